This is an optimization exercise on Yosys and OpenROAD, whose aim is small area, not a production implementation. Where RTL was checked, it was by simulation tests only, not by an equivalence proof against the original. The runs stand in the order in which they began. Some may have run side by side, so a run need not build on the results above it, and the first need not be the original design. The series may have gaps, and a smaller design here may also do less where the tests do not look. Function not checked in run 2: the RTL went through the layout flow alone. The clock cells of runs 6 to 18 come from the design's own scripts or RTL, not from TritonCTS. The flow treats the clock pin as an ideal source. Dropping or thinning the clock tree relies on that and would not hold on a real chip. Power and IR drop assume default switching activity.

==> design.v <==
`timescale 1ns / 1ps
module digital_clock(
    output reg [7:0] seg_out,
    output reg [3:0] seg_digit,
    input clk,
    input reset
    );
	reg [1:0] state;
	integer state_count;
	reg state_sel;
    parameter s0 = 2'b00;
    parameter s1 = 2'b01;
    parameter s2 = 2'b10;
    parameter s3 = 2'b11;
	parameter SEC_LIMIT = 99;
	parameter SCAN_LIMIT = 20;
	integer count;
	integer sec;
	integer min01;
	integer min10;
	integer hour01;
	integer hour10;
	integer mode;
	 always@(posedge clk , negedge reset)begin
			if(!reset)begin
				state_count <= 0;
				state_sel <= 0;
			end
			else begin
				if (state_count <SCAN_LIMIT)begin
					state_count <= state_count + 1 ;
					state_sel <= 0;
				end
				else begin
					state_count <= 0;
					state_sel <= 1;
				end
			end
  end
    always@(posedge clk, negedge reset)
    begin
        if(!reset)
            state <= s0;
        else if(state_sel)
            state <= state + 2'b01;
    end
	always@(posedge clk, negedge reset)begin
        if(!reset)begin
            count<=0;
			sec <= 0;
			min01<=0;
			min10<=0;
			hour01<=0;	
			hour10<=0;
        end
        else begin
            if(count < SEC_LIMIT)
				count <= count +1;
			else begin
				count <= 0;
                if(sec < 59)
					sec <= sec +1;
                else begin
					sec <= 0;
					min01 <= min01 +1 ;
				end
            end
			if(min01 > 9)begin
				min01 <= 0;
				min10 <= min10 + 1;
			end
			else
				;
			if(min10 > 5)begin
				min10 <= 0;
				hour01 <= hour01 +1;
			end
			else
				;
			if(hour01 > 3 && hour10 == 2)begin
				hour01 <= 0;
				hour10 <= 0;
			end
			else if(hour01 > 9) begin
				hour01 <= 0;
				hour10 <= hour10 + 1;
			end	
			else
				;
		end
	end
	always@(posedge clk, negedge reset)begin
		if(!reset)begin
            seg_out <= 8'b1111_1100;
            seg_digit <= 4'b1110;
            mode <= 0;
        end
		else begin
			case(state)
			s0:begin
				seg_digit <= 4'b1110;
				mode <= min01;
			end
			s1:begin
				seg_digit <= 4'b1101;
				mode <= min10;
			end
			s2:begin
				seg_digit <= 4'b1011;
				mode <= hour01;
			end
			s3:begin
				seg_digit <= 4'b0111;
				mode <= hour10;
			end
			endcase
			case(mode)
			0:seg_out[7:0] <= 8'b1111_1100;
			1:seg_out[7:0] <= 8'b0110_0000;
			2:seg_out[7:0] <= 8'b1101_1010;
			3:seg_out[7:0] <= 8'b1111_0010;
			4:seg_out[7:0] <= 8'b0110_0110;
			5:seg_out[7:0] <= 8'b1011_0110;
			6:seg_out[7:0] <= 8'b1011_1110;
			7:seg_out[7:0] <= 8'b1110_0000;
			8:seg_out[7:0] <= 8'b1111_1110;
			9:seg_out[7:0] <= 8'b1110_0110;
			default : seg_out[7:0] <= 8'b1111_1100;
			endcase
		end
	end
endmodule
==> run.sh <==
#!/bin/bash
# synth_recipe.tcl (not shown) runs the flow's synth.tcl, then flattens the netlist and writes it again
# the make line also repeats each setting of config.mk as NAME=value (left out here)
make -C /OpenROAD-flow-scripts/flow DESIGN_CONFIG=/design/flow/config.mk WORK_HOME=/design/flow/orfs CLKGATE_MAP_FILE= SYNTH_SCRIPT=/design/flow/synth_recipe.tcl finish
==> config.mk <==
export PLATFORM = sky130hd
export DESIGN_NAME = digital_clock
export DESIGN_NICKNAME = digital_clock
export VERILOG_FILES = /design/flow/design.v
export SDC_FILE = /design/flow/constraint.sdc
export NUM_CORES = 4
export LEC_CHECK = 0
export CAP_MARGIN = 20
export CORE_MARGIN = 2
export CORE_UTILIZATION = 40
export SLEW_MARGIN = 20
==> constraint.sdc <==
create_clock -name core_clock -period 5.0 [get_ports {clk}]
set_input_delay 1.0000 -clock core_clock [delete_from_list [all_inputs] [get_ports {clk}]]
set_output_delay 1.0000 -clock core_clock [all_outputs]
set_load 0.01 [all_outputs]
==> flow_summary.toml, run 1 <==
[setup_path]
setup.worst_path.class = "flip-flop to flip-flop"
rrSetupSlack_ns = 2.03
crit_required_ns = 5.48
crit_fanout = 30
r2r_end = "min01[29]$_DFFE_PN0P_"
reg2reg_depth = 7
arrival_ns = 3.45
rr_startpoint = "count[0]$_DFF_PN0_"
crit_path_end_kind = "flip-flop"
start_kind = "flip-flop"

[run_status]
outcome = "no timing/DRC/antenna violations"

[route]
wirelength_mm = 38.6
drtPass1Iterations = 10
via_count = 12236
drc_errors = 0
wire_per_inst_um = 19.1
dr.first_iter.drc_count = 1228
ant_nets = 0
vias_per_cell = 6.07

[cts]
cts_resized = 0
clk_latency_ns = 0.59
cts_tree = "built"
cts_max_path_buffers = 3
post_cts_buffers = 0
cts_made_buffers = 31
ctsHoldBuffers = 0
clock-root-buffer = "clkbuf_16"
clkSlewWorstSetupHoldPaths_ns = 0.06
cts_sinks = 270
htreeDepth = 1

[sta]
finalMaxSlewViolations = 0
min_period_over_period = 0.595
slew_headroom = 0.334
hold_violations = 0
tightest_slew_ns = 0.991
fin_crit_ns = 2.97
max_freq_mhz = 336
setup_viol = 0
finalSetupTns_ns = 0
rsz0062_at_grt = "false"
clock_skew_ns = 0.0241

[global_route]
grt_pass1_wl_mm = 63.2
grt-ovfl-total = 0
gr-max-usage-layer = "met2"
grt_util_all_layers = 0.201
grt_pass1_vias = 11692
grt_max_degree = 103
antenna_found_initial = 0
use_met2 = 0.315
use_met3 = 0.0299
grtUsageMet1 = 0.280

[layout]
area_growth_syn_to_layout_pct = 9.49
diodes = 0
nets = 1550
layout-drive-gt1-share = 0.0788

[die]
die_w_um = 197
rows = 70
core_mm2 = 0.0365
dieArea_mm2 = 0.0386
ioPinCount = 14
die_y_um = 197
start_util = 0.406

[synth]
synth_cell_types = 74
synth-edff-count = 0
synth.top_cell.area_share = 0.441
yosysTopAreaCell = "dfrtp_1"
synth_fp_nets = 1581
netlist_instances = 1555
yosysMostFrequentCell = "dfrtp_1"
ys_seq_elements = 270
synthTopCellsByArea = "dfrtp_1 (44%), xnor2_1 (4.0%), a21oi_1 (3.8%), nor4_1 (3.5%), nor2_1 (2.9%)"
yosysWarnings = 1
synthTopCellsByCount = "dfrtp_1 (261), a21oi_1 (114), nor2_1 (114)"
synth.avg_cell_area_um2 = 9.53
ys_async_sr_fraction = 1.00
netlist_area_mm2 = 0.0148
yosys_most_used_dff = "dfrtp_1"
yosysSeqAreaShare = 0.456

[placed_design]
io_buffers = 12
place_congestion = 0.904
hpwl_mm = 26.4

[min_path]
hold_class = "input port to asynchronous set/reset pin"

[run]
drv_cap = 0
worst max path at each step:
stage                       startpoint               endpoint  cells after the start
finish              count[0]$_DFF_PN0_  min01[29]$_DFFE_PN0P_                      7
global route        count[0]$_DFF_PN0_  min01[30]$_DFFE_PN0P_                      7
CTS                 count[0]$_DFF_PN0_     sec[8]$_DFFE_PN0N_                      7
detailed placement  count[0]$_DFF_PN0_  min01[29]$_DFFE_PN0P_                      7
global placement    count[0]$_DFF_PN0_  min01[29]$_DFFE_PN0P_                      7
floorplan           count[0]$_DFF_PN0_  min01[29]$_DFFE_PN0P_                      8
cells by family after synthesis:
group / after synthesis / synth area share
other cells: 1 / 0.000253
buf+inv: 153 / 0.0479
compound gates: 306 / 0.142
simple gates: 675 / 0.256
fa+ha+maj: 24 / 0.0203
flops: 270 / 0.456
mux: 27 / 0.0183
xor+xnor: 99 / 0.0585
critical path, stage by stage, from the launching register on:
cell      delay [ns]
dfrtp_1         0.41
ha_1            0.25
nor4_1          0.44
o211ai_2        0.23
o31ai_4         0.81
buf_4           0.42
nor4_1          0.10
o21a_1          0.20
state kept, by name (all words and copies together) (netlist names):
signal,flops
count,32
hour01,32
hour10,32
min01,32
min10,32
mode,32
sec,32
state_count,32
seg_out,7
seg_digit,4
state,2
state_sel,1
routing by layer:
metal	vias up	share of wire	wire, µm
li1	5780	-	-
met1	6018	0.45	17400
met2	350	0.45	17500
met3	88	0.059	2290
met4	0	0.037	1420
met5	-	0	0
stage by stage:
stage / hold WS (ns) / cells / utilization / cell area [µm²] / worst slack [ns]
2_1_floorplan: 0.455 / 1555 / - / 14800 / 2.84
3_3_place_gp: 0.467 / 1957 / 0.416 / 15200 / 2.12
3_5_place_dp: 0.477 / 1958 / 0.416 / 15200 / 2.03
4_1_cts: 0.465 / 2016 / 0.443 / 16200 / 2.04
5_1_grt: 0.490 / 2017 / 0.444 / 16200 / 1.81
6_report: 0.426 / 2017 / 0.444 / 16200 / 2.03
area by class of cell:
| type | count | area, µm² |
|---|---|---|
| clock buffer | 42 | 857 |
| timing repair buffer | 29 | 285 |
| clock inverter | 16 | 126 |
| inverter | 60 | 225 |
| tap | 468 | 586 |
| sequential | 270 | 6770 |
| fill | 3474 | 20300 |
| multi-input combinational | 1132 | 7380 |
cell usage in the layout, fill, tap and decap left out, types with 7 or more instances in the layout:
| cell | count |
|---|---|
| o21ai_1 | 12 |
| nand2_1 | 99 |
| or4_1 | 45 |
| o2111ai_1 | 7 |
| clkbuf_1 | 7 |
| dfrtp_1 | 261 |
| or3_1 | 44 |
| buf_4 | 15 |
| nor4_1 | 82 |
| inv_1 | 59 |
| nand3_1 | 79 |
| clkinv_2 | 12 |
| o21ai_0 | 35 |
| nand4_1 | 65 |
| dfstp_2 | 9 |
| xor2_1 | 31 |
| mux2i_1 | 26 |
| clkbuf_16 | 31 |
| a21oi_1 | 114 |
| clkdlybuf4s50_1 | 11 |
| a31o_2 | 10 |
| and2_1 | 15 |
| ha_1 | 23 |
| nor3_1 | 37 |
| o31ai_1 | 48 |
| and4_1 | 28 |
| a222oi_1 | 32 |
| and3_1 | 32 |
| nor2_1 | 112 |
| xnor2_1 | 68 |
Power of run 1 is not shown: the default activity estimate is doubtful for this run.
==> inputs of run 2 (changes only) <==
==> design.v (replaced) <==
`timescale 1ns / 1ps
module digital_clock(
    output [7:0] seg_out,
    output [3:0] seg_digit,
    input clk,
    input reset
    );
	reg [6:0] cnt;
	reg [4:0] scnt;
	reg [1:0] sel;       
	reg [5:0] sec;
	reg [3:0] min01;
	reg [2:0] min10;
	reg [3:0] hour01;
	reg [1:0] hour10;
	wire tick  = (cnt == 7'd101);
	wire stick = scnt[4] & scnt[2] & scnt[1] & scnt[0];    
	wire mtick = tick & (sec == 6'd59);
	always @(posedge clk, negedge reset) begin
		if (!reset) begin
			cnt <= 0;
			scnt <= 0;
			sel <= 0;
			sec <= 0;
			min01 <= 0;
			min10 <= 0;
			hour01 <= 0;
			hour10 <= 0;
		end else begin
			cnt <= tick ? 7'd2 : cnt + 7'd1;
			scnt <= stick ? 5'd3 : scnt + 5'd1;
			sel <= sel + {1'b0, stick};
			if (tick)
				sec <= (sec == 6'd59) ? 6'd0 : sec + 6'd1;
			if (mtick)
				min01 <= min01 + 4'd1;
			if (min01[3] & min01[1]) begin           
				min01 <= 0;
				min10 <= min10 + 3'd1;
			end
			if (min10[2] & min10[1]) begin           
				min10 <= 0;
				hour01 <= hour01 + 4'd1;
			end
			if (hour01[2] & hour10[1]) begin         
				hour01 <= 0;
				hour10 <= 0;
			end else if (hour01[3] & hour01[1]) begin   
				hour01 <= 0;
				hour10 <= hour10 + 2'd1;
			end
		end
	end
	wire [1:0] dsel = sel + {1'b0, stick};
	assign seg_digit = ~(4'b0001 << dsel);
	reg [3:0] mode;
	always @(*) begin
		case (sel)
			2'd0: mode = min01;
			2'd1: mode = {1'b0, min10};
			2'd2: mode = hour01;
			default: mode = {2'b00, hour10};
		endcase
	end
	reg [7:0] seg;
	always @(*) begin
		case (mode)
			4'd1: seg = 8'b0110_0000;
			4'd2: seg = 8'b1101_1010;
			4'd3: seg = 8'b1111_0010;
			4'd4: seg = 8'b0110_0110;
			4'd5: seg = 8'b1011_0110;
			4'd6: seg = 8'b1011_1110;
			4'd7: seg = 8'b1110_0000;
			4'd8: seg = 8'b1111_1110;
			4'd9: seg = 8'b1110_0110;
			default: seg = 8'b1111_1100;
		endcase
	end
	assign seg_out = seg;
endmodule
==> run 2 against run 1 <==
  * Area after synthesis decreased by 87%
  * Die area decreased by 87%
  * Maximum frequency decreased by 16%
  * Sequential share of layout area decreased by 3.2 points
  * Still clean
==> flow_summary.toml, run 2 <==
[setup_path]
rr_startpoint = "cnt[1]$_DFF_PN0_"
rrSetupSlack_ns = 3.41
setup.worst_path.class = "flip-flop to output pin"
crit_path_end_kind = "output pin"
crit_fanout = 8
start_kind = "flip-flop"
crit_required_ns = 4.00
reg2reg_depth = 6
arrival_ns = 2.54
r2r_end = "min01[2]$_DFFE_PN0P_"

[layout]
area_growth_syn_to_layout_pct = 15.4
diodes = 0
nFillCells = 400
largest_reg_flops = 7
instances_no_fill = 258
nets = 221
largest-register = "cnt"
final_common_cell = "dfrtp_1"
layout-drive-gt1-share = 0.102
reg.largest.list = "cnt: 7 flops, sec: 6 flops, scnt: 5 flops"
final_cell_mix = "dfrtp_1 (33), nand2_1 (21), nand3_1 (14), ha_1 (14), nor2_1 (13)"

[synth]
synthTopCellsByCount = "dfrtp_1 (33), nand2_1 (21), ha_1 (14), nand3_1 (14), nor2_1 (13)"
synth_fp_nets = 205
yosysTopAreaCell = "dfrtp_1"
netlist_area_mm2 = 0.00186
synth.avg_cell_area_um2 = 9.84
synth-edff-count = 0
yosysWarnings = 1
synth.top_cell.area_share = 0.444
ys_seq_elements = 33
yosysSeqAreaShare = 0.444
ys_async_sr_fraction = 1.00
synth_cell_types = 39
yosysMostFrequentCell = "dfrtp_1"
synthTopCellsByArea = "dfrtp_1 (44%), ha_1 (9.4%), nand2_1 (4.2%), nand3_1 (3.8%), xor2_1 (3.8%)"
yosys_most_used_dff = "dfrtp_1"
netlist_instances = 189

[placed_design]
hpwl_mm = 2.49
place_congestion = 0.791
place_inst = 250
io_buffers = 12

[cts]
ctsHoldBuffers = 0
htreeDepth = 2
clock-root-buffer = "clkbuf_8"
clkSlewWorstSetupHoldPaths_ns = 0.07
cts_resized = 0
cts_max_path_buffers = 2
post_cts_buffers = 0
clk_latency_ns = 0.29
cts_made_buffers = 5
cts_sinks = 33
cts_tree = "built"

[sta]
max_freq_mhz = 282
rsz0062_at_grt = "false"
finalMaxSlewViolations = 0
fin_crit_ns = 3.54
min_period_over_period = 0.709
finalSetupTns_ns = 0
clock_skew_ns = 0.00820
setup_viol = 0
hold_violations = 0

[min_path]
holdPathEnd = "cnt[4]$_DFF_PN0_"
hold-path-cell-count = 1
hold_start = "cnt[4]$_DFF_PN0_"
hold_class = "flip-flop to flip-flop"

[die]
dieArea_mm2 = 0.00521
die_y_um = 72.2
start_util = 0.421
core_mm2 = 0.00441
ioPinCount = 14
die_w_um = 72.2
rows = 24

[route]
via_count = 1369
ant_nets = 0
wirelength_mm = 3.36
wire_per_inst_um = 13.0
drc_errors = 0
vias_per_cell = 5.31
dr.first_iter.drc_count = 54
drtPass1Iterations = 4

[global_route]
grt-ovfl-total = 0
antenna_found_initial = 0
grt_util_all_layers = 0.150
grt_pass1_vias = 1374
grt_pass1_wl_mm = 6.07
grt_max_degree = 34

[run_status]
outcome = "no timing/DRC/antenna violations"

[run]
drv_cap = 0
## run 2: changes by cell type in the layout (fill, tap and decap cells not counted), sizes merged, moves of 78 or more
cell,previous run,this run
nand2,99,21
nor2,114,13
dfrtp,261,33
nor4,88,0
a21oi,116,10
## run 2: cells by family after synthesis
logic type	synth area share
mux	0.0578
buf+inv	0.0343
fa+ha+maj	0.0942
compound gates	0.105
simple gates	0.211
flops	0.444
xor+xnor	0.0518
other cells	0.00202
## run 2: routing by layer
layer | vias to the layer above | wire length, µm | share of wire | global-route usage
met2 | 18 | 1620 | 0.48 | 0.247
met3 | 8 | 106 | 0.032 | 0.0375
li1 | 687 | - | - | -
met1 | 656 | 1560 | 0.46 | 0.182
met4 | 0 | 77 | 0.023 | 0.0734
met5 | - | 0 | 0 | 0
## run 2: worst max path at each step
stage	startpoint	end	slack, ns	depth (start not counted)
2_1_floorplan	sel[0]$_DFF_PN0_	seg_out[2]	2.38	4
3_3_place_gp	sel[1]$_DFF_PN0_	seg_out[7]	1.83	5
3_5_place_dp	sel[1]$_DFF_PN0_	seg_out[7]	1.77	5
4_1_cts	sel[1]$_DFF_PN0_	seg_out[3]	1.44	5
5_1_grt	sel[1]$_DFF_PN0_	seg_out[3]	1.33	5
6_report	sel[1]$_DFF_PN0_	seg_out[7]	1.46	5
## run 2: area by class of cell
type,count,area [µm²],share of cell area
multi-input cells,141,971,0.452
clock buffers,7,86.3,0.0402
well taps,52,65.1,0.0303
inverters,11,41.3,0.0192
clock inverters,1,30.0,0.0140
flip-flops and latches,33,826,0.385
repair buffers,13,128,0.0594
## run 2: worst max-delay path, stage by stage (launching register included)
cell and delay [ns]:
dfrtp_1 0.53, mux4_2 0.60, ha_1 0.26, mux2_2 0.27, nand2_1 0.06, clkdlybuf4s50_1 0.53
## run 2: stage by stage
step / hold WS [ns] / setup WS [ns] / utilization / instance area, µm²
3_5_place_dp: 0.500 / 1.77 / 0.460 / 2030
4_1_cts: 0.511 / 1.44 / 0.486 / 2150
5_1_grt: 0.529 / 1.33 / 0.486 / 2150
3_3_place_gp: 0.489 / 1.83 / 0.460 / 2030
6_report: 0.499 / 1.46 / 0.486 / 2150
2_1_floorplan: 0.453 / 2.38 / - / 1860
Power of run 2 is not shown: the default activity estimate is doubtful for this run.
==> inputs of run 3 (changes only) <==
--- a/design.v
+++ b/design.v
@@ -5,33 +5,28 @@
     input clk,
     input reset
     );
-	reg [6:0] cnt;
-	reg [4:0] scnt;
-	reg [1:0] sel;       
-	reg [5:0] sec;
-	reg [3:0] min01;
-	reg [2:0] min10;
-	reg [3:0] hour01;
-	reg [1:0] hour10;
-	wire tick  = (cnt == 7'd101);
-	wire stick = scnt[4] & scnt[2] & scnt[1] & scnt[0];    
-	wire mtick = tick & (sec == 6'd59);
+	reg [12:0] tim;      
+	reg [4:0]  scn;      
+	reg [1:0]  sel;      
+	reg [3:0]  min01;
+	reg [2:0]  min10;
+	reg [3:0]  hour01;
+	reg [1:0]  hour10;
+	wire mtick = (tim[12:1] == 12'b110100011010);
+	wire stick = (scn[4:1] == 4'b0101);
 	always @(posedge clk, negedge reset) begin
 		if (!reset) begin
-			cnt <= 0;
-			scnt <= 0;
+			tim <= 13'b0010100011010;
+			scn <= 5'b10110;
 			sel <= 0;
-			sec <= 0;
 			min01 <= 0;
 			min10 <= 0;
 			hour01 <= 0;
 			hour10 <= 0;
 		end else begin
-			cnt <= tick ? 7'd2 : cnt + 7'd1;
-			scnt <= stick ? 5'd3 : scnt + 5'd1;
+			tim <= {tim[11:0], ~(tim[12] ^ tim[11]) ^ mtick};
+			scn <= {scn[3:0], ~(scn[4] ^ scn[2]) ^ stick};
 			sel <= sel + {1'b0, stick};
-			if (tick)
-				sec <= (sec == 6'd59) ? 6'd0 : sec + 6'd1;
 			if (mtick)
 				min01 <= min01 + 4'd1;
 			if (min01[3] & min01[1]) begin           
==> run 3 against run 2 <==
  * First-iteration DRC count shrank 69%
  * Cell count shrank 25%
  * Non-clock buffer count is the same
  * Clock skew shrank 0.0038 ns
  * Critical path type unchanged
  * Global-route usage shrank 0.87 points
  * Largest cell class is now registers
  * Critical path depth grew 1
==> flow_summary.toml, run 3 <==
[route]
drc_errors = 0
vias_per_cell = 5.04
drtPass1Iterations = 2
wire_per_inst_um = 13.2
via_count = 977
ant_nets = 0
wirelength_mm = 2.57
dr.first_iter.drc_count = 17

[synth]
synth.avg_cell_area_um2 = 12.0
yosysTopAreaCell = "dfrtp_1"
synth_fa_ha_area_frac = 0.0885
netlist_instances = 130
synth_xor_area_frac = 0.0394
muxShareOfSynthArea = 0.0780
synth-edff-count = 0
yosysSeqAreaShare = 0.537
synthSimpleGateAreaFrac = 0.143
synth_compound_area_frac = 0.0780
netlist_area_mm2 = 0.00156
ys_async_sr_fraction = 1.00
synth_top_family_by_area = "simple AND/OR/NAND/NOR gates"
synthTopCellsByArea = "dfrtp_1 (40%), dfstp_2 (14%), ha_1 (8.8%), xor2_1 (3.4%), mux2i_1 (3.2%)"
yosysWarnings = 1
synth_cell_types = 38
yosysMostFrequentCell = "dfrtp_1"
ys_seq_elements = 33
yosys_most_used_dff = "dfrtp_1"
synthTopCellsByCount = "dfrtp_1 (25), nand2_1 (12), ha_1 (11)"
synth.top_cell.area_share = 0.402
synth_fp_nets = 143

[setup_path]
setup.worst_path.class = "flip-flop to output pin"
critical-path-max-stage-delay_ns = 0.69
rrSetupSlack_ns = 3.64
crit_required_ns = 4.00
crit_path_end_kind = "output pin"
crit_fanout = 7
arrival_ns = 2.59
startpoint = "sel[0]$_DFF_PN0_"
crit_chain = "mux4_1 -> inv_1 -> ha_1 -> mux2i_1 -> o22a_2 -> clkdlybuf4s50_1"
start_kind = "flip-flop"
crit_slowest_cell = "mux4_1"
rr_startpoint = "scn[1]$_DFF_PN1_"

[layout]
area_growth_syn_to_layout_pct = 17.4
final_cell_mix = "dfrtp_1 (25), nand2_1 (12), clkdlybuf4s50_1 (12)"
diodes = 0
nets = 158
largest_reg_flops = 13
final_cell_area_mm2 = 0.00183
layout-drive-gt1-share = 0.171
nFillCells = 356
final_common_cell = "dfrtp_1"
reg.largest.list = "tim: 13 flops, scn: 5 flops"
largest-register = "tim"

[placed_design]
placed_cell_area_mm2 = 0.00171
hpwl_mm = 1.77
io_buffers = 12
pre_cts_slack_ns = 1.71
place_congestion = 0.775

[global_route]
grt-ovfl-total = 0
grt_util_all_layers = 0.141
grt_pass1_wl_mm = 4.47
grt_pass1_vias = 995
antenna_found_initial = 0
grt_max_degree = 34

[cts]
cts_tree = "built"
cts_resized = 0
clkSlewWorstSetupHoldPaths_ns = 0.07
clk_latency_ns = 0.28
ctsHoldBuffers = 0
cts_made_buffers = 5
htreeDepth = 2
clock-root-buffer = "clkbuf_8"
cts_max_path_buffers = 2
post_cts_buffers = 0
cts_sinks = 33

[sta]
finalMaxSlewViolations = 0
finalSetupTns_ns = 0
fin_crit_ns = 3.59
fin_ws_ns = 1.41
rsz0062_at_grt = "false"
hold_violations = 0
min_period_over_period = 0.718
max_freq_mhz = 279
setup_viol = 0
clock_skew_ns = 0.00436

[die]
dieArea_mm2 = 0.00440
die_y_um = 66.4
rows = 22
ioPinCount = 14
die_w_um = 66.4
start_util = 0.422
core_mm2 = 0.00369

[min_path]
hold_start = "tim[0]$_DFF_PN0_"
hold_class = "flip-flop to flip-flop"

[run]
drv_cap = 0

[power]
power_leakage_nw = 0.808
ir_drop_mv = 0.168
power.density_mw_per_mm2 = 287
power_mw = 0.524

[run_status]
outcome = "no timing/DRC/antenna violations"
-- run 3: changes by cell type in the layout (fill, tap and decap cells not counted), sizes merged, moves of 6 or more --
cell and delta:
dfstp +8, nand2 -9, inv -6, o21ai -9, nand3 -8, dfrtp -8, nor2 -8
-- run 3: critical path: cells and delay by family (launching register included) --
| kind | cells | cell delay, ns |
|---|---|---|
| multiplexers | 2 | 0.78 |
| buffers and inverters | 2 | 0.62 |
| flip-flops | 1 | 0.49 |
| AO/OA/AOI/OAI | 1 | 0.20 |
| adder cells (fa/ha/maj) | 1 | 0.20 |
-- run 3: area by class of cell --
cell class	count	area, µm²	share of cell area
Inverter	5	18.8	0.0103
Multi-Input combinational cell	87	668	0.366
Timing Repair Buffer	13	128	0.0699
Clock buffer	5	68.8	0.0377
Tap cell	48	60.1	0.0329
Sequential cell	33	836	0.458
Clock inverter	3	46.3	0.0254
-- run 3: kinds of logic after synthesis --
kind of cell,count (synthesis)
AND/OR/NAND/NOR,41
adder cells (fa/ha/maj),11
multiplexers,9
buffers and inverters,10
other,1
flip-flops,33
AO/OA/AOI/OAI,18
XOR/XNOR,7
-- run 3: per-layer routing --
metal,wire length [µm],GRT usage,vias up,share of wire
met3,112,0.0460,5,0.044
li1,-,-,480,-
met5,0,0,-,0
met1,1230,0.175,474,0.48
met2,1190,0.216,18,0.46
met4,44,0.0765,0,0.017
-- run 3: worst paths after layout --
check                               endpoint  depth (start not counted)
hold reg to reg             tim[1]$_DFF_PN1_                          0
setup reg to reg            sel[1]$_DFF_PN0_                          4
min in group asynchronous  tim[12]$_DFF_PN0_                          2
setup / recovery                  seg_out[3]                          6
max in group asynchronous   tim[8]$_DFF_PN1_                          2
hold / removal              tim[1]$_DFF_PN1_                          0
-- run 3: power by group --
group	internal, mW	total (mW)	switching [mW]
sequential	0.267	0.267	0
clock	0.149	0.250	0.101
combinational	0.00119	0.00636	0.00517
total	0.417	0.524	0.106
-- run 3: per-stage QoR --
stage / utilization / hold WS [ns] / std cells
after CTS: 0.495 / 0.363 / 194
after global routing: 0.495 / 0.372 / 194
after detailed placement: 0.464 / 0.348 / 186
final: 0.495 / 0.357 / 194
after global placement: 0.464 / 0.337 / 186
after floorplan: - / 0.333 / 130
==> inputs of run 4 (changes only) <==
==> flow/run.sh (new file) <==
#!/bin/bash
# Own layout flow: the standard flow, except
#  - synthesis maps the logic with an area-oriented ABC script and no adder
#    cells (registers are checked to match the standard synthesis),
#  - ports are buffered with the smallest buffer,
#  - clock tree synthesis uses small clock buffers and no dummy loads.
set -euo pipefail
W=$(pwd)
F=$W/flow
R=$W/orfs/results/$FLOW_PLATFORM/digital_clock/base

# 1. the standard synthesis, for its register names
bash standard.sh synth > std_synth.log 2>&1
cp $R/1_2_yosys.v std_netlist.v

# 2. our synthesis
export OWN_ABC_SCRIPT=$F/abc_area.script
make -C $FLOW_HOME DESIGN_CONFIG=$FLOW_CONFIG WORK_HOME=$W/orfs_own CLKGATE_MAP_FILE= \
  SYNTH_SCRIPT=$F/own_synth.tcl ADDER_MAP_FILE= synth > own_synth.log 2>&1
cp $W/orfs_own/results/$FLOW_PLATFORM/digital_clock/base/1_2_yosys.v own_netlist.v
if python3 $F/regs.py std_netlist.v own_netlist.v > regs.log 2>&1; then
  cp own_netlist.v $R/1_2_yosys.v
  touch $R/1_2_yosys.v
else
  echo "registers differ; keeping the standard netlist" >> regs.log
fi

# 3. the rest of the standard flow
export BUFFER_PORTS_ARGS="-buffer_cell sky130_fd_sc_hd__buf_1"
export CTS_ARGS="-sink_clustering_enable -repair_clock_nets -dont_use_dummy_load -buf_list {sky130_fd_sc_hd__clkbuf_2 sky130_fd_sc_hd__clkbuf_4 sky130_fd_sc_hd__clkbuf_8}"
bash standard.sh finish > finish.log 2>&1
==> flow/abc_area.script (new file) <==
strash
&get -n
&deepsyn -T 10
&put
dch -f
map -a
==> flow/own_synth.tcl (new file) <==
# The standard flow's synthesis script (synth_recipe.tcl) with one change: the final ABC
# mapping uses the area-oriented script in this folder (OWN_ABC_SCRIPT).
proc synth {args} { yosys synth -nofsm -noshare {*}$args }
proc abc {args} {
  set i [lsearch -exact $args -script]
  if { $i >= 0 } {
    set args [lreplace $args [expr { $i + 1 }] [expr { $i + 1 }] $::env(OWN_ABC_SCRIPT)]
  }
  yosys abc {*}$args
}
source $::env(SCRIPTS_DIR)/synth.tcl
# left out here: clear keep_hierarchy, flatten, clean up, hide names made inside functions, write 1_2_yosys.v
==> flow/regs.py (new file) <==
# regs.py std.v own.v: exit 0 when both netlists hold the same registers
# (same instance names, same cell type up to drive strength)
import re, sys
def regs(path):
    out = {}
    for cell, name in re.findall(r'^\s*(sky130_fd_sc_hd__\w+)\s+(\S+)\s*\(', open(path).read(), re.M):
        base = re.sub(r'_\d+$', '', cell.replace('sky130_fd_sc_hd__', ''))
        if base.startswith(('df', 'edf', 'sdf', 'sedf', 'dl')):
            out[name] = base
    return out
a, b = regs(sys.argv[1]), regs(sys.argv[2])
print(len(a), 'registers in the standard netlist,', len(b), 'in ours')
sys.exit(0 if a == b and a else 1)
==> standard.sh (new file) <==
#!/bin/bash
# synth_recipe.tcl (not shown) runs the flow's synth.tcl, then flattens the netlist and writes it again
# the make line also repeats each setting of config.mk as NAME=value (left out here)
make -C /OpenROAD-flow-scripts/flow DESIGN_CONFIG=/design/flow/config.mk WORK_HOME=/design/flow/orfs CLKGATE_MAP_FILE= SYNTH_SCRIPT=/design/flow/synth_recipe.tcl "${@:-finish}"
removed: run.sh
==> run 4 against run 3 <==
  * Critical path type unchanged
  * Non-clock buffer count fell by 1
  * Sequential share of layout area rose by 11 points
  * First-iteration DRC count rose by 53%
  * Sequential power barely moved
  * Area after synthesis fell by 14%
  * Maximum frequency rose by 3.3%
  * Clock skew rose by 0.012 ns
  * Clock power fell by 53%
  * Worst setup slack improved by 0.11 ns
  * Die area fell by 13%
  * Flip-flop and latch count did not move
  * Via count rose by 0.20%
==> flow_summary.toml, run 4 <==
[layout]
reg.largest.list = "tim: 13 flops, scn: 5 flops"
final_cell_mix = "clkinv_1 (26), dfrtp_1 (25), nor2_1 (22)"
area_growth_syn_to_layout_pct = 9.96
nets = 162
diodes = 0
final_common_cell = "clkinv_1"
largest_reg_flops = 13
instances_no_fill = 204
layout-drive-gt1-share = 0.0949
largest-register = "tim"

[placed_design]
place_inst = 199
pre_cts_slack_ns = 1.88
io_buffers = 12
place_congestion = 0.758
hpwl_mm = 1.75

[sta]
finalMaxSlewViolations = 0
setup_viol = 0
fin_crit_ns = 3.47
fin_ws_ns = 1.53
slew_headroom = 0.496
finalSetupTns_ns = 0
max_freq_mhz = 288
rsz0062_at_grt = "false"
clock_skew_ns = 0.0166
tightest_slew_ns = 0.756
hold_violations = 0
hold_ws_ns = 0.366
min_period_over_period = 0.695

[route]
wirelength_mm = 2.33
ant_nets = 0
vias_per_cell = 4.80
wire_per_inst_um = 11.4
drtPass1Iterations = 4
dr.first_iter.drc_count = 26
via_count = 979
drc_errors = 0

[setup_path]
start_kind = "flip-flop"
crit_fanout = 6
arrival_ns = 2.47
crit_required_ns = 4.00
setup.worst_path.class = "flip-flop to output pin"
crit_path_end_kind = "output pin"

[die]
die_y_um = 62.0
dieArea_mm2 = 0.00384
start_util = 0.409
ioPinCount = 14
core_mm2 = 0.00328
rows = 21
die_w_um = 62.0

[global_route]
grt_pass1_vias = 932
grt-ovfl-total = 0
antenna_found_initial = 0
grt_max_degree = 34
grt_pass1_wl_mm = 3.82
grt_util_all_layers = 0.144

[power]
power.density_mw_per_mm2 = 264
power_leakage_nw = 0.588
ir_drop_mv = 0.160

[synth]
netlist_instances = 142
synth_fp_nets = 144
netlist_area_mm2 = 0.00134
synth.avg_cell_area_um2 = 9.46
yosysWarnings = 1

[cts]
clock-root-buffer = "clkbuf_4"
cts_tree = "built"
cts_sinks = 33
htreeDepth = 2
ctsHoldBuffers = 0
clk_latency_ns = 0.32
cts_max_path_buffers = 2
cts_resized = 0
cts_made_buffers = 5
post_cts_buffers = 0
clkSlewWorstSetupHoldPaths_ns = 0.09

[run_status]
outcome = "no timing/DRC/antenna violations"

[min_path]
hold_class = "flip-flop to flip-flop"

[run]
drv_cap = 0
-- run 4: metrics by stage --
stage           util  power [mW]  area, µm²
2_1_floorplan      -       0.273       1340
3_3_place_gp   0.438       0.278       1440
3_5_place_dp   0.438       0.278       1440
4_1_cts        0.450       0.398       1480
5_1_grt        0.450       0.413       1480
6_report       0.450       0.390       1480
-- run 4: metal layers --
layer  vias to the layer above  track usage  wire length [µm]
li1                        492            -                 -
met1                       476        0.163              1050
met2                         6        0.237              1180
met3                         5       0.0497                63
met4                         0       0.0821                38
met5                         -            0                 0
-- run 4: critical path, stage by stage (launching register included) --
cell and delay [ns]:
dfrtp_1 0.44, nor2_1 0.27, clkinv_1 0.14, o221ai_1 0.39, o21ai_0 0.26, clkinv_1 0.08, nand2_1 0.07, a22oi_1 0.21
nand3b_1 0.15, buf_1 0.16
-- run 4: path summary, 6_finish.rpt --
| kind | slack [ns] | cells after the start | to | from |
|---|---|---|---|---|
| worst min register to register | 0.37 | 0 | scn[1]$_DFF_PN1_ | scn[0]$_DFF_PN0_ |
| min in group asynchronous | 0.74 | 1 | tim[7]$_DFF_PN0_ | reset |
| max in group asynchronous | 3.77 | 1 | min10[0]$_DFFE_PN0P_ | reset |
| worst max-delay path | 1.53 | 9 | seg_out[7] | sel[0]$_DFF_PN0_ |
| worst min-delay path | 0.37 | 0 | scn[1]$_DFF_PN1_ | scn[0]$_DFF_PN0_ |
| worst max register to register | 3.11 | 8 | min01[3]$_DFFE_PN0P_ | tim[4]$_DFF_PN1_ |
-- run 4: cell type report --
type | count | area, µm²
Tap cell | 46 | 57.6
Inverter | 26 | 97.6
Sequential cell | 33 | 836
Clock buffer | 5 | 37.5
Timing Repair Buffer | 12 | 46.3
Multi-Input combinational cell | 82 | 403
Fill cell | 323 | 1810
-- run 4: power breakdown --
group          internal (mW)  switching [mW]
sequential             0.267               0
clock                 0.0468          0.0714
combinational       0.000263         0.00493
==> inputs of run 5 (changes only) <==
==> design.v (replaced) <==
`timescale 1ns / 1ps
module digital_clock(
    output [7:0] seg_out,
    output [3:0] seg_digit,
    input clk,
    input reset
    );
	reg [2:0]  pre;      
	reg [2:0]  sev;      
	reg [10:0] tim;      
	reg [1:0]  sel;      
	reg [3:0]  min01;
	reg [2:0]  min10;
	reg [3:0]  hour01;
	reg [1:0]  hour10;
	wire tend = ~tim[10] & tim[9] & tim[8] & (tim[6:0] == 7'd0);
	wire mtick = tend & pre[1] & pre[0];           
	wire stick = pre[2] & pre[1] & sev[1] & sev[0];   
	wire c1 = min01[3] & min01[1];
	wire c2 = min10[2] & min10[1];
	wire c3 = hour01[3] & hour01[1];
	always @(posedge clk, negedge reset) begin
		if (!reset) begin
			pre <= 3'b000;
			sev <= 3'b000;
			tim <= 11'b00110000000;
			sel <= 0;
			min01 <= 0;
			min10 <= 0;
			hour01 <= 0;
			hour10 <= 0;
		end else begin
			pre <= {pre[1:0], ~pre[0] | pre[2]};
			sev <= {sev[1:0], ~(sev[2] ^ sev[1])};
			tim <= {tim[9:0], ~(tim[10] ^ tim[8]) ^ tend};
			sel <= {sel[1] ^ (sel[0] & stick), sel[0] ^ stick};
			min01[0] <= min01[0] ^ mtick;
			min01[1] <= (min01[1] & ~min01[3]) ^ (mtick & min01[0]);
			min01[2] <= min01[2] ^ (mtick & min01[0] & min01[1]);
			min01[3] <= (min01[3] & ~min01[1]) | (mtick & min01[0] & min01[1] & min01[2]);
			min10[0] <= min10[0] ^ c1;
			min10[1] <= (min10[1] & ~min10[2]) ^ (c1 & min10[0]);
			min10[2] <= (min10[2] & ~min10[1]) | (c1 & min10[0] & min10[1]);
			hour01[0] <= hour01[0] ^ c2;
			hour01[1] <= (hour01[1] & ~hour01[3]) ^ (c2 & hour01[0]);
			hour01[2] <= (hour01[2] & ~hour10[1]) ^ (c2 & hour01[0] & hour01[1]);
			hour01[3] <= (hour01[3] & ~hour01[1]) | (c2 & hour01[0] & hour01[1] & hour01[2]);
			hour10[0] <= hour10[0] ^ c3;
			hour10[1] <= (hour10[1] & ~hour01[2]) | (hour10[0] & c3);
		end
	end
	wire [1:0] dsel = {sel[1] ^ (sel[0] & stick), sel[0] ^ stick};
	assign seg_digit = ~(4'b0001 << dsel);
	wire [3:0] x;
	assign x[3] = ~sel[0] & (sel[1] ? hour01[3] : min01[3]);
	assign x[2] = sel[1] ? (~sel[0] & hour01[2]) : (sel[0] ? min10[2] : min01[2]);
	assign x[1] = sel[1] ? (sel[0] ? hour10[1] : hour01[1]) : (sel[0] ? min10[1] : min01[1]);
	assign x[0] = sel[1] ? (sel[0] ? hour10[0] : hour01[0]) : (sel[0] ? min10[0] : min01[0]);
	assign seg_out[7] = x[3] | x[1] | ~(x[2] ^ x[0]);
	assign seg_out[6] = ~(x[2] & (x[1] ^ x[0]));
	assign seg_out[5] = x[3] | x[2] | ~x[1] | x[0];
	assign seg_out[4] = ~((~x[1] & (x[2] ^ x[0])) | (x[2] & x[1] & x[0]));
	assign seg_out[3] = ~x[0] & (~x[2] | x[1]);
	assign seg_out[2] = ~((~x[3] & ~x[2] & (x[1] | x[0])) | (x[1] & x[0]));
	assign seg_out[1] = ~((~x[3] & ~x[2] & ~x[1]) | (x[2] & x[1] & x[0]) | (x[3] & x[1]));
	assign seg_out[0] = 1'b0;
endmodule
--- a/flow/run.sh
+++ b/flow/run.sh
@@ -27,5 +27,6 @@
 
 # 3. the rest of the standard flow
 export BUFFER_PORTS_ARGS="-buffer_cell sky130_fd_sc_hd__buf_1"
-export CTS_ARGS="-sink_clustering_enable -repair_clock_nets -dont_use_dummy_load -buf_list {sky130_fd_sc_hd__clkbuf_2 sky130_fd_sc_hd__clkbuf_4 sky130_fd_sc_hd__clkbuf_8}"
+CTS_DEFAULT="-sink_clustering_enable -repair_clock_nets -dont_use_dummy_load -buf_list {sky130_fd_sc_hd__clkbuf_2 sky130_fd_sc_hd__clkbuf_4 sky130_fd_sc_hd__clkbuf_8}"
+export CTS_ARGS="${OWN_CTS_ARGS:-$CTS_DEFAULT}"
 bash standard.sh finish > finish.log 2>&1
==> flow/abc_area.script (replaced) <==
strash
&get -n
&deepsyn -T 10
&put
&get -n
&dch -f
&nf -R 1000 -a
&put
strash
&get -n
&dch -f
&nf -R 1000 -a
&put
==> run 5 against run 4 <==
  * Utilization fell by 0.53 points
  * Sequential power decreased by 3%
  * Flip-flop and latch count is 1 lower
  * Critical path type unchanged
==> flow_summary.toml, run 5 <==
[global_route]
grt_max_degree = 33
grt_pass1_wl_mm = 3.51
antenna_found_initial = 0
grt_util_all_layers = 0.133
grt_pass1_vias = 754
grt-ovfl-total = 0

[run]
drv_cap = 0

[synth]
synth.top_cell.area_share = 0.561
netlist_area_mm2 = 0.00134
ys_seq_elements = 32
synthTopCellsByArea = "dfrtp_1 (56%), ha_1 (7.5%), xnor2_1 (4.6%), dfstp_2 (3.9%), mux4_2 (3.4%)"
yosysSeqAreaShare = 0.600
yosysMostFrequentCell = "dfrtp_1"
synthTopCellsByCount = "dfrtp_1 (30), ha_1 (8), nand2_1 (7), nor2_1 (7), xnor2_1 (7)"
synth_cell_types = 29
yosysWarnings = 1
yosysTopAreaCell = "dfrtp_1"
ys_async_sr_fraction = 1.00
synth_fp_nets = 114
synth.avg_cell_area_um2 = 12.9
netlist_instances = 104
synth-edff-count = 0
yosys_most_used_dff = "dfrtp_1"

[die]
die_w_um = 61.9
core_mm2 = 0.00328
rows = 21
start_util = 0.408
ioPinCount = 14
die_y_um = 61.9
dieArea_mm2 = 0.00383

[sta]
finalMaxSlewViolations = 0
finalSetupTns_ns = 0
hold_violations = 0
rsz0062_at_grt = "false"
min_period_over_period = 0.607
setup_viol = 0
fin_crit_ns = 3.03
clock_skew_ns = 0.0154
max_freq_mhz = 330

[route]
wirelength_mm = 1.97
ant_nets = 0
dr.first_iter.drc_count = 27
dr_wl_met3_um = 102
wire_per_inst_um = 11.9
routed-wl-met2_um = 829
met1_length_mm = 1.01
vias_per_cell = 4.46
topRoutingLayerUsed = "met4"
drtPass1Iterations = 4
via_count = 736
drc_errors = 0

[power]
power_frac_comb = 0.015
pwr-share-clk = 0.312
p_seq_frac = 0.673
power_mw = 0.384
switching_share = 0.203
power.density_mw_per_mm2 = 263
ir_drop_mv = 0.164
power_leakage_nw = 0.699
cellInternalPower_mw = 0.306
p_switching_mw = 0.0780

[setup_path]
start_kind = "flip-flop"
crit_required_ns = 4.00
crit_path_end_kind = "output pin"
rrSetupSlack_ns = 3.21
setup.worst_path.class = "flip-flop to output pin"
crit_fanout = 6
arrival_ns = 2.03

[cts]
clkSlewWorstSetupHoldPaths_ns = 0.09
cts_made_buffers = 5
cts_sinks = 32
cts_resized = 0
ctsHoldBuffers = 0
post_cts_buffers = 0
htreeDepth = 2
cts_max_path_buffers = 2
clk_latency_ns = 0.32
clock-root-buffer = "clkbuf_4"
cts_tree = "built"

[placed_design]
io_buffers = 12
hpwl_mm = 1.44
place_congestion = 0.702
place_inst = 160

[layout]
largest-register = "tim"
nFillCells = 309
largest_reg_flops = 11
layout-drive-gt1-share = 0.109
reg.largest.list = "tim: 11 flops, hour01: 4 flops, min01: 4 flops"
utilization = 0.445
instances_no_fill = 165
diodes = 0
final_common_cell = "dfrtp_1"
area_growth_syn_to_layout_pct = 9.07
nets = 131
final_cell_mix = "dfrtp_1 (30), buf_1 (12), ha_1 (8)"

[run_status]
outcome = "no timing/DRC/antenna violations"

[min_path]
hold_class = "flip-flop to flip-flop"
-- run 5: kinds of logic (layout without fill, tap and decap cells) --
family                   Yosys count  in the layout  share of synthesized area
AO/OA/AOI/OAI                      6              6                     0.0327
XOR/XNOR                           9              9                     0.0589
adder cells (fa/ha/maj)            8              8                     0.0748
buffers and inverters              9             24                     0.0364
flip-flops                        32             32                      0.600
multiplexers                       6              6                     0.0645
other                              1              1                    0.00280
AND/OR/NAND/NOR                   33             33                      0.130
-- run 5: layer usage --
metal,vias to the layer above,GRT usage
met5,-,0
met1,340,0.183
li1,373,-
met2,21,0.186
met4,0,0.0547
met3,2,0.0559
-- run 5: final cells by class --
class / count / area, µm² / share of cell area
multi-input combinational: 63 / 487 / 0.333
tap: 46 / 57.6 / 0.0394
clock buffer: 5 / 37.5 / 0.0257
inverter: 6 / 22.5 / 0.0154
timing repair buffer: 13 / 52.6 / 0.0360
sequential: 32 / 803 / 0.550
-- run 5: path summary, 6_finish.rpt --
kind / startpoint / to / cells after the start
worst max-delay path: sel[0]$_DFF_PN0_ / seg_out[7] / 4
worst min-delay path: tim[4]$_DFF_PN0_ / tim[5]$_DFF_PN0_ / 0
worst max register to register: tim[8]$_DFF_PN1_ / min01[2]$_DFF_PN0_ / 6
worst min register to register: tim[4]$_DFF_PN0_ / tim[5]$_DFF_PN0_ / 0
max in group asynchronous: reset / tim[7]$_DFF_PN1_ / 2
min in group asynchronous: reset / tim[1]$_DFF_PN0_ / 2
-- run 5: power by group through the flow --
| stage | combinational (mW) | clock, mW | sequential (mW) |
|---|---|---|---|
| floorplan | 0.000906 | 0 | 0.264 |
| global placement | 0.00593 | 0 | 0.264 |
| detailed placement | 0.00626 | 0 | 0.264 |
| CTS | 0.00628 | 0.128 | 0.259 |
| global route | 0.00713 | 0.142 | 0.259 |
| finish | 0.00575 | 0.120 | 0.259 |
-- run 5: metrics by stage --
stage,hold slack (ns),setup WS (ns),area (µm²)
2_1_floorplan,0.345,2.48,1340
3_3_place_gp,0.346,2.36,1420
3_5_place_dp,0.356,2.31,1420
4_1_cts,0.368,1.94,1460
5_1_grt,0.377,1.78,1460
6_report,0.365,1.97,1460
-- run 5: critical path, stage by stage (launching register included) --
cell	delay [ns]
dfrtp_1	0.50
mux4_2	0.63
xnor2_1	0.15
or3_1	0.30
buf_1	0.13
==> inputs of run 6 (changes only) <==
--- a/flow/run.sh
+++ b/flow/run.sh
@@ -29,4 +29,7 @@
 export BUFFER_PORTS_ARGS="-buffer_cell sky130_fd_sc_hd__buf_1"
 CTS_DEFAULT="-sink_clustering_enable -repair_clock_nets -dont_use_dummy_load -buf_list {sky130_fd_sc_hd__clkbuf_2 sky130_fd_sc_hd__clkbuf_4 sky130_fd_sc_hd__clkbuf_8}"
 export CTS_ARGS="${OWN_CTS_ARGS:-$CTS_DEFAULT}"
+export OWN_CLK_BUF=${OWN_CLK_BUF:-sky130_fd_sc_hd__clkbuf_16}
+export OWN_CLK_NBUF=${OWN_CLK_NBUF:-1}
+export POST_CTS_TCL=$F/post_cts.tcl
 bash standard.sh finish > finish.log 2>&1
==> flow/post_cts.tcl (new file) <==
# POST_CTS_TCL hook: replace the clock tree that CTS built (a root buffer and
# four leaf buffers) with OWN_CLK_NBUF clock buffers of type OWN_CLK_BUF, each
# driven by the clock port and driving one group of registers (k-means on the
# register locations), placed at its group's centre; then re-legalise.
set block [ord::get_db_block]
set db [ord::get_db]
set clk_net [$block findNet clk]
set nbuf $::env(OWN_CLK_NBUF)
set tree {}
foreach inst [$block getInsts] {
  if { [string match "clkbuf_*" [$inst getName]] } {
    lappend tree $inst
  }
}
# register clock pins and their locations
set pins {}
foreach inst [$block getInsts] {
  if { ![[$inst getMaster] isSequential] } { continue }
  set it [$inst findITerm CLK]
  if { $it == "NULL" } { continue }
  set loc [$inst getLocation]
  lappend pins [list $it [lindex $loc 0] [lindex $loc 1]]
}
# k-means, seeded from the pins sorted by x
set sorted [lsort -integer -index 1 $pins]
set np [llength $sorted]
set cx {}
set cy {}
for { set k 0 } { $k < $nbuf } { incr k } {
  set p [lindex $sorted [expr { int(($k + 0.5) * $np / $nbuf) }]]
  lappend cx [lindex $p 1]
  lappend cy [lindex $p 2]
}
for { set iter 0 } { $iter < 20 } { incr iter } {
  set sx [lrepeat $nbuf 0.0]
  set sy [lrepeat $nbuf 0.0]
  set sn [lrepeat $nbuf 0]
  set assign {}
  foreach p $sorted {
    set best 0
    set bd 1e30
    for { set k 0 } { $k < $nbuf } { incr k } {
      set dx [expr { [lindex $p 1] - [lindex $cx $k] }]
      set dy [expr { [lindex $p 2] - [lindex $cy $k] }]
      set d [expr { abs($dx) + abs($dy) }]
      if { $d < $bd } { set bd $d; set best $k }
    }
    lappend assign $best
    lset sx $best [expr { [lindex $sx $best] + [lindex $p 1] }]
    lset sy $best [expr { [lindex $sy $best] + [lindex $p 2] }]
    lset sn $best [expr { [lindex $sn $best] + 1 }]
  }
  for { set k 0 } { $k < $nbuf } { incr k } {
    if { [lindex $sn $k] > 0 } {
      lset cx $k [expr { [lindex $sx $k] / [lindex $sn $k] }]
      lset cy $k [expr { [lindex $sy $k] / [lindex $sn $k] }]
    }
  }
}
# remove the CTS tree
foreach inst $tree {
  foreach it [$inst getITerms] {
    set net [$it getNet]
    if { $net != "NULL" && [$net getName] != "clk" } {
      $it disconnect
      if { [llength [$net getITerms]] == 0 && [llength [$net getBTerms]] == 0 } {
        odb::dbNet_destroy $net
      }
    }
  }
  odb::dbInst_destroy $inst
}
# new buffers
set buf_master [$db findMaster $::env(OWN_CLK_BUF)]
set nets {}
for { set k 0 } { $k < $nbuf } { incr k } {
  set net [odb::dbNet_create $block "clknet_own_$k"]
  $net setSigType CLOCK
  set buf [odb::dbInst_create $block $buf_master "clkbuf_own_$k"]
  [$buf findITerm A] connect $clk_net
  [$buf findITerm X] connect $net
  $buf setLocation [expr { int([lindex $cx $k]) }] [expr { int([lindex $cy $k]) }]
  $buf setPlacementStatus PLACED
  lappend nets $net
}
foreach p $sorted k $assign {
  set it [lindex $p 0]
  $it disconnect
  $it connect [lindex $nets $k]
}
puts "post_cts: [llength $tree] tree buffers replaced by $nbuf $::env(OWN_CLK_BUF) driving $np clock pins"
detailed_placement
check_placement -verbose
estimate_parasitics -placement
==> run 6 against run 5 <==
  * Flip-flop and latch count stayed put
  * Area after synthesis stayed put
  * Sequential share of layout area is 0.48 points higher
  * Clock power is 19% lower
  * Utilization is 0.38 points lower
  * First-iteration DRC count is 19% lower
  * Clock skew is 0.013 ns lower
  * Critical path depth stayed put
  * Routed wire length is 1.2% lower
  * Maximum frequency is 4.3% higher
==> flow_summary.toml, run 6 <==
[run_status]
outcome = "no timing/DRC/antenna violations"

[global_route]
grt_max_degree = 33
grt_pass1_wl_mm = 3.39
grt-ovfl-total = 0
grt_util_all_layers = 0.120
grt_pass1_vias = 697
antenna_found_initial = 0

[power]
power_mw = 0.362
p_seq_frac = 0.715
cellInternalPower_mw = 0.297
switching_share = 0.180
power.density_mw_per_mm2 = 250
ir_drop_mv = 0.199
power_frac_comb = 0.016
p_switching_mw = 0.0653
power_leakage_nw = 0.688
pwr-share-clk = 0.269

[synth]
synthTopCellsByCount = "dfrtp_1 (30), ha_1 (8), nand2_1 (7), nor2_1 (7), xnor2_1 (7)"
synth_cell_types = 29
yosys_most_used_dff = "dfrtp_1"
yosysSeqAreaShare = 0.600
netlist_instances = 104
synthTopCellsByArea = "dfrtp_1 (56%), ha_1 (7.5%), xnor2_1 (4.6%), dfstp_2 (3.9%), mux4_2 (3.4%)"
synth.top_cell.area_share = 0.561
yosysTopAreaCell = "dfrtp_1"
yosysWarnings = 1
yosysMostFrequentCell = "dfrtp_1"
synth-edff-count = 0
synth_fp_nets = 114
synth.avg_cell_area_um2 = 12.9
netlist_area_mm2 = 0.00134
ys_async_sr_fraction = 1.00
ys_seq_elements = 32

[sta]
rsz0062_at_grt = "false"
fin_crit_ns = 2.91
clock_skew_ns = 0.00194
hold_violations = 0
finalSetupTns_ns = 0
min_period_over_period = 0.581
setup_viol = 0
max_freq_mhz = 344
finalMaxSlewViolations = 0

[setup_path]
arrival_ns = 1.91
r2r_end = "min01[2]$_DFF_PN0_"
crit_required_ns = 4.00
start_kind = "flip-flop"
crit_path_end_kind = "output pin"
setup.worst_path.class = "flip-flop to output pin"
rr_startpoint = "tim[8]$_DFF_PN1_"
crit_fanout = 6
reg2reg_depth = 6
rrSetupSlack_ns = 3.24

[route]
dr.first_iter.drc_count = 22
via_count = 718
vias_per_cell = 4.46
ant_nets = 0
wirelength_mm = 1.94
drc_errors = 0
drtPass1Iterations = 4
wire_per_inst_um = 12.1

[cts]
clkSlewWorstSetupHoldPaths_ns = 0.11
clk_latency_ns = 0.17
cts_sinks = 32

[die]
dieArea_mm2 = 0.00383
rows = 21
die_y_um = 61.9
core_mm2 = 0.00328
start_util = 0.408
die_w_um = 61.9
ioPinCount = 14

[placed_design]
place_inst = 160
place_congestion = 0.702
io_buffers = 12
hpwl_mm = 1.44
placed_cell_area_mm2 = 0.00142

[layout]
instances_no_fill = 161
area_growth_syn_to_layout_pct = 8.13
largest_reg_flops = 11
nets = 131
diodes = 0
final_cell_area_mm2 = 0.00145
layout-drive-gt1-share = 0.0783
reg.largest.list = "tim: 11 flops, hour01: 4 flops, min01: 4 flops"
final_common_cell = "dfrtp_1"
final_cell_mix = "dfrtp_1 (30), buf_1 (12), ha_1 (8)"
largest-register = "tim"

[min_path]
hold_start = "tim[7]$_DFF_PN1_"
hold-path-cell-count = 0
holdPathEnd = "tim[8]$_DFF_PN1_"
hold_class = "flip-flop to flip-flop"

[run]
drv_cap = 0
run 6: cell counts after synthesis:
No cell type changed its count.
run 6: critical path, cell delays in order, from the launching register on:
cell	delay, ns
dfrtp_1	0.52
mux4_2	0.63
xnor2_1	0.15
or3_1	0.30
buf_1	0.13
run 6: worst max-delay path by stage:
| stage | start | end | slack (ns) |
|---|---|---|---|
| after floorplan | sel[0]$_DFF_PN0_ | seg_out[7] | 2.48 |
| after global placement | sel[0]$_DFF_PN0_ | seg_out[7] | 2.36 |
| after detailed placement | sel[0]$_DFF_PN0_ | seg_out[7] | 2.31 |
| after global routing | sel[0]$_DFF_PN0_ | seg_out[2] | 1.93 |
| final | sel[0]$_DFF_PN0_ | seg_out[7] | 2.09 |
run 6: logic make-up after synthesis:
group	count (synthesis)	share of synthesized area
compound gates	6	0.0327
xor+xnor	9	0.0589
fa+ha+maj	8	0.0748
buf+inv	9	0.0364
flops	32	0.600
mux	6	0.0645
other cells	1	0.00280
simple gates	33	0.130
run 6: power by group through the flow:
stage	clock network [mW]	logic [mW]	registers [mW]
2_1_floorplan	0	0.000906	0.264
3_3_place_gp	0	0.00593	0.264
3_5_place_dp	0	0.00626	0.264
5_1_grt	0.113	0.00716	0.259
6_report	0.0975	0.00584	0.259
run 6: layer usage:
metal  vias to the layer above  track usage  wire length (µm)
met3                         2       0.0124                47
met5                         -            0                 0
met1                       342        0.195              1060
met4                         0       0.0274                19
li1                        361            -                 -
met2                        13        0.173               820
run 6: cell type report:
cell class,instances,area [µm²]
sequential,32,803
tap,46,57.6
buffer,1,25.0
inverter,6,22.5
multi-input combinational,63,487
timing repair buffer,13,52.6
fill,304,1840
run 6: metrics by stage:
| stage | setup slack, ns | utilization | hold slack (ns) |
|---|---|---|---|
| global placement | 2.36 | 0.433 | 0.346 |
| detailed placement | 2.31 | 0.433 | 0.356 |
| finish | 2.09 | 0.441 | 0.368 |
| floorplan | 2.48 | - | 0.345 |
| global route | 1.93 | 0.441 | 0.380 |
==> inputs of run 7 (changes only) <==
--- a/flow/run.sh
+++ b/flow/run.sh
@@ -29,7 +29,7 @@
 export BUFFER_PORTS_ARGS="-buffer_cell sky130_fd_sc_hd__buf_1"
 CTS_DEFAULT="-sink_clustering_enable -repair_clock_nets -dont_use_dummy_load -buf_list {sky130_fd_sc_hd__clkbuf_2 sky130_fd_sc_hd__clkbuf_4 sky130_fd_sc_hd__clkbuf_8}"
 export CTS_ARGS="${OWN_CTS_ARGS:-$CTS_DEFAULT}"
-export OWN_CLK_BUF=${OWN_CLK_BUF:-sky130_fd_sc_hd__clkbuf_16}
-export OWN_CLK_NBUF=${OWN_CLK_NBUF:-1}
+export OWN_CLK_BUF=${OWN_CLK_BUF:-sky130_fd_sc_hd__clkbuf_8}
+export OWN_CLK_NBUF=${OWN_CLK_NBUF:-2}
 export POST_CTS_TCL=$F/post_cts.tcl
 bash standard.sh finish > finish.log 2>&1
==> run 7 against run 6 <==
  * Still clean
  * Sequential power barely moved
  * Sequential share of layout area fell by 0.096 points
  * Die area did not move
  * Area after synthesis did not move
  * Maximum frequency rose by 0.86%
  * Worst setup slack improved by 0.025 ns
  * Global-route usage rose by 0.13 points
  * Via count rose by 0.56%
  * Critical path depth did not move
  * Largest cell class unchanged
  * Highest routed layer unchanged
==> flow_summary.toml, run 7 <==
[run_status]
outcome = "no timing/DRC/antenna violations"

[layout]
nets = 132
reg.largest.list = "tim: 11 flops, hour01: 4 flops, min01: 4 flops"
diodes = 0
final_cell_mix = "dfrtp_1 (30), buf_1 (12), ha_1 (8)"
largest_reg_flops = 11
largest-register = "tim"
area_growth_syn_to_layout_pct = 8.32
layout-drive-gt1-share = 0.0862
final_common_cell = "dfrtp_1"

[setup_path]
rrSetupSlack_ns = 3.23
setup.worst_path.class = "flip-flop to output pin"
arrival_ns = 1.88
reg2reg_depth = 6
startpoint = "sel[0]$_DFF_PN0_"
start_kind = "flip-flop"
crit_fanout = 6
r2r_end = "min01[2]$_DFF_PN0_"
crit_path_end_kind = "output pin"
crit_path_end = "seg_out[7]"
crit_slowest_cell = "mux4_2"
crit_chain = "mux4_2 -> xnor2_1 -> or3_1 -> buf_1"
rr_startpoint = "tim[8]$_DFF_PN1_"
critical-path-max-stage-delay_ns = 0.63
crit_required_ns = 4.00

[power]
cellInternalPower_mw = 0.296
ir_drop_mv = 0.153
power_frac_comb = 0.016
p_switching_mw = 0.0646
switching_share = 0.179
p_seq_frac = 0.717
pwr-share-clk = 0.267
power_leakage_nw = 0.690
power.density_mw_per_mm2 = 249
power_mw = 0.361

[synth]
yosysTopAreaCell = "dfrtp_1"
yosys_most_used_dff = "dfrtp_1"
synth_fp_nets = 114
ys_seq_elements = 32
netlist_instances = 104
yosysSeqAreaShare = 0.600
ys_async_sr_fraction = 1.00
synthTopCellsByCount = "dfrtp_1 (30), ha_1 (8), nand2_1 (7), nor2_1 (7), xnor2_1 (7)"
synth_fa_ha_area_frac = 0.0748
netlist_area_mm2 = 0.00134
synth_compound_area_frac = 0.0327
synth_top_family_by_area = "simple AND/OR/NAND/NOR gates"
synthTopCellsByArea = "dfrtp_1 (56%), ha_1 (7.5%), xnor2_1 (4.6%), dfstp_2 (3.9%), mux4_2 (3.4%)"
yosysWarnings = 1
synth.avg_cell_area_um2 = 12.9
synth_xor_area_frac = 0.0589
synth_cell_types = 29
yosysMostFrequentCell = "dfrtp_1"
synthSimpleGateAreaFrac = 0.130
synth-edff-count = 0
muxShareOfSynthArea = 0.0645
synth.top_cell.area_share = 0.561

[die]
start_util = 0.408
die_y_um = 61.9
dieArea_mm2 = 0.00383
rows = 21
ioPinCount = 14
die_w_um = 61.9
core_mm2 = 0.00328

[sta]
finalMaxSlewViolations = 0
min_period_over_period = 0.576
max_freq_mhz = 347
fin_ws_ns = 2.12
setup_viol = 0
clock_skew_ns = 0.00696
hold_violations = 0
finalSetupTns_ns = 0
fin_crit_ns = 2.88
rsz0062_at_grt = "false"

[global_route]
antenna_found_initial = 0
grt_max_degree = 33
grt_pass1_wl_mm = 3.41
grt-ovfl-total = 0
grt_pass1_vias = 737
grt_util_all_layers = 0.121

[placed_design]
pre_cts_slack_ns = 2.31
io_buffers = 12
place_congestion = 0.702
hpwl_mm = 1.44

[cts]
cts_sinks = 32
clkSlewWorstSetupHoldPaths_ns = 0.10
clk_latency_ns = 0.15

[route]
wire_per_inst_um = 11.8
drtPass1Iterations = 4
wirelength_mm = 1.92
vias_per_cell = 4.46
via_count = 722
dr.first_iter.drc_count = 19
drc_errors = 0
ant_nets = 0

[run]
drv_cap = 0

[min_path]
hold_class = "flip-flop to flip-flop"
## run 7: kinds of logic (layout without fill, tap and decap cells)
group                      after synthesis  count (layout)
other                                    1               1
adders and majority gates                8               8
DFF                                     32              32
xor gates and xnor gates                 9               9
buffers and inverters                    9              21
muxes                                    6               6
and+or+nand+nor                         33              33
AOI/OAI and AO/OA                        6               6
## run 7: layout make-up
cell class                      count  area (µm²)
Buffer                              2        27.5
Tap cell                           46        57.6
Sequential cell                    32         803
Inverter                            6        22.5
Timing Repair Buffer               13        52.6
Multi-Input combinational cell     63         487
Fill cell                         303        1830
## run 7: per-stage QoR
step	util	instance area (µm²)	hold WS (ns)	std cells
2_1_floorplan	-	1340	0.345	104
3_3_place_gp	0.433	1420	0.346	160
3_5_place_dp	0.433	1420	0.356	160
5_1_grt	0.442	1450	0.377	162
6_report	0.442	1450	0.366	162
## run 7: worst min-delay path by stage
| stage | from | end | slack, ns | depth (start not counted) |
|---|---|---|---|---|
| floorplan | tim[7]$_DFF_PN1_ | tim[8]$_DFF_PN1_ | 0.35 | 0 |
| global placement | tim[7]$_DFF_PN1_ | tim[8]$_DFF_PN1_ | 0.35 | 0 |
| detailed placement | tim[7]$_DFF_PN1_ | tim[8]$_DFF_PN1_ | 0.36 | 0 |
| global route | tim[7]$_DFF_PN1_ | tim[8]$_DFF_PN1_ | 0.38 | 0 |
| finish | tim[7]$_DFF_PN1_ | tim[8]$_DFF_PN1_ | 0.37 | 0 |
## run 7: power by group through the flow
| stage | registers [mW] | clock network (mW) | logic [mW] |
|---|---|---|---|
| final | 0.259 | 0.0965 | 0.00577 |
| after global routing | 0.259 | 0.112 | 0.00713 |
| after global placement | 0.264 | 0 | 0.00593 |
| after floorplan | 0.264 | 0 | 0.000906 |
| after detailed placement | 0.264 | 0 | 0.00626 |
## run 7: layer usage
metal / part of all wire / GRT usage / vias to the layer above / wire length [µm]
met4: 0.015 / 0.0456 / 0 / 29
met5: 0 / 0 / - / 0
met1: 0.53 / 0.182 / 337 / 1010
met3: 0.031 / 0.0124 / 3 / 60
met2: 0.42 / 0.183 / 18 / 815
li1: - / - / 364 / -
## run 7: critical path, delay by kind of cell (launching register included)
| family | cells | cell delay (ns) |
|---|---|---|
| xor+xnor | 1 | 0.15 |
| simple gates | 1 | 0.30 |
| flops | 1 | 0.51 |
| mux | 1 | 0.63 |
| buf+inv | 1 | 0.13 |
==> inputs of run 8 (changes only) <==
--- a/flow/run.sh
+++ b/flow/run.sh
@@ -29,7 +29,7 @@
 export BUFFER_PORTS_ARGS="-buffer_cell sky130_fd_sc_hd__buf_1"
 CTS_DEFAULT="-sink_clustering_enable -repair_clock_nets -dont_use_dummy_load -buf_list {sky130_fd_sc_hd__clkbuf_2 sky130_fd_sc_hd__clkbuf_4 sky130_fd_sc_hd__clkbuf_8}"
 export CTS_ARGS="${OWN_CTS_ARGS:-$CTS_DEFAULT}"
-export OWN_CLK_BUF=${OWN_CLK_BUF:-sky130_fd_sc_hd__clkbuf_8}
-export OWN_CLK_NBUF=${OWN_CLK_NBUF:-2}
+export OWN_CLK_BUF=${OWN_CLK_BUF:-sky130_fd_sc_hd__clkbuf_4}
+export OWN_CLK_NBUF=${OWN_CLK_NBUF:-4}
 export POST_CTS_TCL=$F/post_cts.tcl
 bash standard.sh finish > finish.log 2>&1
==> run 8 against run 7 <==
  * Sequential share of layout area is 0.095 points lower
  * Clock skew grew 0.011 ns
  * Area after synthesis stayed put
  * Register-to-register slack about the same
  * Clock power decreased by 1%
  * Die area stayed put
  * Synthesized cell count did not move
  * Final area up 0.17%
  * Sequential power about the same
  * Worst setup slack better by 0.026 ns
  * Worst hold slack worse by 0.024 ns
==> flow_summary.toml, run 8 <==
[cts]
cts_sinks = 32
clkSlewWorstSetupHoldPaths_ns = 0.10
clk_latency_ns = 0.16

[synth]
synth-edff-count = 0
yosysWarnings = 1
ys_async_sr_fraction = 1.00
netlist_instances = 104
ys_seq_elements = 32
synth_fa_ha_area_frac = 0.0748
synth_compound_area_frac = 0.0327
synth.top_cell.area_share = 0.561
yosys_most_used_dff = "dfrtp_1"
synthSimpleGateAreaFrac = 0.130
synthTopCellsByCount = "dfrtp_1 (30), ha_1 (8), nand2_1 (7), nor2_1 (7), xnor2_1 (7)"
synth_top_family_by_area = "simple AND/OR/NAND/NOR gates"
yosysMostFrequentCell = "dfrtp_1"
synth_fp_nets = 114
yosysTopAreaCell = "dfrtp_1"
netlist_area_mm2 = 0.00134
synthTopCellsByArea = "dfrtp_1 (56%), ha_1 (7.5%), xnor2_1 (4.6%), dfstp_2 (3.9%), mux4_2 (3.4%)"
synth_cell_types = 29
yosysSeqAreaShare = 0.600
muxShareOfSynthArea = 0.0645
synth.avg_cell_area_um2 = 12.9
synth_xor_area_frac = 0.0589

[power]
switching_share = 0.173
p_switching_mw = 0.0624
power.density_mw_per_mm2 = 248
pwr-share-clk = 0.265
ir_drop_mv = 0.138
p_seq_frac = 0.719
power_mw = 0.360
power_leakage_nw = 0.694
power_frac_comb = 0.016
cellInternalPower_mw = 0.298

[global_route]
grt-ovfl-total = 0
grt_pass1_wl_mm = 3.40
antenna_found_initial = 0
grt_max_degree = 33
grt_util_all_layers = 0.124
grt_pass1_vias = 743

[sta]
clock_skew_ns = 0.0183
min_period_over_period = 0.571
fin_ws_ns = 2.14
fin_crit_ns = 2.86
rsz0062_at_grt = "false"
hold_violations = 0
setup_viol = 0
hold_ws_ns = 0.341
finalMaxSlewViolations = 0
max_freq_mhz = 350
finalSetupTns_ns = 0

[route]
ant_nets = 0
wire_per_inst_um = 11.7
wirelength_mm = 1.92
dr.first_iter.drc_count = 22
vias_per_cell = 4.49
drtPass1Iterations = 4
via_count = 736
drc_errors = 0

[die]
core_mm2 = 0.00328
dieArea_mm2 = 0.00383
rows = 21
die_y_um = 61.9
start_util = 0.408
die_w_um = 61.9
ioPinCount = 14

[placed_design]
hpwl_mm = 1.44
place_inst = 160
io_buffers = 12
placed_cell_area_mm2 = 0.00142
pre_cts_slack_ns = 2.31
place_congestion = 0.702

[layout]
utilization = 0.442
final_cell_area_mm2 = 0.00145
largest-register = "tim"
instances_no_fill = 164
reg.largest.list = "tim: 11 flops, hour01: 4 flops, min01: 4 flops"
final_cell_mix = "dfrtp_1 (30), buf_1 (12), ha_1 (8)"
area_growth_syn_to_layout_pct = 8.50
diodes = 0
largest_reg_flops = 11
final_common_cell = "dfrtp_1"
nets = 134
layout-drive-gt1-share = 0.102

[setup_path]
r2r_end = "min01[2]$_DFF_PN0_"
crit_fanout = 6
crit_path_end = "seg_out[7]"
crit_path_end_kind = "output pin"
startpoint = "sel[0]$_DFF_PN0_"
setup.worst_path.class = "flip-flop to output pin"
arrival_ns = 1.86
crit_required_ns = 4.00
rr_startpoint = "tim[8]$_DFF_PN1_"
start_kind = "flip-flop"
reg2reg_depth = 6
rrSetupSlack_ns = 3.22

[run_status]
outcome = "no timing/DRC/antenna violations"

[min_path]
hold_class = "flip-flop to flip-flop"
hold_start = "tim[7]$_DFF_PN1_"

[run]
drv_cap = 0
[run 8: cell families after synthesis]
group / after synthesis
flops: 32
simple gates: 33
fa+ha+maj: 8
xor+xnor: 9
other cells: 1
mux: 6
buf+inv: 9
compound gates: 6
[run 8: area by class of cell]
cell class	instances	area, µm²
buffer	4	30.0
fill	307	1830
inverter	6	22.5
multi-input combinational	63	487
sequential	32	803
tap	46	57.6
timing repair buffer	13	52.6
[run 8: worst min path at each step]
stage,end,cells after the start
global placement,tim[8]$_DFF_PN1_,0
finish,tim[8]$_DFF_PN1_,0
floorplan,tim[8]$_DFF_PN1_,0
detailed placement,tim[8]$_DFF_PN1_,0
global route,tim[8]$_DFF_PN1_,0
[run 8: power by group through the flow]
stage / Combinational (mW) / Sequential (mW) / Clock, mW
after floorplan: 0.000906 / 0.264 / 0
after global placement: 0.00593 / 0.264 / 0
after detailed placement: 0.00626 / 0.264 / 0
after global routing: 0.00713 / 0.259 / 0.112
final: 0.00575 / 0.259 / 0.0955
[run 8: per-layer routing]
| layer | share of wire | track usage |
|---|---|---|
| met1 | 0.52 | 0.180 |
| met3 | 0.036 | 0.0248 |
| met4 | 0.016 | 0.0547 |
| met2 | 0.43 | 0.179 |
| met5 | 0 | 0 |
[run 8: critical path, cell delays in order (launching register included)]
cell and delay, ns:
dfrtp_1 0.49, mux4_2 0.63, xnor2_1 0.15, or3_1 0.30, buf_1 0.13
==> inputs of run 9 (changes only) <==
--- a/flow/run.sh
+++ b/flow/run.sh
@@ -29,7 +29,7 @@
 export BUFFER_PORTS_ARGS="-buffer_cell sky130_fd_sc_hd__buf_1"
 CTS_DEFAULT="-sink_clustering_enable -repair_clock_nets -dont_use_dummy_load -buf_list {sky130_fd_sc_hd__clkbuf_2 sky130_fd_sc_hd__clkbuf_4 sky130_fd_sc_hd__clkbuf_8}"
 export CTS_ARGS="${OWN_CTS_ARGS:-$CTS_DEFAULT}"
-export OWN_CLK_BUF=${OWN_CLK_BUF:-sky130_fd_sc_hd__clkbuf_4}
-export OWN_CLK_NBUF=${OWN_CLK_NBUF:-4}
+export OWN_CLK_BUF=${OWN_CLK_BUF:-sky130_fd_sc_hd__clkbuf_16}
+export OWN_CLK_NBUF=${OWN_CLK_NBUF:-1}
 export POST_CTS_TCL=$F/post_cts.tcl
 bash standard.sh finish > finish.log 2>&1
--- a/config.mk
+++ b/config.mk
@@ -7,5 +7,6 @@
 export LEC_CHECK = 0
 export CAP_MARGIN = 20
 export CORE_MARGIN = 2
-export CORE_UTILIZATION = 40
+export CORE_UTILIZATION = 70
+export PLACE_DENSITY = 0.75
 export SLEW_MARGIN = 20
==> run 9 against run 8 <==
  * Synthesized cell count is the same
  * Clock power shrank 2.8%
  * Maximum frequency shrank 0.22%
  * Die area shrank 40%
  * Via count grew 1.8%
  * Final area shrank 2.2%
  * Global-route usage grew 6.3 points
  * Combinational power shrank 3.8%
  * Sequential share of layout area grew 1.2 points
  * Critical path type unchanged
  * Critical endpoint unchanged
==> flow_summary.toml, run 9 <==
[min_path]
hold-path-cell-count = 0
holdPathEnd = "tim[8]$_DFF_PN1_"
hold_class = "flip-flop to flip-flop"
hold_start = "tim[7]$_DFF_PN1_"

[route]
wirelength_mm = 1.81
dr.first_iter.drc_count = 6
drtPass1Iterations = 4
ant_nets = 0
wire_per_inst_um = 12.9
vias_per_cell = 5.35
via_count = 749
drc_errors = 0

[synth]
synth_fa_ha_area_frac = 0.0748
synth_compound_area_frac = 0.0327
synth_fp_nets = 114
netlist_area_mm2 = 0.00134
synth_cell_types = 29
yosysSeqAreaShare = 0.600
synth.avg_cell_area_um2 = 12.9
synth.top_cell.area_share = 0.561
synthSimpleGateAreaFrac = 0.130
synth-edff-count = 0
yosysTopAreaCell = "dfrtp_1"
synth_xor_area_frac = 0.0589
muxShareOfSynthArea = 0.0645
yosysWarnings = 1
ys_seq_elements = 32
synthTopCellsByCount = "dfrtp_1 (30), ha_1 (8), nand2_1 (7), nor2_1 (7), xnor2_1 (7)"
yosysMostFrequentCell = "dfrtp_1"
netlist_instances = 104
ys_async_sr_fraction = 1.00
synthTopCellsByArea = "dfrtp_1 (56%), ha_1 (7.5%), xnor2_1 (4.6%), dfstp_2 (3.9%), mux4_2 (3.4%)"
yosys_most_used_dff = "dfrtp_1"
synth_top_family_by_area = "simple AND/OR/NAND/NOR gates"

[setup_path]
reg2reg_depth = 6
critical-path-max-stage-delay_ns = 0.62
r2r_end = "min01[2]$_DFF_PN0_"
crit_chain = "mux4_2 -> xnor2_1 -> or3_1 -> buf_1"
crit_fanout = 6
rr_startpoint = "tim[8]$_DFF_PN1_"
start_kind = "flip-flop"
crit_path_end_kind = "output pin"
setup.worst_path.class = "flip-flop to output pin"
crit_slowest_cell = "mux4_2"
arrival_ns = 1.86
crit_required_ns = 4.00
rrSetupSlack_ns = 3.13

[layout]
reg.largest.list = "tim: 11 flops, hour01: 4 flops, min01: 4 flops"
largest_reg_flops = 11
seq_area_um2 = 803
layout-drive-gt1-share = 0.0783
largest-register = "tim"
final_cell_mix = "dfrtp_1 (30), buf_1 (12), ha_1 (8)"
nets = 131
final_cell_area_mm2 = 0.00142
multi_input_area_um2 = 487
diodes = 0
area_growth_syn_to_layout_pct = 6.17
nFillCells = 97
final_common_cell = "dfrtp_1"
utilization = 0.806

[die]
dieArea_mm2 = 0.00228
ioPinCount = 14
die_y_um = 47.7
die_w_um = 47.7
rows = 15
start_util = 0.759
core_mm2 = 0.00176

[power]
p_switching_mw = 0.0606
power_frac_comb = 0.015
pwr-share-clk = 0.260
power.density_mw_per_mm2 = 251
power_mw = 0.357
ir_drop_mv = 0.309
switching_share = 0.170
p_seq_frac = 0.725
power_leakage_nw = 0.688
cellInternalPower_mw = 0.296

[sta]
finalMaxSlewViolations = 0
finalSetupTns_ns = 0
clock_skew_ns = 0.00260
setup_viol = 0
hold_ws_ns = 0.364
hold_violations = 0
fin_crit_ns = 2.86
max_freq_mhz = 349
rsz0062_at_grt = "false"
min_period_over_period = 0.572

[global_route]
grt_max_degree = 33
grt_pass1_vias = 619
antenna_found_initial = 0
grt_pass1_wl_mm = 2.92
grt-ovfl-total = 0
grt_util_all_layers = 0.186

[placed_design]
placed_cell_area_mm2 = 0.00140
place_congestion = 0.798
io_buffers = 12
hpwl_mm = 1.43

[run_status]
outcome = "no timing/DRC/antenna violations"

[run]
drv_cap = 0

[cts]
cts_sinks = 32
clkSlewWorstSetupHoldPaths_ns = 0.10
clk_latency_ns = 0.16
## run 9: cells by family after synthesis
| logic type | Yosys count |
|---|---|
| compound gates | 6 |
| xor+xnor | 9 |
| fa+ha+maj | 8 |
| buf+inv | 9 |
| flops | 32 |
| mux | 6 |
| other cells | 1 |
| simple gates | 33 |
## run 9: critical path: cells and delay by family (launching register included)
kind	cells	cell delay (ns)
multiplexers	1	0.62
flip-flops	1	0.49
AND/OR/NAND/NOR	1	0.31
XOR/XNOR	1	0.15
buffers and inverters	1	0.13
## run 9: how the worst max path moves through the flow
stage	from	endpoint	slack, ns
2_1_floorplan	sel[0]$_DFF_PN0_	seg_out[7]	2.48
3_5_place_dp	sel[0]$_DFF_PN0_	seg_out[7]	2.33
3_3_place_gp	sel[0]$_DFF_PN0_	seg_out[7]	2.37
5_1_grt	sel[0]$_DFF_PN0_	seg_out[2]	2.01
6_report	sel[0]$_DFF_PN0_	seg_out[7]	2.14
## run 9: power by group through the flow
stage / registers [mW] / logic [mW] / clock network [mW]
after floorplan: 0.264 / 0.000906 / 0
final: 0.259 / 0.00553 / 0.0928
after detailed placement: 0.264 / 0.00591 / 0
after global placement: 0.264 / 0.00581 / 0
after global routing: 0.259 / 0.00703 / 0.103
## run 9: through the flow
| step | std cells | worst slack, ns |
|---|---|---|
| 5_1_grt | 140 | 2.01 |
| 2_1_floorplan | 104 | 2.48 |
| 3_3_place_gp | 139 | 2.37 |
| 3_5_place_dp | 139 | 2.33 |
| 6_report | 140 | 2.14 |
## run 9: metal layers
metal / vias to the layer above / global-route usage / wire length [µm]
met3: 2 / 0.0226 / 42
li1: 369 / - / -
met2: 10 / 0.267 / 826
met4: 0 / 0.0324 / 10
met5: - / 0 / 0
met1: 368 / 0.316 / 931
## run 9: cell type report
| class | count | share of cell area |
|---|---|---|
| Multi-Input combinational cell | 63 | 0.342 |
| Inverter | 6 | 0.0158 |
| Buffer | 1 | 0.0176 |
| Sequential cell | 32 | 0.565 |
| Timing Repair Buffer | 13 | 0.0370 |
| Tap cell | 25 | 0.0220 |
==> inputs of run 10 (changes only) <==
--- a/flow/run.sh
+++ b/flow/run.sh
@@ -29,7 +29,7 @@
 export BUFFER_PORTS_ARGS="-buffer_cell sky130_fd_sc_hd__buf_1"
 CTS_DEFAULT="-sink_clustering_enable -repair_clock_nets -dont_use_dummy_load -buf_list {sky130_fd_sc_hd__clkbuf_2 sky130_fd_sc_hd__clkbuf_4 sky130_fd_sc_hd__clkbuf_8}"
 export CTS_ARGS="${OWN_CTS_ARGS:-$CTS_DEFAULT}"
-export OWN_CLK_BUF=${OWN_CLK_BUF:-sky130_fd_sc_hd__clkbuf_16}
-export OWN_CLK_NBUF=${OWN_CLK_NBUF:-1}
+export OWN_CLK_BUF=${OWN_CLK_BUF:-sky130_fd_sc_hd__clkbuf_4}
+export OWN_CLK_NBUF=${OWN_CLK_NBUF:-3}
 export POST_CTS_TCL=$F/post_cts.tcl
 bash standard.sh finish > finish.log 2>&1
==> run 10 against run 9 <==
  * Critical path depth did not move
  * Cell count is 1.4% higher
  * Area after synthesis did not move
  * Die area stayed put
  * Highest routed layer unchanged
==> flow_summary.toml, run 10 <==
[power]
p_switching_mw = 0.0598
pwr-share-clk = 0.240
power_leakage_nw = 0.689
p_seq_frac = 0.744
power.density_mw_per_mm2 = 245
switching_share = 0.172
power_frac_comb = 0.016
cellInternalPower_mw = 0.288
ir_drop_mv = 0.290

[layout]
nFillCells = 104
largest-register = "tim"
diodes = 0
final_cell_mix = "dfrtp_1 (30), buf_1 (12), ha_1 (8)"
reg.largest.list = "tim: 11 flops, hour01: 4 flops, min01: 4 flops"
final_cell_area_mm2 = 0.00142
nets = 133
final_common_cell = "dfrtp_1"
layout-drive-gt1-share = 0.0940
area_growth_syn_to_layout_pct = 5.98
largest_reg_flops = 11

[setup_path]
crit_path_end_kind = "output pin"
crit_slowest_cell = "mux4_2"
reg2reg_depth = 6
crit_fanout = 6
setup.worst_path.class = "flip-flop to output pin"
start_kind = "flip-flop"
rr_startpoint = "tim[8]$_DFF_PN1_"
critical-path-max-stage-delay_ns = 0.62
r2r_end = "min01[2]$_DFF_PN0_"
crit_chain = "mux4_2 -> xnor2_1 -> or3_1 -> buf_1"
crit_required_ns = 4.00
rrSetupSlack_ns = 3.12
arrival_ns = 1.82

[die]
rows = 15
ioPinCount = 14
die_y_um = 47.7
dieArea_mm2 = 0.00228
die_w_um = 47.7
core_mm2 = 0.00176
start_util = 0.759

[cts]
clk_latency_ns = 0.18
clkSlewWorstSetupHoldPaths_ns = 0.12
cts_sinks = 32

[global_route]
grt_max_degree = 33
grt_util_all_layers = 0.193
grt_pass1_vias = 639
antenna_found_initial = 0
grt-ovfl-total = 0
grt_pass1_wl_mm = 2.93

[run]
drv_cap = 0

[sta]
rsz0062_at_grt = "false"
fin_ws_ns = 2.18
clock_skew_ns = 0.0452
finalMaxSlewViolations = 0
finalSetupTns_ns = 0
max_freq_mhz = 355
setup_viol = 0
min_period_over_period = 0.563
hold_ws_ns = 0.338
hold_violations = 0
fin_crit_ns = 2.82

[min_path]
hold_class = "flip-flop to flip-flop"
hold_start = "tim[7]$_DFF_PN1_"
hold-path-cell-count = 0
holdPathEnd = "tim[8]$_DFF_PN1_"

[synth]
synth_fp_nets = 114
yosysMostFrequentCell = "dfrtp_1"
synthTopCellsByArea = "dfrtp_1 (56%), ha_1 (7.5%), xnor2_1 (4.6%), dfstp_2 (3.9%), mux4_2 (3.4%)"
synth_cell_types = 29
ys_async_sr_fraction = 1.00
synthTopCellsByCount = "dfrtp_1 (30), ha_1 (8), nand2_1 (7), nor2_1 (7), xnor2_1 (7)"
netlist_instances = 104
synth-edff-count = 0
synth.top_cell.area_share = 0.561
yosysTopAreaCell = "dfrtp_1"
yosysWarnings = 1
netlist_area_mm2 = 0.00134
yosysSeqAreaShare = 0.600
yosys_most_used_dff = "dfrtp_1"
synth.avg_cell_area_um2 = 12.9
ys_seq_elements = 32

[route]
vias_per_cell = 5.31
drc_errors = 0
dr.first_iter.drc_count = 5
wirelength_mm = 1.84
wire_per_inst_um = 12.9
via_count = 754
drtPass1Iterations = 4
ant_nets = 0

[run_status]
outcome = "no timing/DRC/antenna violations"

[placed_design]
place_congestion = 0.798
pre_cts_slack_ns = 2.33
placed_cell_area_mm2 = 0.00140
io_buffers = 12
hpwl_mm = 1.43
-- run 10: cell counts after synthesis --
Identical to the previous run, type by type.
-- run 10: per-stage QoR --
| step | util | instances | total power [mW] |
|---|---|---|---|
| after floorplan | - | 104 | 0.265 |
| after global placement | 0.791 | 139 | 0.270 |
| after detailed placement | 0.791 | 139 | 0.270 |
| after global routing | 0.804 | 142 | 0.361 |
| final | 0.804 | 142 | 0.348 |
-- run 10: how the worst max path moves through the flow --
stage | startpoint | end | slack (ns) | cells past startpoint
floorplan | sel[0]$_DFF_PN0_ | seg_out[7] | 2.48 | 4
global placement | sel[0]$_DFF_PN0_ | seg_out[7] | 2.37 | 4
detailed placement | sel[0]$_DFF_PN0_ | seg_out[7] | 2.33 | 4
global route | sel[0]$_DFF_PN0_ | seg_out[2] | 2.07 | 6
finish | sel[0]$_DFF_PN0_ | seg_out[7] | 2.18 | 4
-- run 10: routing by layer --
layer | share of wire | up-vias | global-route usage
li1 | - | 373 | -
met1 | 0.52 | 365 | 0.311
met2 | 0.44 | 12 | 0.267
met3 | 0.026 | 4 | 0.0453
met4 | 0.013 | 0 | 0.0541
met5 | 0 | - | 0
-- run 10: power by group through the flow --
stage / registers (mW) / clock network, mW / logic [mW]
after floorplan: 0.264 / 0 / 0.000906
after global placement: 0.264 / 0 / 0.00581
after detailed placement: 0.264 / 0 / 0.00591
after global routing: 0.259 / 0.0951 / 0.00703
final: 0.259 / 0.0836 / 0.00562
-- run 10: cell families (layout without fill, tap and decap cells) --
group | Yosys count | after routing | share of synthesized area
flops | 32 | 32 | 0.600
fa+ha+maj | 8 | 8 | 0.0748
xor+xnor | 9 | 9 | 0.0589
other cells | 1 | 1 | 0.00280
mux | 6 | 6 | 0.0645
buf+inv | 9 | 22 | 0.0364
simple gates | 33 | 33 | 0.130
compound gates | 6 | 6 | 0.0327
-- run 10: critical path: cells and delay by family (launching register included) --
family,cells,cell delay [ns]
xor gates and xnor gates,1,0.15
and+or+nand+nor,1,0.31
DFF,1,0.47
buffers and inverters,1,0.13
muxes,1,0.62
-- run 10: final cells by class --
type	instances	area (µm²)	area share
Multi-Input combinational cell	63	487	0.343
Timing Repair Buffer	13	52.6	0.0370
Buffer	3	22.5	0.0159
Tap cell	25	31.3	0.0220
Inverter	6	22.5	0.0159
Sequential cell	32	803	0.566
==> inputs of run 11 (changes only) <==
--- a/flow/run.sh
+++ b/flow/run.sh
@@ -29,7 +29,7 @@
 export BUFFER_PORTS_ARGS="-buffer_cell sky130_fd_sc_hd__buf_1"
 CTS_DEFAULT="-sink_clustering_enable -repair_clock_nets -dont_use_dummy_load -buf_list {sky130_fd_sc_hd__clkbuf_2 sky130_fd_sc_hd__clkbuf_4 sky130_fd_sc_hd__clkbuf_8}"
 export CTS_ARGS="${OWN_CTS_ARGS:-$CTS_DEFAULT}"
-export OWN_CLK_BUF=${OWN_CLK_BUF:-sky130_fd_sc_hd__clkbuf_4}
-export OWN_CLK_NBUF=${OWN_CLK_NBUF:-3}
+export OWN_CLK_BUF=${OWN_CLK_BUF:-sky130_fd_sc_hd__buf_12}
+export OWN_CLK_NBUF=${OWN_CLK_NBUF:-1}
 export POST_CTS_TCL=$F/post_cts.tcl
 bash standard.sh finish > finish.log 2>&1
==> run 11 against run 10 <==
  * Area after synthesis unchanged
  * Routed wire length rose by 1.1%
  * Worst hold slack better by 0.026 ns
  * Sequential share of layout area is 0.10 points higher
  * Global-route usage down 0.31 points
  * Final area down 0.18%
  * Die area unchanged
  * Worst setup slack worse by 0.033 ns
  * Via count down 0.80%
  * Flip-flop and latch count did not move
==> flow_summary.toml, run 11 <==
[sta]
finalSetupTns_ns = 0
clock_skew_ns = 0.00255
fin_crit_ns = 2.85
hold_violations = 0
finalMaxSlewViolations = 0
setup_viol = 0
min_period_over_period = 0.570
rsz0062_at_grt = "false"
max_freq_mhz = 351

[cts]
clk_latency_ns = 0.14
cts_sinks = 32
clkSlewWorstSetupHoldPaths_ns = 0.11

[global_route]
grt_pass1_vias = 622
grt_max_degree = 33
grt_pass1_wl_mm = 2.91
grt-ovfl-total = 0
grt_util_all_layers = 0.190
antenna_found_initial = 0

[layout]
layout-drive-gt1-share = 0.0783
final_common_cell = "dfrtp_1"
utilization = 0.803
largest-register = "tim"
final_cell_area_mm2 = 0.00142
reg.largest.list = "tim: 11 flops, hour01: 4 flops, min01: 4 flops"
nets = 131
diodes = 0
area_growth_syn_to_layout_pct = 5.79
largest_reg_flops = 11
final_cell_mix = "dfrtp_1 (30), buf_1 (12), ha_1 (8)"

[placed_design]
hpwl_mm = 1.43
io_buffers = 12
place_congestion = 0.798
placed_cell_area_mm2 = 0.00140

[die]
start_util = 0.759
dieArea_mm2 = 0.00228
die_w_um = 47.7
core_mm2 = 0.00176
rows = 15
die_y_um = 47.7
ioPinCount = 14

[route]
via_count = 748
ant_nets = 0
drtPass1Iterations = 4
wirelength_mm = 1.86
vias_per_cell = 5.34
drc_errors = 0
dr.first_iter.drc_count = 5
wire_per_inst_um = 13.3

[run]
drv_cap = 0

[setup_path]
crit_path_end_kind = "output pin"
setup.worst_path.class = "flip-flop to output pin"
arrival_ns = 1.85
crit_fanout = 6
crit_required_ns = 4.00
start_kind = "flip-flop"

[run_status]
outcome = "no timing/DRC/antenna violations"

[power]
ir_drop_mv = 0.335
power.density_mw_per_mm2 = 249
power_leakage_nw = 0.685
power_mw = 0.353

[synth]
synth.avg_cell_area_um2 = 12.9
netlist_area_mm2 = 0.00134
yosys_most_used_dff = "dfrtp_1"
yosysSeqAreaShare = 0.600
synthTopCellsByArea = "dfrtp_1 (56%), ha_1 (7.5%), xnor2_1 (4.6%), dfstp_2 (3.9%), mux4_2 (3.4%)"
synth_cell_types = 29
netlist_instances = 104
yosysTopAreaCell = "dfrtp_1"
synthTopCellsByCount = "dfrtp_1 (30), ha_1 (8), nand2_1 (7), nor2_1 (7), xnor2_1 (7)"
ys_async_sr_fraction = 1.00
ys_seq_elements = 32
synth_fp_nets = 114
yosysWarnings = 1
synth-edff-count = 0
synth.top_cell.area_share = 0.561
yosysMostFrequentCell = "dfrtp_1"

[min_path]
hold_class = "flip-flop to flip-flop"
==> run 11: cell counts after synthesis <==
No cell type changed its count.
==> run 11: layer usage <==
layer / vias up / track usage / part of all wire
li1: 369 / - / -
met4: 0 / 0.0486 / 0.011
met1: 369 / 0.312 / 0.50
met5: - / 0 / 0
met2: 8 / 0.275 / 0.46
met3: 2 / 0.0226 / 0.020
==> run 11: layout make-up <==
cell class,instances,area [µm²]
Fill cell,99,348
Multi-Input combinational cell,63,487
Tap cell,25,31.3
Inverter,6,22.5
Sequential cell,32,803
Buffer,1,20.0
Timing Repair Buffer,13,52.6
==> run 11: where the power goes <==
group	internal, mW	switching, mW
sequential	0.259	0
clock	0.0327	0.0558
combinational	0.000698	0.00497
total	0.292	0.0608
==> run 11: final timing paths <==
kind / startpoint / end / slack [ns] / cells past startpoint
hold / removal: tim[7]$_DFF_PN1_ / tim[8]$_DFF_PN1_ / 0.36 / 0
hold reg to reg: tim[7]$_DFF_PN1_ / tim[8]$_DFF_PN1_ / 0.36 / 0
min in group asynchronous: reset / min01[3]$_DFF_PN0_ / 0.85 / 2
setup / recovery: sel[0]$_DFF_PN0_ / seg_out[7] / 2.15 / 4
max in group asynchronous: reset / tim[8]$_DFF_PN1_ / 3.84 / 2
setup reg to reg: tim[8]$_DFF_PN1_ / min01[2]$_DFF_PN0_ / 3.12 / 6
==> run 11: kinds of logic after synthesis <==
| group | after synthesis | synth area share |
|---|---|---|
| and+or+nand+nor | 33 | 0.130 |
| DFF | 32 | 0.600 |
| xor gates and xnor gates | 9 | 0.0589 |
| buffers and inverters | 9 | 0.0364 |
| adders and majority gates | 8 | 0.0748 |
| AOI/OAI and AO/OA | 6 | 0.0327 |
| muxes | 6 | 0.0645 |
| other | 1 | 0.00280 |
==> run 11: metrics by stage <==
stage / hold slack [ns] / std cells / worst slack, ns
finish: 0.364 / 140 / 2.15
detailed placement: 0.349 / 139 / 2.33
floorplan: 0.345 / 104 / 2.48
global placement: 0.346 / 139 / 2.37
global route: 0.368 / 140 / 2.03
==> run 11: worst max-delay path, stage by stage (launching register included) <==
cell and delay, ns:
dfrtp_1 0.49, mux4_2 0.62, xnor2_1 0.15, or3_1 0.31
buf_1 0.13
==> inputs of run 12 (changes only) <==
==> design.v (replaced) <==
`timescale 1ns / 1ps
module digital_clock(
    output [7:0] seg_out,
    output [3:0] seg_digit,
    input clk,
    input reset
    );
	reg  [2:0] pre_q;
	wire [2:0] pre_n;
	wire [2:0] pre = pre_q ^ 3'd0;
	reg  [2:0] sev_q;
	wire [2:0] sev_n;
	wire [2:0] sev = sev_q ^ 3'd0;
	reg  [10:0] tim_q;
	wire [10:0] tim_n;
	wire [10:0] tim = tim_q ^ 11'd1;
	reg  [1:0] sel_q;
	wire [1:0] sel_n;
	wire [1:0] sel = sel_q ^ 2'd2;
	reg  [3:0] min01_q;
	wire [3:0] min01_n;
	wire [3:0] min01 = min01_q ^ 4'd0;
	reg  [2:0] min10_q;
	wire [2:0] min10_n;
	wire [2:0] min10 = min10_q ^ 3'd0;
	reg  [3:0] hour01_q;
	wire [3:0] hour01_n;
	wire [3:0] hour01 = hour01_q ^ 4'd4;
	reg  [1:0] hour10_q;
	wire [1:0] hour10_n;
	wire [1:0] hour10 = hour10_q ^ 2'd0;
	wire tend = ~tim[10] & tim[9] & tim[8] & (tim[6:0] == 7'd0);
	wire mtick = tend & pre[1] & pre[0];              
	wire stick = pre[2] & pre[1] & sev[1] & sev[0];   
	wire c1 = min01[3] & min01[1];
	wire c2 = min10[2] & min10[1];
	wire c3 = hour01[3] & hour01[1];
	assign pre_n = {pre[1:0], ~pre[0] | pre[2]};
	assign sev_n = {sev[1:0], ~(sev[2] ^ sev[1])};
	assign tim_n = {tim[9:0], ~(tim[10] ^ tim[8]) ^ tend};
	assign sel_n = {sel[1] ^ (sel[0] & stick), sel[0] ^ stick};
	assign min01_n[0] = min01[0] ^ mtick;
	assign min01_n[1] = (min01[1] & ~min01[3]) ^ (mtick & min01[0]);
	assign min01_n[2] = min01[2] ^ (mtick & min01[0] & min01[1]);
	assign min01_n[3] = (min01[3] & ~min01[1]) | (mtick & min01[0] & min01[1] & min01[2]);
	assign min10_n[0] = min10[0] ^ c1;
	assign min10_n[1] = (min10[1] & ~min10[2]) ^ (c1 & min10[0]);
	assign min10_n[2] = min10[2] ^ (min10[1] & (min10[2] | (c1 & min10[0])));
	assign hour01_n[0] = hour01[0] ^ c2;
	assign hour01_n[1] = (hour01[1] & ~hour01[3]) ^ (c2 & hour01[0]);
	assign hour01_n[2] = (hour01[2] & ~hour10[1]) ^ (c2 & hour01[0] & hour01[1]);
	assign hour01_n[3] = (hour01[3] & ~hour01[1]) | (c2 & hour01[0] & hour01[1] & hour01[2]);
	assign hour10_n[0] = hour10[0] ^ c3;
	assign hour10_n[1] = (hour10[1] & ~hour01[2]) | (hour10[0] & c3);
	wire [1:0] dsel = {sel[1] ^ (sel[0] & stick), sel[0] ^ stick};
	assign seg_digit = ~(4'b0001 << dsel);
	wire [3:0] x;
	assign x[3] = ~sel[0] & (sel[1] ? hour01[3] : min01[3]);
	assign x[2] = sel[1] ? (~sel[0] & hour01[2]) : (sel[0] ? min10[2] : min01[2]);
	assign x[1] = sel[1] ? (sel[0] ? hour10[1] : hour01[1]) : (sel[0] ? min10[1] : min01[1]);
	assign x[0] = sel[1] ? (sel[0] ? hour10[0] : hour01[0]) : (sel[0] ? min10[0] : min01[0]);
	assign seg_out[7] = x[3] | x[1] | ~(x[2] ^ x[0]);
	assign seg_out[6] = ~(x[2] & (x[1] ^ x[0]));
	assign seg_out[5] = x[3] | x[2] | ~x[1] | x[0];
	assign seg_out[4] = ~((~x[1] & (x[2] ^ x[0])) | (x[2] & x[1] & x[0]));
	assign seg_out[3] = ~x[0] & (~x[2] | x[1]);
	assign seg_out[2] = ~((~x[3] & ~x[2] & (x[1] | x[0])) | (x[1] & x[0]));
	assign seg_out[1] = ~((~x[3] & ~x[2] & ~x[1]) | (x[2] & x[1] & x[0]) | (x[3] & x[1]));
	assign seg_out[0] = 1'b0;
	always @(posedge clk, negedge reset) begin
		if (!reset) begin
			pre_q <= 3'b000 ^ 3'd0;
			sev_q <= 3'b000 ^ 3'd0;
			tim_q <= 11'b00110000000 ^ 11'd1;
			sel_q <= 2'b00 ^ 2'd2;
			min01_q <= 4'd0 ^ 4'd0;
			min10_q <= 3'd0 ^ 3'd0;
			hour01_q <= 4'd0 ^ 4'd4;
			hour10_q <= 2'd0 ^ 2'd0;
		end else begin
			pre_q <= pre_n ^ 3'd0;
			sev_q <= sev_n ^ 3'd0;
			tim_q <= tim_n ^ 11'd1;
			sel_q <= sel_n ^ 2'd2;
			min01_q <= min01_n ^ 4'd0;
			min10_q <= min10_n ^ 3'd0;
			hour01_q <= hour01_n ^ 4'd4;
			hour10_q <= hour10_n ^ 2'd0;
		end
	end
endmodule
==> flow/run.sh (replaced) <==
#!/bin/bash
# Own layout flow: the standard flow, except
#  - synthesis maps the logic with an area-oriented ABC script and no adder
#    cells, tried with a few seeds; the smallest netlist whose registers match
#    the standard synthesis (names and cell types) is laid out,
#  - ports are buffered with the smallest buffer,
#  - the clock tree CTS builds is replaced by one buffer (post_cts.tcl).
# Each tool's output goes to a log file of its own in this folder.
set -euo pipefail
W=$(pwd)
F=$W/flow
R=$W/orfs/results/$FLOW_PLATFORM/digital_clock/base

# 1. the standard synthesis, for its register names
bash standard.sh synth > std_synth.log 2>&1
cp $R/1_2_yosys.v std_netlist.v

# 2. our synthesis, with a few seeds of ABC's deepsyn; keep the smallest netlist
#    whose registers match the standard synthesis
cands=""
for seed in 0 1 2 3; do
  sed "s/@SEED@/$seed/" $F/abc_area.script > abc_area_$seed.script
  export OWN_ABC_SCRIPT=$W/abc_area_$seed.script
  make -C $FLOW_HOME DESIGN_CONFIG=$FLOW_CONFIG WORK_HOME=$W/orfs_own_$seed CLKGATE_MAP_FILE= \
    SYNTH_SCRIPT=$F/own_synth.tcl ADDER_MAP_FILE= synth > own_synth_$seed.log 2>&1 || true
  cp $W/orfs_own_$seed/results/$FLOW_PLATFORM/digital_clock/base/1_2_yosys.v own_netlist_$seed.v || true
  cands="$cands own_netlist_$seed.v"
done
best=$(python3 $F/pick.py std_netlist.v $cands 2> pick.log)
echo "picked: $best" >> pick.log
if [[ "$best" != "none" ]]; then
  cp $best $R/1_2_yosys.v
  touch $R/1_2_yosys.v
fi

# 3. the rest of the standard flow
export BUFFER_PORTS_ARGS="-buffer_cell sky130_fd_sc_hd__buf_1"
CTS_DEFAULT="-sink_clustering_enable -repair_clock_nets -dont_use_dummy_load -buf_list {sky130_fd_sc_hd__clkbuf_2 sky130_fd_sc_hd__clkbuf_4 sky130_fd_sc_hd__clkbuf_8}"
export CTS_ARGS="${OWN_CTS_ARGS:-$CTS_DEFAULT}"
export OWN_CLK_BUF=${OWN_CLK_BUF:-sky130_fd_sc_hd__buf_12}
export OWN_CLK_NBUF=${OWN_CLK_NBUF:-1}
export POST_CTS_TCL=$F/post_cts.tcl
bash standard.sh finish > finish.log 2>&1
==> flow/abc_area.script (replaced) <==
strash
&get -n
&deepsyn -J 50 -T 100 -S @SEED@
&put
&get -n
&dch -f
&nf -R 1000 -a
&put
strash
&get -n
&dch -f
&nf -R 1000 -a
&put
==> flow/pick.py (new file) <==
# pick.py std.v cand1.v cand2.v ... : print the candidate netlist with the least
# cell area among those holding the same registers as the standard netlist
# (same instance names, same cell type up to drive strength); none if none does.
import re, sys, os
LIB = os.path.join(os.environ['FLOW_HOME'], 'platforms/sky130hd/lib/sky130_fd_sc_hd__tt_025C_1v80.lib')
area = {}
for c in re.split(r'\n\s*cell\s*\(', open(LIB).read())[1:]:
    m = re.match(r'\s*"?(\w+)', c)
    a = re.search(r'\barea\s*:\s*([\d.]+)', c)
    if m and a:
        area[m.group(1)] = float(a.group(1))
def cells(path):
    return re.findall(r'^\s*(sky130_fd_sc_hd__\w+)\s+(\S+)\s*\(', open(path).read(), re.M)
def regs(path):
    out = {}
    for cell, name in cells(path):
        base = re.sub(r'_\d+$', '', cell.replace('sky130_fd_sc_hd__', ''))
        if base.startswith(('df', 'edf', 'sdf', 'sedf', 'dl')):
            out[name] = base
    return out
std = regs(sys.argv[1])
best = None
for cand in sys.argv[2:]:
    if not os.path.exists(cand):
        continue
    a = sum(area[c] for c, _ in cells(cand))
    ok = regs(cand) == std and len(std) > 0
    print('%s: area %.2f, registers %s' % (cand, a, 'match' if ok else 'differ'), file=sys.stderr)
    if ok and (best is None or a < best[0]):
        best = (a, cand)
print(best[1] if best else 'none')
--- a/config.mk
+++ b/config.mk
@@ -6,7 +6,7 @@
 export NUM_CORES = 4
 export LEC_CHECK = 0
 export CAP_MARGIN = 20
-export CORE_MARGIN = 2
-export CORE_UTILIZATION = 70
+export CORE_AREA = 2.3 2.72 59.8 59.84
+export DIE_AREA = 0 0 62.1 62.1
 export PLACE_DENSITY = 0.75
 export SLEW_MARGIN = 20
removed: flow/regs.py
==> run 12 against run 11 <==
  * Combinational power increased by 2%
  * Utilization decreased by 39 points
  * Flip-flop and latch count unchanged
  * Highest routed layer unchanged
  * First-iteration DRC count increased to 19 times the previous value
  * Still clean on timing, DRC and antenna
  * Maximum frequency decreased by 9.1%
  * Global-route usage decreased by 7.4 points
  * Synthesized cell count increased by 5.8%
  * Via count increased by 6.4%
  * Clock skew increased by 0.0018 ns
  * Sequential share of layout area increased by 2.6 points
  * Final area decreased by 3.9%
  * Sequential power about the same
==> flow_summary.toml, run 12 <==
[sta]
hold_ws_ns = 0.370
rsz0062_at_grt = "false"
fin_ws_ns = 1.86
finalSetupTns_ns = 0
finalMaxSlewViolations = 0
setup_viol = 0
hold_violations = 0
min_period_over_period = 0.627
max_freq_mhz = 319
clock_skew_ns = 0.00431
fin_crit_ns = 3.14

[global_route]
use_met3 = 0.0217
gr-max-usage-layer = "met2"
antenna_found_initial = 0
grt-ovfl-total = 0
grtUsageMet1 = 0.163
use_met2 = 0.188
grt_max_degree = 33
grt_pass1_wl_mm = 3.66
grt_util_all_layers = 0.116
grt_pass1_vias = 780

[layout]
largest-register = "tim_q"
seq_area_um2 = 807
final_cell_area_mm2 = 0.00136
multi_input_area_um2 = 405
utilization = 0.414
reg.largest.list = "tim_q: 11 flops, hour01_q: 4 flops, min01_q: 4 flops"
nets = 131
diodes = 0
final_cell_mix = "dfrtp_1 (27), nand2_1 (15), buf_1 (12)"
final_common_cell = "dfrtp_1"
layout-drive-gt1-share = 0.0569
area_growth_syn_to_layout_pct = 9.90
largest_reg_flops = 11
nFillCells = 329
instances_no_fill = 169

[placed_design]
hpwl_mm = 1.55
io_buffers = 12
place_inst = 168
placed_cell_area_mm2 = 0.00134
place_congestion = 0.852
pre_cts_slack_ns = 2.06

[setup_path]
crit_fanout = 9
startpoint = "sel_q[1]$_DFF_PN1_"
start_kind = "flip-flop"
setup.worst_path.class = "flip-flop to output pin"
critical-path-max-stage-delay_ns = 0.63
crit_buf_inv = 1
r2r_end = "min01_q[2]$_DFF_PN0_"
path_delay_family = "simple AND/OR/NAND/NOR gates"
reg2reg_depth = 7
rr_startpoint = "tim_q[2]$_DFF_PN0_"
crit_chain = "nor2b_1 -> a22oi_1 -> nand3_1 -> and2_0 -> nor3_1 -> a21oi_1 -> nand2_1 -> buf_1"
rrSetupSlack_ns = 3.18
cp_num_cells = 8
crit_required_ns = 4.00
crit_path_end = "seg_out[6]"
arrival_ns = 2.14
crit_slowest_cell = "dfstp_2"
crit_path_end_kind = "output pin"

[route]
wire_per_inst_um = 12.2
dr.first_iter.drc_count = 96
vias_per_cell = 4.71
drc_errors = 0
ant_nets = 0
via_count = 796
drtPass1Iterations = 4
wirelength_mm = 2.06

[cts]
cts_sinks = 32
clk_latency_ns = 0.14
clkSlewWorstSetupHoldPaths_ns = 0.11

[min_path]
hold_class = "flip-flop to flip-flop"

[die]
ioPinCount = 14
die_y_um = 62.1
start_util = 0.377
core_mm2 = 0.00328
dieArea_mm2 = 0.00386
rows = 21
die_w_um = 62.1

[power]
power_mw = 0.356
ir_drop_mv = 0.173
power.density_mw_per_mm2 = 262
power_leakage_nw = 0.572

[synth]
netlist_instances = 110
yosysWarnings = 1
synth_fp_nets = 112
netlist_area_mm2 = 0.00124
synth.avg_cell_area_um2 = 11.3

[run]
drv_cap = 0

[run_status]
outcome = "no timing/DRC/antenna violations"
-- run 12: metal layers --
layer,vias up,part of all wire
met5,-,0
met4,0,0.0097
met3,4,0.026
met2,15,0.49
met1,380,0.47
li1,397,-
-- run 12: final cells by class --
| class | count | area share |
|---|---|---|
| buffer | 1 | 0.0147 |
| inverter | 5 | 0.0138 |
| multi-input combinational | 72 | 0.298 |
| sequential | 32 | 0.593 |
| tap | 46 | 0.0423 |
| timing repair buffer | 13 | 0.0386 |
-- run 12: worst register-to-register path, cell delays in order (launching register included) --
cell and delay [ns]:
dfrtp_1 0.40, nor4_1 0.28, nand3b_1 0.11, nor4_1 0.25, and3_1 0.23, and2_0 0.24, nand2_1 0.09, xnor2_1 0.13
-- run 12: worst min path at each step --
stage | from | endpoint | slack [ns] | cells after the start
floorplan | tim_q[7]$_DFF_PN1_ | tim_q[8]$_DFF_PN1_ | 0.35 | 0
global placement | tim_q[7]$_DFF_PN1_ | tim_q[8]$_DFF_PN1_ | 0.35 | 0
detailed placement | tim_q[7]$_DFF_PN1_ | tim_q[8]$_DFF_PN1_ | 0.35 | 0
global route | tim_q[7]$_DFF_PN1_ | tim_q[8]$_DFF_PN1_ | 0.37 | 0
finish | tim_q[7]$_DFF_PN1_ | tim_q[8]$_DFF_PN1_ | 0.37 | 0
-- run 12: power by group --
part	internal (mW)	switching [mW]
Sequential	0.259	0
Clock	0.0327	0.0589
Combinational	0.000698	0.00507
Total	0.292	0.0640
==> inputs of run 13 (changes only) <==
--- a/design.v
+++ b/design.v
@@ -5,18 +5,15 @@
     input clk,
     input reset
     );
-	reg  [2:0] pre_q;
-	wire [2:0] pre_n;
-	wire [2:0] pre = pre_q ^ 3'd0;
-	reg  [2:0] sev_q;
-	wire [2:0] sev_n;
-	wire [2:0] sev = sev_q ^ 3'd0;
+	reg  [4:0] scn_q;
+	wire [4:0] scn_n;
+	wire [4:0] scn = scn_q ^ 5'd0;
 	reg  [10:0] tim_q;
 	wire [10:0] tim_n;
-	wire [10:0] tim = tim_q ^ 11'd1;
+	wire [10:0] tim = tim_q ^ 11'd0;
 	reg  [1:0] sel_q;
 	wire [1:0] sel_n;
-	wire [1:0] sel = sel_q ^ 2'd2;
+	wire [1:0] sel = sel_q ^ 2'd0;
 	reg  [3:0] min01_q;
 	wire [3:0] min01_n;
 	wire [3:0] min01 = min01_q ^ 4'd0;
@@ -28,16 +25,16 @@
 	wire [3:0] hour01 = hour01_q ^ 4'd4;
 	reg  [1:0] hour10_q;
 	wire [1:0] hour10_n;
-	wire [1:0] hour10 = hour10_q ^ 2'd0;
-	wire tend = ~tim[10] & tim[9] & tim[8] & (tim[6:0] == 7'd0);
-	wire mtick = tend & pre[1] & pre[0];              
-	wire stick = pre[2] & pre[1] & sev[1] & sev[0];   
+	wire [1:0] hour10 = hour10_q ^ 2'd1;
+	wire tend = ~tim[10] & tim[9] & tim[8] & ~tim[7] & (tim[6:0] == 7'd0);
+	wire p1 = (~scn[2] & ~scn[0]) | (~scn[3] & ~scn[0]) | (scn[4] & scn[2] & scn[1] & scn[0]) | (scn[4] & ~scn[3] & scn[1]);
+	wire mtick = tend & p1;
+	wire stick = (scn[4] & ~scn[3] & scn[2] & ~scn[1]);
 	wire c1 = min01[3] & min01[1];
 	wire c2 = min10[2] & min10[1];
 	wire c3 = hour01[3] & hour01[1];
-	assign pre_n = {pre[1:0], ~pre[0] | pre[2]};
-	assign sev_n = {sev[1:0], ~(sev[2] ^ sev[1])};
-	assign tim_n = {tim[9:0], ~(tim[10] ^ tim[8]) ^ tend};
+	assign scn_n = {scn[3:0], (~scn[3] & ~scn[1]) | (~scn[4] & scn[2]) | (scn[4] & ~scn[2])};
+	assign tim_n = {tim[9:0], ~(tim[10] ^ tim[8]) | tend};    
 	assign sel_n = {sel[1] ^ (sel[0] & stick), sel[0] ^ stick};
 	assign min01_n[0] = min01[0] ^ mtick;
 	assign min01_n[1] = (min01[1] & ~min01[3]) ^ (mtick & min01[0]);
@@ -69,23 +66,21 @@
 	assign seg_out[0] = 1'b0;
 	always @(posedge clk, negedge reset) begin
 		if (!reset) begin
-			pre_q <= 3'b000 ^ 3'd0;
-			sev_q <= 3'b000 ^ 3'd0;
-			tim_q <= 11'b00110000000 ^ 11'd1;
-			sel_q <= 2'b00 ^ 2'd2;
+			scn_q <= 5'd9 ^ 5'd0;
+			tim_q <= 11'b01110000000 ^ 11'd0;
+			sel_q <= 2'b00 ^ 2'd0;
 			min01_q <= 4'd0 ^ 4'd0;
 			min10_q <= 3'd0 ^ 3'd0;
 			hour01_q <= 4'd0 ^ 4'd4;
-			hour10_q <= 2'd0 ^ 2'd0;
+			hour10_q <= 2'd0 ^ 2'd1;
 		end else begin
-			pre_q <= pre_n ^ 3'd0;
-			sev_q <= sev_n ^ 3'd0;
-			tim_q <= tim_n ^ 11'd1;
-			sel_q <= sel_n ^ 2'd2;
+			scn_q <= scn_n ^ 5'd0;
+			tim_q <= tim_n ^ 11'd0;
+			sel_q <= sel_n ^ 2'd0;
 			min01_q <= min01_n ^ 4'd0;
 			min10_q <= min10_n ^ 3'd0;
 			hour01_q <= hour01_n ^ 4'd4;
-			hour10_q <= hour10_n ^ 2'd0;
+			hour10_q <= hour10_n ^ 2'd1;
 		end
 	end
 endmodule
--- a/flow/run.sh
+++ b/flow/run.sh
@@ -3,7 +3,8 @@
 #  - synthesis maps the logic with an area-oriented ABC script and no adder
 #    cells, tried with a few seeds; the smallest netlist whose registers match
 #    the standard synthesis (names and cell types) is laid out,
-#  - ports are buffered with the smallest buffer,
+#  - ports are buffered with the smallest buffer (also the one synthesis puts
+#    on the constant output),
 #  - the clock tree CTS builds is replaced by one buffer (post_cts.tcl).
 # Each tool's output goes to a log file of its own in this folder.
 set -euo pipefail
@@ -22,7 +23,8 @@
   sed "s/@SEED@/$seed/" $F/abc_area.script > abc_area_$seed.script
   export OWN_ABC_SCRIPT=$W/abc_area_$seed.script
   make -C $FLOW_HOME DESIGN_CONFIG=$FLOW_CONFIG WORK_HOME=$W/orfs_own_$seed CLKGATE_MAP_FILE= \
-    SYNTH_SCRIPT=$F/own_synth.tcl ADDER_MAP_FILE= synth > own_synth_$seed.log 2>&1 || true
+    SYNTH_SCRIPT=$F/own_synth.tcl ADDER_MAP_FILE= \
+    "MIN_BUF_CELL_AND_PORTS=sky130_fd_sc_hd__buf_1 A X" synth > own_synth_$seed.log 2>&1 || true
   cp $W/orfs_own_$seed/results/$FLOW_PLATFORM/digital_clock/base/1_2_yosys.v own_netlist_$seed.v || true
   cands="$cands own_netlist_$seed.v"
 done
==> run 13 against run 12 <==
  * First-iteration DRC count is 44% lower
  * Synthesized cell count increased by 2.7%
  * Routed wire length is 1.8% lower
  * Die area stayed put
  * Highest routed layer unchanged
==> flow_summary.toml, run 13 <==
[placed_design]
hpwl_mm = 1.54
io_buffers = 12
pre_cts_slack_ns = 2.11
place_inst = 171
place_congestion = 0.870

[power]
ir_drop_mv = 0.198
p_switching_mw = 0.0634
pwr-share-clk = 0.263
switching_share = 0.182
power_frac_comb = 0.016
cellInternalPower_mw = 0.284
power.density_mw_per_mm2 = 257
p_seq_frac = 0.721
power_leakage_nw = 0.581

[layout]
diodes = 0
largest_reg_flops = 11
reg.largest.list = "tim_q: 11 flops, scn_q: 5 flops"
nets = 134
final_cell_mix = "dfrtp_1 (24), nand2_1 (19), buf_1 (12)"
final_common_cell = "dfrtp_1"
area_growth_syn_to_layout_pct = 10.3
instances_no_fill = 172
layout-drive-gt1-share = 0.0714
largest-register = "tim_q"

[sta]
min_period_over_period = 0.621
finalSetupTns_ns = 0
rsz0062_at_grt = "false"
finalMaxSlewViolations = 0
hold_violations = 0
fin_ws_ns = 1.89
fin_crit_ns = 3.11
hold_ws_ns = 0.384
clock_skew_ns = 0.00265
setup_viol = 0
max_freq_mhz = 322

[global_route]
grt_pass1_vias = 848
grt-ovfl-total = 0
grt_pass1_wl_mm = 3.71
grt_max_degree = 32
grt_util_all_layers = 0.115
antenna_found_initial = 0

[synth]
yosysWarnings = 1
netlist_instances = 113
netlist_area_mm2 = 0.00123
synth.avg_cell_area_um2 = 10.9
synth_fp_nets = 115

[die]
die_y_um = 62.1
dieArea_mm2 = 0.00386
start_util = 0.374
die_w_um = 62.1
rows = 21
ioPinCount = 14
core_mm2 = 0.00328

[route]
drtPass1Iterations = 4
via_count = 854
vias_per_cell = 4.97
ant_nets = 0
drc_errors = 0
wire_per_inst_um = 11.8
dr.first_iter.drc_count = 54
wirelength_mm = 2.03

[min_path]
hold_class = "flip-flop to flip-flop"

[setup_path]
path_delay_family = "simple AND/OR/NAND/NOR gates"
crit_buf_inv = 1
crit_path_end_kind = "output pin"
crit_required_ns = 4.00
arrival_ns = 2.11
setup.worst_path.class = "flip-flop to output pin"
start_kind = "flip-flop"
crit_slowest_cell = "dfrtp_1"
crit_path_frequent_cell = "nor2b_1"
rrSetupSlack_ns = 3.18
critical-path-max-stage-delay_ns = 0.44
crit_chain = "nor2b_1 -> nor2b_1 -> a221o_1 -> and2_0 -> nor3_1 -> a21oi_1 -> nand2_1 -> buf_1"
crit_fanout = 6

[cts]
clk_latency_ns = 0.14
cts_sinks = 31
clkSlewWorstSetupHoldPaths_ns = 0.11

[run_status]
outcome = "no timing/DRC/antenna violations"

[run]
drv_cap = 0
[run 13: changes by cell type in the layout (fill, tap and decap cells not counted), moves of 3 or more]
cell | before | now
dfrtp_1 | 27 | 24
o21ai_0 | 4 | 8
nand3_1 | 5 | 1
nand2_1 | 15 | 19
[run 13: layer usage]
layer	track usage	up-vias	wire length (µm)
li1	-	404	-
met1	0.154	432	911
met2	0.198	16	1020
met3	0.0181	2	79
met4	0.0250	0	16
met5	0	-	0
[run 13: through the flow]
stage	power, mW	util	area [µm²]
detailed placement	0.262	0.406	1340
global placement	0.261	0.406	1340
finish	0.348	0.413	1360
global route	0.365	0.413	1360
floorplan	0.256	-	1230
[run 13: worst paths after layout]
| path | from | end | cells past startpoint |
|---|---|---|---|
| worst min register to register | tim_q[7]$_DFF_PN1_ | tim_q[8]$_DFF_PN1_ | 0 |
| worst max-delay path | sel_q[1]$_DFF_PN0_ | seg_out[6] | 8 |
| worst min-delay path | tim_q[7]$_DFF_PN1_ | tim_q[8]$_DFF_PN1_ | 0 |
| max in group asynchronous | reset | tim_q[7]$_DFF_PN1_ | 2 |
| worst max register to register | tim_q[8]$_DFF_PN1_ | min01_q[2]$_DFF_PN0_ | 6 |
| min in group asynchronous | reset | hour01_q[3]$_DFF_PN0_ | 2 |
[run 13: power groups by stage]
stage / clock network, mW / registers, mW / logic (mW)
final: 0.0914 / 0.251 / 0.00545
after global routing: 0.107 / 0.251 / 0.00682
after detailed placement: 0 / 0.256 / 0.00604
after global placement: 0 / 0.256 / 0.00571
after floorplan: 0 / 0.256 / 0.000568
[run 13: cell type report]
class                           count  area, µm²
Fill cell                         324       1930
Timing Repair Buffer               13       52.6
Sequential cell                    31        785
Tap cell                           46       57.6
Inverter                            6       22.5
Multi-Input combinational cell     75        418
Buffer                              1       20.0
==> inputs of run 14 (changes only) <==
==> design.v: back to that of run 12 <==
==> run 14 against run 13 <==
  * Register-to-register slack got worse by 0.04 ns
  * Power grew 2.9%
  * Sequential power increased by 3%
  * Critical endpoint unchanged
  * Highest routed layer unchanged
==> flow_summary.toml, run 14 <==
[route]
dr.first_iter.drc_count = 47
drc_errors = 0
wire_per_inst_um = 11.9
drtPass1Iterations = 4
wirelength_mm = 2.01
via_count = 825
vias_per_cell = 4.88
ant_nets = 0

[layout]
largest-register = "tim_q"
nFillCells = 318
largest_reg_flops = 11
seq_area_um2 = 807
final_cell_area_mm2 = 0.00136
reg.largest.list = "tim_q: 11 flops, hour01_q: 4 flops, min01_q: 4 flops"
nets = 131
final_common_cell = "dfrtp_1"
final_cell_mix = "dfrtp_1 (27), nand2_1 (15), buf_1 (12)"
layout-drive-gt1-share = 0.0569
diodes = 0
utilization = 0.414
area_growth_syn_to_layout_pct = 10.2
multi_input_area_um2 = 405

[power]
ir_drop_mv = 0.163
power_leakage_nw = 0.572
power.density_mw_per_mm2 = 263

[run]
drv_cap = 0

[global_route]
use_met2 = 0.185
gr-max-usage-layer = "met2"
grt-ovfl-total = 0
grt_pass1_vias = 831
use_met3 = 0.0254
grt_util_all_layers = 0.108
antenna_found_initial = 0
grt_pass1_wl_mm = 3.46
grtUsageMet1 = 0.143
grt_max_degree = 33

[die]
start_util = 0.376
dieArea_mm2 = 0.00386
die_w_um = 62.1
rows = 21
die_y_um = 62.1
core_mm2 = 0.00328
ioPinCount = 14

[placed_design]
io_buffers = 12
place_congestion = 0.848
hpwl_mm = 1.51
placed_cell_area_mm2 = 0.00134

[synth]
synth.avg_cell_area_um2 = 11.2
yosysWarnings = 1
netlist_instances = 110
synth_fp_nets = 112
netlist_area_mm2 = 0.00123

[setup_path]
startpoint = "sel_q[1]$_DFF_PN1_"
reg2reg_depth = 7
crit_path_end_kind = "output pin"
crit_path_end = "seg_out[6]"
start_kind = "flip-flop"
rrSetupSlack_ns = 3.14
arrival_ns = 2.10
r2r_end = "min01_q[2]$_DFF_PN0_"
rr_startpoint = "tim_q[2]$_DFF_PN0_"
crit_fanout = 9
setup.worst_path.class = "flip-flop to output pin"
crit_required_ns = 4.00

[sta]
finalSetupTns_ns = 0
fin_crit_ns = 3.10
clock_skew_ns = 0.00333
min_period_over_period = 0.620
max_freq_mhz = 322
rsz0062_at_grt = "false"
hold_violations = 0
finalMaxSlewViolations = 0
setup_viol = 0

[cts]
clk_latency_ns = 0.14
clkSlewWorstSetupHoldPaths_ns = 0.11
cts_sinks = 32

[run_status]
outcome = "no timing/DRC/antenna violations"

[min_path]
hold_class = "flip-flop to flip-flop"
[run 14: cell count changes in the layout (fill, tap and decap cells not counted), sizes merged, moves of 3 or more]
cell,previous run,this run
o21ai,8,4
nand3,1,5
nand2,19,15
dfrtp,24,27
[run 14: power by group]
group          total [mW]  internal (mW)  switching [mW]
combinational     0.00566       0.000698         0.00496
sequential          0.259          0.259               0
clock              0.0932         0.0327          0.0605
[run 14: how the worst min path moves through the flow]
stage | start | endpoint | slack [ns] | cells past startpoint
after global routing | tim_q[7]$_DFF_PN1_ | tim_q[8]$_DFF_PN1_ | 0.38 | 0
final | tim_q[7]$_DFF_PN1_ | tim_q[8]$_DFF_PN1_ | 0.37 | 0
after detailed placement | tim_q[7]$_DFF_PN1_ | tim_q[8]$_DFF_PN1_ | 0.35 | 0
after global placement | tim_q[7]$_DFF_PN1_ | tim_q[8]$_DFF_PN1_ | 0.35 | 0
after floorplan | tim_q[7]$_DFF_PN1_ | tim_q[8]$_DFF_PN1_ | 0.35 | 0
[run 14: metal layers]
metal | part of all wire | wire length (µm)
met1 | 0.46 | 935
met2 | 0.47 | 945
met3 | 0.056 | 113
met4 | 0.0085 | 17
met5 | 0 | 0
[run 14: cell type report]
class,instances,share of cell area
buffer,1,0.0147
inverter,5,0.0138
multi-input combinational,72,0.298
sequential,32,0.593
tap,46,0.0423
timing repair buffer,13,0.0386
[run 14: critical path, cell delays in order, from the launching register on]
cell	delay (ns)
dfstp_2	0.61
nor2b_1	0.10
a22oi_1	0.21
nand3_1	0.18
and2_0	0.21
nor3_1	0.33
a21oi_1	0.09
nand2_1	0.08
buf_1	0.14
[run 14: stage by stage]
stage	std cells	hold slack (ns)	worst slack (ns)	total power, mW
floorplan	110	0.345	2.27	0.264
global placement	168	0.347	2.24	0.270
detailed placement	168	0.349	2.09	0.270
global route	169	0.377	1.64	0.369
finish	169	0.366	1.90	0.358
==> inputs of run 15 (changes only) <==
==> design.v: back to that of run 13 <==
--- a/config.mk
+++ b/config.mk
@@ -5,8 +5,9 @@
 export SDC_FILE = /design/flow/constraint.sdc
 export NUM_CORES = 4
 export LEC_CHECK = 0
-export CAP_MARGIN = 20
+export CAP_MARGIN = 0
 export CORE_AREA = 2.3 2.72 59.8 59.84
 export DIE_AREA = 0 0 62.1 62.1
+export GPL_TIMING_DRIVEN = 0
 export PLACE_DENSITY = 0.75
-export SLEW_MARGIN = 20
+export SLEW_MARGIN = 0
==> run 15 against run 14 <==
  * Still clean
  * Area after synthesis fell by 0.51%
  * Synthesized cell count grew 2.7%
  * Power decreased by 3.4%
  * Worst setup slack gained 0.018 ns
  * Utilization fell by 0.27 points
  * Worst hold slack improved by 0.014 ns
  * Final area shrank 0.64%
  * Cell count is 1.8% higher
  * Critical endpoint unchanged
  * Highest routed layer unchanged
==> flow_summary.toml, run 15 <==
[setup_path]
arrival_ns = 2.08
crit_fanout = 6
crit_required_ns = 4.00
crit_slowest_cell = "dfrtp_1"
crit_path_end_kind = "output pin"
critical-path-max-stage-delay_ns = 0.44
start_kind = "flip-flop"
crit_path_frequent_cell = "nor2b_1"
crit_buf_inv = 1
crit_chain = "nor2b_1 -> nor2b_1 -> a221o_1 -> and2_0 -> nor3_1 -> a21oi_1 -> nand2_1 -> buf_1"
setup.worst_path.class = "flip-flop to output pin"
path_delay_family = "simple AND/OR/NAND/NOR gates"

[sta]
clock_skew_ns = 0.00383
setup_viol = 0
finalMaxSlewViolations = 0
tightest_slew_ns = 0.674
slew_headroom = 0.551
min_period_over_period = 0.617
hold_violations = 0
max_freq_mhz = 324
rsz0062_at_grt = "false"
fin_crit_ns = 3.08
finalSetupTns_ns = 0

[global_route]
grt_pass1_vias = 795
grt-ovfl-total = 0
grt_max_degree = 32
antenna_found_initial = 0
grt_pass1_wl_mm = 3.45
grt_util_all_layers = 0.105

[placed_design]
io_buffers = 12
hpwl_mm = 1.51
place_inst = 171
place_congestion = 0.827

[power]
p_seq_frac = 0.726
ir_drop_mv = 0.209
pwr-share-clk = 0.259
power_frac_comb = 0.016
power.density_mw_per_mm2 = 256
cellInternalPower_mw = 0.284
switching_share = 0.178
p_switching_mw = 0.0616
power_leakage_nw = 0.580

[route]
drc_errors = 0
via_count = 852
wirelength_mm = 2.00
wire_per_inst_um = 11.6
vias_per_cell = 4.95
dr_wl_met3_um = 68
routed-wl-met2_um = 985
ant_nets = 0
met1_length_um = 936
dr.first_iter.drc_count = 30
drtPass1Iterations = 4
topRoutingLayerUsed = "met4"

[synth]
yosysWarnings = 1
netlist_instances = 113
netlist_area_mm2 = 0.00123
synth.avg_cell_area_um2 = 10.9
synth_fp_nets = 115

[cts]
clk_latency_ns = 0.14
clkSlewWorstSetupHoldPaths_ns = 0.11
cts_sinks = 31

[die]
ioPinCount = 14
core_mm2 = 0.00328
die_w_um = 62.1
dieArea_mm2 = 0.00386
die_y_um = 62.1
rows = 21
start_util = 0.374

[layout]
largest-register = "tim_q"
final_common_cell = "dfrtp_1"
final_cell_mix = "dfrtp_1 (24), nand2_1 (19), buf_1 (12)"
largest_reg_flops = 11
reg.largest.list = "tim_q: 11 flops, scn_q: 5 flops"
nets = 134
diodes = 0
layout-drive-gt1-share = 0.0714
instances_no_fill = 172
area_growth_syn_to_layout_pct = 10.1

[run_status]
outcome = "no timing/DRC/antenna violations"

[run]
drv_cap = 0

[min_path]
hold_class = "flip-flop to flip-flop"
==> run 15: layout make-up <==
| cell class | instances | area, µm² |
|---|---|---|
| Buffer | 2 | 23.8 |
| Fill cell | 319 | 1930 |
| Inverter | 6 | 22.5 |
| Multi-Input combinational cell | 75 | 418 |
| Sequential cell | 31 | 785 |
| Tap cell | 46 | 57.6 |
| Timing Repair Buffer | 12 | 46.3 |
==> run 15: layer usage <==
metal / track usage / up-vias
li1: - / 403
met1: 0.136 / 434
met2: 0.186 / 13
met3: 0.0199 / 2
met4: 0.0167 / 0
met5: 0 / -
==> run 15: metrics by stage <==
step	setup WS [ns]	power (mW)	area, µm²	hold WS [ns]	util
finish	1.92	0.346	1350	0.380	0.412
global route	1.78	0.361	1350	0.388	0.412
floorplan	2.34	0.256	1230	0.354	-
detailed placement	2.12	0.261	1330	0.361	0.406
global placement	2.23	0.261	1330	0.360	0.405
==> run 15: power groups by stage <==
stage | Sequential, mW | Clock, mW | Combinational, mW
detailed placement | 0.256 | 0 | 0.00575
global route | 0.251 | 0.103 | 0.00658
finish | 0.251 | 0.0894 | 0.00544
floorplan | 0.256 | 0 | 0.000568
global placement | 0.256 | 0 | 0.00528
==> run 15: worst paths after layout <==
kind                               startpoint                    end  slack, ns  cells past startpoint
max                        sel_q[1]$_DFF_PN0_             seg_out[6]       1.92                      8
min                        tim_q[7]$_DFF_PN1_     tim_q[8]$_DFF_PN1_       0.38                      0
max reg2reg                tim_q[8]$_DFF_PN1_   min01_q[2]$_DFF_PN0_       3.17                      6
min reg2reg                tim_q[7]$_DFF_PN1_     tim_q[8]$_DFF_PN1_       0.38                      0
max in group asynchronous               reset   min10_q[0]$_DFF_PN0_       3.69                      1
min in group asynchronous               reset  hour01_q[1]$_DFF_PN0_       0.88                      1
==> inputs of run 16 (changes only) <==
--- a/config.mk
+++ b/config.mk
@@ -5,9 +5,9 @@
 export SDC_FILE = /design/flow/constraint.sdc
 export NUM_CORES = 4
 export LEC_CHECK = 0
-export CAP_MARGIN = 0
+export CAP_MARGIN = 20
 export CORE_AREA = 2.3 2.72 59.8 59.84
 export DIE_AREA = 0 0 62.1 62.1
 export GPL_TIMING_DRIVEN = 0
 export PLACE_DENSITY = 0.75
-export SLEW_MARGIN = 0
+export SLEW_MARGIN = 20
==> run 16 against run 15 <==
  * Maximum frequency unchanged
  * Sequential share of layout area unchanged
  * Utilization unchanged
  * Cell count unchanged
  * Final area unchanged
  * Global-route usage unchanged
  * Register-to-register slack about the same
  * Combinational power about the same
  * First-iteration DRC count unchanged
  * Highest routed layer unchanged
  * Largest power group unchanged
  * Via count unchanged
  * Sequential power about the same
  * Die area unchanged
==> flow_summary.toml, run 16 <==
[layout]
final_common_cell = "dfrtp_1"
area_growth_syn_to_layout_pct = 10.1
final_cell_mix = "dfrtp_1 (24), nand2_1 (19), buf_1 (12)"
nFillCells = 319
nets = 134
multi_input_area_um2 = 418
layout-drive-gt1-share = 0.0714
largest-register = "tim_q"
seq_area_um2 = 785
reg.largest.list = "tim_q: 11 flops, scn_q: 5 flops"
diodes = 0
largest_reg_flops = 11

[setup_path]
crit_path_end_kind = "output pin"
setup.worst_path.class = "flip-flop to output pin"
critical-path-max-stage-delay_ns = 0.44
crit_chain = "nor2b_1 -> nor2b_1 -> a221o_1 -> and2_0 -> nor3_1 -> a21oi_1 -> nand2_1 -> buf_1"
crit_required_ns = 4.00
r2r_end = "min01_q[2]$_DFF_PN0_"
reg2reg_depth = 6
start_kind = "flip-flop"
crit_path_frequent_cell = "nor2b_1"
arrival_ns = 2.08
crit_buf_inv = 1
crit_fanout = 6
rr_startpoint = "tim_q[8]$_DFF_PN1_"
crit_slowest_cell = "dfrtp_1"
rrSetupSlack_ns = 3.17
path_delay_family = "simple AND/OR/NAND/NOR gates"

[sta]
finalSetupTns_ns = 0
max_freq_mhz = 324
fin_ws_ns = 1.92
hold_violations = 0
fin_crit_ns = 3.08
tightest_slew_ns = 0.674
finalMaxSlewViolations = 0
setup_viol = 0
clock_skew_ns = 0.00383
slew_headroom = 0.551
rsz0062_at_grt = "false"
min_period_over_period = 0.617

[min_path]
hold-path-cell-count = 0
hold_class = "flip-flop to flip-flop"
holdPathEnd = "tim_q[8]$_DFF_PN1_"
hold_start = "tim_q[7]$_DFF_PN1_"

[global_route]
grt_pass1_vias = 795
grt-ovfl-total = 0
antenna_found_initial = 0
grt_max_degree = 32
grt_pass1_wl_mm = 3.45
grt_util_all_layers = 0.105

[power]
power_mw = 0.346
power.density_mw_per_mm2 = 256
ir_drop_mv = 0.209
power_leakage_nw = 0.580

[synth]
synth.avg_cell_area_um2 = 10.9
synth_fp_nets = 115
netlist_instances = 113
yosysWarnings = 1
netlist_area_mm2 = 0.00123

[route]
drtPass1Iterations = 4
dr.first_iter.drc_count = 30
vias_per_cell = 4.95
wirelength_mm = 2.00
drc_errors = 0
ant_nets = 0
via_count = 852
wire_per_inst_um = 11.6

[die]
die_y_um = 62.1
start_util = 0.374
die_w_um = 62.1
rows = 21
core_mm2 = 0.00328
dieArea_mm2 = 0.00386
ioPinCount = 14

[cts]
clk_latency_ns = 0.14
cts_sinks = 31
clkSlewWorstSetupHoldPaths_ns = 0.11

[run_status]
outcome = "no timing/DRC/antenna violations"

[placed_design]
pre_cts_slack_ns = 2.12
place_congestion = 0.827
io_buffers = 12
hpwl_mm = 1.51

[run]
drv_cap = 0
==> run 16: cell counts in the layout (fill, tap and decap cells not counted) <==
No cell type changed its count.
==> run 16: final cells by class <==
type / count / share of cell area
Inverter: 6 / 0.0167
Timing Repair Buffer: 12 / 0.0342
Sequential cell: 31 / 0.580
Buffer: 2 / 0.0176
Multi-Input combinational cell: 75 / 0.309
Tap cell: 46 / 0.0426
==> run 16: per-layer routing <==
layer,GRT usage,vias to the layer above,wire (µm),share of wire
met5,0,-,0,0
met3,0.0199,2,68,0.034
met2,0.186,13,985,0.49
li1,-,403,-,-
met4,0.0167,0,10,0.0050
met1,0.136,434,936,0.47
==> run 16: how the worst max path moves through the flow <==
| stage | start | end | cells past startpoint |
|---|---|---|---|
| 6_report | sel_q[1]$_DFF_PN0_ | seg_out[6] | 8 |
| 2_1_floorplan | sel_q[1]$_DFF_PN0_ | seg_out[6] | 7 |
| 3_3_place_gp | sel_q[1]$_DFF_PN0_ | seg_out[6] | 8 |
| 5_1_grt | sel_q[1]$_DFF_PN0_ | seg_out[6] | 9 |
| 3_5_place_dp | sel_q[1]$_DFF_PN0_ | seg_out[6] | 8 |
==> run 16: power breakdown <==
group	total, mW	switching, mW	internal, mW
logic	0.00544	0.00499	0.000454
clock network	0.0894	0.0567	0.0327
registers	0.251	0	0.251
total	0.346	0.0616	0.284
==> run 16: per-stage QoR <==
step | area, µm² | util | cells | hold slack (ns)
6_report | 1350 | 0.412 | 172 | 0.380
5_1_grt | 1350 | 0.412 | 172 | 0.388
3_5_place_dp | 1330 | 0.406 | 171 | 0.361
3_3_place_gp | 1330 | 0.405 | 171 | 0.360
2_1_floorplan | 1230 | - | 113 | 0.354
==> inputs of run 17 (changes only) <==
--- a/flow/run.sh
+++ b/flow/run.sh
@@ -19,7 +19,7 @@
 # 2. our synthesis, with a few seeds of ABC's deepsyn; keep the smallest netlist
 #    whose registers match the standard synthesis
 cands=""
-for seed in 0 1 2 3; do
+for seed in 0 1 2 3 4 5 6 7; do
   sed "s/@SEED@/$seed/" $F/abc_area.script > abc_area_$seed.script
   export OWN_ABC_SCRIPT=$W/abc_area_$seed.script
   make -C $FLOW_HOME DESIGN_CONFIG=$FLOW_CONFIG WORK_HOME=$W/orfs_own_$seed CLKGATE_MAP_FILE= \
==> run 17 against run 16 <==
  * Final area is the same
  * Global-route usage is the same
  * Via count is the same
  * Critical path type unchanged
  * Register-to-register slack is essentially flat
  * Critical path depth is the same
  * Combinational power is essentially flat
  * Cell count is the same
  * Sequential power is essentially flat
  * Maximum frequency is the same
  * First-iteration DRC count is the same
  * Power is the same
==> flow_summary.toml, run 17 <==
[run_status]
outcome = "no timing/DRC/antenna violations"

[power]
p_seq_frac = 0.726
switching_share = 0.178
pwr-share-clk = 0.259
ir_drop_mv = 0.209
cellInternalPower_mw = 0.284
power_mw = 0.346
power_leakage_nw = 0.580
power.density_mw_per_mm2 = 256
p_switching_mw = 0.0616
power_frac_comb = 0.016

[sta]
finalSetupTns_ns = 0
max_freq_mhz = 324
tightest_slew_ns = 0.674
setup_viol = 0
hold_ws_ns = 0.380
hold_violations = 0
slew_headroom = 0.551
rsz0062_at_grt = "false"
min_period_over_period = 0.617
fin_crit_ns = 3.08
finalMaxSlewViolations = 0
clock_skew_ns = 0.00383

[die]
dieArea_mm2 = 0.00386
ioPinCount = 14
rows = 21
core_mm2 = 0.00328
die_w_um = 62.1
start_util = 0.374
die_y_um = 62.1

[setup_path]
setup.worst_path.class = "flip-flop to output pin"
critical-path-max-stage-delay_ns = 0.44
reg2reg_depth = 6
arrival_ns = 2.08
rrSetupSlack_ns = 3.17
crit_fanout = 6
start_kind = "flip-flop"
crit_path_end_kind = "output pin"
crit_slowest_cell = "dfrtp_1"
crit_path_frequent_cell = "nor2b_1"
crit_required_ns = 4.00
crit_chain = "nor2b_1 -> nor2b_1 -> a221o_1 -> and2_0 -> nor3_1 -> a21oi_1 -> nand2_1 -> buf_1"

[route]
wire_per_inst_um = 11.6
drtPass1Iterations = 4
wirelength_mm = 2.00
vias_per_cell = 4.95
drc_errors = 0
via_count = 852
dr.first_iter.drc_count = 30
ant_nets = 0

[global_route]
grt_pass1_wl_mm = 3.45
use_met3 = 0.0199
gr-max-usage-layer = "met2"
grt_max_degree = 32
antenna_found_initial = 0
grtUsageMet1 = 0.136
grt_pass1_vias = 795
grt_util_all_layers = 0.105
grt-ovfl-total = 0
use_met2 = 0.186

[cts]
cts_sinks = 31
clkSlewWorstSetupHoldPaths_ns = 0.11
clk_latency_ns = 0.14

[layout]
layout-drive-gt1-share = 0.0714
largest-register = "tim_q"
area_growth_syn_to_layout_pct = 10.1
final_cell_mix = "dfrtp_1 (24), nand2_1 (19), buf_1 (12)"
nets = 134
reg.largest.list = "tim_q: 11 flops, scn_q: 5 flops"
largest_reg_flops = 11
utilization = 0.412
final_common_cell = "dfrtp_1"
diodes = 0

[placed_design]
io_buffers = 12
place_congestion = 0.827
hpwl_mm = 1.51

[synth]
netlist_area_mm2 = 0.00123
synth_fp_nets = 115
netlist_instances = 113
synth.avg_cell_area_um2 = 10.9
yosysWarnings = 1

[run]
drv_cap = 0

[min_path]
hold_class = "flip-flop to flip-flop"
hold-path-cell-count = 0
-- run 17: cell counts in the layout (fill, tap and decap cells not counted) --
Identical to the previous run, type by type.
-- run 17: area by class of cell --
cell class	instances	area, µm²
inverter	6	22.5
timing repair buffer	12	46.3
sequential	31	785
buffer	2	23.8
multi-input combinational	75	418
fill	319	1930
tap	46	57.6
-- run 17: final timing paths --
| kind | startpoint | endpoint |
|---|---|---|
| setup / recovery | sel_q[1]$_DFF_PN0_ | seg_out[6] |
| hold / removal | tim_q[7]$_DFF_PN1_ | tim_q[8]$_DFF_PN1_ |
| setup reg to reg | tim_q[8]$_DFF_PN1_ | min01_q[2]$_DFF_PN0_ |
| hold reg to reg | tim_q[7]$_DFF_PN1_ | tim_q[8]$_DFF_PN1_ |
| max in group asynchronous | reset | min10_q[0]$_DFF_PN0_ |
| min in group asynchronous | reset | hour01_q[1]$_DFF_PN0_ |
-- run 17: layer usage --
layer	vias to the layer above	wire length [µm]
li1	403	-
met3	2	68
met4	0	10
met2	13	985
met5	-	0
met1	434	936
-- run 17: power by group through the flow --
stage	Clock [mW]	Combinational, mW	Sequential (mW)
after detailed placement	0	0.00575	0.256
final	0.0894	0.00544	0.251
after floorplan	0	0.000568	0.256
after global placement	0	0.00528	0.256
after global routing	0.103	0.00658	0.251
-- run 17: worst max-delay path, delay by kind of cell (launching register included) --
family | cells | cell delay, ns
DFF | 1 | 0.44
buffers and inverters | 1 | 0.14
AOI/OAI and AO/OA | 2 | 0.43
and+or+nand+nor | 5 | 0.93
-- run 17: stage by stage --
stage	worst slack [ns]	cells	cell area, µm²
after global placement	2.23	171	1330
after global routing	1.78	172	1350
after floorplan	2.34	113	1230
final	1.92	172	1350
after detailed placement	2.12	171	1330
==> inputs of run 18 (changes only) <==
--- a/design.v
+++ b/design.v
@@ -25,7 +25,7 @@
 	wire [3:0] hour01 = hour01_q ^ 4'd4;
 	reg  [1:0] hour10_q;
 	wire [1:0] hour10_n;
-	wire [1:0] hour10 = hour10_q ^ 2'd1;
+	wire [1:0] hour10 = hour10_q ^ 2'd0;
 	wire tend = ~tim[10] & tim[9] & tim[8] & ~tim[7] & (tim[6:0] == 7'd0);
 	wire p1 = (~scn[2] & ~scn[0]) | (~scn[3] & ~scn[0]) | (scn[4] & scn[2] & scn[1] & scn[0]) | (scn[4] & ~scn[3] & scn[1]);
 	wire mtick = tend & p1;
@@ -72,7 +72,7 @@
 			min01_q <= 4'd0 ^ 4'd0;
 			min10_q <= 3'd0 ^ 3'd0;
 			hour01_q <= 4'd0 ^ 4'd4;
-			hour10_q <= 2'd0 ^ 2'd1;
+			hour10_q <= 2'd0 ^ 2'd0;
 		end else begin
 			scn_q <= scn_n ^ 5'd0;
 			tim_q <= tim_n ^ 11'd0;
@@ -80,7 +80,7 @@
 			min01_q <= min01_n ^ 4'd0;
 			min10_q <= min10_n ^ 3'd0;
 			hour01_q <= hour01_n ^ 4'd4;
-			hour10_q <= hour10_n ^ 2'd1;
+			hour10_q <= hour10_n ^ 2'd0;
 		end
 	end
 endmodule
==> run 18 against run 17 <==
  * Synthesized cell count down 2.7%
  * Critical path depth down 1
  * Power up 0.13%
  * Sequential power about the same
  * Still clean on timing, DRC and antenna
  * Critical path type unchanged
  * Highest routed layer unchanged
  * Flip-flop and latch count unchanged
  * Worst setup slack worse by 0.13 ns
  * Cell count down 1.7%
  * Area after synthesis down 0.61%
  * First-iteration DRC count up 80%
  * Maximum frequency down 4.0%
==> flow_summary.toml, run 18 <==
[run_status]
outcome = "no timing/DRC/antenna violations"

[die]
die_y_um = 62.1
start_util = 0.372
ioPinCount = 14
die_w_um = 62.1
dieArea_mm2 = 0.00386
rows = 21
core_mm2 = 0.00328

[power]
power.density_mw_per_mm2 = 257
power_mw = 0.346
ir_drop_mv = 0.126
power_leakage_nw = 0.587

[layout]
final_common_cell = "dfrtp_1"
nFillCells = 334
largest_reg_flops = 11
layout-drive-gt1-share = 0.0650
reg.largest.list = "tim_q: 11 flops, scn_q: 5 flops"
area_growth_syn_to_layout_pct = 10.1
largest-register = "tim_q"
final_cell_mix = "dfrtp_1 (25), nand2_1 (17), buf_1 (12)"
nets = 131
diodes = 0

[global_route]
antenna_found_initial = 0
grt_pass1_vias = 839
grt_util_all_layers = 0.120
grt-ovfl-total = 0
grt_pass1_wl_mm = 3.71
grt_max_degree = 32

[route]
drc_errors = 0
drtPass1Iterations = 6
dr.first_iter.drc_count = 54
wirelength_mm = 2.09
ant_nets = 0
vias_per_cell = 4.91
routed-wl-met2_mm = 1.07
wire_per_inst_um = 12.4
met1_length_um = 915
dr_wl_met3_um = 72
via_count = 830
topRoutingLayerUsed = "met4"

[sta]
rsz0062_at_grt = "false"
setup_viol = 0
finalSetupTns_ns = 0
hold_violations = 0
slew_headroom = 0.558
clock_skew_ns = 0.00245
hold_ws_ns = 0.376
fin_ws_ns = 1.79
min_period_over_period = 0.642
max_freq_mhz = 311
fin_crit_ns = 3.21
finalMaxSlewViolations = 0
tightest_slew_ns = 0.663

[setup_path]
crit_required_ns = 4.00
crit_path_frequent_cell = "a21oi_1"
critical-path-max-stage-delay_ns = 0.54
path_delay_family = "compound AO/OA/AOI/OAI gates"
crit_fanout = 7
cp_num_cells = 7
crit_buf_inv = 1
start_kind = "flip-flop"
rrSetupSlack_ns = 3.17
r2r_end = "min01_q[2]$_DFF_PN0_"
crit_slowest_cell = "a222oi_1"
crit_path_end_kind = "output pin"
arrival_ns = 2.21
crit_chain = "nor2b_1 -> a222oi_1 -> a21oi_1 -> nor3_1 -> a21oi_1 -> nand2_1 -> buf_1"
reg2reg_depth = 6
rr_startpoint = "tim_q[8]$_DFF_PN1_"
setup.worst_path.class = "flip-flop to output pin"

[synth]
netlist_area_mm2 = 0.00122
netlist_instances = 110
synth.avg_cell_area_um2 = 11.1
synth_fp_nets = 112
yosysWarnings = 1

[min_path]
hold_start = "tim_q[7]$_DFF_PN1_"
hold-path-cell-count = 0
holdPathEnd = "tim_q[8]$_DFF_PN1_"
hold_class = "flip-flop to flip-flop"

[cts]
clkSlewWorstSetupHoldPaths_ns = 0.11
cts_sinks = 31
clk_latency_ns = 0.14

[placed_design]
place_congestion = 0.746
pre_cts_slack_ns = 2.01
io_buffers = 12
hpwl_mm = 1.58

[run]
drv_cap = 0
run 18: layer usage:
metal | vias up | global-route usage
met5 | - | 0
met4 | 0 | 0.0556
met3 | 2 | 0.0163
met2 | 16 | 0.219
met1 | 409 | 0.139
li1 | 403 | -
run 18: final cells by class:
class | count | area [µm²] | share of cell area
flip-flops and latches | 31 | 783 | 0.582
well taps | 46 | 57.6 | 0.0428
inverters | 4 | 15.0 | 0.0112
plain buffers | 2 | 23.8 | 0.0177
multi-input cells | 74 | 419 | 0.312
repair buffers | 12 | 46.3 | 0.0344
run 18: how the worst max path moves through the flow:
stage | startpoint | to | slack, ns
6_report | sel_q[1]$_DFF_PN0_ | seg_out[6] | 1.79
5_1_grt | sel_q[1]$_DFF_PN0_ | seg_out[6] | 1.53
3_5_place_dp | sel_q[1]$_DFF_PN0_ | seg_out[6] | 2.01
3_3_place_gp | sel_q[1]$_DFF_PN0_ | seg_out[6] | 2.17
2_1_floorplan | sel_q[1]$_DFF_PN0_ | seg_out[6] | 2.25
run 18: per-stage QoR:
step | utilization | instances | area (µm²)
floorplan | - | 110 | 1220
finish | 0.410 | 169 | 1350
global placement | 0.403 | 168 | 1320
detailed placement | 0.403 | 168 | 1330
global route | 0.410 | 169 | 1350
run 18: report_power, final:
group | switching (mW) | internal (mW) | total, mW
Clock | 0.0572 | 0.0327 | 0.0899
Combinational | 0.00491 | 0.000453 | 0.00536
Sequential | 0 | 0.251 | 0.251
Total | 0.0621 | 0.284 | 0.346

[static timing again, ports no longer ideal]
In the flow no input, the clock included, has a driving cell. The finished layouts below were timed again as built, in two steps.
Step 1 (the two cells are an assumption about what drives the block):
set clk [get_ports {clk}]
set_driving_cell -lib_cell sky130_fd_sc_hd__clkbuf_16 $clk
set_driving_cell -lib_cell sky130_fd_sc_hd__buf_2 [delete_from_list [all_inputs] $clk]
Step 2 also shifts input and output timing later by t, the mid clock arrival at the registers, as if the neighbouring blocks saw the same clock.
a / b / c = ideal ports / drivers / drivers and shift; a / b = the first two.
run | t (ns) | setup slack, ns | clock arrival spread, ns | slew at the worst register clock pin (ns) | worst data-port slew with drivers (ns)
run 1 | 0.636 | 2.027 / 2.027 / 2.027 | 0.025 / 0.024 | 0.06 / 0.06 | 0.05
run 2 | 0.307 | 1.456 / 1.430 / 1.737 | 0.008 / 0.009 | 0.07 / 0.07 | 0.03
run 3 | 0.307 | 1.411 / 1.385 / 1.692 | 0.004 / 0.004 | 0.07 / 0.07 | 0.03
run 4 | 0.330 | 1.525 / 1.503 / 1.833 | 0.016 / 0.017 | 0.09 / 0.09 | 0.03
run 5 | 0.329 | 1.966 / 1.948 / 2.277 | 0.015 / 0.016 | 0.09 / 0.09 | 0.03
run 6 | 0.194 | 2.093 / 2.066 / 2.260 | 0.002 / 0.002 | 0.11 / 0.11 | 0.03
run 7 | 0.179 | 2.118 / 2.086 / 2.266 | 0.007 / 0.007 | 0.10 / 0.10 | 0.03
run 8 | 0.181 | 2.144 / 2.107 / 2.289 | 0.031 / 0.031 | 0.10 / 0.10 | 0.03
run 9 | 0.190 | 2.138 / 2.110 / 2.300 | 0.003 / 0.003 | 0.10 / 0.10 | 0.03
run 10 | 0.185 | 2.183 / 2.153 / 2.339 | 0.045 / 0.045 | 0.12 / 0.12 | 0.03
run 11 | 0.167 | 2.150 / 2.119 / 2.286 | 0.003 / 0.002 | 0.11 / 0.11 | 0.03
run 12 | 0.170 | 1.863 / 1.834 / 2.004 | 0.004 / 0.004 | 0.11 / 0.11 | 0.03
run 13 | 0.170 | 1.893 / 1.864 / 2.033 | 0.002 / 0.003 | 0.11 / 0.11 | 0.03
run 14 | 0.170 | 1.899 / 1.872 / 2.041 | 0.003 / 0.003 | 0.11 / 0.11 | 0.03
run 15 | 0.167 | 1.917 / 1.888 / 2.055 | 0.004 / 0.004 | 0.11 / 0.11 | 0.03
run 16 | 0.167 | 1.917 / 1.888 / 2.055 | 0.004 / 0.004 | 0.11 / 0.11 | 0.03
run 17 | 0.167 | 1.917 / 1.888 / 2.055 | 0.004 / 0.004 | 0.11 / 0.11 | 0.03
run 18 | 0.173 | 1.789 / 1.754 / 1.928 | 0.003 / 0.003 | 0.11 / 0.11 | 0.03
After both steps setup and hold are still met in every run listed.
